This design comes from an exercise in tuning for small area and a short achievable clock period on the open sky130 flow, not from production work. RTL that was checked went through simulation tests only; none was proved equivalent to the original. Order is by start time. A run may have started before the one above it ended, and the first run may already hold edits. Some runs may be left out. An edit can pass the tests and still lose a function that they never use. The RTL of runs 1 to 7, 16, 18 and 22 was laid out without a check of its function.

<file path="config.mk">
export PLATFORM = sky130hd
export DESIGN_NAME = StepperPositionController
export DESIGN_NICKNAME = StepperPositionController
export VERILOG_FILES = /design/flow/design.v
export SDC_FILE = /design/flow/constraint.sdc
export NUM_CORES = 4
export LEC_CHECK = 0
export CAP_MARGIN = 20
export CORE_MARGIN = 2
export CORE_UTILIZATION = 40
export SLEW_MARGIN = 20
</file>
<file path="constraint.sdc">
create_clock -name core_clock -period 100.0 [get_ports {clk}]
set_input_delay 20.0000 -clock core_clock [delete_from_list [all_inputs] [get_ports {clk}]]
set_output_delay 20.0000 -clock core_clock [all_outputs]
set_load 0.01 [all_outputs]
</file>
<file path="design.v">
module quadrature_decoder (
    input clk,
    input reset,
    input a,
    input b,
    output reg direction,
    output reg signed [31:0] position
  );
  parameter INVERT = 0;
  reg [2:0] a_delayed, b_delayed;
  wire count_enable = a_delayed[1] ^ a_delayed[2] ^ b_delayed[1] ^ b_delayed[2];
  wire count_direction = a_delayed[1] ^ b_delayed[2] ^ (INVERT != 0);
  always @ ( posedge clk, posedge reset ) begin
    if(reset)begin
      a_delayed <= 3'b000;
      b_delayed <= 3'b000;
      direction <= 1'b0;
      position <= 0;
    end else begin
      a_delayed <= {a_delayed[1:0], a};
      b_delayed <= {b_delayed[1:0], b};
      if(count_enable)begin
        direction <= count_direction;
        if(count_direction)begin
          position <= position + 1;
        end else begin
          position <= position - 1;
        end
      end
    end
  end
endmodule
module StepperPositionController (
    input clk,
    input reset,
    input write,
    input [4:0] address,
    input signed [31:0] writedata,
    input read,
    output signed [31:0] readdata,
    output step,
    output dir,
    input A,
    input B,
    input I,
    output reg enable,
    output reg [1:0] MS,
    input endswitch
  );
  parameter CLOCK_FREQ_HZ = 50_000_000;
  reg slow_clk;
  integer clk_counter;
  integer step_freq_hz;
  assign step = slow_clk;
  always @ ( posedge reset, posedge clk ) begin
    if(reset)begin
      clk_counter <= 0;
      slow_clk <= 0;
    end else begin
      if(step_freq_hz>0)begin
        if(clk_counter==0)begin
          clk_counter <= CLOCK_FREQ_HZ/step_freq_hz/2-1;
          slow_clk <= !slow_clk;
        end else begin
          clk_counter <= clk_counter - 1;
        end
      end
    end
  end
  integer setpoint, Kp, Ki, deadband, integralMax, outputMax, error, position,
      pterm, iterm, term_sum, result, pos, pos_offset, ramp_up_limit, ramp_up_threshold;
  integer result_freq;
  integer pos_prev, clk_counter_millisecond, ticks_per_millisecond;
  assign dir = result>=0;
  assign readdata = (
        (address==5'h0)?setpoint:
        (address==5'h1)?Kp:
        (address==5'h2)?Ki:
        (address==5'h3)?deadband:
        (address==5'h4)?integralMax:
        (address==5'h5)?outputMax:
        (address==5'h6)?error:
        (address==5'h7)?position:
        (address==5'h8)?pterm:
        (address==5'h9)?iterm:
        (address==5'hA)?term_sum:
        (address==5'hB)?result:
        (address==5'hC)?pos_offset:
        (address==5'hD)?endswitch:  
        (address==5'hE)?ticks_per_millisecond:
        (address==5'hF)?enable:
        (address==5'h10)?MS:
        (address==5'h11)?result_freq:
        (address==5'h12)?ramp_up_limit:
        (address==5'h13)?ramp_up_threshold:
        0
        );
  always @ ( posedge clk, posedge reset ) begin: AVALON_INTERFACE
  if(reset)begin
    setpoint<=0;
    Kp<=0;
    Ki<=0;
    deadband<=0;
    integralMax<=0;
    outputMax<=12000;
    pos_offset<=0;
    enable<=1'b1;
    MS<=2'b00;
    ramp_up_limit<=6000;
    ramp_up_threshold<=30;
  end else begin
    if(write)begin
      case (address)
        5'h0: setpoint <= writedata;
        5'h1: Kp <= writedata;
        5'h2: Ki <= writedata;
        5'h3: deadband <= writedata;
        5'h4: integralMax <= writedata;
        5'h5: outputMax <= writedata;
        5'hC: pos_offset <= pos;
        5'hF: enable <= !writedata[0];  
        5'h10: MS <= writedata[1:0];  
        5'h12: ramp_up_limit <= writedata;
        5'h13: ramp_up_threshold <= writedata;
      endcase
      end
    end
  end
  integer error_n, pterm_n, iterm_n, term_sum_n, result_n;
  always @(*) begin: PI_CONTROLLER_NEXT
      error_n = (setpoint-position);
      pterm_n = (Kp * error_n);
      iterm_n = iterm + (Ki * error_n);  
      if (iterm_n > integralMax) begin
        iterm_n = integralMax;
      end else if (iterm_n < -integralMax) begin
        iterm_n = -integralMax;
      end
      term_sum_n = pterm_n + iterm_n;
      if(term_sum_n>deadband || term_sum_n<-deadband)begin
          result_n = term_sum_n;
      end else begin
        result_n = 0;
      end
  end
  always @ ( posedge clk, posedge reset ) begin: PI_CONTROLLER
    if(reset)begin
      position <= 0;
      error <= 0;
      pterm <= 0;
      iterm <= 0;
      term_sum <= 0;
      result <= 0;
    end else begin
      position <= pos-pos_offset;
      error <= error_n;
      pterm <= pterm_n;
      iterm <= iterm_n;
      term_sum <= term_sum_n;
      result <= result_n;
    end
  end
  always @ ( posedge reset, posedge clk ) begin: RAMP_UP_CONTROL
  if( reset )begin
    step_freq_hz <= 0;
    result_freq <= 0;
  end else begin
    if(result>ramp_up_limit && ticks_per_millisecond>ramp_up_threshold)begin
      result_freq <= outputMax;
    end else if(result<-ramp_up_limit && ticks_per_millisecond<-ramp_up_threshold)begin
      result_freq <= -outputMax;
    end else begin
      if(result>ramp_up_limit)begin
        result_freq <= ramp_up_limit;
      end else if(result<-ramp_up_limit)begin
        result_freq <= -ramp_up_limit;
      end else begin
        result_freq <= result;
      end
    end
    if(endswitch)begin  
      step_freq_hz <= result_freq>=0?result_freq:-result_freq;
    end else begin
      step_freq_hz <= result_freq>=0?0:-result_freq;  
    end
  end
  end
  always @ ( posedge clk, posedge reset ) begin: TICKS_PER_MILLISECOND
    if(reset)begin
      clk_counter_millisecond <= 0;
      ticks_per_millisecond <= 0;
      pos_prev <= 0;
    end else begin
      clk_counter_millisecond <= clk_counter_millisecond+1;
      if(clk_counter_millisecond==(CLOCK_FREQ_HZ/1000-1))begin
        clk_counter_millisecond <= 0;
        ticks_per_millisecond <= (position-pos_prev);
        pos_prev <= position;
      end
    end
  end
  wire encoder_movement_direction;
  quadrature_decoder #(0) quad_counter(
     .clk(clk),
     .reset(reset),
     .a(A),
     .b(B),
     .direction(encoder_movement_direction),
     .position(pos)
   );
endmodule  
</file>
<file path="run.sh">
#!/bin/bash
# synth_recipe.tcl (not shown) runs the flow's synth.tcl, then flattens the netlist and writes it again
# the make line also repeats each setting of config.mk as NAME=value (left out here)
make -C /OpenROAD-flow-scripts/flow DESIGN_CONFIG=/design/flow/config.mk WORK_HOME=/design/flow/orfs CLKGATE_MAP_FILE= SYNTH_SCRIPT=/design/flow/synth_recipe.tcl finish
</file>
==> results of run 1 <==
## worst paths after layout
kind	slack (ps)	cells past startpoint	end	from
worst max-delay path	7540	356	clk_counter[19]	step_freq_hz[0]
worst min-delay path	350	0	quad_counter.b_delayed[1]	quad_counter.b_delayed[0]
worst max register to register	7540	356	clk_counter[19]	step_freq_hz[0]
worst min register to register	350	0	quad_counter.b_delayed[1]	quad_counter.b_delayed[0]
max in group asynchronous	77950	4	step_freq_hz[31]	reset
min in group asynchronous	19800	2	slow_clk	reset
## placed cells by master (no fill, tap or decap), types with 228 or more instances in the layout
cell type  Yosys  routed
mux2_2       366     366
dfrtp_1      695     693
and2_1       228     228
ha_1        1215    1214
xnor2_1      569     547
inv_1       1720    1717
a21oi_1      649     647
a21o_1       276     276
nand2_1     1640    1640
nor3_1       247     240
nand3_1      249     249
nor2_1       873     856
fa_1         851     850
o21ai_0      674     673
## metrics by stage
step           cell area [um2]  std cells
3_5_place_dp            115000      16740
3_3_place_gp            115000      16740
2_1_floorplan           109600      13420
6_report                117900      16900
4_1_cts                 117800      16890
5_1_grt                 117900      16890
## cell families (layout without fill, tap and decap cells)
family,Yosys count,in the layout,synth area share
simple gates,4195,4195,0.1793
flops,714,714,0.1633
compound gates,2958,2958,0.1787
fa+ha+maj,2066,2066,0.2942
mux,416,416,0.04224
buf+inv,2296,2178,0.07904
other cells,1,11,0.00003423
xor+xnor,776,776,0.06316
## final cells by class
type	count	area [um2]
fillers	27500	155300
multi-input cells	10410	83640
flip-flops and latches	714	17890
inverters	1721	6467
well taps	3589	4491
repair buffers	305	2521
clock buffers	114	2366
clock inverters	38	473.0
diodes	10	25.02
## per-layer routing
layer,up-vias,share of wire,GRT usage,wire [um]
li1,45410,-,-,-
met1,46800,0.42,0.3323,152600
met2,2843,0.46,0.4291,167300
met3,643,0.060,0.03356,21620
met4,2,0.051,0.1109,18350
met5,-,0.000033,0,12
==> summary.md, run 1 <==
| Metric | Value |
|---|---|
| Num CTS Buffers | between 80 and 90 |
| Main synth FF type | dfrtp_1 |
| Mapped Area | 109600 um2 |
| Area contributors post-synth | dfrtp_1, fa_1, ha_1 |
| Layout area overhead | 7.591% |
| I/O Buffers | 79 |
| Async SR Flop Fraction | 1.000 |
| Slew Limit Fails | 0 |
| Row cnt | between 150 and 200 |
| # DRC | 0 |
| WP data arrival | a little over 90000 ps |
| Setup WS post-layout | 7536 ps |
| Die area | about 280000 um2 |
| Via count | approximately 96000 |
| DR vias/cell | between 5 and 6 |
| Minimum clock period | just over 90000 ps |
| Tcrit/Tclk final | 0.9246 |
| Final setup vio count | 0 |
| Gate Count Post-Synth | 13420 |
| Clk latency of the worst-skew pair | between 600 and 700 ps |
| Largest area contributor in the netlist | dfrtp_1 |
| Initial antenna violation count | 15 |
| Share of layout cells above drive strength 1 | 0.07374 |
| CP Capture Type | flop |
| Slowest cell on crit path | o41ai_1 |
| Sequential element share of the synthesized area | 0.1633 |
| EDFF count, synth | 0 |
| Vias in the first global route | about 94000 |
| Total negative setup slack | 0 ps |
| CTS root buf | clkbuf_16 |
| Initial Util | 0.4011 |
| NumNets Final | 15350 |
| Iter 0 DRT Violations | roughly 7600 |
| Peak Freq | 0.01082 GHz |
| Count of state elements after synthesis | slightly above 700 |
| Sink Count | a little over 700 |
| Max-cap violations | 0 |
| Post-synthesis area per instance | between 8 and 9 um2 |
| Hold Path Class | flop to flop |
| Largest net degree at the start of global routing | 166 |
| Cell repeated most along the worst path | a21o_1 |
| Total Routed Length | ~360000 um |
| Endpoints failing hold | 0 |
| Clock buffer depth | 3 |
| WP buf/inv | 23 |
| Clock skew | 26.68 ps |
| Post-CTS setup buffers | 0 |
| Worst-margin pin slew | between 1000 and 1500 ps |
| Most common cell in the synthesized netlist | inv_1 |
| CP startpoint kind | flop |
| RSZ-0062 raised after global routing | false |
| Worst hold slack | around 350 ps |
| H-tree levels | 3 |
| Routability cong. | between 0.9 and 1 |
| Setup slack at placement | 8797 ps |
| Die width | between 500 and 600 um |
| Post-CTS Hold Fix Bufs | 0 |
| Register clock-pin slew on the reported worst setup and hold paths | 60 ps |
| GRT Util Overall | 0.2570 |
| Worst-path maximum fanout | 77 |
| First-pass GRT wire length | between 500000 and 600000 um |
| Worst path max stage delay | 710 ps |
| Post-layout util | 0.4316 |
| Hpwl dp | 278000 um |
| Relative slew slack | 0.2334 |
| Die Y | 527.4 um |
| Residual overflow from global routing | 0 |
| CTS tree | done |
| CP delay by family, top | compound AO/OA/AOI/OAI gates |
| Crit path kind | flop to flop |
| Yosys cell types | approximately 120 |
| WL/cell | 21.29 um |
| Outcome | no timing/DRC/antenna violations |
| Critical Path RT | ~100000 ps |
| Core area | around 270000 um2 |
| Synth top area share | 0.1587 |
| Post-synth top cells | inv_1, nand2_1, ha_1 |
| Pre-Repair DR Iteration Count | 9 |
| Post-DRT Antenna Nets | 0 |
| Yosys warning count | 2 |
| IO Pins | 82 |
| Post-cts repair resize count | 0 |
Power of run 1 is not shown: default switching activity piles up to over one toggle a cycle in this logic, so the estimate is an artifact.
## Run 2: large edit since run 1, in outline
design.v: 211 -> 5821 lines; modules unchanged: 0
  quadrature_decoder: edited, 32 -> 21 lines
  StepperPositionController: edited, 179 -> 5800 lines, shown in part
==> module quadrature_decoder as of run 2 <==
module quadrature_decoder (
    input clk,
    input reset,
    input a,
    input b,
    output count_enable,
    output count_up
  );
  reg [2:0] a_delayed, b_delayed;
  assign count_enable = a_delayed[1] ^ a_delayed[2] ^ b_delayed[1] ^ b_delayed[2];
  assign count_up = a_delayed[1] ^ b_delayed[2];
  always @ ( posedge clk, posedge reset ) begin
    if(reset)begin
      a_delayed <= 3'b000;
      b_delayed <= 3'b000;
    end else begin
      a_delayed <= {a_delayed[1:0], a};
      b_delayed <= {b_delayed[1:0], b};
    end
  end
endmodule
==> module StepperPositionController, changes in run 2, first 94 of 5925 lines <==
@@ -17,78 +17,5696 @@
   );
-  parameter CLOCK_FREQ_HZ = 50_000_000;
+  parameter CLOCK_FREQ_HZ = 50_000_000;    
+  localparam [24:0] HALF = CLOCK_FREQ_HZ / 2;
+  localparam [15:0] MS_LAST = CLOCK_FREQ_HZ / 1000 - 1;
+  reg [31:0] setpoint, Kp, Ki, deadband, integralMax, outputMax, pos_offset;
+  reg [31:0] ramp_up_limit, ramp_up_threshold;
+  reg [31:0] count, E, error, iterm, term_sum;
+  reg res_nz;
+  reg [31:0] result_freq;
+  reg sf_act, sf_big;
+  reg [24:0] Dsf;
+  reg [31:0] R;
+  reg [24:0] Dr;
   reg slow_clk;
-  integer clk_counter;
-  integer step_freq_hz;
+  reg [15:0] ms_cnt;
+  reg [31:0] ticks_per_millisecond, pos_prev;
+  wire [31:0] E_next;
+  wire [31:0] count_next;
+  wire [31:0] i_raw;
+  wire [31:0] neg_imax;
+  wire [31:0] ts_n;
+  wire [31:0] pterm;
+  wire [31:0] position;
+  wire [31:0] ticks_n;
+  wire [31:0] rf_n;
+  wire [31:0] rf_abs;
+  wire [31:0] R_dec;
+  wire [24:0] R_load;
+  wire [15:0] ms_inc;
+  wire s_1;
+  wire c_2;
+  wire s_3;
+  wire c_4;
+  wire s_5;
+  wire c_6;
+  wire s_7;
+  wire c_8;
+  wire s_9;
+  wire c_10;
+  wire s_11;
+  wire c_12;
+  wire s_13;
+  wire c_14;
+  wire s_15;
+  wire c_16;
+  wire s_17;
+  wire c_18;
+  wire s_19;
+  wire c_20;
+  wire s_21;
+  wire c_22;
+  wire s_23;
+  wire c_24;
+  wire s_25;
+  wire c_26;
+  wire s_27;
+  wire c_28;
+  wire s_29;
+  wire c_30;
+  wire s_31;
+  wire c_32;
+  wire s_33;
+  wire c_34;
+  wire s_35;
+  wire c_36;
+  wire s_37;
+  wire c_38;
+  wire s_39;
+  wire c_40;
+  wire s_41;
+  wire c_42;
+  wire s_43;
+  wire c_44;
+  wire s_45;
+  wire c_46;
+  wire s_47;
+  wire c_48;
+  wire s_49;
+  wire c_50;
+  wire s_51;
+  wire c_52;
+  wire s_53;
+  wire c_54;
+  wire s_55;
+  wire c_56;
+  wire s_57;
+  wire c_58;
+  wire s_59;
+  wire c_60;
+  wire s_61;
==> run 2 against run 1 <==
Net effect: hold slack got worse by 6.7 ps; global-route usage increased by 7.7 points; still clean; sequential share of layout area increased by 6.9 points; via count down 33%; largest cell class unchanged; clock-buffer cell count fell by 19; die area down 36%.
==> summary.md, run 2 <==
| Metric | Value |
|---|---|
| Largest area contributor in the netlist | dfrtp_1 |
| Post-synth top cells | nand2_1, inv_1, fa_1 |
| Final setup vio count | 0 |
| Gate Count Post-Synth | 7877 |
| Clk latency of the worst-skew pair | ~700 ps |
| R2r setup slk | ~65000 ps |
| Most frequent cells in the layout | nand2_1, inv_1, fa_1, dfrtp_1, a21oi_1 |
| H-tree levels | 3 |
| Post-DRT Antenna Nets | 0 |
| Worst R2R Start | E[1] |
| CP Capture Type | output port |
| Clock buffer depth | 3 |
| Die width | between 400 and 500 um |
| Slew Limit Fails | 0 |
| Residual overflow from global routing | 0 |
| Crit path to | readdata[10] |
| Initial antenna violation count | 14 |
| Critical Path RT | 80000 ps |
| Largest net degree at the start of global routing | approximately 150 |
| Most common cell in the synthesized netlist | nand2_1 |
| Sink Count | between 600 and 700 |
| Sequential element share of the synthesized area | 0.2363 |
| Post-CTS setup buffers | 0 |
| Outcome | no timing/DRC/antenna violations |
| Initial Util | 0.4035 |
| Total negative setup slack | 0 ps |
| Worst-margin pin slew | 1284 ps |
| Minimum clock period | about 44000 ps |
| WL/cell | between 30 and 40 um |
| DR top layer | met5 |
| Area contributors post-synth | dfrtp_1, fa_1, nand2_1 |
| Layout area overhead | 7.470% |
| Async SR Flop Fraction | 1.000 |
| Met1 WL | 116500 um |
| Clock skew | between 50 and 60 ps |
| RSZ-0062 raised after global routing | false |
| Post-cts repair resize count | 0 |
| Routability cong. | 1.008 |
| Peak Freq | ~0.023 GHz |
| Wire length on met3 | 37040 um |
| DR vias/cell | around 6.5 |
| EDFF count, synth | 0 |
| CTS tree | done |
| Post-CTS Hold Fix Bufs | 0 |
| # DRC | 0 |
| Hold Path Depth | 0 |
| Endpoints failing hold | 0 |
| Post-layout util | 0.4337 |
| Hold Crit Start | quad_counter.a_delayed[0] |
| Tcrit/Tclk final | 0.4428 |
| Max-cap violations | 0 |
| Worst Setup SP | address[2] |
| Count of state elements after synthesis | 655 |
| CP startpoint kind | input pin |
| Via count | around 64000 |
| Synth top area share | 0.2288 |
| Num CTS Buffers | 67 |
| Detail Route met2 WL | 126700 um |
| Total Routed Length | about 300000 um |
| Mapped Area | ~69000 um2 |
| CTS root buf | clkbuf_16 |
| Yosys cell types | 90 |
| IO Pins | a little over 80 |
| Most common cell after layout, fill and taps aside | nand2_1 |
| NumNets Final | approximately 8400 |
| Worst R2R Path Depth | 86 |
| WP data arrival | 24280 ps |
| Iter 0 DRT Violations | 9277 |
| Post-synthesis area per instance | between 8 and 9 um2 |
| Die Y | 420.7 um |
| Crit path kind | input pin to output port |
| Yosys warning count | 2 |
| Hold Path Class | flop to flop |
| R2R Path End | res_nz |
| Worst-path maximum fanout | 25 |
| Relative slew slack | 0.1409 |
| Pre-Repair DR Iteration Count | 10 |
| Register clock-pin slew on the reported worst setup and hold paths | 60 ps |
| Core area | about 170000 um2 |
| Die area | ~180000 um2 |
| GRT Util Overall | 0.3344 |
| First-pass GRT wire length | ~430000 um |
| Vias in the first global route | just over 60000 |
| Row cnt | 152 |
| I/O Buffers | slightly below 80 |
| Hpwl dp | 217000 um |
| Main synth FF type | dfrtp_1 |
| Share of layout cells above drive strength 1 | 0.1003 |
## run 2: cell types whose count changed after synthesis, moves of 214 or more
cell     delta
ha_1     -1010
inv_1     -908
nand2_1   -686
nor2_1    -619
xnor2_1   -446
a22oi_1   +293
a21o_1    -271
o21a_1    -220
nor3_1    -216
o21ai_0   -214
## run 2: cells by family (layout without fill, tap and decap cells)
family | Yosys count | after routing | synth area share
AO/OA/AOI/OAI | 2293 | 2293 | 0.2186
AND/OR/NAND/NOR | 1665 | 1665 | 0.1064
buffers and inverters | 1597 | 1255 | 0.08663
adder cells (fa/ha/maj) | 1087 | 1087 | 0.2643
flip-flops | 655 | 655 | 0.2363
multiplexers | 381 | 381 | 0.06010
XOR/XNOR | 199 | 199 | 0.02762
other | 0 | 7 | 0
## run 2: worst min path at each step
stage	to	slack (ps)
floorplan	quad_counter.a_delayed[1]	330
global placement	quad_counter.b_delayed[1]	330
detailed placement	quad_counter.b_delayed[1]	340
CTS	quad_counter.b_delayed[1]	350
global route	quad_counter.a_delayed[1]	360
finish	quad_counter.a_delayed[1]	350
## run 2: layout make-up
| type | instances | area [um2] |
|---|---|---|
| antenna | 7 | 17.52 |
| clock inverter | 26 | 376.6 |
| tap | 2310 | 2890 |
| multi-input combinational | 5625 | 47230 |
| timing repair buffer | 308 | 2591 |
| clock buffer | 95 | 1942 |
| fill | 16630 | 97470 |
| inverter | 826 | 3108 |
| sequential | 655 | 16490 |
## run 2: layer usage
| metal | global-route usage | vias up |
|---|---|---|
| met5 | 0 | - |
| met2 | 0.4938 | 4417 |
| met3 | 0.08978 | 850 |
| li1 | - | 26630 |
| met1 | 0.4435 | 31880 |
| met4 | 0.1857 | 4 |
## run 2: critical path, stage by stage
cell             delay (ps)
clkdlybuf4s50_1         940
nand2_1                 690
nor3b_2                 740
buf_4                   520
a222oi_1                200
nand3_1                 120
a21oi_1                  50
nand4_1                 250
clkdlybuf4s50_1         730
## run 2: stage by stage
stage          area, um2  worst slack [ps]  cells  hold WS [ps]
2_1_floorplan      69460             58160   7877         331.2
3_3_place_gp       72250             55940   9722         333.9
3_5_place_dp       72270             55900   9723         335.5
4_1_cts            74590             55870   9844         349.5
5_1_grt            74630             55780   9846         355.6
6_report           74650             55720   9852         345.9
Power of run 2 is left out for the same reason.
==> inputs of run 3 (changes only) <==
--- a/config.mk
+++ b/config.mk
@@ -7,2 +7,3 @@
 export LEC_CHECK = 0
+export ABC_AREA = 1
 export CAP_MARGIN = 20
==> run 3 against run 2 <==
Net effect: still clean on timing, DRC and antenna; global-route usage decreased by 2.0 points; register-to-register slack improved by 1500 ps; cell area decreased by 12%; sequential cell count unchanged; utilization increased by 0.75 points; sequential share of layout area increased by 2.8 points.
==> summary.md, run 3 <==
| Metric | Value |
|---|---|
| Core area | approximately 150000 um2 |
| GRT Util Overall | 0.3142 |
| Residual overflow from global routing | 0 |
| Most common cell after layout, fill and taps aside | inv_1 |
| H-tree levels | 3 |
| Hpwl dp | between 150000 and 200000 um |
| I/O Buffers | just under 80 |
| Slew Limit Fails | 0 |
| Gate Count Post-Synth | ~6800 |
| Register clock-pin slew on the reported worst setup and hold paths | 60 ps |
| Worst hold endpoint | quad_counter.b_delayed[1] |
| Post-CTS Hold Fix Bufs | 0 |
| Yosys cell types | 52 |
| Tcrit/Tclk final | 0.4417 |
| RSZ-0062 raised after global routing | false |
| Sink Count | between 600 and 700 |
| R2R Path End | res_nz |
| Diode count | 0 |
| Worst R2R Path Depth | between 90 and 100 |
| Peak Freq | between 0.02 and 0.025 GHz |
| Via count | a little over 50000 |
| Total Routed Length | around 240000 um |
| Main synth FF type | dfrtp_1 |
| Cell area after layout | between 60000 and 70000 um2 |
| Post-synthesis area per instance | just under 9 um2 |
| Clk latency of the worst-skew pair | ~690 ps |
| Largest net degree at the start of global routing | roughly 170 |
| CTS tree | done |
| Routability cong. | a little under 1 |
| Post-DRT Antenna Nets | 0 |
| Clock skew | roughly 46 ps |
| Hold Crit Start | quad_counter.b_delayed[0] |
| DP Area | 62930 um2 |
| Endpoints failing hold | 0 |
| Sequential element share of the synthesized area | 0.2732 |
| # DRC | 0 |
| Layout area overhead | 9.743% |
| Worst-margin pin slew | approximately 1200 ps |
| Iter 0 DRT Violations | 5679 |
| Die area | about 150000 um2 |
| # fillers | about 14000 |
| Async SR Flop Fraction | 1.000 |
| CP Capture Type | output port |
| CP startpoint kind | input pin |
| Worst R2R Start | E[1] |
| R2r setup slk | approximately 66000 ps |
| Yosys warning count | 2 |
| Worst hold slack | about 350 ps |
| Pre-Repair DR Iteration Count | 7 |
| Critical Path RT | around 80000 ps |
| Post-cts repair resize count | 0 |
| Row cnt | between 100 and 150 |
| Largest area contributor in the netlist | dfrtp_1 |
| Die width | approximately 400 um |
| Post-synth top cells | inv_1, nand2_1, o22ai_1 |
| Most frequent cells in the layout | inv_1, nand2_1, o22ai_1, fa_1, dfrtp_1 |
| Max-cap violations | 0 |
| Clock buffer depth | 3 |
| Final setup vio count | 0 |
| Synth top area share | 0.2645 |
| Vias in the first global route | 50940 |
| CTS root buf | clkbuf_16 |
| WP data arrival | 24170 ps |
| Num CTS Buffers | 80 |
| Share of layout cells above drive strength 1 | 0.05541 |
| DR vias/cell | about 5.8 |
| Count of state elements after synthesis | around 660 |
| Initial Util | 0.4021 |
| WL/cell | about 28 um |
| Initial antenna violation count | 16 |
| Most common cell in the synthesized netlist | inv_1 |
| Die Y | 391.6 um |
| IO Pins | a little over 80 |
| Crit path kind | input pin to output port |
| First-pass GRT wire length | 350500 um |
| Area contributors post-synth | dfrtp_1, fa_1, xor2_1 |
| EDFF count, synth | 0 |
| Minimum clock period | between 40000 and 50000 ps |
| Outcome | no timing/DRC/antenna violations |
| Hold Path Depth | 0 |
| Hold Path Class | flop to flop |
| Post-CTS setup buffers | 0 |
| Total negative setup slack | 0 ps |
| Mapped Area | 60080 um2 |
| Worst-path maximum fanout | 28 |
| NumNets Final | 7581 |
| Relative slew slack | 0.2291 |
==> run 3: worst max-delay path, stage by stage <==
cell and delay (ps):
clkdlybuf4s50_1 520, nor2_1 80, nand2_1 180, nor2_1 110, buf_4 190, inv_1 270, buf_4 480, o22ai_1 150
a211oi_1 620, nand4_1 820, clkdlybuf4s50_1 710
==> run 3: worst max-delay path by stage <==
| stage | end | cells past startpoint | slack [ps] | startpoint |
|---|---|---|---|---|
| final | readdata[28] | 11 | 55830 | address[3] |
| after global placement | readdata[12] | 12 | 56100 | address[0] |
| after detailed placement | readdata[12] | 12 | 56050 | address[0] |
| after floorplan | readdata[6] | 10 | 58520 | address[2] |
| after global routing | readdata[28] | 11 | 55800 | address[3] |
| after CTS | readdata[12] | 12 | 56040 | address[0] |
==> run 3: cell type report <==
class                           count  area [um2]  area share
Multi-Input combinational cell   4433       37500      0.5688
Sequential cell                   655       16420      0.2491
Inverter                         1261        4752     0.07208
Tap cell                         2016        2522     0.03826
Clock buffer                      105        2247     0.03408
Timing Repair Buffer              204        1807     0.02740
Clock inverter                     38       678.2     0.01029
==> run 3: cells by family after synthesis <==
kind of cell               synth area share
adders and majority gates            0.2746
DFF                                  0.2732
xor gates and xnor gates            0.09518
and+or+nand+nor                     0.08635
muxes                             0.0008539
buffers and inverters                0.1048
AOI/OAI and AO/OA                    0.1650
==> run 3: through the flow <==
step,util,setup slack [ps],cells
final,0.4412,55830,8712
after global routing,0.4412,55800,8712
after CTS,0.4407,56040,8710
after detailed placement,0.4212,56050,8567
after global placement,0.4210,56100,8566
after floorplan,-,58520,6751
==> run 3: per-layer routing <==
layer	GRT usage	wire, um	up-vias
li1	-	-	21830
met2	0.4864	107100	2825
met4	0.2025	18920	10
met5	0.0009569	66	-
met3	0.06746	22240	813
met1	0.3983	91460	25240
Power of run 3 is left out for the same reason.
==> inputs of run 4 (changes only) <==
--- a/config.mk
+++ b/config.mk
@@ -10,3 +10,3 @@
 export CORE_MARGIN = 2
-export CORE_UTILIZATION = 40
+export CORE_UTILIZATION = 60
 export SLEW_MARGIN = 20
==> run 4 against run 3 <==
Net effect: cell area is 1.7% lower; synthesized cell count stayed put; global-route usage grew 17 points; clock-buffer cell count grew 13; synthesized area is the same; wire length grew 4.0%; via count is 5.5% higher; hold slack got worse by 2.5 ps; fmax about the same; first-iteration DRC count increased by 32%; critical endpoint is now readdata[29]; largest cell class unchanged; highest routed layer unchanged.
==> summary.md, run 4 <==
| Metric | Value |
|---|---|
| Outcome | no timing/DRC/antenna violations |
| Core area | 99710 um2 |
| Post-cts repair resize count | 0 |
| Hpwl dp | around 180000 um |
| CP Capture Type | output port |
| Count of state elements after synthesis | ~660 |
| Minimum clock period | ~44000 ps |
| Peak Freq | around 0.023 GHz |
| NumNets Final | 7604 |
| Yosys warning count | 2 |
| Worst-path maximum fanout | 13 |
| Relative slew slack | 0.1750 |
| Die width | 320.4 um |
| WL/cell | around 31 um |
| R2r setup slk | around 65000 ps |
| Most common cell in the synthesized netlist | inv_1 |
| Total negative setup slack | 0 ps |
| Pre-Repair DR Iteration Count | 8 |
| Critical Path RT | 80000 ps |
| GRT Util Overall | 0.4868 |
| Final setup vio count | 0 |
| Routability cong. | about 1.0 |
| Layout area overhead | 7.914% |
| Yosys cell types | 52 |
| Die Y | 320.4 um |
| Worst Setup SP | address[3] |
| Crit path kind | input pin to output port |
| Crit path to | readdata[29] |
| WP data arrival | 24150 ps |
| Initial antenna violation count | 13 |
| Initial Util | 0.6025 |
| Gate Count Post-Synth | a little under 7000 |
| Worst R2R Start | E[0] |
| Sink Count | 655 |
| Hold Path Class | flop to flop |
| Worst-margin pin slew | 1236 ps |
| CTS root buf | clkbuf_16 |
| EDFF count, synth | 0 |
| # DRC | 0 |
| Total Routed Length | 249400 um |
| Post-DRT Antenna Nets | 0 |
| Critical path depth | 11 |
| Post-synth top cells | inv_1, nand2_1, o22ai_1 |
| Largest area contributor in the netlist | dfrtp_1 |
| WP buf/inv | 5 |
| RSZ-0062 raised after global routing | false |
| Clock skew | between 15 and 20 ps |
| Share of layout cells above drive strength 1 | 0.05727 |
| Slew Limit Fails | 0 |
| Area contributors post-synth | dfrtp_1, fa_1, xor2_1 |
| Num CTS Buffers | 77 |
| Main synth FF type | dfrtp_1 |
| Clk latency of the worst-skew pair | 650 ps |
| H-tree levels | 3 |
| Post-synthesis area per instance | around 8.9 um2 |
| Sequential element share of the synthesized area | 0.2732 |
| Register clock-pin slew on the reported worst setup and hold paths | roughly 50 ps |
| Synth top area share | 0.2645 |
| CP Cell Sequence | clkdlybuf4s50_1, nor2_1, nand2_1, nor2_1, buf_4, inv_1, buf_4, o22ai_1, a221oi_1, nand4_1, clkdlybuf4s50_1 |
| Iter 0 DRT Violations | about 7500 |
| CP startpoint kind | input pin |
| DR vias/cell | about 6.7 |
| I/O Buffers | between 70 and 80 |
| Die area | 102700 um2 |
| Clock buffer depth | 3 |
| Async SR Flop Fraction | 1.000 |
| CP delay by family, top | buffers and inverters |
| Post-CTS Hold Fix Bufs | 0 |
| R2R Path End | res_nz |
| # fillers | around 8500 |
| CTS tree | done |
| Slowest cell on crit path | nand4_1 |
| Worst path max stage delay | 700 ps |
| Endpoints failing hold | 0 |
| Most frequent cells in the layout | inv_1, nand2_1, o22ai_1, fa_1, dfrtp_1 |
| Vias in the first global route | around 52000 |
| IO Pins | between 80 and 90 |
| Most common cell after layout, fill and taps aside | inv_1 |
| Residual overflow from global routing | 0 |
| Post-CTS setup buffers | 0 |
| Largest net degree at the start of global routing | roughly 160 |
| Row cnt | between 100 and 150 |
| Worst R2R Path Depth | between 90 and 100 |
| Max-cap violations | 0 |
| Via count | roughly 54000 |
| Tcrit/Tclk final | 0.4415 |
| First-pass GRT wire length | roughly 360000 um |
| Mapped Area | ~60000 um2 |
==> run 4: cell counts after synthesis <==
No cell type changed its count.
==> run 4: cells by family (layout without fill, tap and decap cells) <==
kind of cell / Yosys count / in the layout / share of synthesized area
XOR/XNOR: 652 / 652 / 0.09518
multiplexers: 5 / 5 / 0.0008539
other: 0 / 6 / 0
adder cells (fa/ha/maj): 901 / 901 / 0.2746
AND/OR/NAND/NOR: 1294 / 1294 / 0.08635
flip-flops: 655 / 655 / 0.2732
AO/OA/AOI/OAI: 1581 / 1581 / 0.1650
buffers and inverters: 1663 / 1634 / 0.1048
==> run 4: metal layers <==
metal  track usage  vias up  wire, um
met4        0.2798       20     17590
met1        0.6322    26270     90600
met5       0.02080        -       407
met3        0.2188     1053     40490
met2        0.6701     4279    100300
li1              -    21900         -
==> run 4: how the worst min path moves through the flow <==
stage | from | cells after the start | slack [ps] | to
6_report | quad_counter.b_delayed[0] | 0 | 350 | quad_counter.b_delayed[1]
5_1_grt | quad_counter.a_delayed[0] | 0 | 360 | quad_counter.a_delayed[1]
4_1_cts | quad_counter.b_delayed[0] | 0 | 350 | quad_counter.b_delayed[1]
3_5_place_dp | quad_counter.b_delayed[0] | 0 | 340 | quad_counter.b_delayed[1]
3_3_place_gp | quad_counter.b_delayed[0] | 0 | 330 | quad_counter.b_delayed[1]
2_1_floorplan | quad_counter.a_delayed[0] | 0 | 330 | quad_counter.a_delayed[1]
==> run 4: through the flow <==
stage | util | instance area [um2] | worst slack, ps | hold WS [ps] | instances
floorplan | - | 60080 | 58520 | 331.2 | 6751
global placement | 0.6240 | 62220 | 56130 | 332.5 | 7877
detailed placement | 0.6240 | 62220 | 56130 | 336.5 | 7877
CTS | 0.6500 | 64810 | 56100 | 349.2 | 8020
global route | 0.6501 | 64820 | 55820 | 355.1 | 8023
finish | 0.6502 | 64830 | 55850 | 346.0 | 8026
==> run 4: cell type report <==
type                            count  area, um2  share of cell area
Multi-Input combinational cell   4433      37490              0.5782
Sequential cell                   655      16420              0.2533
Inverter                         1261       4752             0.07330
Clock buffer                      118       2271             0.03503
Timing Repair Buffer              230       1941             0.02993
Tap cell                         1298       1624             0.02505
Clock inverter                     25      322.8            0.004979
Antenna cell                        6      15.01           0.0002316
==> run 4: worst reg2reg max path, delay by kind of cell, from the launching register on <==
kind	cells	cell delay, ps
AO/OA/AOI/OAI	5	850
AND/OR/NAND/NOR	7	880
XOR/XNOR	13	2990
buffers and inverters	11	2030
flip-flops	1	550
adder cells (fa/ha/maj)	61	27430
Power of run 4 is left out for the same reason.
==> run 5: too many edits to list; what changed since run 4 <==
design.v: 5821 -> 5694 lines; modules unchanged: 1
  StepperPositionController: edited, 5800 -> 5673 lines, shown in part
==> module StepperPositionController, changes in run 5, first 97 of 1796 lines <==
@@ -22,3 +22,3 @@
   reg [31:0] ramp_up_limit, ramp_up_threshold;
-  reg [31:0] count, E, error, iterm, term_sum;
+  reg [31:0] count, position, error, iterm, term_sum;
   reg res_nz;
@@ -31,4 +31,5 @@
   reg [15:0] ms_cnt;
-  reg [31:0] ticks_per_millisecond, pos_prev;
-  wire [31:0] E_next;
+  reg [31:0] ticks_per_millisecond, pos_prev_n;    
+  wire [31:0] position_next;
+  wire [31:0] E;
   wire [31:0] count_next;
@@ -38,3 +39,2 @@
   wire [31:0] pterm;
-  wire [31:0] position;
   wire [31:0] ticks_n;
@@ -2319,68 +2319,68 @@
   wire c_2274;
-  wire s_2275;
-  wire c_2276;
-  wire s_2277;
-  wire c_2278;
-  wire s_2279;
-  wire c_2280;
-  wire s_2281;
-  wire c_2282;
-  wire s_2283;
-  wire c_2284;
-  wire s_2285;
-  wire c_2286;
-  wire s_2287;
-  wire c_2288;
-  wire s_2289;
-  wire c_2290;
-  wire s_2291;
-  wire c_2292;
-  wire s_2293;
-  wire c_2294;
-  wire s_2295;
-  wire c_2296;
-  wire s_2297;
-  wire c_2298;
-  wire s_2299;
-  wire c_2300;
-  wire s_2301;
-  wire c_2302;
-  wire s_2303;
-  wire c_2304;
-  wire s_2305;
-  wire c_2306;
-  wire s_2307;
-  wire c_2308;
-  wire s_2309;
-  wire c_2310;
-  wire s_2311;
-  wire c_2312;
-  wire s_2313;
-  wire c_2314;
-  wire s_2315;
-  wire c_2316;
-  wire s_2317;
-  wire c_2318;
-  wire s_2319;
-  wire c_2320;
-  wire s_2321;
-  wire c_2322;
-  wire s_2323;
-  wire c_2324;
-  wire s_2325;
-  wire c_2326;
-  wire s_2327;
-  wire c_2328;
-  wire s_2329;
-  wire c_2330;
-  wire s_2331;
-  wire c_2332;
-  wire s_2333;
-  wire c_2334;
-  wire s_2335;
-  wire c_2336;
-  wire s_2337;
-  wire c_2338;
+  wire g_2275;
+  wire g_2276;
+  wire g_2277;
+  wire g_2278;
+  wire g_2279;
+  wire g_2280;
+  wire g_2281;
+  wire g_2282;
+  wire g_2283;
+  wire g_2284;
+  wire g_2285;
+  wire g_2286;
+  wire g_2287;
+  wire g_2288;
--- a/config.mk
+++ b/config.mk
@@ -10,3 +10,4 @@
 export CORE_MARGIN = 2
-export CORE_UTILIZATION = 60
+export CORE_UTILIZATION = 40
+export CTS_BUF_LIST = sky130_fd_sc_hd__clkbuf_4
 export SLEW_MARGIN = 20
==> run 5 against run 4 <==
Net effect: still clean; first-iteration DRC count shrank 26%; sequential share of layout area grew 0.20 points; synthesized area shrank 0.68%; wire length shrank 13%.
==> summary.md, run 5 <==
| Metric | Value |
|---|---|
| DR vias/cell | approximately 5.8 |
| I/O Buffers | 79 |
| Gate Count Post-Synth | between 6000 and 7000 |
| Relative slew slack | 0.2389 |
| Worst-margin pin slew | 1142 ps |
| Total Routed Length | 217400 um |
| Routability cong. | between 0.9 and 1 |
| Multiplexer share of the synthesized area | 0.001048 |
| Synth top area share | 0.2529 |
| Register clock-pin slew on the reported worst setup and hold paths | around 80 ps |
| Post-synthesis area per instance | 8.810 um2 |
| Sequential element share of the synthesized area | 0.2758 |
| Critical Path RT | about 80000 ps |
| Die width | about 400 um |
| Area contributors post-synth | dfrtp_1, fa_1, xor2_1 |
| # DRC | 0 |
| Max-cap violations | 0 |
| Row cnt | 141 |
| Worst hold slack | 358.3 ps |
| Initial Util | 0.4036 |
| Num CTS Buffers | ~170 |
| Post-synth top cells | inv_1, nand2_1, o22ai_1 |
| Die Y | ~390 um |
| Mapped Area | a little under 60000 um2 |
| Worst path max stage delay | about 640 ps |
| Share of layout cells above drive strength 1 | 0.07560 |
| Die area | 152300 um2 |
| Post-CTS Hold Fix Bufs | 0 |
| Most common cell after layout, fill and taps aside | inv_1 |
| Yosys warning count | 2 |
| Worst R2R Path Depth | 100 |
| Largest area contributor in the netlist | dfrtp_1 |
| WL/cell | 24.74 um |
| WP buf/inv | 7 |
| Vias in the first global route | just over 50000 |
| Tcrit/Tclk final | 0.4373 |
| Largest family of logic cells by synthesized area | adder cells |
| Hold Path Depth | 0 |
| Peak Freq | about 0.023 GHz |
| CTS tree | done |
| Endpoints failing hold | 0 |
| Clock skew | approximately 66 ps |
| Clk latency of the worst-skew pair | between 1000 and 1500 ps |
| Main synth FF type | dfrtp_1 |
| Slowest cell on crit path | a2111oi_0 |
| Clock buffer depth | 3 |
| Async SR Flop Fraction | 1.000 |
| First-pass GRT wire length | 327600 um |
| Core area | approximately 150000 um2 |
| Residual overflow from global routing | 0 |
| Pre-Repair DR Iteration Count | 9 |
| Simple-gate portion of the synthesized area | 0.08706 |
| Post-DRT Antenna Nets | 0 |
| Iter 0 DRT Violations | approximately 5500 |
| RSZ-0062 raised after global routing | false |
| Post-Synth Adder-Cell Area | 0.2658 |
| EDFF count, synth | 0 |
| Worst-path maximum fanout | 20 |
| # fillers | between 10000 and 15000 |
| Hpwl dp | 157400 um |
| Post-synthesis compound-gate area fraction | 0.1676 |
| CTS root buf | clkbuf_4 |
| CP delay by family, top | buffers and inverters |
| Crit path kind | input pin to output port |
| Most frequent cells in the layout | inv_1, nand2_1, o22ai_1, fa_1, dfrtp_1 |
| Most common cell in the synthesized netlist | inv_1 |
| Post-CTS setup buffers | 0 |
| CP Capture Type | output port |
| WP data arrival | around 24000 ps |
| Layout area overhead | 8.060% |
| Slew Limit Fails | 0 |
| Count of state elements after synthesis | 655 |
| Post-Synth XOR/XNOR Area | 0.09551 |
| Hold Path Class | flop to flop |
| Total negative setup slack | 0 ps |
| GRT Util Overall | 0.2872 |
| Yosys cell types | 59 |
| CP startpoint kind | input pin |
| Via count | slightly above 50000 |
| H-tree levels | 4 |
| Minimum clock period | between 40000 and 50000 ps |
| Sink Count | 655 |
| Critical path depth | 14 |
| CP Cell Sequence | clkdlybuf4s50_1, inv_1, nand2_1, nor2_1, inv_1, nor2_1, buf_4, clkinv_1, buf_4, o22ai_1, a2111oi_0, o2111ai_1, a2111o_1, clkdlybuf4s50_1 |
| Final setup vio count | 0 |
| NumNets Final | 7633 |
| Post-cts repair resize count | 0 |
| Outcome | no timing/DRC/antenna violations |
| Largest net degree at the start of global routing | roughly 120 |
| Initial antenna violation count | 8 |
| IO Pins | roughly 80 |
-- run 5: final timing paths --
kind / endpoint / slack, ps / start
max in group asynchronous: setpoint[16] / 78110 / reset
worst max register to register: res_nz / 66680 / position[0]
min in group asynchronous: result_freq[4] / 19440 / reset
worst max-delay path: readdata[3] / 56270 / address[1]
worst min-delay path: quad_counter.a_delayed[1] / 360 / quad_counter.a_delayed[0]
worst min register to register: quad_counter.a_delayed[1] / 360 / quad_counter.a_delayed[0]
-- run 5: area by class of cell --
cell class,count,area [um2],share of cell area
diodes,5,12.51,0.0001940
multi-input cells,4429,37000,0.5738
inverters,1277,4810,0.07459
clock buffers,247,1854,0.02876
flip-flops and latches,655,16460,0.2552
clock inverters,55,316.6,0.004909
well taps,1930,2415,0.03745
repair buffers,189,1615,0.02505
-- run 5: metrics by stage --
stage | cells | setup slack, ps | utilization | cell area [um2]
2_1_floorplan | 6773 | 58480 | - | 59670
3_3_place_gp | 8480 | 56100 | 0.4211 | 62260
3_5_place_dp | 8480 | 56100 | 0.4211 | 62260
4_1_cts | 8782 | 56090 | 0.4358 | 64430
5_1_grt | 8785 | 56000 | 0.4361 | 64480
6_report | 8787 | 56270 | 0.4362 | 64480
-- run 5: routing by layer --
metal,share of wire,GRT usage,wire (um),up-vias
met4,0.057,0.1473,12370,12
met1,0.40,0.3789,87160,25130
met5,0.00039,0,84,-
met3,0.098,0.07223,21230,629
met2,0.44,0.4371,96540,2652
li1,-,-,-,22110
-- run 5: logic make-up after synthesis --
logic type                 Yosys count
AOI/OAI and AO/OA                 1611
xor gates and xnor gates           649
adders and majority gates          870
buffers and inverters             1689
DFF                                655
muxes                                6
and+or+nand+nor                   1293
Power of run 5 is left out for the same reason.
==> inputs of run 6 (changes only) <==
--- a/config.mk
+++ b/config.mk
@@ -8,6 +8,7 @@
 export ABC_AREA = 1
-export CAP_MARGIN = 20
+export CAP_MARGIN = 0
 export CORE_MARGIN = 2
 export CORE_UTILIZATION = 40
-export CTS_BUF_LIST = sky130_fd_sc_hd__clkbuf_4
-export SLEW_MARGIN = 20
+export CTS_BUF_LIST = sky130_fd_sc_hd__clkbuf_8
+export CTS_CLUSTER_SIZE = 30
+export SLEW_MARGIN = 0
==> run 6 against run 5 <==
Net effect: still clean; utilization shrank 0.11 points; via count shrank 0.94%; sequential cell count is the same; global-route usage shrank 0.17 points.
==> summary.md, run 6 <==
| Metric | Value |
|---|---|
| Relative slew slack | 0.1455 |
| EDFF count, synth | 0 |
| Total negative setup slack | 0 ps |
| Critical Path RT | 80000 ps |
| Gate Count Post-Synth | between 6000 and 7000 |
| Sequential element share of the synthesized area | 0.2758 |
| Initial antenna violation count | 5 |
| Share of layout cells above drive strength 1 | 0.05820 |
| Die width | 390.2 um |
| NumNets Final | approximately 7600 |
| Worst-path maximum fanout | 23 |
| CP startpoint kind | input pin |
| Post-synthesis area per instance | around 8.8 um2 |
| Yosys cell types | 59 |
| Most frequent cells in the layout | inv_1, nand2_1, o22ai_1, fa_1, dfrtp_1 |
| WL/cell | between 20 and 25 um |
| Clk latency of the worst-skew pair | approximately 800 ps |
| Worst hold endpoint | quad_counter.a_delayed[1] |
| CTS root buf | clkbuf_8 |
| Async SR Flop Fraction | 1.000 |
| Hold Path Class | flop to flop |
| Post-layout util | 0.4351 |
| I/O Buffers | just under 80 |
| Final setup vio count | 0 |
| Post-synth top cells | inv_1, nand2_1, o22ai_1 |
| Post-CTS Hold Fix Bufs | 0 |
| Post-cts repair resize count | 0 |
| Row cnt | between 100 and 150 |
| Worst-margin pin slew | about 1300 ps |
| Post-CTS setup buffers | 0 |
| Peak Freq | between 0.02 and 0.025 GHz |
| CP Capture Type | output port |
| Die area | about 150000 um2 |
| # fillers | approximately 15000 |
| Register clock-pin slew on the reported worst setup and hold paths | 70 ps |
| IO Pins | 82 |
| Clock buffer depth | 3 |
| Largest area contributor in the netlist | dfrtp_1 |
| Main synth FF type | dfrtp_1 |
| Clock skew | 26.10 ps |
| Iter 0 DRT Violations | about 5500 |
| Die Y | a little under 400 um |
| R2R Path End | res_nz |
| Vias in the first global route | 50400 |
| Non-Filler Instances | between 8000 and 9000 |
| Area contributors post-synth | dfrtp_1, fa_1, xor2_1 |
| Max-cap violations | 0 |
| Routability cong. | slightly above 0.9 |
| Post-DRT Antenna Nets | 0 |
| H-tree levels | 3 |
| DR vias/cell | a little under 6 |
| Endpoints failing hold | 0 |
| Dpl cells | 8480 |
| Num CTS Buffers | about 110 |
| WP data arrival | roughly 24000 ps |
| Via count | around 50000 |
| Hpwl dp | 157400 um |
| Count of state elements after synthesis | approximately 660 |
| Crit path kind | input pin to output port |
| First-pass GRT wire length | roughly 330000 um |
| Yosys warning count | 2 |
| CTS tree | done |
| Most common cell after layout, fill and taps aside | inv_1 |
| Sink Count | roughly 660 |
| Outcome | no timing/DRC/antenna violations |
| Mapped Area | slightly below 60000 um2 |
| Total Routed Length | around 220000 um |
| Hold Crit Start | quad_counter.a_delayed[0] |
| Initial Util | 0.4036 |
| Hold Path Depth | 0 |
| Pre-Repair DR Iteration Count | 7 |
| Residual overflow from global routing | 0 |
| Synth top area share | 0.2529 |
| GRT Util Overall | 0.2855 |
| # DRC | 0 |
| Largest net degree at the start of global routing | about 120 |
| Most common cell in the synthesized netlist | inv_1 |
| Core area | roughly 150000 um2 |
| RSZ-0062 raised after global routing | false |
| Worst R2R Start | position[0] |
| Tcrit/Tclk final | 0.4392 |
| Minimum clock period | 43920 ps |
| Slew Limit Fails | 0 |
| Worst R2R Path Depth | 100 |
| Layout area overhead | 7.798% |
| R2r setup slk | 66630 ps |
==> run 6: cell count changes in the layout (fill, tap and decap cells not counted), sizes merged <==
cell / before / now
buf: 111 / 110
bufinv: 3 / 1
clkinv: 68 / 36
clkdlybuf4s50: 78 / 79
clkbuf: 247 / 128
clkinvlp: 2 / 1
diode: 5 / 3
inv: 1259 / 1296
==> run 6: layout make-up <==
type	count	area, um2	share of cell area
Multi-Input combinational cell	4429	36960	0.5746
Antenna cell	3	7.507	0.0001167
Inverter	1277	4810	0.07477
Tap cell	1930	2415	0.03754
Sequential cell	655	16460	0.2558
Timing Repair Buffer	189	1617	0.02513
Clock inverter	57	299.0	0.004649
Clock buffer	128	1762	0.02739
==> run 6: cells by family after synthesis <==
group                      after synthesis  share of synthesized area
xor gates and xnor gates               649                    0.09551
and+or+nand+nor                       1293                    0.08706
AOI/OAI and AO/OA                     1611                     0.1676
muxes                                    6                   0.001048
buffers and inverters                 1689                     0.1071
adders and majority gates              870                     0.2658
DFF                                    655                     0.2758
==> run 6: per-stage QoR <==
step / cell area, um2 / setup WS (ps) / hold slack [ps]
3_5_place_dp: 62260 / 56100 / 341.2
5_1_grt: 64320 / 55870 / 363.8
3_3_place_gp: 62260 / 56100 / 334.9
4_1_cts: 64320 / 56090 / 352.3
6_report: 64320 / 56080 / 351.9
2_1_floorplan: 59670 / 58480 / 331.2
==> run 6: metal layers <==
layer  wire length (um)  up-vias  track usage
met5                 55        -            0
met4              12500        8       0.1426
met3              20350      594      0.06282
met2              96240     2574       0.4368
met1              87450    24990       0.3819
li1                   -    21900            -
==> run 6: critical path, cell delays in order <==
cell and delay (ps):
clkdlybuf4s50_1 550, nor2_1 70, inv_1 70, nor2_1 40, inv_1 140, nor2_1 300
a21oi_1 310, inv_1 70, buf_4 240, nand2_1 100, o211ai_1 80, a2111oi_0 600
o2111ai_1 400, a2111o_1 440, clkdlybuf4s50_1 500
==> run 6: how the worst max path moves through the flow <==
stage | from | end | slack [ps] | depth (start not counted)
after floorplan | address[1] | readdata[3] | 58480 | 13
after global placement | address[0] | readdata[3] | 56100 | 15
after detailed placement | address[0] | readdata[3] | 56100 | 15
after CTS | address[0] | readdata[3] | 56090 | 15
after global routing | address[0] | readdata[3] | 55870 | 15
final | address[0] | readdata[3] | 56080 | 15
Power of run 6 is left out for the same reason.
## Run 7: large edit since run 6, in outline
design.v: 5694 -> 4843 lines; modules unchanged: 0
  quadrature_decoder: edited, 21 -> 9 lines
  StepperPositionController: edited, 5673 -> 4826 lines, shown in part
  sp_fa: new, 4 lines
  sp_ha: new, 4 lines
==> module quadrature_decoder as of run 7 <==
module quadrature_decoder (
    input [2:0] a_delayed,
    input [2:0] b_delayed,
    output count_enable,
    output count_up
  );
  assign count_enable = a_delayed[1] ^ a_delayed[2] ^ b_delayed[1] ^ b_delayed[2];
  assign count_up = a_delayed[1] ^ b_delayed[2];
endmodule
==> module StepperPositionController, changes in run 7, first 86 of 6065 lines <==
@@ -19,6 +19,5 @@
   localparam [24:0] HALF = CLOCK_FREQ_HZ / 2;
-  localparam [15:0] MS_LAST = CLOCK_FREQ_HZ / 1000 - 1;
   reg [31:0] setpoint, Kp, Ki, deadband, integralMax, outputMax, pos_offset;
   reg [31:0] ramp_up_limit, ramp_up_threshold;
-  reg [31:0] count, position, error, iterm, term_sum;
+  reg [31:0] count, E, error, iterm, term_sum;
   reg res_nz;
@@ -30,6 +29,6 @@
   reg slow_clk;
-  reg [15:0] ms_cnt;
+  reg [15:0] ms_lfsr;    
   reg [31:0] ticks_per_millisecond, pos_prev_n;    
-  wire [31:0] position_next;
-  wire [31:0] E;
+  wire [31:0] E_next;
+  wire [31:0] position;
   wire [31:0] count_next;
@@ -44,3 +43,2 @@
   wire [24:0] R_load;
-  wire [15:0] ms_inc;
   wire s_1;
@@ -237,66 +235,66 @@
   wire c_192;
-  wire ppi_193;
-  wire ppi_194;
-  wire ppi_195;
-  wire ppi_196;
-  wire ppi_197;
-  wire ppi_198;
-  wire ppi_199;
-  wire ppi_200;
-  wire ppi_201;
-  wire ppi_202;
-  wire ppi_203;
-  wire ppi_204;
-  wire ppi_205;
-  wire ppi_206;
-  wire ppi_207;
-  wire ppi_208;
-  wire ppi_209;
-  wire ppi_210;
-  wire ppi_211;
-  wire ppi_212;
-  wire ppi_213;
-  wire ppi_214;
-  wire ppi_215;
-  wire ppi_216;
-  wire ppi_217;
-  wire ppi_218;
-  wire ppi_219;
-  wire ppi_220;
-  wire ppi_221;
-  wire ppi_222;
-  wire ppi_223;
-  wire ppi_224;
-  wire ppi_225;
-  wire ppi_226;
-  wire ppi_227;
-  wire ppi_228;
-  wire ppi_229;
-  wire ppi_230;
-  wire ppi_231;
-  wire ppi_232;
-  wire ppi_233;
-  wire ppi_234;
-  wire ppi_235;
-  wire ppi_236;
-  wire ppi_237;
-  wire ppi_238;
-  wire ppi_239;
-  wire ppi_240;
-  wire ppi_241;
-  wire ppi_242;
-  wire ppi_243;
-  wire ppi_244;
-  wire ppi_245;
-  wire ppi_246;
-  wire ppi_247;
-  wire ppi_248;
-  wire ppi_249;
-  wire ppi_250;
-  wire ppi_251;
-  wire ppi_252;
-  wire ppi_253;
-  wire ppi_254;
==> module sp_fa as of run 7 <==
module sp_fa (input a, input b, input ci, output s, output co);
  assign s = a ^ b ^ ci;
  assign co = (a & b) | (a & ci) | (b & ci);
endmodule
==> module sp_ha as of run 7 <==
module sp_ha (input a, input b, output s, output co);
  assign s = a ^ b;
  assign co = a & b;
endmodule
--- a/config.mk
+++ b/config.mk
@@ -11,4 +11,5 @@
 export CORE_UTILIZATION = 40
-export CTS_BUF_LIST = sky130_fd_sc_hd__clkbuf_8
-export CTS_CLUSTER_SIZE = 30
+export CTS_BUF_LIST = sky130_fd_sc_hd__clkbuf_4
+export GPL_TIMING_DRIVEN = 0
 export SLEW_MARGIN = 0
+export SYNTH_HIERARCHICAL = 1
==> run 7 against run 6 <==
Net effect: now fails the layout checks on max-capacitance violations, max-slew violations; first-iteration DRC count up 33%; non-clock buffer count is 335 higher; synthesized cell count fell by 4.8%; sequential cell count did not move; hold slack improved by 2.4 ps; fmax down 2.4%; via count increased by 7.4%; largest cell class unchanged; clock skew rose by 77 ps; critical path depth decreased by 3; global-route usage grew 7.6 points.
==> summary.md, run 7 <==
| Metric | Value |
|---|---|
| Most common cell in the synthesized netlist | nand2_1 |
| Post-synth top cells | nand2_1, inv_1, fa_1 |
| Global route hottest layer | met2 |
| IO Pins | 82 |
| WP buf/inv | 7 |
| CTS root buf | clkbuf_4 |
| Main synth FF type | dfrtp_1 |
| Critical Path RT | 80000 ps |
| Total negative setup slack | 0 ps |
| Post-DRT Antenna Nets | 0 |
| EDFF count, synth | 0 |
| Initial antenna violation count | 20 |
| CP Capture Type | output port |
| CP delay by family, top | buffers and inverters |
| Yosys warning count | 7 |
| DR vias/cell | a little over 6 |
| Largest net degree at the start of global routing | ~120 |
| Clock buffer depth | 3 |
| Clock skew | roughly 100 ps |
| WL/cell | around 31 um |
| Area contributors post-synth | fa_1, dfrtp_1, xor2_1 |
| Relative slew slack | -0.06890 |
| Core area | 147300 um2 |
| Hold Path Class | flop to flop |
| Routability cong. | around 1.0 |
| NumNets Final | 7717 |
| Layout area overhead | 9.935% |
| Most common cell after layout, fill and taps aside | nand2_1 |
| Minimum clock period | around 45000 ps |
| Mapped Area | about 59000 um2 |
| Row cnt | roughly 140 |
| Worst-margin pin slew | around 1600 ps |
| Post-layout util | 0.4419 |
| CP startpoint kind | input pin |
| Register clock-pin slew on the reported worst setup and hold paths | around 70 ps |
| Die width | 388.8 um |
| WP data arrival | ~25000 ps |
| Worst hold slack | roughly 350 ps |
| First-pass GRT wire length | about 390000 um |
| H-tree levels | 4 |
| Critical path depth | 12 |
| Endpoints failing hold | 0 |
| Post-synthesis area per instance | approximately 9.2 um2 |
| Outcome | complete, but fails checks |
| Residual overflow from global routing | 0 |
| Async SR Flop Fraction | 1.000 |
| # fillers | about 15000 |
| DP Area | about 63000 um2 |
| Sink Count | ~660 |
| Die Y | 388.8 um |
| Cell repeated most along the worst path | inv_1 |
| Worst path max stage delay | 890 ps |
| Met2 GRT Util | 0.5260 |
| Via count | between 50000 and 60000 |
| Clk latency of the worst-skew pair | ~1200 ps |
| Most frequent cells in the layout | nand2_1, inv_1, fa_1, o22ai_1, dfrtp_1 |
| Post-CTS Hold Fix Bufs | 0 |
| Met1 Resource Use GR | 0.4905 |
| Max-cap violations | 2 |
| Synth top area share | 0.2546 |
| Grt met3 use | 0.1030 |
| Slowest cell on crit path | nor2_1 |
| Total Routed Length | roughly 280000 um |
| Crit path kind | input pin to output port |
| Worst-path maximum fanout | 10 |
| Cell area after layout | between 60000 and 70000 um2 |
| Final setup vio count | 0 |
| Slew Limit Fails | 8 |
| Vias in the first global route | 51920 |
| Initial Util | 0.4020 |
| Iter 0 DRT Violations | 7293 |
| Flip-flop and latch area | between 15000 and 20000 um2 |
| Die area | 151100 um2 |
| CTS tree | done |
| I/O Buffers | just under 80 |
| GRT Util Overall | 0.3616 |
| Sequential element share of the synthesized area | 0.2779 |
| Yosys cell types | 44 |
| Tcrit/Tclk final | 0.4502 |
| CP Cell Sequence | clkdlybuf4s50_1, inv_1, nor2_1, inv_1, nor2_1, inv_1, clkbuf_1, clkbuf_1, o21ai_0, a211oi_1, nand4_1, clkdlybuf4s50_1 |
| Gate Count Post-Synth | about 6400 |
| Count of state elements after synthesis | roughly 660 |
| Hpwl dp | 222800 um |
| RSZ-0062 raised after global routing | false |
| Layout violations | max-capacitance violations, max-slew violations |
| Pre-Repair DR Iteration Count | 8 |
| # DRC | 0 |
| Largest area contributor in the netlist | fa_1 |
| Area occupied by multi-input gates | around 38000 um2 |
| Worst R2R Path Depth | 82 |
| Hold Path Depth | 0 |
| Share of layout cells above drive strength 1 | 0.05915 |
| Post-cts repair resize count | 0 |
| Post-CTS setup buffers | 0 |
| Peak Freq | ~0.022 GHz |
| Num CTS Buffers | roughly 180 |
==> run 7: cell count changes after synthesis, moves of 20 or more <==
| cell | change |
|---|---|
| fa_1 | +90 |
| inv_1 | -466 |
| a21oi_1 | -20 |
| xnor2_1 | -55 |
| o221ai_1 | -62 |
| o21ai_0 | -46 |
| nand2_1 | +116 |
| clkbuf_1 | +37 |
| nand3b_1 | +32 |
| o211ai_1 | -67 |
| nand3_1 | +186 |
| nor2_1 | -32 |
| buf_1 | -26 |
==> run 7: metrics by stage <==
step	cells	setup slack, ps
after floorplan	6448	58410
after global placement	8457	53040
after detailed placement	8469	55340
after CTS	8794	55330
after global routing	8798	55000
final	8807	54980
==> run 7: cell type report <==
type / count / area share
Tap cell: 1930 / 0.03709
Multi-Input combinational cell: 4565 / 0.5855
Clock buffer: 275 / 0.03171
Timing Repair Buffer: 91 / 0.01634
Sequential cell: 655 / 0.2528
Antenna cell: 13 / 0.0004997
Inverter: 795 / 0.04595
Clock inverter: 50 / 0.004228
Buffer: 433 / 0.02585
==> run 7: path summary, 6_finish.rpt <==
kind / from / endpoint / slack [ps]
setup / recovery: address[1] / readdata[20] / 54980
hold / removal: b_delayed[0] / b_delayed[1] / 350
setup reg to reg: E[3] / res_nz / 68020
hold reg to reg: b_delayed[0] / b_delayed[1] / 350
max in group asynchronous: reset / iterm[3] / 79080
min in group asynchronous: reset / sf_big / 19360
==> run 7: logic make-up (layout without fill, tap and decap cells) <==
family	after synthesis	count (layout)	synth area share
AO/OA/AOI/OAI	1444	1444	0.1489
adder cells (fa/ha/maj)	950	950	0.2962
flip-flops	655	655	0.2779
AND/OR/NAND/NOR	1591	1591	0.1125
XOR/XNOR	580	580	0.08578
buffers and inverters	1228	1644	0.07877
other	0	13	0
==> run 7: metal layers <==
metal | vias up | routed length, um | share of wire
li1 | 22150 | - | -
met1 | 27260 | 110600 | 0.40
met2 | 3650 | 116200 | 0.42
met3 | 706 | 31730 | 0.12
met4 | 16 | 17020 | 0.062
met5 | - | 113 | 0.00041
==> run 7: modules after synthesis, one instance, submodules excluded <==
module,cells,times used,cell area [um2],flops+latches
quadrature_decoder,16,1,70.07,0
sp_ha,1,159,12.51,0
StepperPositionController,5520,1,42080,655
sp_fa,1,753,20.02,0
Power of run 7 is left out for the same reason.
==> run 8: too many edits to list; what changed since run 7 <==
design.v: 4843 -> 1376 lines; modules unchanged: 1
  StepperPositionController: edited, 4826 -> 1288 lines, shown in part
  sp_csa: new, 10 lines
  sp_hsa: new, 9 lines
  sp_rca: new, 22 lines
  sp_inc: new, 19 lines
  sp_ugt: new, 19 lines
  removed: sp_fa, sp_ha
==> module StepperPositionController, changes in run 8, first 82 of 5784 lines <==
@@ -27,3 +27,5 @@
   reg [31:0] R;
-  reg [24:0] Dr;
+  reg Dr0;              
+  reg [24:1] Dr_hi;
+  wire [24:0] Dr = {Dr_hi, Dr0};
   reg slow_clk;
@@ -31,2754 +33,517 @@
   reg [31:0] ticks_per_millisecond, pos_prev_n;    
+  wire [31:0] g_s1;
+  wire [31:0] g_c2;
+  wire [31:0] g_a3;
+  wire [0:0] g_k4;
   wire [31:0] E_next;
+  wire [31:0] g_a5;
+  wire [0:0] g_k6;
   wire [31:0] position;
+  wire [31:0] g_a7;
+  wire [0:0] g_k8;
   wire [31:0] count_next;
+  wire [31:0] ppi0;
+  wire [29:0] ppi1;
+  wire [27:0] ppi2;
+  wire [25:0] ppi3;
+  wire [23:0] ppi4;
+  wire [21:0] ppi5;
+  wire [19:0] ppi6;
+  wire [17:0] ppi7;
+  wire [15:0] ppi8;
+  wire [13:0] ppi9;
+  wire [11:0] ppi10;
+  wire [9:0] ppi11;
+  wire [7:0] ppi12;
+  wire [5:0] ppi13;
+  wire [3:0] ppi14;
+  wire [1:0] ppi15;
+  wire [19:0] g_s9;
+  wire [19:0] g_c10;
+  wire [9:0] g_s11;
+  wire [9:0] g_c12;
+  wire [51:0] g_s13;
+  wire [51:0] g_c14;
+  wire [7:0] g_s15;
+  wire [7:0] g_c16;
+  wire [59:0] g_s17;
+  wire [59:0] g_c18;
+  wire [5:0] g_s19;
+  wire [5:0] g_c20;
+  wire [49:0] g_s21;
+  wire [49:0] g_c22;
+  wire [3:0] g_s23;
+  wire [3:0] g_c24;
+  wire [27:0] g_s25;
+  wire [27:0] g_c26;
+  wire [1:0] g_s27;
+  wire [1:0] g_c28;
+  wire [29:0] g_s29;
+  wire [29:0] g_c30;
+  wire [1:0] g_s31;
+  wire [1:0] g_c32;
+  wire [31:0] g_a33;
+  wire [0:0] g_k34;
   wire [31:0] i_raw;
+  wire [0:0] g_g35;
+  wire [0:0] g_g36;
+  wire [0:0] g_g37;
+  wire [0:0] g_g38;
+  wire [0:0] g_g39;
+  wire [0:0] g_g40;
+  wire [0:0] g_g41;
+  wire [0:0] g_g42;
+  wire [0:0] g_g43;
+  wire [0:0] g_g44;
+  wire [0:0] g_g45;
+  wire [0:0] g_g46;
+  wire [0:0] g_g47;
+  wire [0:0] g_g48;
+  wire [0:0] g_g49;
+  wire [0:0] g_g50;
+  wire [0:0] g_g51;
+  wire [0:0] g_g52;
+  wire [0:0] g_g53;
==> module sp_csa as of run 8 <==
module sp_csa #(parameter N = 1) (
    input [N-1:0] a,
    input [N-1:0] b,
    input [N-1:0] c,
    output [N-1:0] s,
    output [N-1:0] co
  );
  assign s = a ^ b ^ c;
  assign co = (a & b) | (a & c) | (b & c);
endmodule
==> module sp_hsa as of run 8 <==
module sp_hsa #(parameter N = 1) (
    input [N-1:0] a,
    input [N-1:0] b,
    output [N-1:0] s,
    output [N-1:0] co
  );
  assign s = a ^ b;
  assign co = a & b;
endmodule
==> module sp_rca as of run 8 <==
module sp_rca #(parameter N = 32) (
    input [N-1:0] a,
    input [N-1:0] b,
    input ci,
    output [N-1:0] s,
    output co
  );
  genvar i;
  generate
    for (i = 0; i < N; i = i + 1) begin : bit_
      wire cin;
      if (i == 0) begin : first
        assign cin = ci;
      end else begin : next
        assign cin = bit_[i-1].cout;
      end
      wire cout;
      sp_csa #(.N(1)) fa (.a(a[i]), .b(b[i]), .c(cin), .s(s[i]), .co(cout));
    end
  endgenerate
  assign co = bit_[N-1].cout;
endmodule
==> module sp_inc as of run 8 <==
module sp_inc #(parameter N = 32) (
    input [N-1:0] a,
    input ci,
    output [N-1:0] s
  );
  genvar i;
  generate
    for (i = 0; i < N; i = i + 1) begin : bit_
      wire cin;
      if (i == 0) begin : first
        assign cin = ci;
      end else begin : next
        assign cin = bit_[i-1].cout;
      end
      wire cout = cin & a[i];
      assign s[i] = a[i] ^ cin;
    end
  endgenerate
endmodule
==> module sp_ugt as of run 8 <==
module sp_ugt #(parameter N = 32) (
    input [N-1:0] a,
    input [N-1:0] b,
    output gt
  );
  genvar i;
  generate
    for (i = 0; i < N; i = i + 1) begin : bit_
      wire gin;
      if (i == 0) begin : first
        assign gin = 1'b0;
      end else begin : next
        assign gin = bit_[i-1].gout;
      end
      wire gout = (a[i] ^ b[i]) ? a[i] : gin;
    end
  endgenerate
  assign gt = bit_[N-1].gout;
endmodule
--- a/config.mk
+++ b/config.mk
@@ -8,3 +8,3 @@
 export ABC_AREA = 1
-export CAP_MARGIN = 0
+export CAP_MARGIN = 20
 export CORE_MARGIN = 2
@@ -12,4 +12,3 @@
 export CTS_BUF_LIST = sky130_fd_sc_hd__clkbuf_4
-export GPL_TIMING_DRIVEN = 0
-export SLEW_MARGIN = 0
+export SLEW_MARGIN = 20
 export SYNTH_HIERARCHICAL = 1
==> run 8 against run 7 <==
Net effect: largest cell class unchanged; sequential share of layout area up 0.26 points; global-route usage down 5.5 points; clock-buffer cell count increased by 1; cell area decreased by 0.88%; critical endpoint is now readdata[26]; via count fell by 4.9%; clock skew decreased by 16 ps; utilization fell by 0.34 points; sequential cell count is the same; first-iteration DRC count is 16% lower; now clean on timing, DRC and antenna; synthesized cell count fell by 0.82%; final cell count down 3.8%; register-to-register slack better by 1300 ps.
==> summary.md, run 8 <==
| Metric | Value |
|---|---|
| CP Cell Sequence | clkdlybuf4s50_1, inv_1, nor3_1, inv_1, nor2_1, inv_1, buf_4, o21ai_0, a211oi_1, nand4_1, clkdlybuf4s50_1 |
| WL/cell | ~27 um |
| Wire length on met3 | 25300 um |
| Largest area contributor in the netlist | fa_1 |
| CTS root buf | clkbuf_4 |
| Critical Path RT | 80000 ps |
| Yosys cell types | 53 |
| Post-layout util | 0.4386 |
| R2R Path End | res_nz |
| Initial antenna violation count | 10 |
| I/O Buffers | 79 |
| Clk latency of the worst-skew pair | 1150 ps |
| Endpoints failing hold | 0 |
| Detail Route met2 WL | between 100000 and 150000 um |
| Register clock-pin slew on the reported worst setup and hold paths | 70 ps |
| First-pass GRT wire length | 343300 um |
| Most frequent cells in the layout | nand2_1, fa_1, o22ai_1, inv_1, xor2_1 |
| Clock buffer depth | 3 |
| Slowest cell on crit path | nor2_1 |
| # DRC | 0 |
| DR vias/cell | roughly 6.0 |
| Worst hold endpoint | a_delayed[1] |
| Crit path kind | input pin to output port |
| Gate Count Post-Synth | roughly 6400 |
| Num CTS Buffers | between 150 and 200 |
| Worst R2R Path Depth | 80 |
| Total Routed Length | between 200000 and 250000 um |
| Most common cell in the synthesized netlist | nand2_1 |
| CTS tree | done |
| Worst-path maximum fanout | 25 |
| H-tree levels | 4 |
| Main synth FF type | dfrtp_1 |
| R2r setup slk | about 69000 ps |
| Hold Path Depth | 0 |
| Count of state elements after synthesis | between 600 and 700 |
| Slew Limit Fails | 0 |
| Minimum clock period | about 44000 ps |
| Outcome | no timing/DRC/antenna violations |
| Pre-Repair DR Iteration Count | 8 |
| Worst path max stage delay | roughly 950 ps |
| Post-CTS setup buffers | 0 |
| Post-cts repair resize count | 0 |
| Mapped Area | between 50000 and 60000 um2 |
| Residual overflow from global routing | 0 |
| Cell area after layout | roughly 65000 um2 |
| Hold Crit Start | a_delayed[0] |
| EDFF count, synth | 24 |
| # fillers | ~14000 |
| DR top layer | met5 |
| Post-synth top cells | nand2_1, fa_1, o22ai_1 |
| Die Y | between 300 and 400 um |
| Relative slew slack | 0.1712 |
| DP Area | 62020 um2 |
| CP Capture Type | output port |
| Synth top area share | 0.2585 |
| CP startpoint kind | input pin |
| Area occupied by multi-input gates | about 38000 um2 |
| Clock skew | around 87 ps |
| Area contributors post-synth | fa_1, dfrtp_1, xor2_1 |
| Sequential element share of the synthesized area | 0.2784 |
| Row cnt | approximately 140 |
| Share of layout cells above drive strength 1 | 0.08803 |
| Async SR Flop Fraction | 0.9252 |
| NumNets Final | between 7000 and 8000 |
| Hold Path Class | flop to flop |
| Peak Freq | between 0.02 and 0.025 GHz |
| Met1 WL | 87420 um |
| Initial Util | 0.4016 |
| Worst R2R Start | E[1] |
| Post-CTS Hold Fix Bufs | 0 |
| Post-DRT Antenna Nets | 0 |
| Worst Setup SP | address[3] |
| Die area | between 150000 and 200000 um2 |
| Routability cong. | between 0.9 and 1 |
| Via count | roughly 50000 |
| Final setup vio count | 0 |
| Hpwl dp | approximately 160000 um |
| Most common cell after layout, fill and taps aside | nand2_1 |
| Vias in the first global route | 51860 |
| Tcrit/Tclk final | 0.4420 |
| Total negative setup slack | 0 ps |
| GRT Util Overall | 0.3069 |
| Post-synthesis area per instance | between 9 and 10 um2 |
| Yosys warning count | 7 |
| Die width | between 300 and 400 um |
| Largest net degree at the start of global routing | about 170 |
| Flip-flop and latch area | about 16000 um2 |
| Worst-margin pin slew | about 1200 ps |
| Max-cap violations | 0 |
| Sink Count | 655 |
| Cell repeated most along the worst path | inv_1 |
| RSZ-0062 raised after global routing | false |
| Layout area overhead | 9.191% |
| Worst hold slack | between 300 and 400 ps |
| Core area | roughly 150000 um2 |
| IO Pins | roughly 80 |
| Iter 0 DRT Violations | a little over 6000 |
| WP data arrival | 24200 ps |
[run 8: cell types whose count changed in the layout (fill, tap and decap cells not counted), sizes merged, moves of 13 or more]
cell    change
buf        +64
o22ai      -27
nand2      +20
edfxtp     +24
nand3     -101
or2        +13
clkbuf    -364
inv        -58
a31oi      +28
nor2       +29
dfxtp      +25
a21oi      +37
dfrtp      -49
ha         -16
[run 8: final cells by class]
type,count,share of cell area
Tap cell,1930,0.03742
Clock inverter,55,0.006089
Timing Repair Buffer,223,0.02967
Inverter,739,0.04311
Sequential cell,655,0.2554
Antenna cell,10,0.0003878
Clock buffer,276,0.03211
Multi-Input combinational cell,4584,0.5959
[run 8: per-module statistics from Yosys, one instance, submodules excluded, a selection]
module,flops+latches,cells,copies in the design
StepperPositionController,655,5554,1
quadrature_decoder,0,16,1
[run 8: cells by family after synthesis]
logic type	after synthesis	synth area share
AOI/OAI and AO/OA	1494	0.1550
and+or+nand+nor	1549	0.1079
xor gates and xnor gates	586	0.08685
adders and majority gates	944	0.2968
other	2	0.0001271
buffers and inverters	1165	0.07487
DFF	655	0.2784
[run 8: worst max-delay path: cells and delay by family]
kind                   cells  cell delay (ps)
AO/OA/AOI/OAI              2              340
buffers and inverters      6             1990
AND/OR/NAND/NOR            3             1810
[run 8: how the worst max path moves through the flow]
stage	end	cells past startpoint
2_1_floorplan	readdata[19]	9
3_3_place_gp	readdata[26]	11
3_5_place_dp	readdata[23]	11
4_1_cts	readdata[23]	11
5_1_grt	readdata[25]	11
6_report	readdata[26]	11
[run 8: stage by stage]
step / setup slack, ps / instances
after global routing: 55750 / 8467
after floorplan: 58400 / 6404
after detailed placement: 56270 / 8130
after global placement: 56290 / 8129
after CTS: 56250 / 8461
final: 55800 / 8472
[run 8: per-layer routing]
layer / up-vias / track usage
li1: 21430 / -
met1: 25350 / 0.3944
met2: 3534 / 0.4754
met3: 824 / 0.07052
met4: 9 / 0.1784
met5: - / 0
Power of run 8 is left out for the same reason.
==> inputs of run 9 (changes only) <==
==> flow/run.sh (new file) <==
#!/bin/bash
# Standard layout, with the clock tree built without dummy balancing loads.
set -o pipefail
cp standard.sh standard.sh.txt 2>/dev/null
export CTS_ARGS="-sink_clustering_enable -repair_clock_nets -dont_use_dummy_load -buf_list sky130_fd_sc_hd__clkbuf_4"
bash standard.sh > standard.log 2>&1
==> standard.sh (new file) <==
#!/bin/bash
# synth_recipe.tcl (not shown) runs the flow's synth.tcl, then flattens the netlist and writes it again
# the make line also repeats each setting of config.mk as NAME=value (left out here)
make -C /OpenROAD-flow-scripts/flow DESIGN_CONFIG=/design/flow/config.mk WORK_HOME=/design/flow/orfs CLKGATE_MAP_FILE= SYNTH_SCRIPT=/design/flow/synth_recipe.tcl "${@:-finish}"
removed: run.sh
==> run 9 against run 8 <==
Net effect: still clean on timing, DRC and antenna; synthesized area is the same; wire length shrank 0.18%; hold slack lost 3.9 ps; synthesized cell count is the same; critical path depth is the same; first-iteration DRC count grew 1.9%; sequential cell count is the same; utilization shrank 0.75 points; critical path type unchanged; highest routed layer unchanged.
==> summary.md, run 9 <==
| Metric | Value |
|---|---|
| Initial Util | 0.4016 |
| Setup slack at placement | between 50000 and 60000 ps |
| Max-cap violations | 0 |
| Hold Path Class | flop to flop |
| Most frequent cells in the layout | nand2_1, fa_1, o22ai_1, inv_1, xor2_1 |
| Total Routed Length | between 200000 and 250000 um |
| H-tree levels | 4 |
| Post-Synth Adder-Cell Area | 0.2968 |
| Post-DRT Antenna Nets | 0 |
| Post-CTS Hold Fix Bufs | 0 |
| Worst-path maximum fanout | 25 |
| I/O Buffers | just under 80 |
| Worst-margin pin slew | 1256 ps |
| Area contributors post-synth | fa_1, dfrtp_1, xor2_1 |
| Core area | between 100000 and 150000 um2 |
| Total negative setup slack | 0 ps |
| WL/cell | 27.92 um |
| DR top layer | met5 |
| Async SR Flop Fraction | 0.9252 |
| EDFF count, synth | 24 |
| Post-synthesis area per instance | 9.241 um2 |
| Die area | 150800 um2 |
| Most common cell in the synthesized netlist | nand2_1 |
| IO Pins | 82 |
| Setup WS post-layout | between 50000 and 60000 ps |
| Sequential element share of the synthesized area | 0.2784 |
| Sink Count | 655 |
| Die Y | 388.4 um |
| Post-cts repair resize count | 0 |
| DR vias/cell | roughly 6 |
| RSZ-0062 raised after global routing | false |
| Clk latency of the worst-skew pair | around 1100 ps |
| Tcrit/Tclk final | 0.4420 |
| Peak Freq | 0.02263 GHz |
| # DRC | 0 |
| Multiplexer share of the synthesized area | 0 |
| GRT Util Overall | 0.3064 |
| Vias in the first global route | around 52000 |
| Largest family of logic cells by synthesized area | adder cells |
| Initial antenna violation count | 9 |
| Iter 0 DRT Violations | between 6000 and 7000 |
| Largest area contributor in the netlist | fa_1 |
| Wire length on met3 | roughly 25000 um |
| Endpoints failing hold | 0 |
| CP startpoint kind | input pin |
| Largest net degree at the start of global routing | 165 |
| Pre-Repair DR Iteration Count | 8 |
| Yosys cell types | 53 |
| Residual overflow from global routing | 0 |
| Detail Route met2 WL | approximately 100000 um |
| CTS root buf | clkbuf_4 |
| # fillers | approximately 14000 |
| Critical Path RT | 80000 ps |
| WP data arrival | ~24000 ps |
| Minimum clock period | about 44000 ps |
| Count of state elements after synthesis | 655 |
| Num CTS Buffers | 181 |
| Layout area overhead | 7.317% |
| First-pass GRT wire length | ~340000 um |
| Most common cell after layout, fill and taps aside | nand2_1 |
| Clock buffer depth | 3 |
| Register clock-pin slew on the reported worst setup and hold paths | 60 ps |
| Yosys warning count | 7 |
| Gate Count Post-Synth | between 6000 and 7000 |
| Crit path kind | input pin to output port |
| Main synth FF type | dfrtp_1 |
| CP Capture Type | output port |
| Synth top area share | 0.2585 |
| Clock skew | approximately 100 ps |
| Post-Synth XOR/XNOR Area | 0.08685 |
| Share of layout cells above drive strength 1 | 0.07240 |
| Simple-gate portion of the synthesized area | 0.1079 |
| Die width | roughly 390 um |
| NumNets Final | approximately 7400 |
| Relative slew slack | 0.1594 |
| Outcome | no timing/DRC/antenna violations |
| Row cnt | 141 |
| Slew Limit Fails | 0 |
| Hpwl dp | between 150000 and 200000 um |
| CTS tree | done |
| Met1 WL | ~87000 um |
| Post-synthesis compound-gate area fraction | 0.1550 |
| Mapped Area | roughly 59000 um2 |
| Post-synth top cells | nand2_1, fa_1, o22ai_1 |
| Post-CTS setup buffers | 0 |
| Via count | 50980 |
| Final setup vio count | 0 |
| Routability cong. | just under 1 |
-- run 9: layout make-up --
type | count | area (um2) | share of cell area
Antenna cell | 9 | 22.52 | 0.0003551
Clock buffer | 181 | 1359 | 0.02143
Inverter | 739 | 2781 | 0.04386
Multi-Input combinational cell | 4584 | 38450 | 0.6064
Sequential cell | 655 | 16480 | 0.2598
Tap cell | 1930 | 2415 | 0.03808
Timing Repair Buffer | 222 | 1909 | 0.03011
-- run 9: layer usage --
metal	global-route usage	vias to the layer above
li1	-	21290
met1	0.3906	25340
met2	0.4742	3499
met3	0.07615	848
met4	0.1774	6
met5	0	-
-- run 9: through the flow --
stage	area (um2)	hold WS [ps]	cells	util
final	63420	326.9	8320	0.4310
after global routing	63410	348.7	8315	0.4309
after CTS	63380	329.9	8311	0.4308
after detailed placement	62020	336.3	8130	0.4215
after global placement	62000	341.0	8129	0.4214
after floorplan	59130	331.2	6404	-
-- run 9: logic make-up (layout without fill, tap and decap cells) --
group	after synthesis	count (layout)
simple gates	1549	1549
compound gates	1494	1494
buf+inv	1165	1142
fa+ha+maj	944	944
flops	655	655
xor+xnor	586	586
other cells	2	20
-- run 9: worst max-delay path, cell delays in order --
cell             delay, ps
clkdlybuf4s50_1        520
inv_1                   80
nor3_1                 360
inv_1                  160
nor2_1                 960
inv_1                  270
buf_4                  330
o21ai_0                220
a211oi_1               120
nand4_1                470
clkdlybuf4s50_1        640
-- run 9: path summary, 6_finish.rpt --
check | start | slack [ps] | end | depth (start not counted)
setup / recovery | address[3] | 55800 | readdata[26] | 11
hold / removal | a_delayed[0] | 330 | a_delayed[1] | 0
setup reg to reg | E[1] | 69240 | res_nz | 80
hold reg to reg | a_delayed[0] | 330 | a_delayed[1] | 0
max in group asynchronous | reset | 78510 | E[7] | 4
min in group asynchronous | reset | 19320 | R[11] | 2
-- run 9: Yosys stat by module, one instance, submodules excluded, excerpt --
module	flip-flops and latches	area, um2	times used	cells inside
StepperPositionController	655	42970	1	5554
quadrature_decoder	0	70.07	1	16
Power of run 9 is left out for the same reason.
--- run 10: outline of the changes from run 9 ---
design.v: 1376 -> 1372 lines; modules unchanged: 6
  StepperPositionController: edited, 1288 -> 1284 lines, shown in part
==> module StepperPositionController, changes in run 10, first 78 of 1228 lines <==
@@ -21,3 +21,3 @@
   reg [31:0] ramp_up_limit, ramp_up_threshold;
-  reg [31:0] count, E, error, iterm, term_sum;
+  reg [31:0] count, position, error, iterm, term_sum;
   reg res_nz;
@@ -33,12 +33,10 @@
   reg [31:0] ticks_per_millisecond, pos_prev_n;    
-  wire [31:0] g_s1;
-  wire [31:0] g_c2;
+  wire [31:0] g_a1;
+  wire [0:0] g_k2;
+  wire [31:0] position_next;
   wire [31:0] g_a3;
   wire [0:0] g_k4;
-  wire [31:0] E_next;
+  wire [31:0] E;
   wire [31:0] g_a5;
   wire [0:0] g_k6;
-  wire [31:0] position;
-  wire [31:0] g_a7;
-  wire [0:0] g_k8;
   wire [31:0] count_next;
@@ -60,29 +58,31 @@
   wire [1:0] ppi15;
-  wire [19:0] g_s9;
-  wire [19:0] g_c10;
-  wire [9:0] g_s11;
-  wire [9:0] g_c12;
-  wire [51:0] g_s13;
-  wire [51:0] g_c14;
-  wire [7:0] g_s15;
-  wire [7:0] g_c16;
-  wire [59:0] g_s17;
-  wire [59:0] g_c18;
-  wire [5:0] g_s19;
-  wire [5:0] g_c20;
-  wire [49:0] g_s21;
-  wire [49:0] g_c22;
-  wire [3:0] g_s23;
-  wire [3:0] g_c24;
-  wire [27:0] g_s25;
-  wire [27:0] g_c26;
-  wire [1:0] g_s27;
-  wire [1:0] g_c28;
-  wire [29:0] g_s29;
-  wire [29:0] g_c30;
-  wire [1:0] g_s31;
-  wire [1:0] g_c32;
-  wire [31:0] g_a33;
-  wire [0:0] g_k34;
+  wire [19:0] g_s7;
+  wire [19:0] g_c8;
+  wire [9:0] g_s9;
+  wire [9:0] g_c10;
+  wire [51:0] g_s11;
+  wire [51:0] g_c12;
+  wire [7:0] g_s13;
+  wire [7:0] g_c14;
+  wire [59:0] g_s15;
+  wire [59:0] g_c16;
+  wire [5:0] g_s17;
+  wire [5:0] g_c18;
+  wire [49:0] g_s19;
+  wire [49:0] g_c20;
+  wire [3:0] g_s21;
+  wire [3:0] g_c22;
+  wire [27:0] g_s23;
+  wire [27:0] g_c24;
+  wire [1:0] g_s25;
+  wire [1:0] g_c26;
+  wire [29:0] g_s27;
+  wire [29:0] g_c28;
+  wire [1:0] g_s29;
+  wire [1:0] g_c30;
+  wire [31:0] g_a31;
+  wire [0:0] g_k32;
   wire [31:0] i_raw;
+  wire [0:0] g_g33;
removed: flow/run.sh
removed: standard.sh
==> run.sh (new file) <==
#!/bin/bash
# synth_recipe.tcl (not shown) runs the flow's synth.tcl, then flattens the netlist and writes it again
# the make line also repeats each setting of config.mk as NAME=value (left out here)
make -C /OpenROAD-flow-scripts/flow DESIGN_CONFIG=/design/flow/config.mk WORK_HOME=/design/flow/orfs CLKGATE_MAP_FILE= SYNTH_SCRIPT=/design/flow/synth_recipe.tcl finish
==> run 10 against run 9 <==
Net effect: still clean on timing, DRC and antenna; synthesized cell count rose by 0.13%; hold slack improved by 26 ps; cell area rose by 0.50%; non-clock buffer count fell by 29; die area fell by 0.72%; clock-buffer cell count rose by 69; via count fell by 3.7%; register-to-register slack got worse by 2500 ps; sequential cell count did not move; final cell count rose by 1.0%; fmax rose by 0.49%; first-iteration DRC count fell by 14%.
==> summary.md, run 10 <==
| Metric | Value |
|---|---|
| Mapped Area | a little under 60000 um2 |
| Crit path kind | input pin to output port |
| Hpwl dp | 151400 um |
| Die width | 387.0 um |
| Num CTS Buffers | ~170 |
| Tcrit/Tclk final | 0.4398 |
| Total negative setup slack | 0 ps |
| WP data arrival | roughly 24000 ps |
| Clk latency of the worst-skew pair | 1120 ps |
| # DRC | 0 |
| Outcome | no timing/DRC/antenna violations |
| Routability cong. | ~0.95 |
| Count of state elements after synthesis | 655 |
| WL/cell | between 20 and 25 um |
| Area contributors post-synth | fa_1, dfrtp_1, xor2_1 |
| Yosys warning count | 7 |
| Synth top area share | 0.2495 |
| Most frequent cells in the layout | nand2_1, o22ai_1, inv_1, fa_1, xor2_1 |
| Iter 0 DRT Violations | 5364 |
| Die Y | 387.0 um |
| Largest area contributor in the netlist | fa_1 |
| Worst-margin pin slew | 1165 ps |
| I/O Buffers | a little under 80 |
| Worst-path maximum fanout | 26 |
| Vias in the first global route | around 50000 |
| Sink Count | between 600 and 700 |
| GRT Util Overall | 0.2719 |
| Total Routed Length | approximately 210000 um |
| Async SR Flop Fraction | 0.9252 |
| NumNets Final | roughly 7300 |
| Hold Path Class | flop to flop |
| Initial Util | 0.4030 |
| CTS root buf | clkbuf_4 |
| CP startpoint kind | input pin |
| Residual overflow from global routing | 0 |
| Clock buffer depth | 3 |
| Main synth FF type | dfrtp_1 |
| Layout area overhead | 8.644% |
| DR vias/cell | just under 6 |
| Die area | about 150000 um2 |
| Yosys cell types | 56 |
| Post-DRT Antenna Nets | 0 |
| First-pass GRT wire length | slightly above 300000 um |
| Relative slew slack | 0.2217 |
| Slew Limit Fails | 0 |
| Sequential element share of the synthesized area | 0.2804 |
| H-tree levels | 4 |
| # fillers | ~14000 |
| Post-CTS Hold Fix Bufs | 0 |
| Post-synthesis area per instance | 9.162 um2 |
| Final setup vio count | 0 |
| Register clock-pin slew on the reported worst setup and hold paths | 60 ps |
| Max-cap violations | 0 |
| CP Capture Type | output port |
| EDFF count, synth | 24 |
| Endpoints failing hold | 0 |
| Area occupied by multi-input gates | ~38000 um2 |
| Minimum clock period | around 44000 ps |
| Largest net degree at the start of global routing | between 150 and 200 |
| Gate Count Post-Synth | about 6400 |
| Initial antenna violation count | 8 |
| CTS tree | done |
| Row cnt | 140 |
| Core area | roughly 150000 um2 |
| Clock skew | between 60 and 70 ps |
| IO Pins | a little over 80 |
| Post-CTS setup buffers | 0 |
| Post-cts repair resize count | 0 |
| Pre-Repair DR Iteration Count | 6 |
| Flip-flop and latch area | 16450 um2 |
| Share of layout cells above drive strength 1 | 0.07829 |
| RSZ-0062 raised after global routing | false |
| Post-synth top cells | nand2_1, o22ai_1, fa_1 |
| Via count | approximately 49000 |
| Most common cell after layout, fill and taps aside | nand2_1 |
| Most common cell in the synthesized netlist | nand2_1 |
| Critical Path RT | 80000 ps |
| Peak Freq | between 0.02 and 0.025 GHz |
==> run 10: cells by family after synthesis <==
group	after synthesis	share of synthesized area
buf+inv	1185	0.07659
other cells	2	0.0001280
compound gates	1485	0.1564
flops	655	0.2804
simple gates	1577	0.1107
mux	1	0.0001919
xor+xnor	586	0.08749
fa+ha+maj	912	0.2881
==> run 10: worst max-delay path: stages <==
cell and delay (ps):
clkdlybuf4s50_1 630, inv_1 100, nand2_1 110, nor2_1 50, inv_1 150, nor2_1 60, buf_4 190, clkinv_1 530
nor2_1 70, a2111oi_0 920, nand4_1 530, clkdlybuf4s50_1 630
==> run 10: final cells by class <==
class                           instances  share of cell area
Timing Repair Buffer                  193             0.02713
Antenna cell                           10           0.0003926
Multi-Input combinational cell       4571              0.5961
Sequential cell                       655              0.2581
Inverter                              752             0.04441
Clock inverter                         55            0.006792
Clock buffer                          250             0.02945
Tap cell                             1917             0.03763
==> run 10: through the flow <==
step,hold WS (ps),setup slack (ps),cell area (um2),util,cells
6_report,352.7,56020,63740,0.4379,8403
5_1_grt,369.0,55950,63740,0.4379,8403
4_1_cts,355.5,56120,63600,0.4369,8390
3_5_place_dp,338.0,56130,61290,0.4211,8085
3_3_place_gp,337.1,56190,61270,0.4209,8084
2_1_floorplan,331.2,58390,58700,-,6411
==> run 10: final timing paths <==
check                        startpoint      endpoint  slack [ps]  depth (start not counted)
setup / recovery             address[0]  readdata[16]       56020                         12
max in group asynchronous         reset      count[1]       77790                          5
hold / removal             b_delayed[0]  b_delayed[1]         350                          0
min in group asynchronous         reset   ms_lfsr[11]       19410                          2
setup reg to reg            position[0]        res_nz       66700                         88
hold reg to reg            b_delayed[0]  b_delayed[1]         350                          0
==> run 10: Yosys stat by module, one instance, submodules excluded, excerpt <==
module                     cell area, um2  cells  times used  flops+latches
StepperPositionController           43190   5594           1            655
quadrature_decoder                  70.07     16           1              0
==> run 10: routing by layer <==
layer,GRT usage,up-vias,routed length (um)
li1,-,21350,-
met1,0.3683,24430,84710
met2,0.4112,2788,90600
met3,0.07817,525,22740
met4,0.1060,6,7816
met5,0,-,34
Power of run 10 is left out for the same reason.
==> inputs of run 11 (changes only) <==
==> flow/run.sh (new file) <==
#!/bin/bash
# The standard layout (standard.sh), with the clock tree built without the
# dummy loads that CTS otherwise adds for balancing. Each tool's output goes to
# the ORFS logs under orfs/logs; standard.sh's own output to standard.log.
set -o pipefail
export CTS_ARGS="-sink_clustering_enable -repair_clock_nets -dont_use_dummy_load -buf_list sky130_fd_sc_hd__clkbuf_4"
bash standard.sh > standard.log 2>&1
==> standard.sh (new file) <==
#!/bin/bash
# synth_recipe.tcl (not shown) runs the flow's synth.tcl, then flattens the netlist and writes it again
# the make line also repeats each setting of config.mk as NAME=value (left out here)
make -C /OpenROAD-flow-scripts/flow DESIGN_CONFIG=/design/flow/config.mk WORK_HOME=/design/flow/orfs CLKGATE_MAP_FILE= SYNTH_SCRIPT=/design/flow/synth_recipe.tcl "${@:-finish}"
removed: run.sh
==> run 11 against run 10 <==
Net effect: utilization shrank 0.72 points; wire length shrank 0.23%; clock skew grew 14 ps; non-clock buffer count is the same; sequential share of layout area grew 0.43 points; die area is the same; critical path type unchanged; synthesized area is the same; global-route usage shrank 0.060 points; first-iteration DRC count shrank 3.0%; register-to-register slack gained 100 ps; via count shrank 0.52%.
==> summary.md, run 11 <==
| Metric | Value |
|---|---|
| Largest net degree at the start of global routing | 153 |
| Relative slew slack | 0.2005 |
| Total Routed Length | approximately 210000 um |
| I/O Buffers | around 80 |
| Area contributors post-synth | fa_1, dfrtp_1, xor2_1 |
| Slew Limit Fails | 0 |
| Multiplexer share of the synthesized area | 0.0001920 |
| IO Pins | 82 |
| Clk latency of the worst-skew pair | 1110 ps |
| Post-Synth XOR/XNOR Area | 0.08749 |
| # DRC | 0 |
| DR vias/cell | around 5.9 |
| Routability cong. | roughly 0.95 |
| Minimum clock period | ~44000 ps |
| Worst Setup SP | address[0] |
| RSZ-0062 raised after global routing | false |
| CTS tree | done |
| Initial Util | 0.4030 |
| Async SR Flop Fraction | 0.9252 |
| Hpwl dp | about 150000 um |
| Cell repeated most along the worst path | nor2_1 |
| Row cnt | 140 |
| CTS root buf | clkbuf_4 |
| Largest area contributor in the netlist | fa_1 |
| Hold Crit Start | b_delayed[0] |
| WL/cell | between 20 and 25 um |
| Post-synthesis compound-gate area fraction | 0.1564 |
| Layout area overhead | 6.870% |
| Final setup vio count | 0 |
| Total negative setup slack | 0 ps |
| Count of state elements after synthesis | between 600 and 700 |
| Yosys warning count | 7 |
| Worst R2R Start | position[0] |
| Post-CTS Hold Fix Bufs | 0 |
| Clock skew | 76.04 ps |
| Residual overflow from global routing | 0 |
| Sequential element share of the synthesized area | 0.2804 |
| Post-CTS setup buffers | 0 |
| Simple-gate portion of the synthesized area | 0.1107 |
| Post-Synth Adder-Cell Area | 0.2881 |
| Most frequent cells in the layout | nand2_1, o22ai_1, inv_1, fa_1, xor2_1 |
| Worst-margin pin slew | ~1200 ps |
| CP Cell Sequence | clkdlybuf4s50_1, inv_1, nand2_1, nor2_1, inv_1, nor2_1, buf_4, clkinv_1, nor2_1, a2111oi_0, nand4_1, clkdlybuf4s50_1 |
| Synth top area share | 0.2495 |
| Pre-Repair DR Iteration Count | 6 |
| Peak Freq | around 0.023 GHz |
| Die area | roughly 150000 um2 |
| Critical Path RT | about 80000 ps |
| Post-cts repair resize count | 0 |
| Worst path max stage delay | between 900 and 1000 ps |
| Tcrit/Tclk final | 0.4400 |
| Num CTS Buffers | between 150 and 200 |
| Sink Count | approximately 660 |
| Mapped Area | roughly 60000 um2 |
| Die width | a little under 400 um |
| Gate Count Post-Synth | between 6000 and 7000 |
| R2r setup slk | 66800 ps |
| First-pass GRT wire length | 309600 um |
| CP startpoint kind | input pin |
| CP Capture Type | output port |
| Outcome | no timing/DRC/antenna violations |
| Clock buffer depth | 3 |
| Most common cell after layout, fill and taps aside | nand2_1 |
| Max-cap violations | 0 |
| NumNets Final | approximately 7300 |
| Post-synthesis area per instance | a little over 9 um2 |
| WP data arrival | around 24000 ps |
| H-tree levels | 4 |
| Die Y | 387.0 um |
| Iter 0 DRT Violations | 5205 |
| Largest family of logic cells by synthesized area | adder cells |
| GRT Util Overall | 0.2713 |
| Main synth FF type | dfrtp_1 |
| Via count | between 40000 and 50000 |
| Core area | 145600 um2 |
| Slowest cell on crit path | a2111oi_0 |
| Most common cell in the synthesized netlist | nand2_1 |
| Post-DRT Antenna Nets | 0 |
| EDFF count, synth | 24 |
| Worst-path maximum fanout | 26 |
| Yosys cell types | between 50 and 60 |
| Endpoints failing hold | 0 |
| Share of layout cells above drive strength 1 | 0.06325 |
| Register clock-pin slew on the reported worst setup and hold paths | about 60 ps |
| Initial antenna violation count | 7 |
| Vias in the first global route | 49970 |
| Post-synth top cells | nand2_1, o22ai_1, fa_1 |
| Hold Path Class | flop to flop |
| Crit path kind | input pin to output port |
[run 11: cell counts after synthesis]
Identical to the previous run, type by type.
[run 11: final cells by class]
| cell class | count | area, um2 |
|---|---|---|
| inverter | 752 | 2830 |
| multi-input combinational | 4571 | 37990 |
| sequential | 655 | 16450 |
| timing repair buffer | 193 | 1729 |
| clock buffer | 169 | 1269 |
| antenna | 10 | 25.02 |
| fill | 14080 | 82870 |
| tap | 1917 | 2399 |
[run 11: path summary, 6_finish.rpt]
path                       cells after the start      endpoint
max                                           12  readdata[16]
min                                            0  b_delayed[1]
max reg2reg                                   88        res_nz
min reg2reg                                    0  b_delayed[1]
max in group asynchronous                      5      count[1]
min in group asynchronous                      2   ms_lfsr[11]
[run 11: critical path, delay by kind of cell]
family	cells	cell delay, ps
AO/OA/AOI/OAI	1	920
buffers and inverters	6	2230
AND/OR/NAND/NOR	5	810
[run 11: kinds of logic after synthesis]
kind of cell | count (synthesis)
other | 2
AO/OA/AOI/OAI | 1485
AND/OR/NAND/NOR | 1577
flip-flops | 655
buffers and inverters | 1185
multiplexers | 1
adder cells (fa/ha/maj) | 912
XOR/XNOR | 586
[run 11: per-module statistics from Yosys, one instance, submodules excluded, excerpt]
module	area [um2]	flops+latches	cells	times used
StepperPositionController	43190	655	5594	1
quadrature_decoder	70.07	0	16	1
[run 11: per-stage QoR]
| stage | hold slack (ps) | instances | instance area (um2) | utilization | setup WS [ps] |
|---|---|---|---|---|---|
| global placement | 337.1 | 8084 | 61270 | 0.4209 | 56190 |
| CTS | 355.4 | 8254 | 62560 | 0.4298 | 56120 |
| floorplan | 331.2 | 6411 | 58700 | - | 58390 |
| finish | 352.6 | 8267 | 62700 | 0.4307 | 56000 |
| global route | 368.9 | 8265 | 62690 | 0.4307 | 55960 |
| detailed placement | 338.0 | 8085 | 61290 | 0.4211 | 56130 |
[run 11: layer usage]
metal  global-route usage  wire length [um]  vias to the layer above
met4               0.1080              8002                        6
met2               0.4089             90120                     2776
met3              0.07732             22270                      522
met5                    0                34                        -
li1                     -                 -                    21220
met1               0.3682             85000                    24320
Power of run 11 is left out for the same reason.
==> inputs of run 12 (changes only) <==
--- a/flow/run.sh
+++ b/flow/run.sh
@@ -5,3 +5,3 @@
 set -o pipefail
-export CTS_ARGS="-sink_clustering_enable -repair_clock_nets -dont_use_dummy_load -buf_list sky130_fd_sc_hd__clkbuf_4"
+export CTS_ARGS="-sink_clustering_enable -repair_clock_nets -dont_use_dummy_load -buf_list sky130_fd_sc_hd__clkbuf_8 -sink_clustering_size 16 -sink_clustering_max_diameter 80"
 bash standard.sh > standard.log 2>&1
==> run 12 against run 11 <==
Net effect: still clean; cell area fell by 1.0%; wire length shrank 0.70%; register-to-register slack lost 170 ps; synthesized cell count is the same; largest cell class unchanged; highest routed layer unchanged.
==> summary.md, run 12 <==
| Metric | Value |
|---|---|
| Crit path kind | input pin to output port |
| WL/cell | approximately 25 um |
| Clock buffer depth | 3 |
| Share of layout cells above drive strength 1 | 0.04503 |
| Tcrit/Tclk final | 0.4394 |
| Endpoints failing hold | 0 |
| # fillers | roughly 14000 |
| Sequential element share of the synthesized area | 0.2804 |
| Worst-path maximum fanout | 26 |
| Minimum clock period | roughly 44000 ps |
| Slowest cell on crit path | a2111oi_0 |
| Worst path max stage delay | between 800 and 900 ps |
| CTS root buf | clkbuf_8 |
| First-pass GRT wire length | around 310000 um |
| Die Y | between 300 and 400 um |
| Pre-Repair DR Iteration Count | 6 |
| CP delay by family, top | buffers and inverters |
| Main synth FF type | dfrtp_1 |
| Post-cts repair resize count | 0 |
| Hpwl dp | between 150000 and 200000 um |
| CP Capture Type | output port |
| Post-synthesis area per instance | just over 9 um2 |
| Outcome | no timing/DRC/antenna violations |
| Clk latency of the worst-skew pair | slightly above 700 ps |
| Routability cong. | roughly 0.95 |
| Met2 GRT Util | 0.4083 |
| Post-CTS Hold Fix Bufs | 0 |
| Worst-margin pin slew | roughly 1200 ps |
| Residual overflow from global routing | 0 |
| Async SR Flop Fraction | 0.9252 |
| CP Cell Sequence | clkdlybuf4s50_1, inv_1, nand2_1, nor2_1, inv_1, nor2_1, buf_4, clkinv_1, nor2_1, a2111oi_0, nand4_1, clkdlybuf4s50_1 |
| WP buf/inv | 6 |
| Setup slack at placement | roughly 56000 ps |
| Clock skew | around 65 ps |
| Critical Path RT | roughly 80000 ps |
| Most common cell in the synthesized netlist | nand2_1 |
| Largest net degree at the start of global routing | 153 |
| Relative slew slack | 0.2059 |
| Setup WS post-layout | around 56000 ps |
| Num CTS Buffers | 48 |
| Grt met3 use | 0.06363 |
| Post-CTS setup buffers | 0 |
| WP data arrival | 23940 ps |
| Iter 0 DRT Violations | about 5300 |
| CTS tree | done |
| DP Area | approximately 60000 um2 |
| Most frequent cells in the layout | nand2_1, o22ai_1, inv_1, fa_1, xor2_1 |
| Layout area overhead | 5.756% |
| Largest area contributor in the netlist | fa_1 |
| Gate Count Post-Synth | 6403 |
| Global route hottest layer | met2 |
| Yosys warning count | 7 |
| CP startpoint kind | input pin |
| EDFF count, synth | 24 |
| Initial antenna violation count | 4 |
| Count of state elements after synthesis | about 660 |
| # DRC | 0 |
| Final setup vio count | 0 |
| GRT Util Overall | 0.2678 |
| Post-synth top cells | nand2_1, o22ai_1, fa_1 |
| Sink Count | roughly 660 |
| Die width | between 300 and 400 um |
| Via count | roughly 48000 |
| Core area | approximately 150000 um2 |
| Mapped Area | roughly 60000 um2 |
| DR vias/cell | 5.924 |
| Met1 Resource Use GR | 0.3707 |
| I/O Buffers | a little under 80 |
| Total Routed Length | 204000 um |
| Synth top area share | 0.2495 |
| Area contributors post-synth | fa_1, dfrtp_1, xor2_1 |
| Cell area after layout | 62040 um2 |
| Total negative setup slack | 0 ps |
| Row cnt | 140 |
| Vias in the first global route | around 50000 |
| Initial Util | 0.4030 |
| Die area | ~150000 um2 |
| Cell repeated most along the worst path | nor2_1 |
| IO Pins | between 80 and 90 |
| Most common cell after layout, fill and taps aside | nand2_1 |
| RSZ-0062 raised after global routing | false |
| Peak Freq | 0.02276 GHz |
| H-tree levels | 2 |
| NumNets Final | approximately 7200 |
| Hold Path Class | flop to flop |
| Post-DRT Antenna Nets | 0 |
| Max-cap violations | 0 |
| Slew Limit Fails | 0 |
| Yosys cell types | 56 |
| Register clock-pin slew on the reported worst setup and hold paths | 110 ps |
[run 12: cell counts after synthesis]
No cell type changed its count.
[run 12: per-layer routing]
layer,share of wire,vias up
li1,-,20900
met4,0.037,2
met2,0.44,2673
met1,0.42,24170
met5,0.000034,-
met3,0.11,452
[run 12: cells by family after synthesis]
group | count (synthesis) | synth area share
AND/OR/NAND/NOR | 1577 | 0.1107
XOR/XNOR | 586 | 0.08749
adder cells (fa/ha/maj) | 912 | 0.2881
flip-flops | 655 | 0.2804
other | 2 | 0.0001280
buffers and inverters | 1185 | 0.07659
multiplexers | 1 | 0.0001919
AO/OA/AOI/OAI | 1485 | 0.1564
[run 12: Yosys stat by module, one instance, submodules excluded, excerpt]
| module | copies in the design | area, um2 |
|---|---|---|
| StepperPositionController | 1 | 43190 |
| quadrature_decoder | 1 | 70.07 |
[run 12: worst register-to-register path: cells and delay by family (launching register included)]
kind / cells / cell delay, ps
fa+ha+maj: 68 / 28890
compound gates: 4 / 580
flops: 1 / 450
buf+inv: 5 / 2120
simple gates: 9 / 1040
xor+xnor: 1 / 190
[run 12: stage by stage]
step                      hold WS (ps)  std cells    util
final                            363.5       8137  0.4262
after global routing             380.9       8136  0.4262
after CTS                        366.6       8133  0.4256
after detailed placement         338.0       8085  0.4211
after global placement           337.1       8084  0.4209
after floorplan                  331.2       6411       -
[run 12: layout make-up]
class	count	area [um2]	share of cell area
Multi-Input combinational cell	4571	37990	0.6123
Sequential cell	655	16450	0.2652
Clock buffer	48	660.6	0.01065
Inverter	752	2830	0.04562
Timing Repair Buffer	192	1704	0.02747
Tap cell	1917	2399	0.03866
Antenna cell	2	5.005	0.00008067
[run 12: path summary, 6_finish.rpt]
| path | start | end | slack, ps | cells after the start |
|---|---|---|---|---|
| min | b_delayed[0] | b_delayed[1] | 360 | 0 |
| max in group asynchronous | reset | ramp_up_limit[3] | 77430 | 5 |
| max | address[0] | readdata[16] | 56060 | 12 |
| max reg2reg | position[0] | res_nz | 66630 | 87 |
| min reg2reg | b_delayed[0] | b_delayed[1] | 360 | 0 |
| min in group asynchronous | reset | ms_lfsr[10] | 19790 | 2 |
Power of run 12 is left out for the same reason.
==> inputs of run 13 (changes only) <==
==> flow/run.sh (replaced) <==
#!/bin/bash
# The standard layout (standard.sh), with two changes passed to ORFS:
#  - the clock tree is built without the dummy loads CTS otherwise adds for balancing;
#  - the port buffers are sky130_fd_sc_hd__buf_2 cells.
# Each tool's output goes to the ORFS logs under orfs/logs; standard.sh's own
# output to standard.log.
set -o pipefail
export CTS_ARGS="-sink_clustering_enable -repair_clock_nets -dont_use_dummy_load -buf_list sky130_fd_sc_hd__clkbuf_4"
export BUFFER_PORTS_ARGS="-buffer_cell sky130_fd_sc_hd__buf_2"
bash standard.sh > standard.log 2>&1
==> run 13 against run 12 <==
Net effect: still clean on timing, DRC and antenna; final cell count rose by 1.5%; register-to-register slack got worse by 750 ps; critical path depth decreased by 3; wire length rose by 0.61%; synthesized area unchanged; sequential cell count stayed put; critical endpoint is now readdata[22].
==> summary.md, run 13 <==
| Metric | Value |
|---|---|
| Cell area after layout | approximately 62000 um2 |
| WP buf/inv | 4 |
| Outcome | no timing/DRC/antenna violations |
| CP startpoint kind | input pin |
| Worst-margin pin slew | 1153 ps |
| Slew Limit Fails | 0 |
| Routability cong. | 0.9375 |
| Most common cell after layout, fill and taps aside | nand2_1 |
| CP Capture Type | output port |
| Cell repeated most along the worst path | buf_2 |
| Worst R2R Start | position[0] |
| Sink Count | around 660 |
| Post-CTS Hold Fix Bufs | 0 |
| Max-cap violations | 0 |
| Layout area overhead | 6.100% |
| Count of state elements after synthesis | 655 |
| Peak Freq | ~0.023 GHz |
| Non-Filler Instances | 8260 |
| EDFF count, synth | 24 |
| Register clock-pin slew on the reported worst setup and hold paths | approximately 50 ps |
| I/O Buffers | approximately 80 |
| Die area | about 150000 um2 |
| Vias in the first global route | about 50000 |
| Num CTS Buffers | ~170 |
| R2R Path End | res_nz |
| WP data arrival | between 20000 and 25000 ps |
| IO Pins | just over 80 |
| Clk latency of the worst-skew pair | approximately 1100 ps |
| Worst path max stage delay | roughly 900 ps |
| Mapped Area | roughly 59000 um2 |
| Total negative setup slack | 0 ps |
| Tcrit/Tclk final | 0.4305 |
| Synth top area share | 0.2495 |
| Critical path depth | 9 |
| CTS tree | done |
| Post-CTS setup buffers | 0 |
| Worst R2R Path Depth | 87 |
| Post-synth top cells | nand2_1, o22ai_1, fa_1 |
| CP Cell Sequence | buf_2, or3_1, nor2_1, buf_4, clkinv_1, o221ai_1, a211oi_1, nand4_1, buf_2 |
| DR vias/cell | 5.913 |
| Worst-path maximum fanout | 26 |
| Endpoints failing hold | 0 |
| Post-DRT Antenna Nets | 0 |
| Iter 0 DRT Violations | 5095 |
| Row cnt | 140 |
| Critical Path RT | about 80000 ps |
| Die Y | between 300 and 400 um |
| Pre-Repair DR Iteration Count | 8 |
| DP Area | ~60000 um2 |
| Post-synthesis area per instance | 9.162 um2 |
| CP delay by family, top | buffers and inverters |
| Final setup vio count | 0 |
| Relative slew slack | 0.2303 |
| First-pass GRT wire length | a little over 300000 um |
| Crit path to | readdata[22] |
| Yosys warning count | 7 |
| Worst hold slack | ~350 ps |
| Share of layout cells above drive strength 1 | 0.07543 |
| Most frequent cells in the layout | nand2_1, o22ai_1, fa_1, inv_1, xor2_1 |
| Residual overflow from global routing | 0 |
| Crit path kind | input pin to output port |
| Slowest cell on crit path | clkinv_1 |
| Gate Count Post-Synth | roughly 6400 |
| Area contributors post-synth | fa_1, dfrtp_1, xor2_1 |
| Die width | 387.0 um |
| Worst Setup SP | address[1] |
| Hpwl dp | between 150000 and 200000 um |
| Largest net degree at the start of global routing | around 120 |
| CTS root buf | clkbuf_4 |
| RSZ-0062 raised after global routing | false |
| Dpl cells | slightly above 8000 |
| GRT Util Overall | 0.2713 |
| # DRC | 0 |
| Total Routed Length | just over 200000 um |
| Initial Util | 0.4030 |
| H-tree levels | 4 |
| Via count | between 40000 and 50000 |
| Async SR Flop Fraction | 0.9252 |
| Sequential element share of the synthesized area | 0.2804 |
| Clock buffer depth | 3 |
| Most common cell in the synthesized netlist | nand2_1 |
| Hold Path Class | flop to flop |
| Main synth FF type | dfrtp_1 |
| Largest area contributor in the netlist | fa_1 |
| Yosys cell types | 56 |
| Post-cts repair resize count | 0 |
| NumNets Final | between 7000 and 8000 |
| Clock skew | between 70 and 80 ps |
| Minimum clock period | about 43000 ps |
| WL/cell | between 20 and 25 um |
| R2r setup slk | about 66000 ps |
| Initial antenna violation count | 12 |
| Core area | roughly 150000 um2 |
[run 13: cell counts after synthesis]
Identical to the previous run, type by type.
[run 13: per-layer routing]
metal,track usage,vias up,wire [um]
li1,-,21210,-
met1,0.3682,24330,84190
met2,0.4077,2719,89790
met3,0.07103,582,22120
met4,0.1206,6,9096
met5,0,-,36
[run 13: cell type report]
cell class,count,area [um2]
clock buffer,168,1261
inverter,752,2830
timing repair buffer,191,1284
antenna,6,15.01
fill,14150,83320
sequential,655,16450
multi-input combinational,4571,38000
tap,1917,2399
[run 13: cells by family (layout without fill, tap and decap cells)]
family,after synthesis,after routing,synth area share
other,2,16,0.0001280
AO/OA/AOI/OAI,1485,1485,0.1564
AND/OR/NAND/NOR,1577,1577,0.1107
XOR/XNOR,586,586,0.08749
multiplexers,1,1,0.0001919
flip-flops,655,655,0.2804
buffers and inverters,1185,1111,0.07659
adder cells (fa/ha/maj),912,912,0.2881
[run 13: worst min-delay path by stage]
stage	from	depth (start not counted)	slack (ps)	end
final	b_delayed[0]	0	350	b_delayed[1]
after global routing	a_delayed[0]	0	360	a_delayed[1]
after CTS	b_delayed[0]	0	350	b_delayed[1]
after detailed placement	a_delayed[0]	0	340	a_delayed[1]
after global placement	b_delayed[0]	0	340	b_delayed[1]
after floorplan	a_delayed[0]	0	330	a_delayed[1]
[run 13: per-stage QoR]
step | setup WS (ps) | util
6_report | 56950 | 0.4276
4_1_cts | 57020 | 0.4268
2_1_floorplan | 58390 | -
5_1_grt | 56810 | 0.4275
3_5_place_dp | 57020 | 0.4181
3_3_place_gp | 57060 | 0.4181
[run 13: modules after synthesis, one instance, submodules excluded, excerpt]
| module | flip-flops and latches | times used | cells inside |
|---|---|---|---|
| StepperPositionController | 655 | 1 | 5594 |
| quadrature_decoder | 0 | 1 | 16 |
Power of run 13 is left out for the same reason.
==> inputs of run 14 (changes only) <==
==> flow/run.sh (replaced) <==
#!/bin/bash
# The standard layout (standard.sh), with two changes passed to ORFS:
#  - the clock tree uses sky130_fd_sc_hd__clkbuf_8 cells on sink clusters of at
#    most 16 flip-flops within 80 um, without the dummy loads CTS otherwise adds
#    for balancing;
#  - the port buffers are sky130_fd_sc_hd__buf_2 cells.
# Each tool's output goes to the ORFS logs under orfs/logs; standard.sh's own
# output to standard.log.
set -o pipefail
export CTS_ARGS="-sink_clustering_enable -repair_clock_nets -dont_use_dummy_load -buf_list sky130_fd_sc_hd__clkbuf_8 -sink_clustering_size 16 -sink_clustering_max_diameter 80"
export BUFFER_PORTS_ARGS="-buffer_cell sky130_fd_sc_hd__buf_2"
bash standard.sh > standard.log 2>&1
--- a/config.mk
+++ b/config.mk
@@ -11,3 +11,3 @@
 export CORE_UTILIZATION = 40
-export CTS_BUF_LIST = sky130_fd_sc_hd__clkbuf_4
+export CTS_BUF_LIST = sky130_fd_sc_hd__clkbuf_8
 export SLEW_MARGIN = 20
==> run 14 against run 13 <==
Net effect: critical path type unchanged; critical path depth is the same; still clean on timing, DRC and antenna; die area is the same; utilization shrank 0.42 points; largest cell class unchanged.
==> summary.md, run 14 <==
| Metric | Value |
|---|---|
| Outcome | no timing/DRC/antenna violations |
| Gate Count Post-Synth | roughly 6400 |
| CP Capture Type | output port |
| Endpoints failing hold | 0 |
| Routability cong. | around 0.94 |
| Worst R2R Path Depth | between 80 and 90 |
| Die width | between 300 and 400 um |
| Iter 0 DRT Violations | between 5000 and 6000 |
| # DRC | 0 |
| Share of layout cells above drive strength 1 | 0.05743 |
| Slew Limit Fails | 0 |
| IO Pins | just over 80 |
| Hold Crit Start | b_delayed[0] |
| # fillers | about 14000 |
| Yosys cell types | 56 |
| Layout area overhead | 5.048% |
| Most common cell in the synthesized netlist | nand2_1 |
| CP delay by family, top | buffers and inverters |
| Async SR Flop Fraction | 0.9252 |
| R2R Path End | res_nz |
| Tcrit/Tclk final | 0.4300 |
| Post-synthesis area per instance | 9.162 um2 |
| Most frequent cells in the layout | nand2_1, o22ai_1, fa_1, inv_1, xor2_1 |
| Clock skew | around 43 ps |
| Area contributors post-synth | fa_1, dfrtp_1, xor2_1 |
| Row cnt | 140 |
| Core area | between 100000 and 150000 um2 |
| Count of state elements after synthesis | between 600 and 700 |
| Slowest cell on crit path | clkinv_1 |
| Clock buffer depth | 3 |
| Num CTS Buffers | 47 |
| Worst hold endpoint | b_delayed[1] |
| Worst R2R Start | position[0] |
| Most common cell after layout, fill and taps aside | nand2_1 |
| Total Routed Length | between 200000 and 250000 um |
| Die area | 149700 um2 |
| Max-cap violations | 0 |
| Cell repeated most along the worst path | buf_2 |
| Pre-Repair DR Iteration Count | 6 |
| GRT Util Overall | 0.2681 |
| Clk latency of the worst-skew pair | roughly 720 ps |
| Total negative setup slack | 0 ps |
| Cell area after layout | 61630 um2 |
| RSZ-0062 raised after global routing | false |
| Post-DRT Antenna Nets | 0 |
| Largest net degree at the start of global routing | 123 |
| Hold Path Depth | 0 |
| Largest area contributor in the netlist | fa_1 |
| I/O Buffers | 79 |
| CTS root buf | clkbuf_8 |
| CTS tree | done |
| Initial antenna violation count | 12 |
| H-tree levels | 2 |
| Minimum clock period | ~43000 ps |
| WP buf/inv | 4 |
| Residual overflow from global routing | 0 |
| Critical Path RT | 80000 ps |
| NumNets Final | 7175 |
| CP Cell Sequence | buf_2, or3_1, nor2_1, buf_4, clkinv_1, o221ai_1, a211oi_1, nand4_1, buf_2 |
| Main synth FF type | dfrtp_1 |
| Peak Freq | 0.02326 GHz |
| Sequential element share of the synthesized area | 0.2804 |
| EDFF count, synth | 24 |
| Register clock-pin slew on the reported worst setup and hold paths | 100 ps |
| DR vias/cell | 5.935 |
| Yosys warning count | 7 |
| WL/cell | between 20 and 30 um |
| Crit path kind | input pin to output port |
| Via count | ~48000 |
| Worst-path maximum fanout | 26 |
| Hold Path Class | flop to flop |
| Hpwl dp | 151700 um |
| Relative slew slack | 0.2236 |
| Post-CTS setup buffers | 0 |
| Final setup vio count | 0 |
| DP Area | 60870 um2 |
| WP data arrival | ~23000 ps |
| Worst-margin pin slew | 1163 ps |
| Vias in the first global route | 48720 |
| Initial Util | 0.4030 |
| Post-synth top cells | nand2_1, o22ai_1, fa_1 |
| R2r setup slk | ~66000 ps |
| Post-CTS Hold Fix Bufs | 0 |
| First-pass GRT wire length | approximately 300000 um |
| Mapped Area | 58670 um2 |
| Post-cts repair resize count | 0 |
| Worst path max stage delay | between 800 and 900 ps |
| Synth top area share | 0.2495 |
| CP startpoint kind | input pin |
| Sink Count | approximately 660 |
| Die Y | 387.0 um |
==> run 14: how the worst max path moves through the flow <==
| stage | startpoint | to | slack (ps) | cells after the start |
|---|---|---|---|---|
| 2_1_floorplan | address[1] | readdata[25] | 58390 | 8 |
| 3_3_place_gp | address[1] | readdata[10] | 57060 | 9 |
| 6_report | address[1] | readdata[22] | 57000 | 9 |
| 3_5_place_dp | address[1] | readdata[22] | 57020 | 9 |
| 5_1_grt | address[1] | readdata[10] | 56810 | 9 |
| 4_1_cts | address[1] | readdata[22] | 57020 | 9 |
==> run 14: per-layer routing <==
layer	GRT usage	vias to the layer above	share of wire	routed length (um)
met5	0	-	0.00021	42
met4	0.09362	8	0.040	8147
met3	0.06256	514	0.11	22070
met2	0.4110	2677	0.44	89620
met1	0.3720	24180	0.41	84050
li1	-	20920	-	-
==> run 14: cell families after synthesis <==
| kind of cell | share of synthesized area |
|---|---|
| buf+inv | 0.07659 |
| simple gates | 0.1107 |
| fa+ha+maj | 0.2881 |
| xor+xnor | 0.08749 |
| flops | 0.2804 |
| compound gates | 0.1564 |
| mux | 0.0001919 |
| other cells | 0.0001280 |
==> run 14: through the flow <==
stage	hold WS (ps)	worst slack [ps]	cells	utilization
2_1_floorplan	331.2	58390	6411	-
3_3_place_gp	338.8	57060	8083	0.4181
3_5_place_dp	338.0	57020	8083	0.4181
4_1_cts	368.8	57020	8130	0.4226
5_1_grt	378.7	56810	8134	0.4233
6_report	361.1	57000	8138	0.4234
==> run 14: modules after synthesis, one instance, submodules excluded, excerpt <==
module / flip-flops and latches / times used / cell area, um2
quadrature_decoder: 0 / 1 / 70.07
StepperPositionController: 655 / 1 / 43190
==> run 14: layout make-up <==
type / count / area (um2) / area share
Clock buffer: 47 / 646.9 / 0.01050
Inverter: 752 / 2830 / 0.04593
Multi-Input combinational cell: 4571 / 38000 / 0.6166
Tap cell: 1917 / 2399 / 0.03892
Sequential cell: 655 / 16450 / 0.2670
Antenna cell: 5 / 12.51 / 0.0002030
Timing Repair Buffer: 191 / 1284 / 0.02083
Power of run 14 is left out for the same reason.
==> inputs of run 15 (changes only) <==
==> flow/run.sh (replaced) <==
#!/bin/bash
# The standard layout (standard.sh), with two changes passed to ORFS:
#  - the clock tree uses sky130_fd_sc_hd__clkbuf_8 cells on sink clusters of at
#    most 14 flip-flops within 70 um, without the dummy loads CTS otherwise adds
#    for balancing;
#  - the port buffers are sky130_fd_sc_hd__buf_2 cells.
# Each tool's output goes to the ORFS logs under orfs/logs; standard.sh's own
# output to standard.log.
set -o pipefail
export CTS_ARGS="-sink_clustering_enable -repair_clock_nets -dont_use_dummy_load -buf_list sky130_fd_sc_hd__clkbuf_8 -sink_clustering_size 14 -sink_clustering_max_diameter 70"
export BUFFER_PORTS_ARGS="-buffer_cell sky130_fd_sc_hd__buf_2"
bash standard.sh > standard.log 2>&1
==> run 15 against run 14 <==
Net effect: cell area rose by 0.14%; critical path type unchanged; sequential cell count did not move; critical path depth did not move.
==> summary.md, run 15 <==
| Metric | Value |
|---|---|
| Outcome | no timing/DRC/antenna violations |
| H-tree levels | 2 |
| Total negative setup slack | 0 ps |
| CTS tree | done |
| DR vias/cell | 5.920 |
| Row cnt | 140 |
| Layout area overhead | 5.195% |
| Gate Count Post-Synth | 6403 |
| Post-synth top cells | nand2_1, o22ai_1, fa_1 |
| I/O Buffers | just under 80 |
| Async SR Flop Fraction | 0.9252 |
| Post-DRT Antenna Nets | 0 |
| Area occupied by multi-input gates | about 38000 um2 |
| Post-CTS Hold Fix Bufs | 0 |
| Critical Path RT | 80000 ps |
| Endpoints failing hold | 0 |
| Most common cell after layout, fill and taps aside | nand2_1 |
| Max-cap violations | 0 |
| CTS root buf | clkbuf_8 |
| WP data arrival | approximately 23000 ps |
| Iter 0 DRT Violations | just over 5000 |
| Relative slew slack | 0.2321 |
| IO Pins | a little over 80 |
| NumNets Final | ~7200 |
| Clk latency of the worst-skew pair | about 760 ps |
| Share of layout cells above drive strength 1 | 0.05864 |
| Largest net degree at the start of global routing | approximately 120 |
| Flip-flop and latch area | ~16000 um2 |
| Vias in the first global route | 48850 |
| Crit path kind | input pin to output port |
| Total Routed Length | around 200000 um |
| Minimum clock period | 43030 ps |
| Hold Path Class | flop to flop |
| Mapped Area | between 50000 and 60000 um2 |
| Final setup vio count | 0 |
| Routability cong. | 0.9375 |
| Num CTS Buffers | 56 |
| Area contributors post-synth | fa_1, dfrtp_1, xor2_1 |
| CP Capture Type | output port |
| Yosys cell types | 56 |
| Die area | 149700 um2 |
| Main synth FF type | dfrtp_1 |
| Register clock-pin slew on the reported worst setup and hold paths | about 90 ps |
| WL/cell | around 25 um |
| CP startpoint kind | input pin |
| GRT Util Overall | 0.2683 |
| # DRC | 0 |
| RSZ-0062 raised after global routing | false |
| Clock buffer depth | 3 |
| Synth top area share | 0.2495 |
| Pre-Repair DR Iteration Count | 7 |
| Peak Freq | between 0.02 and 0.025 GHz |
| Count of state elements after synthesis | between 600 and 700 |
| Tcrit/Tclk final | 0.4303 |
| Worst-margin pin slew | about 1200 ps |
| Post-synthesis area per instance | 9.162 um2 |
| Initial antenna violation count | 12 |
| Post-cts repair resize count | 0 |
| Most common cell in the synthesized netlist | nand2_1 |
| Initial Util | 0.4030 |
| Sequential element share of the synthesized area | 0.2804 |
| Clock skew | 69.20 ps |
| Core area | 145600 um2 |
| Worst-path maximum fanout | 26 |
| Hpwl dp | 151700 um |
| Largest area contributor in the netlist | fa_1 |
| Most frequent cells in the layout | nand2_1, o22ai_1, fa_1, inv_1, xor2_1 |
| # fillers | roughly 14000 |
| Post-CTS setup buffers | 0 |
| Die width | 387.0 um |
| First-pass GRT wire length | slightly above 300000 um |
| Residual overflow from global routing | 0 |
| Yosys warning count | 7 |
| Slew Limit Fails | 0 |
| Die Y | between 300 and 400 um |
| Sink Count | approximately 660 |
| Via count | between 40000 and 50000 |
| EDFF count, synth | 24 |
[run 15: cell count changes in the layout (fill, tap and decap cells not counted), sizes merged]
cell | previous run | this run
clkbuf | 47 | 56
diode | 5 | 1
buf | 191 | 190
[run 15: kinds of logic (layout without fill, tap and decap cells)]
family          after synthesis  count (layout)  synth area share
other cells                   2              11         0.0001280
compound gates             1485            1485            0.1564
fa+ha+maj                   912             912            0.2881
simple gates               1577            1577            0.1107
buf+inv                    1185             998           0.07659
mux                           1               1         0.0001919
xor+xnor                    586             586           0.08749
flops                       655             655            0.2804
[run 15: modules after synthesis, one instance, submodules excluded, a selection]
module                     cells  cell area (um2)
StepperPositionController   5594            43190
quadrature_decoder            16            70.07
[run 15: through the flow]
stage / worst slack [ps] / util / hold slack (ps) / area (um2) / std cells
final: 56970 / 0.4240 / 357.3 / 61710 / 8142
after CTS: 57020 / 0.4234 / 363.4 / 61640 / 8139
after floorplan: 58390 / - / 331.2 / 58700 / 6411
after global placement: 57060 / 0.4181 / 338.8 / 60860 / 8083
after global routing: 56810 / 0.4240 / 367.5 / 61710 / 8142
after detailed placement: 57020 / 0.4181 / 338.0 / 60870 / 8083
[run 15: cell type report]
cell class / count / area share
inverters: 752 / 0.04586
diodes: 1 / 0.00004055
clock buffers: 56 / 0.01249
repair buffers: 190 / 0.02036
well taps: 1917 / 0.03887
flip-flops and latches: 655 / 0.2666
multi-input cells: 4571 / 0.6158
[run 15: final timing paths]
path / start / end / slack (ps) / cells after the start
setup / recovery: address[1] / readdata[22] / 56970 / 9
hold reg to reg: a_delayed[0] / a_delayed[1] / 360 / 0
hold / removal: a_delayed[0] / a_delayed[1] / 360 / 0
max in group asynchronous: reset / count[2] / 76880 / 6
setup reg to reg: position[0] / res_nz / 65920 / 87
min in group asynchronous: reset / ms_lfsr[14] / 19450 / 2
[run 15: critical path, cell delays in order]
cell,delay [ps]
buf_2,130
or3_1,510
nor2_1,140
buf_4,220
clkinv_1,880
o221ai_1,520
a211oi_1,120
nand4_1,270
buf_2,190
[run 15: layer usage]
layer | GRT usage | share of wire
met1 | 0.3688 | 0.41
met2 | 0.4097 | 0.44
met3 | 0.06602 | 0.11
met4 | 0.09996 | 0.042
met5 | 0 | 0.00027
Power of run 15 is left out for the same reason.
==> inputs of run 16 (changes only) <==
--- a/design.v
+++ b/design.v
@@ -1265,27 +1265,38 @@
   end
+  wire [19:0] rsel0, rsel1, rsel2, rsel3;
+  sp_rddec rdec0 (.address(address), .sel(rsel0));
+  sp_rddec rdec1 (.address(address), .sel(rsel1));
+  sp_rddec rdec2 (.address(address), .sel(rsel2));
+  sp_rddec rdec3 (.address(address), .sel(rsel3));
+  wire [31:0] rd_src [0:19];
+  assign rd_src[0] = setpoint;
+  assign rd_src[1] = Kp;
+  assign rd_src[2] = Ki;
+  assign rd_src[3] = deadband;
+  assign rd_src[4] = integralMax;
+  assign rd_src[5] = outputMax;
+  assign rd_src[6] = error;
+  assign rd_src[7] = position;
+  assign rd_src[8] = pterm;
+  assign rd_src[9] = iterm;
+  assign rd_src[10] = term_sum;
+  assign rd_src[11] = result;
+  assign rd_src[12] = pos_offset;
+  assign rd_src[13] = {31'd0, endswitch};
+  assign rd_src[14] = ticks_per_millisecond;
+  assign rd_src[15] = {31'd0, enable};
+  assign rd_src[16] = {30'd0, MS};
+  assign rd_src[17] = result_freq;
+  assign rd_src[18] = ramp_up_limit;
+  assign rd_src[19] = ramp_up_threshold;
   reg [31:0] rd;
+  integer rk;
   always @(*) begin
-    case (address)
-      5'h0: rd = setpoint;
-      5'h1: rd = Kp;
-      5'h2: rd = Ki;
-      5'h3: rd = deadband;
-      5'h4: rd = integralMax;
-      5'h5: rd = outputMax;
-      5'h6: rd = error;
-      5'h7: rd = position;
-      5'h8: rd = pterm;
-      5'h9: rd = iterm;
-      5'hA: rd = term_sum;
-      5'hB: rd = result;
-      5'hC: rd = pos_offset;
-      5'hD: rd = {31'd0, endswitch};
-      5'hE: rd = ticks_per_millisecond;
-      5'hF: rd = {31'd0, enable};
-      5'h10: rd = {30'd0, MS};
-      5'h11: rd = result_freq;
-      5'h12: rd = ramp_up_limit;
-      5'h13: rd = ramp_up_threshold;
-      default: rd = 32'd0;
-    endcase
+    rd = 32'd0;
+    for (rk = 0; rk < 20; rk = rk + 1) begin
+      rd[7:0] = rd[7:0] | (rd_src[rk][7:0] & {8{rsel0[rk]}});
+      rd[15:8] = rd[15:8] | (rd_src[rk][15:8] & {8{rsel1[rk]}});
+      rd[23:16] = rd[23:16] | (rd_src[rk][23:16] & {8{rsel2[rk]}});
+      rd[31:24] = rd[31:24] | (rd_src[rk][31:24] & {8{rsel3[rk]}});
+    end
   end
@@ -1372 +1383,12 @@
 endmodule
+module sp_rddec (
+    input [4:0] address,
+    output [19:0] sel
+  );
+  genvar k;
+  generate
+    for (k = 0; k < 20; k = k + 1) begin : dec
+      assign sel[k] = address == k;
+    end
+  endgenerate
+endmodule
==> run 16 against run 15 <==
Net effect: still clean on timing, DRC and antenna; non-clock buffer count shrank 26; cell area grew 1.1%; die area grew 1.6%; final cell count grew 3.0%; register-to-register slack gained 440 ps; via count grew 1.8%; sequential cell count is the same; critical path depth grew 6; highest routed layer is now met4.
==> summary.md, run 16 <==
| Metric | Value |
|---|---|
| Pre-Repair DR Iteration Count | 7 |
| RSZ-0062 raised after global routing | false |
| Clock buffer depth | 3 |
| CP startpoint kind | input pin |
| Vias in the first global route | 50480 |
| Total negative setup slack | 0 ps |
| CTS root buf | clkbuf_8 |
| Total Routed Length | between 150000 and 200000 um |
| Layout area overhead | 4.658% |
| IO Pins | 82 |
| Share of layout cells above drive strength 1 | 0.05549 |
| Worst-margin pin slew | 1188 ps |
| CTS tree | done |
| Post-CTS setup buffers | 0 |
| NumNets Final | between 7000 and 8000 |
| Yosys warning count | 7 |
| Worst-path maximum fanout | 28 |
| Initial Util | 0.4034 |
| Clk latency of the worst-skew pair | between 700 and 800 ps |
| Slowest cell on crit path | buf_2 |
| I/O Buffers | 79 |
| Cell repeated most along the worst path | a221oi_1 |
| Sink Count | between 600 and 700 |
| # DRC | 0 |
| H-tree levels | 2 |
| Most common cell after layout, fill and taps aside | nand2_1 |
| Residual overflow from global routing | 0 |
| Crit path kind | input pin to output port |
| GRT Util Overall | 0.2590 |
| Post-CTS Hold Fix Bufs | 0 |
| Hpwl dp | between 100000 and 150000 um |
| DR vias/cell | around 5.9 |
| Most frequent cells in the layout | nand2_1, inv_1, fa_1, o22ai_1, xor2_1 |
| Slew Limit Fails | 0 |
| Worst hold slack | ~360 ps |
| Mapped Area | around 60000 um2 |
| Post-cts repair resize count | 0 |
| Peak Freq | around 0.023 GHz |
| WL/cell | roughly 24 um |
| Critical Path RT | ~80000 ps |
| Core area | 147800 um2 |
| Largest net degree at the start of global routing | 160 |
| Iter 0 DRT Violations | roughly 4600 |
| First-pass GRT wire length | ~300000 um |
| Row cnt | 141 |
| CP Capture Type | output port |
| Register clock-pin slew on the reported worst setup and hold paths | 100 ps |
| Routability cong. | between 0.9 and 1 |
| Die width | between 300 and 400 um |
| Tcrit/Tclk final | 0.4315 |
| Final setup vio count | 0 |
| Post-synthesis area per instance | approximately 8.9 um2 |
| Worst path max stage delay | ~470 ps |
| Relative slew slack | 0.2081 |
| CP Cell Sequence | buf_2, inv_1, nand3_1, nor2_1, inv_1, o21ai_0, a221oi_1, o21ai_0, a21oi_1, nand3_1, a221oi_1, o211ai_1, a221oi_1, o2111ai_1, buf_2 |
| Post-DRT Antenna Nets | 0 |
| Die Y | 390.1 um |
| WP data arrival | 23150 ps |
| Hold Path Class | flop to flop |
| Endpoints failing hold | 0 |
| Via count | 49080 |
| Initial antenna violation count | 3 |
| Minimum clock period | 43150 ps |
| Max-cap violations | 0 |
| Clock skew | about 70 ps |
| Outcome | no timing/DRC/antenna violations |
| Die area | ~150000 um2 |
| Num CTS Buffers | 54 |
| Gate Count Post-Synth | between 6000 and 7000 |
[run 16: metal layers]
layer / track usage / vias to the layer above / routed length [um]
li1: - / 21530 / -
met5: 0 / - / 0
met1: 0.3494 / 24480 / 80840
met2: 0.4081 / 2514 / 89420
met3: 0.05003 / 555 / 18420
met4: 0.1080 / 0 / 8579
[run 16: per-stage QoR]
step                        util  instances  area, um2  setup slack (ps)
after CTS                 0.4219       8381      62370             56870
final                     0.4222       8384      62410             56850
after global routing      0.4222       8383      62410             56570
after global placement    0.4165       8325      61580             56930
after floorplan                -       6678      59670             58040
after detailed placement  0.4168       8327      61630             56890
[run 16: worst paths after layout]
path | startpoint | end | slack (ps) | cells past startpoint
max | address[1] | readdata[6] | 56850 | 15
min | b_delayed[0] | b_delayed[1] | 360 | 0
max reg2reg | position[0] | res_nz | 66360 | 90
min reg2reg | b_delayed[0] | b_delayed[1] | 360 | 0
max in group asynchronous | reset | iterm[26] | 78300 | 4
min in group asynchronous | reset | b_delayed[1] | 19410 | 2
[run 16: final cells by class]
type | count | area, um2
antenna | 2 | 5.005
clock buffer | 54 | 743.2
fill | 14300 | 85430
inverter | 776 | 2920
multi-input combinational | 4803 | 38770
sequential | 655 | 16450
tap | 1930 | 2415
timing repair buffer | 164 | 1102
[run 16: critical path: cells and delay by family]
| kind | cells | cell delay [ps] |
|---|---|---|
| AO/OA/AOI/OAI | 8 | 1690 |
| buffers and inverters | 4 | 1090 |
| AND/OR/NAND/NOR | 3 | 340 |
Power of run 16 is left out for the same reason.
==> inputs of run 17 (changes only) <==
--- a/design.v
+++ b/design.v
@@ -1265,38 +1265,27 @@
   end
-  wire [19:0] rsel0, rsel1, rsel2, rsel3;
-  sp_rddec rdec0 (.address(address), .sel(rsel0));
-  sp_rddec rdec1 (.address(address), .sel(rsel1));
-  sp_rddec rdec2 (.address(address), .sel(rsel2));
-  sp_rddec rdec3 (.address(address), .sel(rsel3));
-  wire [31:0] rd_src [0:19];
-  assign rd_src[0] = setpoint;
-  assign rd_src[1] = Kp;
-  assign rd_src[2] = Ki;
-  assign rd_src[3] = deadband;
-  assign rd_src[4] = integralMax;
-  assign rd_src[5] = outputMax;
-  assign rd_src[6] = error;
-  assign rd_src[7] = position;
-  assign rd_src[8] = pterm;
-  assign rd_src[9] = iterm;
-  assign rd_src[10] = term_sum;
-  assign rd_src[11] = result;
-  assign rd_src[12] = pos_offset;
-  assign rd_src[13] = {31'd0, endswitch};
-  assign rd_src[14] = ticks_per_millisecond;
-  assign rd_src[15] = {31'd0, enable};
-  assign rd_src[16] = {30'd0, MS};
-  assign rd_src[17] = result_freq;
-  assign rd_src[18] = ramp_up_limit;
-  assign rd_src[19] = ramp_up_threshold;
   reg [31:0] rd;
-  integer rk;
   always @(*) begin
-    rd = 32'd0;
-    for (rk = 0; rk < 20; rk = rk + 1) begin
-      rd[7:0] = rd[7:0] | (rd_src[rk][7:0] & {8{rsel0[rk]}});
-      rd[15:8] = rd[15:8] | (rd_src[rk][15:8] & {8{rsel1[rk]}});
-      rd[23:16] = rd[23:16] | (rd_src[rk][23:16] & {8{rsel2[rk]}});
-      rd[31:24] = rd[31:24] | (rd_src[rk][31:24] & {8{rsel3[rk]}});
-    end
+    case (address)
+      5'h0: rd = setpoint;
+      5'h1: rd = Kp;
+      5'h2: rd = Ki;
+      5'h3: rd = deadband;
+      5'h4: rd = integralMax;
+      5'h5: rd = outputMax;
+      5'h6: rd = error;
+      5'h7: rd = position;
+      5'h8: rd = pterm;
+      5'h9: rd = iterm;
+      5'hA: rd = term_sum;
+      5'hB: rd = result;
+      5'hC: rd = pos_offset;
+      5'hD: rd = {31'd0, endswitch};
+      5'hE: rd = ticks_per_millisecond;
+      5'hF: rd = {31'd0, enable};
+      5'h10: rd = {30'd0, MS};
+      5'h11: rd = result_freq;
+      5'h12: rd = ramp_up_limit;
+      5'h13: rd = ramp_up_threshold;
+      default: rd = 32'd0;
+    endcase
   end
@@ -1383,12 +1372 @@
 endmodule
-module sp_rddec (
-    input [4:0] address,
-    output [19:0] sel
-  );
-  genvar k;
-  generate
-    for (k = 0; k < 20; k = k + 1) begin : dec
-      assign sel[k] = address == k;
-    end
-  endgenerate
-endmodule
--- a/config.mk
+++ b/config.mk
@@ -12,2 +12,3 @@
 export CTS_BUF_LIST = sky130_fd_sc_hd__clkbuf_8
+export PLACE_DENSITY = 0.8
 export SLEW_MARGIN = 20
==> run 17 against run 16 <==
Net effect: setup slack lost 320 ps; clock-buffer cell count shrank 2; critical path depth shrank 3; global-route usage shrank 0.33 points; sequential share of layout area grew 0.35 points; non-clock buffer count grew 15; synthesized area shrank 1.6%; critical endpoint is now readdata[31].
==> summary.md, run 17 <==
| Metric | Value |
|---|---|
| Worst-margin pin slew | roughly 1300 ps |
| Largest family of logic cells by synthesized area | adder cells |
| Post-synthesis area per instance | a little over 9 um2 |
| Most common cell after layout, fill and taps aside | nand2_1 |
| Worst Setup SP | address[0] |
| Yosys cell types | 56 |
| Tcrit/Tclk final | 0.4347 |
| Post-synth top cells | nand2_1, o22ai_1, fa_1 |
| DR vias/cell | 6.112 |
| Core area | roughly 150000 um2 |
| Main synth FF type | dfrtp_1 |
| CP Cell Sequence | buf_2, inv_1, nor2_1, inv_1, nor2_1, inv_1, nor2_1, clkinv_1, o221ai_1, a221oi_1, nand4_1, buf_2 |
| IO Pins | a little over 80 |
| Synth top area share | 0.2495 |
| Post-DRT Antenna Nets | 0 |
| Post-Synth XOR/XNOR Area | 0.08749 |
| Worst hold slack | between 300 and 400 ps |
| Die area | 149700 um2 |
| Slowest cell on crit path | clkinv_1 |
| Die width | approximately 390 um |
| R2r setup slk | ~67000 ps |
| Most common cell in the synthesized netlist | nand2_1 |
| Initial Util | 0.4030 |
| Endpoints failing hold | 0 |
| Critical Path RT | 80000 ps |
| Outcome | no timing/DRC/antenna violations |
| CP delay by family, top | buffers and inverters |
| Clk latency of the worst-skew pair | between 700 and 800 ps |
| Largest area contributor in the netlist | fa_1 |
| NumNets Final | between 7000 and 8000 |
| # DRC | 0 |
| Worst-path maximum fanout | 27 |
| Mapped Area | ~59000 um2 |
| Via count | 49680 |
| Most frequent cells in the layout | nand2_1, o22ai_1, fa_1, inv_1, xor2_1 |
| Max-cap violations | 0 |
| Post-CTS setup buffers | 0 |
| Clock skew | around 73 ps |
| Slew Limit Fails | 0 |
| Share of layout cells above drive strength 1 | 0.05637 |
| Area contributors post-synth | fa_1, dfrtp_1, xor2_1 |
| Final setup vio count | 0 |
| I/O Buffers | 79 |
| CTS tree | done |
| RSZ-0062 raised after global routing | false |
| Multiplexer share of the synthesized area | 0.0001920 |
| Sequential element share of the synthesized area | 0.2804 |
| Pre-Repair DR Iteration Count | 29 |
| Num CTS Buffers | between 50 and 60 |
| Hold Path Class | flop to flop |
| Residual overflow from global routing | 0 |
| CP startpoint kind | input pin |
| Yosys warning count | 7 |
| Die Y | approximately 390 um |
| Clock buffer depth | 3 |
| WL/cell | 24.01 um |
| Total Routed Length | a little under 200000 um |
| Initial antenna violation count | 9 |
| Peak Freq | around 0.023 GHz |
| Post-synthesis compound-gate area fraction | 0.1564 |
| Row cnt | 140 |
| Simple-gate portion of the synthesized area | 0.1107 |
| Layout area overhead | 4.991% |
| Worst R2R Path Depth | 91 |
| Worst R2R Start | position[0] |
| Register clock-pin slew on the reported worst setup and hold paths | approximately 90 ps |
| Sink Count | approximately 660 |
| Critical path depth | 12 |
| CTS root buf | clkbuf_8 |
| GRT Util Overall | 0.2556 |
| Routability cong. | 0.9781 |
| Largest net degree at the start of global routing | about 180 |
| Relative slew slack | 0.1517 |
| Hpwl dp | roughly 140000 um |
| Vias in the first global route | 51080 |
| Count of state elements after synthesis | 655 |
| Post-CTS Hold Fix Bufs | 0 |
| Gate Count Post-Synth | approximately 6400 |
| Post-Synth Adder-Cell Area | 0.2881 |
| R2R Path End | res_nz |
| Iter 0 DRT Violations | between 7000 and 8000 |
| Post-cts repair resize count | 0 |
| WP data arrival | 23470 ps |
| Worst path max stage delay | between 1000 and 1500 ps |
| Crit path to | readdata[31] |
| First-pass GRT wire length | 299600 um |
| Total negative setup slack | 0 ps |
| CP Capture Type | output port |
| Async SR Flop Fraction | 0.9252 |
| Minimum clock period | 43470 ps |
| EDFF count, synth | 24 |
| Crit path kind | input pin to output port |
| H-tree levels | 2 |
| WP buf/inv | 6 |
==> run 17: how the worst min path moves through the flow <==
stage	start	end	slack, ps	depth (start not counted)
after floorplan	a_delayed[0]	a_delayed[1]	330	0
after global placement	b_delayed[0]	b_delayed[1]	350	0
after detailed placement	a_delayed[0]	a_delayed[1]	340	0
after CTS	a_delayed[0]	a_delayed[1]	360	0
after global routing	a_delayed[0]	a_delayed[1]	370	0
final	a_delayed[0]	a_delayed[1]	360	0
==> run 17: per-module statistics from Yosys, one instance, submodules excluded, excerpt <==
| module | flip-flops and latches | cells inside | times used | cell area, um2 |
|---|---|---|---|---|
| quadrature_decoder | 0 | 16 | 1 | 70.07 |
| StepperPositionController | 655 | 5594 | 1 | 43190 |
==> run 17: area by class of cell <==
type                    instances  area [um2]
repair buffers                179        1214
fillers                     13640       83970
flip-flops and latches        655       16450
well taps                    1917        2399
inverters                     752        2830
diodes                          3       7.507
clock buffers                  52       715.7
multi-input cells            4571       37980
==> run 17: logic make-up (layout without fill, tap and decap cells) <==
group	after synthesis	after routing
XOR/XNOR	586	586
AO/OA/AOI/OAI	1485	1485
multiplexers	1	1
buffers and inverters	1185	983
other	2	13
adder cells (fa/ha/maj)	912	912
AND/OR/NAND/NOR	1577	1577
flip-flops	655	655
==> run 17: per-layer routing <==
metal,GRT usage,part of all wire,up-vias
met4,0.1197,0.057,6
met3,0.08168,0.14,901
met2,0.3930,0.44,3717
met5,0,0.00017,-
li1,-,-,20890
met1,0.3274,0.37,24160
==> run 17: through the flow <==
step	worst slack (ps)	cells	utilization	cell area, um2
finish	56530	8129	0.4231	61590
global route	56380	8127	0.4231	61590
CTS	56500	8123	0.4225	61500
detailed placement	56510	8071	0.4175	60780
global placement	56530	8071	0.4175	60770
floorplan	58390	6411	-	58700
==> run 17: worst register-to-register path, delay by kind of cell, from the launching register on <==
family	cells	cell delay, ps
xor+xnor	1	200
buf+inv	6	2160
flops	1	490
simple gates	12	1070
fa+ha+maj	68	28810
compound gates	4	610
Power of run 17 is left out for the same reason.
==> inputs of run 18 (changes only) <==
--- a/design.v
+++ b/design.v
@@ -1265,28 +1265,37 @@
   end
-  reg [31:0] rd;
-  always @(*) begin
-    case (address)
-      5'h0: rd = setpoint;
-      5'h1: rd = Kp;
-      5'h2: rd = Ki;
-      5'h3: rd = deadband;
-      5'h4: rd = integralMax;
-      5'h5: rd = outputMax;
-      5'h6: rd = error;
-      5'h7: rd = position;
-      5'h8: rd = pterm;
-      5'h9: rd = iterm;
-      5'hA: rd = term_sum;
-      5'hB: rd = result;
-      5'hC: rd = pos_offset;
-      5'hD: rd = {31'd0, endswitch};
-      5'hE: rd = ticks_per_millisecond;
-      5'hF: rd = {31'd0, enable};
-      5'h10: rd = {30'd0, MS};
-      5'h11: rd = result_freq;
-      5'h12: rd = ramp_up_limit;
-      5'h13: rd = ramp_up_threshold;
-      default: rd = 32'd0;
-    endcase
-  end
+  wire [19:0] rsel0, rsel1, rsel2, rsel3;
+  sp_rddec rdec0 (.address(address), .sel(rsel0));
+  sp_rddec rdec1 (.address(address), .sel(rsel1));
+  sp_rddec rdec2 (.address(address), .sel(rsel2));
+  sp_rddec rdec3 (.address(address), .sel(rsel3));
+  wire [31:0] rd_src [0:19];
+  assign rd_src[0] = setpoint;
+  assign rd_src[1] = Kp;
+  assign rd_src[2] = Ki;
+  assign rd_src[3] = deadband;
+  assign rd_src[4] = integralMax;
+  assign rd_src[5] = outputMax;
+  assign rd_src[6] = error;
+  assign rd_src[7] = position;
+  assign rd_src[8] = pterm;
+  assign rd_src[9] = iterm;
+  assign rd_src[10] = term_sum;
+  assign rd_src[11] = result;
+  assign rd_src[12] = pos_offset;
+  assign rd_src[13] = {31'd0, endswitch};
+  assign rd_src[14] = ticks_per_millisecond;
+  assign rd_src[15] = {31'd0, enable};
+  assign rd_src[16] = {30'd0, MS};
+  assign rd_src[17] = result_freq;
+  assign rd_src[18] = ramp_up_limit;
+  assign rd_src[19] = ramp_up_threshold;
+  wire [31:0] rd;
+  assign rd[7:0] =
+    ((((((rd_src[0][7:0] & {8{rsel0[0]}}) | (rd_src[1][7:0] & {8{rsel0[1]}})) | ((rd_src[2][7:0] & {8{rsel0[2]}}) | (rd_src[3][7:0] & {8{rsel0[3]}}))) | (((rd_src[4][7:0] & {8{rsel0[4]}}) | (rd_src[5][7:0] & {8{rsel0[5]}})) | ((rd_src[6][7:0] & {8{rsel0[6]}}) | (rd_src[7][7:0] & {8{rsel0[7]}})))) | ((((rd_src[8][7:0] & {8{rsel0[8]}}) | (rd_src[9][7:0] & {8{rsel0[9]}})) | ((rd_src[10][7:0] & {8{rsel0[10]}}) | (rd_src[11][7:0] & {8{rsel0[11]}}))) | (((rd_src[12][7:0] & {8{rsel0[12]}}) | (rd_src[13][7:0] & {8{rsel0[13]}})) | ((rd_src[14][7:0] & {8{rsel0[14]}}) | (rd_src[15][7:0] & {8{rsel0[15]}}))))) | (((rd_src[16][7:0] & {8{rsel0[16]}}) | (rd_src[17][7:0] & {8{rsel0[17]}})) | ((rd_src[18][7:0] & {8{rsel0[18]}}) | (rd_src[19][7:0] & {8{rsel0[19]}}))));
+  assign rd[15:8] =
+    ((((((rd_src[0][15:8] & {8{rsel1[0]}}) | (rd_src[1][15:8] & {8{rsel1[1]}})) | ((rd_src[2][15:8] & {8{rsel1[2]}}) | (rd_src[3][15:8] & {8{rsel1[3]}}))) | (((rd_src[4][15:8] & {8{rsel1[4]}}) | (rd_src[5][15:8] & {8{rsel1[5]}})) | ((rd_src[6][15:8] & {8{rsel1[6]}}) | (rd_src[7][15:8] & {8{rsel1[7]}})))) | ((((rd_src[8][15:8] & {8{rsel1[8]}}) | (rd_src[9][15:8] & {8{rsel1[9]}})) | ((rd_src[10][15:8] & {8{rsel1[10]}}) | (rd_src[11][15:8] & {8{rsel1[11]}}))) | (((rd_src[12][15:8] & {8{rsel1[12]}}) | (rd_src[13][15:8] & {8{rsel1[13]}})) | ((rd_src[14][15:8] & {8{rsel1[14]}}) | (rd_src[15][15:8] & {8{rsel1[15]}}))))) | (((rd_src[16][15:8] & {8{rsel1[16]}}) | (rd_src[17][15:8] & {8{rsel1[17]}})) | ((rd_src[18][15:8] & {8{rsel1[18]}}) | (rd_src[19][15:8] & {8{rsel1[19]}}))));
+  assign rd[23:16] =
+    ((((((rd_src[0][23:16] & {8{rsel2[0]}}) | (rd_src[1][23:16] & {8{rsel2[1]}})) | ((rd_src[2][23:16] & {8{rsel2[2]}}) | (rd_src[3][23:16] & {8{rsel2[3]}}))) | (((rd_src[4][23:16] & {8{rsel2[4]}}) | (rd_src[5][23:16] & {8{rsel2[5]}})) | ((rd_src[6][23:16] & {8{rsel2[6]}}) | (rd_src[7][23:16] & {8{rsel2[7]}})))) | ((((rd_src[8][23:16] & {8{rsel2[8]}}) | (rd_src[9][23:16] & {8{rsel2[9]}})) | ((rd_src[10][23:16] & {8{rsel2[10]}}) | (rd_src[11][23:16] & {8{rsel2[11]}}))) | (((rd_src[12][23:16] & {8{rsel2[12]}}) | (rd_src[13][23:16] & {8{rsel2[13]}})) | ((rd_src[14][23:16] & {8{rsel2[14]}}) | (rd_src[15][23:16] & {8{rsel2[15]}}))))) | (((rd_src[16][23:16] & {8{rsel2[16]}}) | (rd_src[17][23:16] & {8{rsel2[17]}})) | ((rd_src[18][23:16] & {8{rsel2[18]}}) | (rd_src[19][23:16] & {8{rsel2[19]}}))));
+  assign rd[31:24] =
+    ((((((rd_src[0][31:24] & {8{rsel3[0]}}) | (rd_src[1][31:24] & {8{rsel3[1]}})) | ((rd_src[2][31:24] & {8{rsel3[2]}}) | (rd_src[3][31:24] & {8{rsel3[3]}}))) | (((rd_src[4][31:24] & {8{rsel3[4]}}) | (rd_src[5][31:24] & {8{rsel3[5]}})) | ((rd_src[6][31:24] & {8{rsel3[6]}}) | (rd_src[7][31:24] & {8{rsel3[7]}})))) | ((((rd_src[8][31:24] & {8{rsel3[8]}}) | (rd_src[9][31:24] & {8{rsel3[9]}})) | ((rd_src[10][31:24] & {8{rsel3[10]}}) | (rd_src[11][31:24] & {8{rsel3[11]}}))) | (((rd_src[12][31:24] & {8{rsel3[12]}}) | (rd_src[13][31:24] & {8{rsel3[13]}})) | ((rd_src[14][31:24] & {8{rsel3[14]}}) | (rd_src[15][31:24] & {8{rsel3[15]}}))))) | (((rd_src[16][31:24] & {8{rsel3[16]}}) | (rd_src[17][31:24] & {8{rsel3[17]}})) | ((rd_src[18][31:24] & {8{rsel3[18]}}) | (rd_src[19][31:24] & {8{rsel3[19]}}))));
   assign readdata = rd;
@@ -1372 +1381,12 @@
 endmodule
+module sp_rddec (
+    input [4:0] address,
+    output [19:0] sel
+  );
+  genvar k;
+  generate
+    for (k = 0; k < 20; k = k + 1) begin : dec
+      assign sel[k] = address == k;
+    end
+  endgenerate
+endmodule
--- a/config.mk
+++ b/config.mk
@@ -12,3 +12,2 @@
 export CTS_BUF_LIST = sky130_fd_sc_hd__clkbuf_8
-export PLACE_DENSITY = 0.8
 export SLEW_MARGIN = 20
==> run 18 against run 17 <==
Net effect: clock-buffer cell count grew 7; synthesized cell count grew 2.0%; via count shrank 0.38%; critical path type unchanged; critical path depth shrank 2.
==> summary.md, run 18 <==
| Metric | Value |
|---|---|
| Via count | approximately 49000 |
| Worst-margin pin slew | about 1200 ps |
| Final setup vio count | 0 |
| CP startpoint kind | input pin |
| RSZ-0062 raised after global routing | false |
| Outcome | no timing/DRC/antenna violations |
| CP Cell Sequence | buf_2, buf_4, inv_1, nand3_1, nor2_1, inv_1, o2111ai_1, a2111oi_0, o2111ai_1, buf_2 |
| Mapped Area | around 59000 um2 |
| H-tree levels | 2 |
| Setup slack at placement | between 50000 and 60000 ps |
| Row cnt | 140 |
| Post-cts repair resize count | 0 |
| Clock skew | approximately 120 ps |
| CP delay by family, top | compound AO/OA/AOI/OAI gates |
| Relative slew slack | 0.1842 |
| Residual overflow from global routing | 0 |
| WL/cell | approximately 26 um |
| Clock buffer depth | 3 |
| Setup WS post-layout | roughly 57000 ps |
| Slew Limit Fails | 0 |
| Die Y | ~390 um |
| Hold Path Class | flop to flop |
| Post-CTS setup buffers | 0 |
| Most common cell after layout, fill and taps aside | nand2_1 |
| Num CTS Buffers | between 50 and 60 |
| Hpwl dp | 161600 um |
| First-pass GRT wire length | approximately 320000 um |
| CP Capture Type | output port |
| Sink Count | between 600 and 700 |
| Initial antenna violation count | 9 |
| Die area | ~150000 um2 |
| WP data arrival | approximately 23000 ps |
| Layout area overhead | 5.155% |
| Max-cap violations | 0 |
| Most frequent cells in the layout | nand2_1, inv_1, o22ai_1, fa_1, xor2_1 |
| Worst-path maximum fanout | 28 |
| Post-synthesis area per instance | approximately 9 um2 |
| Routability cong. | 0.9512 |
| Total negative setup slack | 0 ps |
| Post-DRT Antenna Nets | 0 |
| I/O Buffers | 79 |
| Gate Count Post-Synth | 6529 |
| Largest net degree at the start of global routing | 120 |
| Endpoints failing hold | 0 |
| NumNets Final | 7322 |
| # DRC | 0 |
| Clk latency of the worst-skew pair | 800 ps |
| Vias in the first global route | between 40000 and 50000 |
| WP buf/inv | 5 |
| Die width | between 300 and 400 um |
| GRT Util Overall | 0.2852 |
| Pre-Repair DR Iteration Count | 9 |
| Post-CTS Hold Fix Bufs | 0 |
| Yosys warning count | 7 |
| Initial Util | 0.4035 |
| Total Routed Length | approximately 220000 um |
| Cell area after layout | ~62000 um2 |
| DP Area | between 60000 and 70000 um2 |
| CTS root buf | clkbuf_8 |
| Core area | 145900 um2 |
| IO Pins | between 80 and 90 |
| Register clock-pin slew on the reported worst setup and hold paths | ~90 ps |
| Critical Path RT | approximately 80000 ps |
| Crit path kind | input pin to output port |
| Tcrit/Tclk final | 0.4299 |
| Worst hold slack | roughly 380 ps |
| Worst path max stage delay | 780 ps |
| Share of layout cells above drive strength 1 | 0.05846 |
| Slowest cell on crit path | a2111oi_0 |
| Minimum clock period | 42990 ps |
| Peak Freq | ~0.023 GHz |
| # fillers | between 10000 and 15000 |
| Iter 0 DRT Violations | between 6000 and 7000 |
| CTS tree | done |
| DR vias/cell | 5.974 |
[run 18: stage by stage]
stage,cells,utilization
2_1_floorplan,6537,-
3_3_place_gp,8220,0.4186
3_5_place_dp,8220,0.4186
4_1_cts,8279,0.4242
5_1_grt,8281,0.4243
6_report,8284,0.4243
[run 18: worst paths after layout]
path | startpoint | to | slack [ps] | cells after the start
min | ms_lfsr[9] | ms_lfsr[10] | 380 | 0
max | address[1] | readdata[2] | 57010 | 10
min reg2reg | ms_lfsr[9] | ms_lfsr[10] | 380 | 0
max reg2reg | position[0] | res_nz | 66820 | 89
max in group asynchronous | reset | iterm[8] | 77640 | 5
min in group asynchronous | reset | a_delayed[0] | 19340 | 2
[run 18: cell type report]
type                    count  area (um2)  share of cell area
diodes                      4       10.01           0.0001617
repair buffers            182        1172             0.01893
multi-input cells        4697       38170              0.6165
flip-flops and latches    655       16450              0.2657
well taps                1917        2399             0.03874
clock buffers              59       812.0             0.01312
inverters                 770        2898             0.04680
[run 18: metal layers]
layer | GRT usage | part of all wire | routed length [um]
met5 | 0 | 0.00014 | 31
met4 | 0.1257 | 0.050 | 10780
met3 | 0.05940 | 0.10 | 22170
met2 | 0.4256 | 0.44 | 93890
met1 | 0.3996 | 0.41 | 88590
Power of run 18 is left out for the same reason.
==> inputs of run 19 (changes only) <==
==> design.v: back to that of run 10 <==
--- a/config.mk
+++ b/config.mk
@@ -12,2 +12,3 @@
 export CTS_BUF_LIST = sky130_fd_sc_hd__clkbuf_8
+export GPL_TIMING_DRIVEN = 0
 export SLEW_MARGIN = 20
==> run 19 against run 18 <==
Net effect: synthesized cell count fell by 1.9%; critical endpoint is now readdata[9]; die area fell by 0.36%; highest routed layer unchanged; setup slack got worse by 1300 ps; sequential share of layout area fell by 0.35 points; non-clock buffer count rose by 341; clock-buffer cell count rose by 9; utilization rose by 0.67 points; global-route usage rose by 7.8 points.
==> summary.md, run 19 <==
| Metric | Value |
|---|---|
| Worst-margin pin slew | around 1300 ps |
| Initial antenna violation count | 12 |
| Vias in the first global route | slightly above 50000 |
| Via count | just over 50000 |
| Dpl cells | around 8400 |
| Post-CTS Hold Fix Bufs | 0 |
| Iter 0 DRT Violations | between 5000 and 6000 |
| Non-Filler Instances | about 8500 |
| Relative slew slack | 0.1392 |
| Die width | between 300 and 400 um |
| Clock skew | 95.75 ps |
| Tcrit/Tclk final | 0.4425 |
| Yosys cell types | 56 |
| Area contributors post-synth | fa_1, dfrtp_1, xor2_1 |
| Hpwl dp | around 230000 um |
| Yosys warning count | 7 |
| Register clock-pin slew on the reported worst setup and hold paths | ~90 ps |
| CP startpoint kind | input pin |
| Post-cts repair resize count | 0 |
| Gate Count Post-Synth | 6403 |
| Most common cell after layout, fill and taps aside | nand2_1 |
| Peak Freq | around 0.023 GHz |
| IO Pins | just over 80 |
| Sink Count | between 600 and 700 |
| Cell area after layout | 62740 um2 |
| Pre-Repair DR Iteration Count | 8 |
| Largest net degree at the start of global routing | between 90 and 100 |
| NumNets Final | 7528 |
| Largest area contributor in the netlist | fa_1 |
| H-tree levels | 3 |
| Total negative setup slack | 0 ps |
| Post-CTS setup buffers | 0 |
| I/O Buffers | 79 |
| Minimum clock period | 44250 ps |
| Main synth FF type | dfrtp_1 |
| WP buf/inv | 5 |
| Crit path kind | input pin to output port |
| WP data arrival | 24250 ps |
| CTS root buf | clkbuf_8 |
| DR vias/cell | a little under 6 |
| Die area | about 150000 um2 |
| Most frequent cells in the layout | nand2_1, o22ai_1, fa_1, inv_1, xor2_1 |
| Post-synthesis area per instance | slightly above 9 um2 |
| WL/cell | approximately 32 um |
| Post-DRT Antenna Nets | 0 |
| Share of layout cells above drive strength 1 | 0.04049 |
| Mapped Area | a little under 60000 um2 |
| Die Y | between 300 and 400 um |
| CP Capture Type | output port |
| Async SR Flop Fraction | 0.9252 |
| Total Routed Length | roughly 270000 um |
| Num CTS Buffers | between 60 and 70 |
| Most common cell in the synthesized netlist | nand2_1 |
| Core area | ~150000 um2 |
| EDFF count, synth | 24 |
| Initial Util | 0.4030 |
| Worst-path maximum fanout | 10 |
| Endpoints failing hold | 0 |
| Worst path max stage delay | just over 900 ps |
| Sequential element share of the synthesized area | 0.2804 |
| CP delay by family, top | buffers and inverters |
| GRT Util Overall | 0.3630 |
| CP Cell Sequence | buf_2, or3_1, clkbuf_1, nor2_1, clkinv_1, clkbuf_1, o22ai_1, a221oi_1, nand4_1, buf_2 |
| CTS tree | done |
| Setup slack at placement | between 50000 and 60000 ps |
| Routability cong. | between 1 and 1.5 |
| Synth top area share | 0.2495 |
| # DRC | 0 |
| R2r setup slk | 64970 ps |
| Clk latency of the worst-skew pair | about 790 ps |
| Setup WS post-layout | 55750 ps |
| Row cnt | between 100 and 150 |
| First-pass GRT wire length | about 390000 um |
| Layout area overhead | 6.938% |
| Max-cap violations | 0 |
| Clock buffer depth | 3 |
| Hold Path Class | flop to flop |
| # fillers | ~14000 |
| Residual overflow from global routing | 0 |
| RSZ-0062 raised after global routing | false |
| Slowest cell on crit path | clkinv_1 |
| Critical Path RT | approximately 80000 ps |
| Post-synth top cells | nand2_1, o22ai_1, fa_1 |
| Count of state elements after synthesis | between 600 and 700 |
| Outcome | no timing/DRC/antenna violations |
| Slew Limit Fails | 0 |
| Final setup vio count | 0 |
| DP Area | 61780 um2 |
-- run 19: cell type report --
cell class,instances,area (um2),share of cell area
tap,1917,2399,0.03823
multi-input combinational,4571,37780,0.6022
timing repair buffer,90,650.6,0.01037
inverter,752,2830,0.04511
buffer,433,1674,0.02669
antenna,7,17.52,0.0002792
clock buffer,68,935.9,0.01492
sequential,655,16450,0.2622
-- run 19: final timing paths --
path | startpoint | end | cells past startpoint
min in group asynchronous | reset | position[25] | 2
max reg2reg | position[0] | res_nz | 88
max | address[1] | readdata[9] | 10
max in group asynchronous | reset | iterm[5] | 5
min reg2reg | b_delayed[0] | b_delayed[1] | 0
min | b_delayed[0] | b_delayed[1] | 0
-- run 19: cell families (layout without fill, tap and decap cells) --
| family | count (synthesis) | after routing | share of synthesized area |
|---|---|---|---|
| AND/OR/NAND/NOR | 1577 | 1577 | 0.1107 |
| AO/OA/AOI/OAI | 1485 | 1485 | 0.1564 |
| buffers and inverters | 1185 | 1343 | 0.07659 |
| adder cells (fa/ha/maj) | 912 | 912 | 0.2881 |
| flip-flops | 655 | 655 | 0.2804 |
| XOR/XNOR | 586 | 586 | 0.08749 |
| other | 2 | 17 | 0.0001280 |
| multiplexers | 1 | 1 | 0.0001919 |
-- run 19: Yosys stat by module, one instance, submodules excluded, a selection --
module / flops+latches / copies in the design / cells inside
quadrature_decoder: 0 / 1 / 16
StepperPositionController: 655 / 1 / 5594
-- run 19: through the flow --
| step | util | hold slack (ps) |
|---|---|---|
| 6_report | 0.4310 | 358.1 |
| 5_1_grt | 0.4309 | 377.7 |
| 4_1_cts | 0.4308 | 361.2 |
| 3_5_place_dp | 0.4244 | 341.2 |
| 3_3_place_gp | 0.4224 | 341.0 |
| 2_1_floorplan | - | 331.2 |
-- run 19: worst reg2reg max path: cells and delay by family (launching register included) --
| family | cells | cell delay [ps] |
|---|---|---|
| AOI/OAI and AO/OA | 2 | 350 |
| DFF | 1 | 530 |
| adders and majority gates | 70 | 30460 |
| xor gates and xnor gates | 1 | 510 |
| buffers and inverters | 6 | 1590 |
| and+or+nand+nor | 9 | 1470 |
-- run 19: routing by layer --
layer / global-route usage / part of all wire
met3: 0.06072 / 0.072
met4: 0.2487 / 0.082
met1: 0.4518 / 0.39
met2: 0.5793 / 0.46
met5: 0 / 0.00027
Power of run 19 is left out for the same reason.
==> inputs of run 20 (changes only) <==
--- a/config.mk
+++ b/config.mk
@@ -10,5 +10,4 @@
 export CORE_MARGIN = 2
-export CORE_UTILIZATION = 40
+export CORE_UTILIZATION = 50
 export CTS_BUF_LIST = sky130_fd_sc_hd__clkbuf_8
-export GPL_TIMING_DRIVEN = 0
 export SLEW_MARGIN = 20
==> run 20 against run 19 <==
Net effect: still clean; hold slack improved by 8.9 ps; global-route usage fell by 3.0 points; non-clock buffer count fell by 327; clock skew fell by 46 ps; register-to-register slack improved by 1400 ps; critical path type unchanged; critical endpoint is now readdata[0].
==> summary.md, run 20 <==
| Metric | Value |
|---|---|
| Setup WS post-layout | 56880 ps |
| Clk latency of the worst-skew pair | roughly 730 ps |
| Area occupied by multi-input gates | approximately 38000 um2 |
| Sink Count | 655 |
| Largest area contributor in the netlist | fa_1 |
| Hold Crit Start | a_delayed[0] |
| Critical Path RT | 80000 ps |
| WP data arrival | approximately 23000 ps |
| Core area | about 120000 um2 |
| Most common cell in the synthesized netlist | nand2_1 |
| Iter 0 DRT Violations | roughly 5500 |
| Count of state elements after synthesis | around 660 |
| Synth top area share | 0.2495 |
| I/O Buffers | 79 |
| RSZ-0062 raised after global routing | false |
| Die width | roughly 350 um |
| Die Y | ~350 um |
| Async SR Flop Fraction | 0.9252 |
| Post-CTS Hold Fix Bufs | 0 |
| Residual overflow from global routing | 0 |
| Worst hold endpoint | a_delayed[1] |
| Tcrit/Tclk final | 0.4312 |
| Share of layout cells above drive strength 1 | 0.05955 |
| Die area | roughly 120000 um2 |
| Worst-margin pin slew | about 1100 ps |
| IO Pins | a little over 80 |
| Sequential element share of the synthesized area | 0.2804 |
| Vias in the first global route | about 48000 |
| Setup slack at placement | about 57000 ps |
| Register clock-pin slew on the reported worst setup and hold paths | 90 ps |
| Clock buffer depth | 3 |
| Main synth FF type | dfrtp_1 |
| Post-CTS setup buffers | 0 |
| Max-cap violations | 0 |
| Initial antenna violation count | 9 |
| Initial Util | 0.5048 |
| Clock skew | 49.54 ps |
| Minimum clock period | roughly 43000 ps |
| NumNets Final | between 7000 and 8000 |
| Largest net degree at the start of global routing | 110 |
| Gate Count Post-Synth | between 6000 and 7000 |
| Worst R2R Start | position[0] |
| Total negative setup slack | 0 ps |
| Peak Freq | between 0.02 and 0.025 GHz |
| H-tree levels | 2 |
| Routability cong. | 0.9395 |
| Relative slew slack | 0.2305 |
| Crit path kind | input pin to output port |
| Most frequent cells in the layout | nand2_1, o22ai_1, fa_1, inv_1, xor2_1 |
| Area contributors post-synth | fa_1, dfrtp_1, xor2_1 |
| CTS tree | done |
| Worst-path maximum fanout | 26 |
| EDFF count, synth | 24 |
| Post-synthesis area per instance | 9.162 um2 |
| Final setup vio count | 0 |
| R2r setup slk | roughly 66000 ps |
| Flip-flop and latch area | 16450 um2 |
| WL/cell | between 20 and 30 um |
| # fillers | 10710 |
| Yosys warning count | 7 |
| Hold Path Class | flop to flop |
| # DRC | 0 |
| Total Routed Length | between 200000 and 250000 um |
| R2R Path End | res_nz |
| Yosys cell types | 56 |
| Num CTS Buffers | between 50 and 60 |
| Via count | slightly below 50000 |
| Slew Limit Fails | 0 |
| CP Capture Type | output port |
| Hpwl dp | between 100000 and 150000 um |
| Post-DRT Antenna Nets | 0 |
| DR vias/cell | between 6 and 7 |
| DP Area | between 60000 and 70000 um2 |
| Layout area overhead | 4.389% |
| Post-synth top cells | nand2_1, o22ai_1, fa_1 |
| Post-cts repair resize count | 0 |
| Most common cell after layout, fill and taps aside | nand2_1 |
| Outcome | no timing/DRC/antenna violations |
| Mapped Area | about 60000 um2 |
| Hold Path Depth | 0 |
| Pre-Repair DR Iteration Count | 7 |
| First-pass GRT wire length | between 300000 and 400000 um |
| Worst R2R Path Depth | 87 |
| Endpoints failing hold | 0 |
| GRT Util Overall | 0.3329 |
| Row cnt | between 100 and 150 |
| Cell area after layout | a little over 60000 um2 |
| CP startpoint kind | input pin |
| CTS root buf | clkbuf_8 |
==> run 20: per-layer routing <==
metal  GRT usage  wire, um  vias to the layer above
met1      0.4702     84390                    24120
met3     0.07348     19860                      471
met4      0.1256      7937                        4
met2      0.5025     88440                     2592
met5           0        28                        -
li1            -         -                    20940
==> run 20: worst max-delay path by stage <==
stage | from | to | slack [ps] | cells after the start
after floorplan | address[1] | readdata[25] | 58390 | 8
after CTS | address[1] | readdata[0] | 56890 | 9
after global routing | address[1] | readdata[0] | 56780 | 9
final | address[1] | readdata[0] | 56880 | 9
after global placement | address[1] | readdata[0] | 56970 | 9
after detailed placement | address[1] | readdata[0] | 56870 | 9
==> run 20: area by class of cell <==
cell class,instances,area share
Timing Repair Buffer,196,0.02080
Inverter,752,0.04622
Sequential cell,655,0.2687
Tap cell,1524,0.03114
Multi-Input combinational cell,4571,0.6205
Clock buffer,56,0.01259
Antenna cell,2,0.00008172
==> run 20: modules after synthesis, one instance, submodules excluded, a selection <==
module / cells / area, um2 / copies in the design / flops+latches
quadrature_decoder: 16 / 70.07 / 1 / 0
StepperPositionController: 5594 / 43190 / 1 / 655
==> run 20: per-stage QoR <==
stage	utilization	cells	hold WS, ps
after global routing	0.5270	7755	382.7
after global placement	0.5200	7698	338.4
after floorplan	-	6411	331.2
after detailed placement	0.5200	7698	343.4
final	0.5270	7756	367.0
after CTS	0.5267	7754	371.5
==> run 20: critical path: stages <==
cell,delay [ps]
buf_2,130
or3_1,480
nor2_1,130
buf_4,230
clkinv_1,910
o21ai_0,480
nor4_1,130
o211ai_1,330
buf_2,280
==> run 20: logic make-up (layout without fill, tap and decap cells) <==
group	count (synthesis)	in the layout	synth area share
AOI/OAI and AO/OA	1485	1485	0.1564
muxes	1	1	0.0001919
xor gates and xnor gates	586	586	0.08749
buffers and inverters	1185	1004	0.07659
and+or+nand+nor	1577	1577	0.1107
adders and majority gates	912	912	0.2881
DFF	655	655	0.2804
other	2	12	0.0001280
Power of run 20 is left out for the same reason.
==> inputs of run 21 (changes only) <==
--- a/flow/run.sh
+++ b/flow/run.sh
@@ -5,3 +5,3 @@
 #    for balancing;
-#  - the port buffers are sky130_fd_sc_hd__buf_2 cells.
+#  - the port buffers are sky130_fd_sc_hd__buf_4 cells.
 # Each tool's output goes to the ORFS logs under orfs/logs; standard.sh's own
@@ -10,3 +10,3 @@
 export CTS_ARGS="-sink_clustering_enable -repair_clock_nets -dont_use_dummy_load -buf_list sky130_fd_sc_hd__clkbuf_8 -sink_clustering_size 14 -sink_clustering_max_diameter 70"
-export BUFFER_PORTS_ARGS="-buffer_cell sky130_fd_sc_hd__buf_2"
+export BUFFER_PORTS_ARGS="-buffer_cell sky130_fd_sc_hd__buf_4"
 bash standard.sh > standard.log 2>&1
--- a/config.mk
+++ b/config.mk
@@ -10,3 +10,3 @@
 export CORE_MARGIN = 2
-export CORE_UTILIZATION = 50
+export CORE_UTILIZATION = 40
 export CTS_BUF_LIST = sky130_fd_sc_hd__clkbuf_8
==> run 21 against run 20 <==
Net effect: critical path type unchanged; clock skew about the same; final cell count increased by 5.0%; wire length is 0.52% higher; fmax up 0.51%; setup slack improved by 220 ps.
==> summary.md, run 21 <==
| Metric | Value |
|---|---|
| Slowest cell on crit path | a2111oi_0 |
| Post-Synth XOR/XNOR Area | 0.08749 |
| Sequential element share of the synthesized area | 0.2804 |
| Sink Count | approximately 660 |
| Crit path kind | input pin to output port |
| Largest family of logic cells by synthesized area | adder cells |
| Die area | roughly 150000 um2 |
| Initial antenna violation count | 4 |
| EDFF count, synth | 24 |
| Most common cell after layout, fill and taps aside | nand2_1 |
| Post-cts repair resize count | 0 |
| Endpoints failing hold | 0 |
| Slew Limit Fails | 0 |
| Total Routed Length | 201700 um |
| CP startpoint kind | input pin |
| Worst-margin pin slew | about 1200 ps |
| Row cnt | 140 |
| Outcome | no timing/DRC/antenna violations |
| Area contributors post-synth | fa_1, dfrtp_1, xor2_1 |
| Clk latency of the worst-skew pair | about 720 ps |
| Clock buffer depth | 3 |
| Iter 0 DRT Violations | approximately 4800 |
| CTS tree | done |
| Multiplexer share of the synthesized area | 0.0001920 |
| H-tree levels | 2 |
| Gate Count Post-Synth | about 6400 |
| Yosys cell types | between 50 and 60 |
| Post-synth top cells | nand2_1, o22ai_1, fa_1 |
| Tcrit/Tclk final | 0.4290 |
| # DRC | 0 |
| Register clock-pin slew on the reported worst setup and hold paths | about 80 ps |
| Residual overflow from global routing | 0 |
| WP buf/inv | 7 |
| Largest area contributor in the netlist | fa_1 |
| Main synth FF type | dfrtp_1 |
| I/O Buffers | just under 80 |
| CP Capture Type | output port |
| Simple-gate portion of the synthesized area | 0.1107 |
| Most frequent cells in the layout | nand2_1, o22ai_1, inv_1, fa_1, xor2_1 |
| Via count | between 40000 and 50000 |
| Post-Synth Adder-Cell Area | 0.2881 |
| Post-CTS Hold Fix Bufs | 0 |
| Minimum clock period | around 43000 ps |
| Mapped Area | approximately 59000 um2 |
| Max-cap violations | 0 |
| RSZ-0062 raised after global routing | false |
| Most common cell in the synthesized netlist | nand2_1 |
| Total negative setup slack | 0 ps |
| Relative slew slack | 0.1938 |
| Final setup vio count | 0 |
| Post-synthesis area per instance | 9.162 um2 |
| Post-layout util | 0.4253 |
| Post-CTS setup buffers | 0 |
| Count of state elements after synthesis | between 600 and 700 |
| CP delay by family, top | buffers and inverters |
| Post-DRT Antenna Nets | 0 |
| GRT Util Overall | 0.2664 |
| IO Pins | 82 |
| Initial Util | 0.4030 |
| CTS root buf | clkbuf_8 |
| Vias in the first global route | 48950 |
| Share of layout cells above drive strength 1 | 0.05818 |
| Routability cong. | 0.9616 |
| Die Y | 387.0 um |
| DR vias/cell | about 6 |
| Async SR Flop Fraction | 0.9252 |
| First-pass GRT wire length | slightly above 300000 um |
| Pre-Repair DR Iteration Count | 6 |
| Layout area overhead | 5.520% |
| Num CTS Buffers | 53 |
| Cell repeated most along the worst path | buf_4 |
| Post-synthesis compound-gate area fraction | 0.1564 |
| CP Cell Sequence | buf_4, inv_1, nand2_1, nor2_1, inv_1, nor2_1, buf_4, clkinv_1, buf_4, nor2_1, a2111oi_0, nand4_1, buf_4 |
| WP data arrival | approximately 23000 ps |
| NumNets Final | 7181 |
| Clock skew | ~50 ps |
| Die width | ~390 um |
| Worst path max stage delay | about 880 ps |
| Hold Path Class | flop to flop |
| Peak Freq | 0.02331 GHz |
| WL/cell | approximately 25 um |
| Core area | between 100000 and 150000 um2 |
| Synth top area share | 0.2495 |
| Worst-path maximum fanout | 25 |
| Hpwl dp | approximately 150000 um |
| Yosys warning count | 7 |
| Largest net degree at the start of global routing | roughly 160 |
| Critical Path RT | 80000 ps |
[run 21: cells by family after synthesis]
group           Yosys count
fa+ha+maj               912
compound gates         1485
other cells               2
buf+inv                1185
xor+xnor                586
mux                       1
simple gates           1577
flops                   655
[run 21: worst paths after layout]
check,startpoint,end,slack (ps),cells past startpoint
setup / recovery,address[0],readdata[16],57100,13
hold / removal,a_delayed[0],a_delayed[1],350,0
setup reg to reg,position[0],res_nz,66370,87
hold reg to reg,a_delayed[0],a_delayed[1],350,0
max in group asynchronous,reset,error[0],77510,5
min in group asynchronous,reset,ms_lfsr[15],19460,2
[run 21: worst register-to-register path, delay by kind of cell, from the launching register on]
kind / cells / cell delay [ps]
xor+xnor: 1 / 220
flops: 1 / 410
buf+inv: 5 / 2380
fa+ha+maj: 68 / 28890
simple gates: 9 / 1040
compound gates: 4 / 590
[run 21: layout make-up]
cell class	count	area (um2)
diodes	2	5.005
clock buffers	53	729.5
fillers	14080	83660
inverters	752	2830
multi-input cells	4571	38000
flip-flops and latches	655	16450
well taps	1917	2399
repair buffers	191	1491
[run 21: layer usage]
| layer | vias up | global-route usage | routed length [um] |
|---|---|---|---|
| li1 | 20910 | - | - |
| met1 | 23900 | 0.3697 | 84570 |
| met2 | 2536 | 0.4016 | 88000 |
| met3 | 507 | 0.06564 | 20710 |
| met4 | 2 | 0.1015 | 8401 |
| met5 | - | 0 | 10 |
[run 21: Yosys stat by module (local to each module, per instance), excerpt]
module | copies in the design | flip-flops and latches
StepperPositionController | 1 | 655
quadrature_decoder | 1 | 0
[run 21: per-stage QoR]
step / cells / cell area [um2] / hold slack [ps] / worst slack [ps]
6_report: 8141 / 61900 / 352.0 / 57100
5_1_grt: 8140 / 61900 / 376.5 / 57030
4_1_cts: 8137 / 61820 / 358.2 / 57280
3_5_place_dp: 8084 / 61090 / 334.7 / 57280
3_3_place_gp: 8083 / 61060 / 335.4 / 57330
2_1_floorplan: 6411 / 58700 / 331.2 / 58390
Power of run 21 is left out for the same reason.
## Run 22: large edit since run 21, in outline
design.v: 1372 -> 1380 lines; modules unchanged: 6
  StepperPositionController: edited, 1284 -> 1292 lines, shown in part
==> module StepperPositionController, changes in run 22, first 85 of 1466 lines <==
@@ -85,68 +85,68 @@
   wire [31:0] i_raw;
-  wire [0:0] g_g33;
+  wire [31:0] g_d33;
   wire [0:0] g_g34;
-  wire [0:0] g_g35;
+  wire [0:0] g_h35;
   wire [0:0] g_g36;
-  wire [0:0] g_g37;
+  wire [0:0] g_h37;
   wire [0:0] g_g38;
-  wire [0:0] g_g39;
+  wire [0:0] g_h39;
   wire [0:0] g_g40;
-  wire [0:0] g_g41;
+  wire [0:0] g_h41;
   wire [0:0] g_g42;
-  wire [0:0] g_g43;
+  wire [0:0] g_h43;
   wire [0:0] g_g44;
-  wire [0:0] g_g45;
+  wire [0:0] g_h45;
   wire [0:0] g_g46;
-  wire [0:0] g_g47;
+  wire [0:0] g_h47;
   wire [0:0] g_g48;
-  wire [0:0] g_g49;
+  wire [0:0] g_h49;
   wire [0:0] g_g50;
-  wire [0:0] g_g51;
+  wire [0:0] g_h51;
   wire [0:0] g_g52;
-  wire [0:0] g_g53;
+  wire [0:0] g_h53;
   wire [0:0] g_g54;
-  wire [0:0] g_g55;
+  wire [0:0] g_h55;
   wire [0:0] g_g56;
-  wire [0:0] g_g57;
+  wire [0:0] g_h57;
   wire [0:0] g_g58;
-  wire [0:0] g_g59;
+  wire [0:0] g_h59;
   wire [0:0] g_g60;
-  wire [0:0] g_g61;
+  wire [0:0] g_h61;
   wire [0:0] g_g62;
-  wire [0:0] g_g63;
+  wire [0:0] g_h63;
   wire [0:0] g_g64;
-  wire [0:0] g_g65;
+  wire [0:0] g_h65;
   wire [0:0] g_g66;
-  wire [0:0] g_g67;
+  wire [0:0] g_h67;
   wire [0:0] g_g68;
-  wire [0:0] g_g69;
+  wire [0:0] g_h69;
   wire [0:0] g_g70;
-  wire [0:0] g_g71;
+  wire [0:0] g_h71;
   wire [0:0] g_g72;
-  wire [0:0] g_g73;
+  wire [0:0] g_h73;
   wire [0:0] g_g74;
-  wire [0:0] g_g75;
+  wire [0:0] g_h75;
   wire [0:0] g_g76;
-  wire [0:0] g_g77;
+  wire [0:0] g_h77;
   wire [0:0] g_g78;
-  wire [0:0] g_g79;
+  wire [0:0] g_h79;
   wire [0:0] g_g80;
-  wire [0:0] g_g81;
+  wire [0:0] g_h81;
   wire [0:0] g_g82;
-  wire [0:0] g_g83;
+  wire [0:0] g_h83;
   wire [0:0] g_g84;
-  wire [0:0] g_g85;
+  wire [0:0] g_h85;
   wire [0:0] g_g86;
-  wire [0:0] g_g87;
+  wire [0:0] g_h87;
--- a/flow/run.sh
+++ b/flow/run.sh
@@ -5,3 +5,3 @@
 #    for balancing;
-#  - the port buffers are sky130_fd_sc_hd__buf_4 cells.
+#  - the port buffers are sky130_fd_sc_hd__buf_2 cells.
 # Each tool's output goes to the ORFS logs under orfs/logs; standard.sh's own
@@ -10,3 +10,3 @@
 export CTS_ARGS="-sink_clustering_enable -repair_clock_nets -dont_use_dummy_load -buf_list sky130_fd_sc_hd__clkbuf_8 -sink_clustering_size 14 -sink_clustering_max_diameter 70"
-export BUFFER_PORTS_ARGS="-buffer_cell sky130_fd_sc_hd__buf_4"
+export BUFFER_PORTS_ARGS="-buffer_cell sky130_fd_sc_hd__buf_2"
 bash standard.sh > standard.log 2>&1
==> run 22 against run 21 <==
Net effect: still clean on timing, DRC and antenna; die area is 0.37% higher; sequential cell count is the same; register-to-register slack got worse by 910 ps; clock skew up 43 ps; critical endpoint is now readdata[0]; highest routed layer unchanged.
==> summary.md, run 22 <==
| Metric | Value |
|---|---|
| Die Y | a little under 400 um |
| CP startpoint kind | input pin |
| Clk latency of the worst-skew pair | 750 ps |
| Peak Freq | approximately 0.023 GHz |
| Post-synthesis compound-gate area fraction | 0.1464 |
| Outcome | no timing/DRC/antenna violations |
| Sink Count | ~660 |
| Pre-Repair DR Iteration Count | 6 |
| CTS root buf | clkbuf_8 |
| Setup slack at placement | around 57000 ps |
| Post-Synth XOR/XNOR Area | 0.08806 |
| RSZ-0062 raised after global routing | false |
| Main synth FF type | dfrtp_1 |
| Total negative setup slack | 0 ps |
| # DRC | 0 |
| WL/cell | roughly 25 um |
| Iter 0 DRT Violations | between 5000 and 6000 |
| Via count | roughly 49000 |
| Vias in the first global route | approximately 50000 |
| Area contributors post-synth | fa_1, dfrtp_1, xor2_1 |
| DP Area | ~60000 um2 |
| Initial antenna violation count | 8 |
| IO Pins | approximately 80 |
| Count of state elements after synthesis | 655 |
| DR vias/cell | a little under 6 |
| Most common cell after layout, fill and taps aside | nand2_1 |
| Gate Count Post-Synth | between 6000 and 7000 |
| Post-DRT Antenna Nets | 0 |
| Synth top area share | 0.2485 |
| Clock skew | ~93 ps |
| Most frequent cells in the layout | nand2_1, fa_1, o22ai_1, inv_1, xor2_1 |
| Final setup vio count | 0 |
| Max-cap violations | 0 |
| Slew Limit Fails | 0 |
| Cell area after layout | 61930 um2 |
| Minimum clock period | between 40000 and 50000 ps |
| Endpoints failing hold | 0 |
| Most common cell in the synthesized netlist | nand2_1 |
| Setup WS post-layout | ~57000 ps |
| Post-CTS setup buffers | 0 |
| Hpwl dp | ~150000 um |
| Post-CTS Hold Fix Bufs | 0 |
| EDFF count, synth | 24 |
| Post-Synth Adder-Cell Area | 0.2870 |
| Crit path kind | input pin to output port |
| Worst-path maximum fanout | 30 |
| Worst-margin pin slew | approximately 1100 ps |
| Largest net degree at the start of global routing | roughly 150 |
| Share of layout cells above drive strength 1 | 0.06091 |
| CP Capture Type | output port |
| Multiplexer share of the synthesized area | 0.0001912 |
| CTS tree | done |
| Async SR Flop Fraction | 0.9252 |
| Tcrit/Tclk final | 0.4304 |
| Residual overflow from global routing | 0 |
| Total Routed Length | between 200000 and 250000 um |
| Die width | a little under 400 um |
| WP data arrival | between 20000 and 25000 ps |
| Mapped Area | just under 60000 um2 |
| Routability cong. | ~0.97 |
| Post-synth top cells | nand2_1, fa_1, o22ai_1 |
| H-tree levels | 2 |
| Initial Util | 0.4035 |
| Largest area contributor in the netlist | fa_1 |
| Clock buffer depth | 3 |
| Layout area overhead | 5.178% |
| Row cnt | between 100 and 150 |
| Post-cts repair resize count | 0 |
| Register clock-pin slew on the reported worst setup and hold paths | around 90 ps |
| Yosys warning count | 7 |
| Post-synthesis area per instance | 9.080 um2 |
| Sequential element share of the synthesized area | 0.2794 |
| NumNets Final | a little over 7000 |
| Simple-gate portion of the synthesized area | 0.1220 |
| Hold Path Class | flop to flop |
| Critical Path RT | ~80000 ps |
| Num CTS Buffers | 55 |
| Largest family of logic cells by synthesized area | adder cells |
| I/O Buffers | 79 |
| Yosys cell types | 52 |
| Core area | around 150000 um2 |
| Worst hold slack | about 360 ps |
| Relative slew slack | 0.2553 |
| Die area | around 150000 um2 |
| GRT Util Overall | 0.2706 |
| First-pass GRT wire length | just over 300000 um |
-- run 22: final timing paths --
kind	startpoint	endpoint	slack [ps]	cells after the start
setup / recovery	address[0]	readdata[0]	56960	11
hold / removal	b_delayed[0]	b_delayed[1]	360	0
setup reg to reg	position[0]	res_nz	65460	89
hold reg to reg	b_delayed[0]	b_delayed[1]	360	0
max in group asynchronous	reset	outputMax[2]	77390	5
min in group asynchronous	reset	a_delayed[1]	19430	2
-- run 22: routing by layer --
metal | up-vias | track usage | part of all wire
met5 | - | 0 | 0.000063
met4 | 2 | 0.09411 | 0.037
met3 | 450 | 0.05338 | 0.095
met2 | 2595 | 0.4188 | 0.45
met1 | 24420 | 0.3781 | 0.42
li1 | 21140 | - | -
-- run 22: worst max-delay path, stage by stage --
cell      delay [ps]
buf_2            120
nand2_1          220
nor3_1            70
nand2_1           70
buf_4            410
inv_1            230
a221oi_1         310
nand4_1          260
nor4_1           540
o211ai_1         500
buf_2            290
-- run 22: through the flow --
step	std cells	utilization
CTS	8217	0.4237
global route	8222	0.4244
finish	8227	0.4244
floorplan	6493	-
global placement	8161	0.4183
detailed placement	8162	0.4185
-- run 22: cells by family (layout without fill, tap and decap cells) --
family,count (synthesis),in the layout
AOI/OAI and AO/OA,1422,1422
other,2,16
buffers and inverters,1176,987
and+or+nand+nor,1725,1725
adders and majority gates,912,912
DFF,655,655
muxes,1,1
xor gates and xnor gates,592,592
-- run 22: area by class of cell --
type / count / area, um2
antenna: 6 / 15.01
clock buffer: 55 / 757.0
fill: 14240 / 83980
inverter: 734 / 2764
multi-input combinational: 4662 / 38180
sequential: 655 / 16450
tap: 1917 / 2399
timing repair buffer: 198 / 1361
-- run 22: modules after synthesis, one instance, submodules excluded, excerpt --
module                     flip-flops and latches  times used  cells inside
StepperPositionController                     655           1          5676
quadrature_decoder                              0           1            16
Power of run 22 is left out for the same reason.

static timing again, ports no longer ideal:
No port has a modelled driver above. Below, the same layouts with a new extraction and two added sets of constraints. Step 1: set_driving_cell puts a clkbuf_16 on clk and a buf_2 on each other input, an assumption about the parent block. Step 2 adds t to the input delays and takes it off the output delays; t is the mean of the earliest and latest rising clock arrival at the registers after step 1. Input paths then give back, and output paths get back, about the clock's delay inside the block. Slacks: no drivers / after step 1 / after step 2; pairs: no drivers / after step 1.
| run | shift t [ns] | setup WS [ns] | slew at the worst register clock pin (ns) | pins driven straight from the clock port |
|---|---|---|---|---|
| run 1 | 0.740 | 7.536 / 7.536 / 7.536 | 0.07 / 0.07 | 1 |
| run 2 | 0.756 | 55.721 / 55.652 / 55.652 | 0.07 / 0.07 | 1 |
| run 3 | 0.748 | 55.827 / 55.793 / 55.793 | 0.07 / 0.07 | 1 |
| run 4 | 0.724 | 55.852 / 55.821 / 55.821 | 0.07 / 0.07 | 1 |
| run 5 | 1.136 | 56.269 / 56.229 / 56.229 | 0.09 / 0.09 | 1 |
| run 6 | 0.843 | 56.078 / 56.046 / 56.046 | 0.08 / 0.08 | 1 |
| run 7 | 1.206 | 54.980 / 54.940 / 54.940 | 0.08 / 0.08 | 1 |
| run 8 | 1.167 | 55.804 / 55.770 / 55.770 | 0.08 / 0.08 | 1 |
| run 9 | 1.157 | 55.803 / 55.768 / 55.768 | 0.08 / 0.08 | 1 |
| run 10 | 1.158 | 56.017 / 55.986 / 55.986 | 0.08 / 0.08 | 1 |
| run 11 | 1.135 | 55.995 / 55.965 / 55.965 | 0.07 / 0.07 | 1 |
| run 12 | 0.760 | 56.058 / 56.028 / 56.028 | 0.12 / 0.12 | 1 |
| run 13 | 1.119 | 56.947 / 56.879 / 56.879 | 0.08 / 0.08 | 1 |
| run 14 | 0.764 | 57.004 / 56.937 / 56.937 | 0.12 / 0.12 | 1 |
| run 15 | 0.791 | 56.971 / 56.906 / 56.906 | 0.11 / 0.11 | 1 |
| run 16 | 0.778 | 56.846 / 56.816 / 56.816 | 0.11 / 0.11 | 1 |
| run 17 | 0.770 | 56.527 / 56.445 / 56.445 | 0.11 / 0.11 | 1 |
| run 18 | 0.814 | 57.007 / 56.948 / 56.948 | 0.11 / 0.11 | 1 |
| run 19 | 0.830 | 55.752 / 55.719 / 55.719 | 0.10 / 0.10 | 1 |
| run 20 | 0.782 | 56.881 / 56.807 / 56.807 | 0.10 / 0.10 | 1 |
| run 21 | 0.768 | 57.098 / 57.026 / 57.026 | 0.11 / 0.11 | 1 |
| run 22 | 0.783 | 56.955 / 56.891 / 56.891 | 0.11 / 0.11 | 1 |
For run 17, which loses most, drivers alone change the setup slack by -0.082 ns; drivers and shift together by -0.082 ns.
